Context: an optimization exercise on an open-source flow, tuned for small area. The choices shown serve that exercise and are no tape-out recipe. Where RTL was checked, it was by simulation tests only, not by an equivalence proof against the original. The runs stand in the order in which they began. Some may have run side by side, so a run need not build on the results above it, and the first need not be the original design. Some runs may be left out. An edit can pass the tests and still lose a function that they never use. Function not checked in runs 5 to 10 and 13: the RTL went through the layout flow alone. Power is estimated from default activity; no workload was simulated.

==> design.v <==
module char_decoder(
        output reg [255:0] OUT,
        input [3:0] IN
    );
    always @(*)
    begin
        case(IN[3:0])
                4'd1:  OUT = {{16{1'b0}}, {16{1'b0}}, {16{1'b0}}, 160'b0000000000100000_0000000000100000_0000000000100000_0000000000100000_0000000000100000_0000000000100000_0000000111100000_0000000000100000_0000000000100000_0000011111100000, {16{1'b0}}, {16{1'b0}}, {16{1'b0}}};  
                4'd2:  OUT = {{16{1'b0}}, {16{1'b0}}, {16{1'b0}}, 160'b0000011111100000_0000100000100000_0000100000100000_0000100000100000_0000100000100000_0000011111100000_0000001000100000_0000001000100000_0000001000100000_0000000111100000, {16{1'b0}}, {16{1'b0}}, {16{1'b0}}};  
                4'd3:  OUT = {{16{1'b0}}, {16{1'b0}}, {16{1'b0}}, 160'b0000001111000000_0000010000100000_0000010000000000_0000010000000000_0000010000000000_0000001111000000_0000000000100000_0000000000100000_0000010000100000_0000001111000000, {16{1'b0}}, {16{1'b0}}, {16{1'b0}}};  
                4'd4:  OUT = {{16{1'b0}}, {16{1'b0}}, {16{1'b0}}, 160'b0000011111100000_0000000000100000_0000000001000000_0000000010000000_0000000100000000_0000001000000000_0000010000000000_0000010000000000_0000010000100000_0000001111000000, {16{1'b0}}, {16{1'b0}}, {16{1'b0}}};  
                4'd5:  OUT = {{16{1'b0}}, {16{1'b0}}, {16{1'b0}}, 160'b0000001111000000_0000010000100000_0000010000000000_0000010000000000_0000010000000000_0000001110000000_0000010000000000_0000010000000000_0000010000100000_0000001111000000, {16{1'b0}}, {16{1'b0}}, {16{1'b0}}};  
                4'd6:  OUT = {{16{1'b0}}, {16{1'b0}}, {16{1'b0}}, 160'b0000000111000000_0000001000000000_0000010000000000_0000010000000000_0000011111000000_0000010000100000_0000010000100000_0000010000100000_0000010000100000_0000001111000000, {16{1'b0}}, {16{1'b0}}, {16{1'b0}}};  
                4'd7:  OUT = {{16{1'b0}}, {16{1'b0}}, {16{1'b0}}, 160'b0000111100111000_0001000010010000_0001000010010000_0001000010010000_0001000010010000_0001000010010000_0001000010010000_0001000010010000_0001000010011000_0000111100010000, {16{1'b0}}, {16{1'b0}}, {16{1'b0}}};  
                4'd8:  OUT = {{16{1'b0}}, {16{1'b0}}, {16{1'b0}}, 160'b0000000000100000_0000000000100000_0000000000100000_0000000000100000_0000000000100000_0000011111100000_0000010000100000_0000010000100000_0000010000100000_0000011111100000, {16{1'b0}}, {16{1'b0}}, {16{1'b0}}};  
                4'd9:  OUT = {{16{1'b0}}, {16{1'b0}}, {16{1'b0}}, 160'b0000000111000000_0000000010000000_0000000010000000_0000000010000000_0000000010000000_0000000010000000_0000000010000000_0000000010000000_0000000000110000_0000000010000000, {16{1'b0}}, {16{1'b0}}, {16{1'b0}}};  
                4'd10: OUT = {{16{1'b0}}, {16{1'b0}}, {16{1'b0}}, 160'b0000111011100000_0001000100010000_0001000100010000_0001000100010000_0001000100010000_0001000000010000_0001000000010000_0001000000010000_0001000000010000_0001000000010000, {16{1'b0}}, {16{1'b0}}, {16{1'b0}}};  
                4'd11: OUT = {{16{1'b0}}, {16{1'b0}}, {16{1'b0}}, 160'b0000000111000000_0000000010000000_0000000010000000_0000000010000000_0000000010000000_0000000010000000_0000000010000000_0000000010000000_0000000010000000_0000000111000000, {16{1'b0}}, {16{1'b0}}, {16{1'b0}}};  
                4'd12: OUT = {{16{1'b0}}, {16{1'b0}}, {16{1'b0}}, 160'b0000010000100000_0000011000100000_0000011000100000_0000010100100000_0000010100100000_0000010010100000_0000010010100000_0000010001100000_0000010001100000_0000010000100000, {16{1'b0}}, {16{1'b0}}, {16{1'b0}}};  
                default: OUT = {256{1'b0}};  
        endcase
    end
endmodule
module draw_board_datapath(
    input clk,
	input resetn,
	input write,
	input update_x_y,
	output reg [2:0] colour,
    output reg [7:0] x,
    output reg [6:0] y, 
    output reg plot,
	output reg [14:0] long_counter,
	output reg [7:0] counter,
	input [2:0] raw_x,
	input [2:0] raw_y,
	output reg [5:0] x_y_pos,  
	input [2:0] current_phase,
	input [2:0] mouse_x,
	input [2:0] mouse_y,
	input [5:0] draw_value,
	input turn_player
    );
	wire [255:0] unit_pixels;
	char_decoder c_d1(
		.OUT(unit_pixels[255:0]),
		.IN(draw_value[4:0])
	);
    always@(posedge clk) begin
		if (update_x_y) begin
			x_y_pos <= x_y_pos + 1'b1; 
		end
		else if (write) begin
			case(draw_value[4:0])
				5'b11000: begin  
					x <= long_counter[7:0];
					y <= long_counter[14:8];
					colour <= 3'b111;
					plot <= 1'b1;
					long_counter <= long_counter + 1'b1;
				end
				5'b11100: begin  
					x <= 8'd138 + counter[3:0];
					y <= 4'd30 + counter[7:4];
					colour <= turn_player ? 3'b100 : 3'b001;
					plot <= 1'b1;
					counter <= counter + 1'b1;
				end
				5'b00000: begin  
					x <= 1'b1 + x_y_pos[2:0]*5'd17 + counter[3:0];
					y <= 1'b1 + x_y_pos[5:3]*5'd17 + counter[7:4];
					plot <= 1'b1;
					if ((raw_x[2:0] == x_y_pos[2:0]) && (raw_y[2:0] == x_y_pos[5:3]))
						colour <= 3'b101;
					else
						colour <= 3'b000;
					counter <= counter + 1'b1;
				end
				5'b11111: begin  
					x <= 1'b1 + x_y_pos[2:0]*5'd17 + counter[3:0];
					y <= 1'b1 + x_y_pos[5:3]*5'd17 + counter[7:4];
					colour <= 3'b111;
					plot <= 1'b1;
					counter <= counter + 1'b1;
				end
				default: begin
						x <= 1'b1 + x_y_pos[2:0]*5'd17 + counter[3:0];
						y <= 1'b1 + x_y_pos[5:3]*5'd17 + counter[7:4];
						plot <= 1'b1;
					if ((current_phase[2:0] == 3'd3) && (mouse_x[2:0] == x_y_pos[2:0]) && (mouse_y[2:0] == x_y_pos[5:3]))
						colour <= (unit_pixels[counter[3:0]+16*counter[7:4] +: 1] && draw_value[5:5] == turn_player) ? 3'b111 : 3'b010;
					else if ((raw_x[2:0] == x_y_pos[2:0]) && (raw_y[2:0] == x_y_pos[5:3]))
						colour <= (unit_pixels[counter[3:0]+16*counter[7:4] +: 1] && draw_value[5:5] == turn_player) ? 3'b111 : (draw_value[5:5] ? 3'b110 : 3'b011);
					else
						colour <= (unit_pixels[counter[3:0]+16*counter[7:4] +: 1] && draw_value[5:5] == turn_player) ? 3'b111 : (draw_value[5:5] ? 3'b100 : 3'b001);
					counter <= counter + 1'b1;
				end
			endcase
		end
		if (!resetn) begin
			x_y_pos <= 6'd0;
			long_counter <= 15'd0;
			counter <= 8'd0;
			x <= 8'd0;
			y <= 7'd0;
			colour <= 3'd0;
			plot <= 1'b0;
		end
	end
endmodule
module draw_board_control(clk, resetn, board, long_counter, counter, x_y_pos, write, update_x_y, draw_value);
	input clk;
	input resetn;
	input [384:0] board;
	input [14:0] long_counter;
	input [7:0] counter;              
	input [5:0] x_y_pos;  
	output reg write;
	output reg update_x_y;
	output reg [5:0] draw_value;
	reg [2:0] current_state, next_state;
	localparam S_START = 3'd0,
			   S_DRAW_BOARD = 3'd1,
			   S_DRAW_PIECE = 3'd2,
			   S_UPDATE_X_Y = 3'd3,
			   S_DRAW_PLAYER_TURN = 3'd4;
	always @(posedge clk)
	begin
		case (current_state)
			S_START: next_state <= S_DRAW_BOARD;
			S_DRAW_BOARD: begin
				if (long_counter == 15'b1111111_10001000)
					next_state <= S_DRAW_PIECE;
				else
					next_state <= S_DRAW_BOARD;
			end
			S_DRAW_PIECE: begin
				if (counter == 8'b11111111)
					next_state <= S_UPDATE_X_Y;
				else
					next_state <= S_DRAW_PIECE;
			end
			S_UPDATE_X_Y: next_state <= S_DRAW_PIECE;
		endcase
		if (!resetn)
			next_state <= S_START;
	end
	always @(posedge clk)
	begin
		write <= 1'b0;
		draw_value <= 6'd0;
		update_x_y <= 1'b0;
		case (current_state)
			S_DRAW_BOARD: begin
				write <= 1'b1;
				draw_value <= 6'b011000;  
			end
			S_DRAW_PIECE: begin
				write <= 1'b1;
				draw_value <= board[(x_y_pos[2:0] + x_y_pos[5:3]*8)*6 +: 6];
			end
			S_UPDATE_X_Y: begin
				update_x_y <= 1'b1;
			end
			S_DRAW_PLAYER_TURN: begin
				write <= 1'b1;
				draw_value <= 6'b011100;
			end
		endcase
		if (!resetn) begin
			write <= 1'b0;
			update_x_y <= 1'b0;
			draw_value <= 6'd0;
		end
	end
	always @(posedge clk)
	begin
		current_state <= next_state;  
		if (!resetn)
			current_state <= S_START;
	end
endmodule
module datapath(
    input clk,
    input resetn,
	input [2:0] raw_x,
	input [2:0] raw_y,
		input [2:0] current_phase,
		input [1:0]command,  
		input go,  
		output reg [2:0] mouse_x,
		output reg [2:0] mouse_y,
		output [11:0] ledr,
	output reg [384:0] board 
    );
	reg [2:0] c_r;
	reg [7:0] x_r;
	reg [6:0] y_r;
	reg [50:0] score;
	reg [8:0] pos;
	reg turn;
	localparam
	C_CAPTURE = 2'b00,
	C_DIE	= 2'b01,
	C_TRADE= 2'b10;
	localparam
		REMOVE_SQUARE = 2'd0,  
		DRAW_SQUARE = 2'd1,
		DRAW_LETTER = 2'd2,
		DRAW_CURSOR = 2'd3;
	localparam
		S_P1_START = 3'b000,
		S_P2_START = 3'b001,
		S_TURN =  3'b010,
		S_MOVE =  3'b011,
		S_CAP =   3'b100,
		S_CAP2 =  3'b101,
		S_STATE1 =  3'b110,
		S_DEAD =   3'b111;
	localparam
		U_F	=5'b00001,
		U_B	=5'b00010,
		U_S	=5'b00011,
		U_2 =5'b00100,
		U_3	=5'b00101,
		U_9	=5'b00110,
		U_10=5'b00111,
		U_P = 5'b01000,
		U_1 = 5'b01001,
		U_W = 5'b01010,
		U_I = 5'b01011,
		U_N = 5'b01100,
		U_BLANK = 6'b000000,
		U_NMOVE = 6'b111111;
	assign ledr[11:6] = board[ (mouse_x[2:0] + mouse_y[2:0] * 4'd8) * 4'd6+:6];
	assign ledr[2:0] = mouse_y;
	assign ledr[5:3] = mouse_x;
	always@(posedge clk) begin
		if(!resetn) begin
			pos <= 1'b0;
			mouse_x <= 3'd0;
			mouse_y <= 3'd0;
		end 
		else begin
			pos <= (raw_x[2:0] + raw_y[2:0] * 4'd8) * 4'd6;
			case (current_phase)
				S_TURN: begin	
					mouse_y[2:0] <= raw_y[2:0];				
					mouse_x[2:0] <= raw_x[2:0];
				end	
				S_CAP:
				begin
					case (command)
						C_CAPTURE:
						begin
							board[ pos+:6] <= board[ (mouse_x + mouse_y * 4'd8) * 4'd6 +: 6];
						end
						C_DIE: board[ (mouse_x + mouse_y * 4'd8) * 4'd6 +:6] <= 6'b000000;
					endcase
				end
				S_CAP2:
				begin
					case (command)
						C_CAPTURE:
						begin
							board[ (mouse_x + mouse_y * 4'd8) * 4'd6+: 6] <= 6'b000000;
						end
					endcase
				end
			endcase
		end
        if(!resetn) begin
				board <= 336'b100001_100010_000000_000000_000000_000000_000000_000000_100010_100011_000000_000000_000000_000000_000000_000000_100100_100100_000000_111111_111111_000000_000111_000110_100101_100111_000000_000000_000000_000000_000101_000101_100000_100000_000000_111111_111111_000000_000100_000100_000000_000000_000000_000000_000000_000000_000011_000010_000000_000000_000000_000000_000000_000000_000010_000001;
        end
      end
endmodule
module control(
	input clk, 
	input resetn,
	input go, 
	input back,
	output [11:0]ledr, 
		output reg [2:0]current_phase,
		output reg [1:0]command,
		output reg turn_player,
		input [384:0] board,
		input [2:0] raw_x,
		input [2:0] raw_y,
		input [2:0] mouse_x,
		input [2:0] mouse_y
	);		
	reg [2:0] next_phase;
	reg temp;  
	reg [8:0] pos;
	localparam
		C_CAPTURE = 2'b00,
		C_DIE	= 2'b01,
		C_TRADE= 2'b10;
	localparam
		U_F	=5'b00001,
		U_B	=5'b00010,
		U_S	=5'b00011,
		U_2 =5'b00100,
		U_3	=5'b00101,
		U_9	=5'b00110,
		U_10=5'b00111,
		U_P = 5'b01000,
		U_1 = 5'b01001,
		U_W = 5'b01010,
		U_I = 5'b01011,
		U_N = 5'b01100,
		U_BLANK = 6'b000000,
		U_NMOVE = 6'b111111;
	localparam
			S_P1_START = 3'd0,
			S_P2_START = 3'd1,
			S_TURN =  3'd2,
			S_MOVE =  3'd3,
			S_CAP =   3'd4,
			S_CAP2 =  3'd5,
			S_STATE1 =  3'd6,
			S_DEAD =   3'd7,
			S_LOAD_X = 			4'd7,
			S_LOAD_X_WAIT = 	4'd1,
			S_LOAD_Y = 			4'd2,
			S_LOAD_Y_WAIT = 	4'd3,
			S_LOAD_COLOUR = 	4'd4,
			S_LOAD_COLOUR_WAIT =4'd5,
			S_LOAD_COLOUR2 = 	4'd6,
			S_LOAD_COLOUR2_WAIT=4'd7,
			S_CYCLE_0 = 		4'd8,
			S_START =			4'd0;
	assign ledr[2:0] = current_phase;
	assign ledr[3:3] = turn_player;
	assign ledr[11:4] = 8'd0;
	always @(posedge clk)
	begin
		pos <= (raw_x[2:0] + raw_y[2:0] * 4'd8) * 4'd6;
		case (current_phase)
			S_TURN: 	
			begin
				next_phase <= S_TURN;
				if (go)
							begin
							next_phase <= S_MOVE;		
							end
			end
			S_MOVE: begin			
				if (back)
					next_phase <= S_TURN;
				else if (go) begin
					if ((raw_x[2:0] > mouse_x ? raw_x[2:0] - mouse_x : mouse_x - raw_x[2:0]) + (raw_y[2:0] > mouse_y ? raw_y[2:0] - mouse_y : mouse_y - raw_y[2:0]) == 1'b1)
					begin	
						if (board[ pos+:6] == 6'b000000) begin
							command <= C_CAPTURE;
							next_phase <=S_CAP;
						end
						else if (board[ pos+:6] != 6'b111111 && board[ pos+:1] != turn_player) 
						begin
							next_phase <=S_CAP;
							if (board[ (mouse_x + mouse_y * 4'd8) * 4'd6+1 +:5] == board[ pos+1 +:5])
							begin
								command <= C_TRADE;
							end
							else if (board[ pos+1 +:5] == U_B)
								command <= C_DIE;
							else if (board[ pos+1 +:5] == U_F) begin
								command <= C_CAPTURE;
							end
							else if (board[ pos+1 +:5] == U_S)begin
								command <= C_CAPTURE;
							end
							else if (board[ (mouse_x + mouse_y * 4'd8) * 4'd6+1 +:5] == U_3 && board[ pos+1 +:5] == U_B)
							begin
								command <= C_CAPTURE;
							end
							else if (board[ (mouse_x + mouse_y * 4'd8) * 4'd6+1 +:5] == U_S && board[ pos+1 +:5] == U_10)
							begin
								command <= C_CAPTURE;
							end
							if (board[ (mouse_x + mouse_y * 4'd8) * 4'd6+1 +:5] > board[ pos+ 1 +:5])
							begin
								command <= C_CAPTURE;
							end
							else
								command <= C_DIE;
						end
					end
				end
				else next_phase <= S_MOVE;
			end
			S_CAP: next_phase <= S_CAP2;
			S_CAP2: 
				begin 
				next_phase <= S_TURN;
					if (turn_player == 1'b0)
						turn_player <= 1'b1;
					else
						turn_player <= 1'b0;
				end
		endcase
		if (!resetn) begin
			current_phase <= S_TURN;
			next_phase <= S_TURN;
			turn_player <= 1'b0;
			command <= C_CAPTURE;
			end
		else begin
			current_phase <= next_phase;
			end
	end
endmodule
module stratigo
	(
		CLOCK_50,						 
        KEY,
        SW,
		LEDR,
		PIX_X,
		PIX_Y,
		PIX_COLOUR,
		PIX_PLOT
	);
	input			CLOCK_50;				 
	input   [9:0]   SW;
	input   [3:0]   KEY;
	output  [17:0] LEDR;
	output	[7:0]	PIX_X;
	output	[6:0]	PIX_Y;
	output	[2:0]	PIX_COLOUR;
	output			PIX_PLOT;
	wire [2:0] colour;
	wire [7:0] x;
	wire [6:0] y;
	wire plot;
	wire [14:0] long_counter;
	wire [7:0] counter;
	wire [5:0] x_y_pos;
	wire write;
	wire update_x_y;
	wire [5:0] draw_value;
	wire resetn;
	wire turn_player;
	assign resetn = KEY[2];
	wire [384:0] board;
	wire [2:0] current_phase;
	wire [1:0] command;
	wire [2:0] mouse_x;
	wire [2:0] mouse_y;
	wire [11:0] control_ledr;
	assign PIX_X = x;
	assign PIX_Y = y;
	assign PIX_COLOUR = colour;
	assign PIX_PLOT = plot;
		draw_board_datapath board_path(
		.clk(CLOCK_50),
		.resetn(resetn),
		.write(write),
		.update_x_y(update_x_y),
		.colour(colour),
		.x(x),
		.y(y),
		.plot(plot),
		.long_counter(long_counter),
		.counter(counter),
		.raw_x(SW[5:3]),
		.raw_y(SW[2:0]),
		.x_y_pos(x_y_pos),
		.current_phase(current_phase),
		.mouse_x(mouse_x),
		.mouse_y(mouse_y),
		.draw_value(draw_value),
		.turn_player(turn_player)
		);
	draw_board_control board_control(
		.clk(CLOCK_50),
		.resetn(resetn),
		.board(board),
		.long_counter(long_counter),
		.counter(counter),
		.x_y_pos(x_y_pos),
		.write(write),
		.update_x_y(update_x_y),
		.draw_value(draw_value)
		);
	datapath d0(
		.clk(CLOCK_50),
		.resetn(resetn),
		.raw_x(SW[5:3]),
		.raw_y(SW[2:0]),
		.current_phase(current_phase),
		.command(command),
		.go(~KEY[1]),
		.mouse_x(mouse_x),
		.mouse_y(mouse_y),
		.ledr(LEDR[17:6]),
		.board(board)
		);
    control c0(
		.clk(CLOCK_50),
		.resetn(resetn),
		.go(~KEY[1]),
		.back(~KEY[0]),
		.ledr(control_ledr),  
		.current_phase(current_phase),
		.command(command),
		.turn_player(turn_player),
		.board(board),
		.raw_x(SW[5:3]),
		.raw_y(SW[2:0]),
		.mouse_x(mouse_x),
		.mouse_y(mouse_y)
		);
	assign LEDR[3:0] = control_ledr[3:0];
	assign LEDR[5:4] = 2'b00;
endmodule
==> run.sh <==
#!/bin/bash
# synth_recipe.tcl (not shown) runs the flow's synth.tcl, then flattens the netlist and writes it again
# the make line also repeats each setting of config.mk as NAME=value (left out here)
make -C /OpenROAD-flow-scripts/flow DESIGN_CONFIG=/design/flow/config.mk WORK_HOME=/design/flow/orfs CLKGATE_MAP_FILE= SYNTH_SCRIPT=/design/flow/synth_recipe.tcl finish
==> config.mk <==
export PLATFORM = sky130hd
export DESIGN_NAME = stratigo
export DESIGN_NICKNAME = stratigo
export VERILOG_FILES = /design/flow/design.v
export SDC_FILE = /design/flow/constraint.sdc
export NUM_CORES = 4
export LEC_CHECK = 0
export CAP_MARGIN = 20
export CORE_MARGIN = 2
export CORE_UTILIZATION = 40
export SLEW_MARGIN = 20
==> constraint.sdc <==
create_clock -name core_clock -period 10.0 [get_ports {CLOCK_50}]
set_input_delay 2.0000 -clock core_clock [delete_from_list [all_inputs] [get_ports {CLOCK_50}]]
set_output_delay 2.0000 -clock core_clock [all_outputs]
set_load 0.01 [all_outputs]
==> results_dict.tcl, run 1 <==
set metrics [dict create \
    seqPwrFrac 0.308 \
    die_h_um 357 \
    syn-cell-area_mm2 0.0498 \
    p_leak_nw 17.0 \
    worstSetupPathType "reg -> reg" \
    cts_num_sinks 516 \
    cts_buffers 66 \
    hp-class "reg -> reg" \
    rows 129 \
    drc 0 \
    critPathBufInv 2 \
    min-delay-start "c0.next_phase[2]$_SDFFE_PN0P_" \
    synth-async-reset-ratio 0 \
    dieArea_mm2 0.127 \
    drive_gt1_frac 0.236 \
    avgSynthCellArea_um2 10.1 \
    max_freq_mhz 133 \
    h-tree-depth 3 \
    swShare 0.388 \
    power.density_mw_per_mm2 129 \
    worstPathMaxFanout 51 \
    cpLargestDelayFamily "compound AO/OA/AOI/OAI gates" \
    ys_seq_elements 516 \
    dpl_cell_area_mm2 0.0514 \
    initial_core_util 0.402 \
    rsz0062_at_grt "no" \
    first_global_vias 45100 \
    slew_violations 0 \
    synth_edf_count 0 \
    antenna_found_initial 12 \
    num_vias 48000 \
    tns_ps 0 \
    grt_util_all_layers 0.357 \
    worst_pin_slew_ps 1290 \
    pin_count 52 \
    fp.dieW_um 357 \
    max-cap-violations 0 \
    clkPwrFrac 0.382 \
    postSynthCellCount 4931 \
    wl_mm 232 \
    slew_headroom 0.137 \
    nets 4802 \
    cts_buffer_depth 3 \
    crit_chain "clkinv_1 > ha_4 > nand2_2 > buf_4 > o221ai_1 > o22ai_1 > nor3_1 > a21oi_1 > a21oi_1 > nand3_1 > o21ai_0 > ha_1 > nor2b_1 > o21ai_0 > nand2b_1 > a21oi_1 > nor2b_1 > o22ai_1 > nand4_1 > o21ai_0 > and3_1 > a311o_1" \
    drt-pass1-iter-count 6 \
    yosys.area.top_type_share 0.343 \
    cts-hold-fix-buffers 0 \
    status "complete, no violations" \
    post_drt_wl_per_cell_um 36.2 \
    vias_per_cell 7.51 \
    synth_top_cell_by_area "mux4_2" \
    yosysSeqAreaShare 0.208 \
    max_stage_delay_ps 970 \
    reg2reg_depth 22 \
    worstPathArrival_ps 8130 \
    grt_max_degree 129 \
    globalRouteOverflowTotal 0 \
    ys_types 95 \
    intPower_mw 4.25 \
    cp-end-kind "flip-flop" \
    stdcell_area_mm2 0.0538 \
    irDropWorstVdd_mv 0.136 \
    r2r_start "d0.mouse_x[0]$_SDFFE_PN0N_" \
    cts-resized-gates 0 \
    cts_setup_buffers 0 \
    synth.area.top_cells "mux4_2 34%, dfxtp_1 21%, mux2i_1 6.5%" \
    worstSetupStartpoint "d0.mouse_x[0]$_SDFFE_PN0N_" \
    gp_congestion 1.02 \
    comb_power_share 0.310 \
    root_buffer "clkbuf_16" \
    finalCriticalPeriod_ps 7510 \
    port_buffers 44 \
    dr.first_iter.drc_count 7467 \
    finClkSkew_ps 56.2 \
    core_area_mm2 0.124 \
    crit_slowest_cell "dfxtp_4" \
    crit_path_start_kind "flip-flop" \
    clk_pin_slew_worst_paths_ps 60 \
    cp.required_ps 10620 \
    fillers 11900 \
    grt_pass1_wl_mm 330 \
    dp_hpwl_mm 155 \
    min_period_over_period 0.751 \
    min_delay_path_depth 2 \
    area_delta_synth_final_pct 8.09 \
    yosys_warnings 7 \
    p_sw_mw 2.69 \
    cp_num_cells 22 \
    cts_tree "built" \
    setup_viol 0 \
    synth_ff_type "dfxtp_1" \
    clock_latency_ps 720 \
    ant_nets 0 \
    hold_violations 0 \
]
-- path summary, 6_finish.rpt --
check                                         to  slack [ps]
hold reg to reg   c0.current_phase[2]$_SDFF_PN0_         460
hold / removal    c0.current_phase[2]$_SDFF_PN0_         460
setup / recovery      c0.command[0]$_SDFFE_PN0P_        2490
setup reg to reg      c0.command[0]$_SDFFE_PN0P_        2490
-- cells in the mapped netlist (17+ instances only) --
cell type,n
xor2_1,32
buf_6,27
mux2i_1,325
buf_2,91
a221oi_1,47
o221ai_1,80
o22ai_1,78
nand2b_1,24
a221o_1,25
inv_1,82
ha_1,73
mux2_2,34
a211oi_1,36
mux4_2,757
o21ai_0,313
nand4_1,29
a21oi_1,326
a21o_1,20
nand2_1,505
nor2b_1,36
nor2_1,441
a22oi_1,170
buf_4,46
nand3_1,91
buf_1,24
clkbuf_1,293
and2_1,17
xnor2_1,42
mux4_1,19
dfxtp_1,516
nor3_1,56
o211ai_1,43
-- cell usage in the layout (no fill, tap or decap), types with 34 or more instances in the layout --
master,synthesis,final
o22ai_1,78,75
nor3_1,56,51
mux2_2,34,34
o21ai_0,313,311
nor2b_1,36,35
mux2i_1,325,324
a221oi_1,47,47
nor2_1,441,432
nand2_1,505,501
o211ai_1,43,43
ha_1,73,71
inv_1,82,81
dfxtp_1,516,508
buf_4,46,132
clkbuf_16,0,67
clkdlybuf4s50_1,0,43
a21oi_1,326,324
a211oi_1,36,36
o221ai_1,80,80
mux4_2,757,757
nand3_1,91,91
a22oi_1,170,170
xnor2_1,42,39
-- worst register-to-register path: stages, from the launching register on --
cell and delay (ps):
dfxtp_4 970, clkinv_1 730, ha_4 680, nand2_2 610, buf_4 600, o221ai_1 420, o22ai_1 160, nor3_1 510
a21oi_1 100, a21oi_1 380, nand3_1 130, o21ai_0 210, ha_1 330, nor2b_1 130, o21ai_0 140, nand2b_1 80
a21oi_1 150, nor2b_1 60, o22ai_1 360, nand4_1 180, o21ai_0 220, and3_1 180, a311o_1 110
-- cell type report --
| class | instances | area [um2] | share of cell area |
|---|---|---|---|
| Sequential cell | 516 | 10400 | 0.193 |
| Timing Repair Buffer | 186 | 1650 | 0.0307 |
| Clock buffer | 88 | 1850 | 0.0343 |
| Tap cell | 1637 | 2050 | 0.0381 |
| Multi-Input combinational cell | 3841 | 37100 | 0.689 |
| Antenna cell | 5 | 12.5 | 0.000233 |
| Clock inverter | 30 | 457 | 0.00849 |
| Inverter | 91 | 352 | 0.00654 |
-- metrics by stage --
stage                     hold slack [ps]  utilization  worst slack (ps)  power [mW]  std cells
after floorplan                       422            -              4220        3.29       4932
after global placement                439        0.416              2840        4.17       6269
after detailed placement              442        0.416              2730        4.17       6269
after CTS                             460        0.435              2700        6.78       6387
after global routing                  475        0.435              2170        7.00       6389
final                                 459        0.435              2490        6.93       6394
-- kinds of logic (layout without fill, tap and decap cells) --
kind of cell               count (synthesis)  count (layout)  share of synthesized area
adders and majority gates                 85              85                     0.0232
buffers and inverters                    575             395                     0.0541
xor gates and xnor gates                  76              76                     0.0138
DFF                                      516             516                      0.208
and+or+nand+nor                         1274            1274                      0.110
muxes                                   1135            1135                      0.426
AOI/OAI and AO/OA                       1269            1269                      0.165
other                                      1               7                  0.0000754
-- sequential cells by signal, summed over array words and instances (netlist names), 2 cells and up --
register / flops
d0.board: 385
board_path.counter: 8
c0.pos: 8
c0.next_phase: 3
d0.mouse_x: 3
board_control.next_state: 2
board_path.x_y_pos: 6
board_path.unit_pixels: 41
board_path.y: 7
board_path.colour: 3
board_path.long_counter: 15
d0.mouse_y: 3
board_control.draw_value: 6
c0.current_phase: 3
board_path.x: 8
board_control.current_state: 2
d0.pos: 8
-- power groups by stage --
stage,Sequential (mW),Combinational (mW),Clock (mW)
after floorplan,2.13,1.16,0
after global placement,2.18,1.99,0
after detailed placement,2.18,1.99,0
after CTS,2.13,2.00,2.65
after global routing,2.14,2.13,2.73
final,2.14,2.15,2.65
-- routing by layer --
| layer | GRT usage | part of all wire | vias up |
|---|---|---|---|
| met1 | 0.429 | 0.34 | 23800 |
| met3 | 0.171 | 0.16 | 1038 |
| met2 | 0.498 | 0.41 | 4019 |
| met5 | 0.00630 | 0.00063 | - |
| li1 | - | - | 19100 |
| met4 | 0.254 | 0.086 | 10 |
==> run 2: changes to the inputs <==
==> design.v (replaced) <==
module char_decoder(
	input [3:0] IN,
	input [3:0] ROW,
	input [3:0] COL,
	output PIX
	);
	reg [15:0] line;
	always @(*) begin
		case ({IN, ROW})
			8'h13: line = 16'b0000011111100000;
			8'h14: line = 16'b0000000000100000;
			8'h15: line = 16'b0000000000100000;
			8'h16: line = 16'b0000000111100000;
			8'h17: line = 16'b0000000000100000;
			8'h18: line = 16'b0000000000100000;
			8'h19: line = 16'b0000000000100000;
			8'h1a: line = 16'b0000000000100000;
			8'h1b: line = 16'b0000000000100000;
			8'h1c: line = 16'b0000000000100000;
			8'h23: line = 16'b0000000111100000;
			8'h24: line = 16'b0000001000100000;
			8'h25: line = 16'b0000001000100000;
			8'h26: line = 16'b0000001000100000;
			8'h27: line = 16'b0000011111100000;
			8'h28: line = 16'b0000100000100000;
			8'h29: line = 16'b0000100000100000;
			8'h2a: line = 16'b0000100000100000;
			8'h2b: line = 16'b0000100000100000;
			8'h2c: line = 16'b0000011111100000;
			8'h33: line = 16'b0000001111000000;
			8'h34: line = 16'b0000010000100000;
			8'h35: line = 16'b0000000000100000;
			8'h36: line = 16'b0000000000100000;
			8'h37: line = 16'b0000001111000000;
			8'h38: line = 16'b0000010000000000;
			8'h39: line = 16'b0000010000000000;
			8'h3a: line = 16'b0000010000000000;
			8'h3b: line = 16'b0000010000100000;
			8'h3c: line = 16'b0000001111000000;
			8'h43: line = 16'b0000001111000000;
			8'h44: line = 16'b0000010000100000;
			8'h45: line = 16'b0000010000000000;
			8'h46: line = 16'b0000010000000000;
			8'h47: line = 16'b0000001000000000;
			8'h48: line = 16'b0000000100000000;
			8'h49: line = 16'b0000000010000000;
			8'h4a: line = 16'b0000000001000000;
			8'h4b: line = 16'b0000000000100000;
			8'h4c: line = 16'b0000011111100000;
			8'h53: line = 16'b0000001111000000;
			8'h54: line = 16'b0000010000100000;
			8'h55: line = 16'b0000010000000000;
			8'h56: line = 16'b0000010000000000;
			8'h57: line = 16'b0000001110000000;
			8'h58: line = 16'b0000010000000000;
			8'h59: line = 16'b0000010000000000;
			8'h5a: line = 16'b0000010000000000;
			8'h5b: line = 16'b0000010000100000;
			8'h5c: line = 16'b0000001111000000;
			8'h63: line = 16'b0000001111000000;
			8'h64: line = 16'b0000010000100000;
			8'h65: line = 16'b0000010000100000;
			8'h66: line = 16'b0000010000100000;
			8'h67: line = 16'b0000010000100000;
			8'h68: line = 16'b0000011111000000;
			8'h69: line = 16'b0000010000000000;
			8'h6a: line = 16'b0000010000000000;
			8'h6b: line = 16'b0000001000000000;
			8'h6c: line = 16'b0000000111000000;
			8'h73: line = 16'b0000111100010000;
			8'h74: line = 16'b0001000010011000;
			8'h75: line = 16'b0001000010010000;
			8'h76: line = 16'b0001000010010000;
			8'h77: line = 16'b0001000010010000;
			8'h78: line = 16'b0001000010010000;
			8'h79: line = 16'b0001000010010000;
			8'h7a: line = 16'b0001000010010000;
			8'h7b: line = 16'b0001000010010000;
			8'h7c: line = 16'b0000111100111000;
			8'h83: line = 16'b0000011111100000;
			8'h84: line = 16'b0000010000100000;
			8'h85: line = 16'b0000010000100000;
			8'h86: line = 16'b0000010000100000;
			8'h87: line = 16'b0000011111100000;
			8'h88: line = 16'b0000000000100000;
			8'h89: line = 16'b0000000000100000;
			8'h8a: line = 16'b0000000000100000;
			8'h8b: line = 16'b0000000000100000;
			8'h8c: line = 16'b0000000000100000;
			8'h93: line = 16'b0000000010000000;
			8'h94: line = 16'b0000000000110000;
			8'h95: line = 16'b0000000010000000;
			8'h96: line = 16'b0000000010000000;
			8'h97: line = 16'b0000000010000000;
			8'h98: line = 16'b0000000010000000;
			8'h99: line = 16'b0000000010000000;
			8'h9a: line = 16'b0000000010000000;
			8'h9b: line = 16'b0000000010000000;
			8'h9c: line = 16'b0000000111000000;
			8'ha3: line = 16'b0001000000010000;
			8'ha4: line = 16'b0001000000010000;
			8'ha5: line = 16'b0001000000010000;
			8'ha6: line = 16'b0001000000010000;
			8'ha7: line = 16'b0001000000010000;
			8'ha8: line = 16'b0001000100010000;
			8'ha9: line = 16'b0001000100010000;
			8'haa: line = 16'b0001000100010000;
			8'hab: line = 16'b0001000100010000;
			8'hac: line = 16'b0000111011100000;
			8'hb3: line = 16'b0000000111000000;
			8'hb4: line = 16'b0000000010000000;
			8'hb5: line = 16'b0000000010000000;
			8'hb6: line = 16'b0000000010000000;
			8'hb7: line = 16'b0000000010000000;
			8'hb8: line = 16'b0000000010000000;
			8'hb9: line = 16'b0000000010000000;
			8'hba: line = 16'b0000000010000000;
			8'hbb: line = 16'b0000000010000000;
			8'hbc: line = 16'b0000000111000000;
			8'hc3: line = 16'b0000010000100000;
			8'hc4: line = 16'b0000010001100000;
			8'hc5: line = 16'b0000010001100000;
			8'hc6: line = 16'b0000010010100000;
			8'hc7: line = 16'b0000010010100000;
			8'hc8: line = 16'b0000010100100000;
			8'hc9: line = 16'b0000010100100000;
			8'hca: line = 16'b0000011000100000;
			8'hcb: line = 16'b0000011000100000;
			8'hcc: line = 16'b0000010000100000;
			default: line = 16'd0;
		endcase
	end
	assign PIX = line[COL];
endmodule
module draw_board_datapath(
	input clk,
	input rst,
	input write,
	input update_x_y,
	input [5:0] draw_value,
	input [2:0] raw_x,
	input [2:0] raw_y,
	input [1:0] ph,
	input [2:0] mouse_x,
	input [2:0] mouse_y,
	input turn_player,
	output reg [7:0] x,
	output reg [6:0] y,
	output reg [2:0] colour,
	output reg plot,
	output reg [14:0] long_counter,
	output reg [7:0] counter,
	output reg [5:0] x_y_pos  
	);
	wire pix;
	char_decoder c_d1(.IN(draw_value[3:0]), .ROW(counter[7:4]), .COL(counter[3:0]), .PIX(pix));
	wire on_mouse = (mouse_x == x_y_pos[2:0]) && (mouse_y == x_y_pos[5:3]);
	wire on_raw = (raw_x == x_y_pos[2:0]) && (raw_y == x_y_pos[5:3]);
	wire lit = pix && (draw_value[5] == turn_player);
	wire [7:0] sq_x = 8'd1 + x_y_pos[2:0]*5'd17 + counter[3:0];
	wire [6:0] sq_y = 7'd1 + x_y_pos[5:3]*5'd17 + counter[7:4];
	always @(posedge clk) begin
		if (update_x_y)
			x_y_pos <= x_y_pos + 1'b1;
		else if (write) begin
			plot <= 1'b1;
			if (draw_value[4:0] == 5'b11000) begin
				x <= long_counter[7:0];
				y <= long_counter[14:8];
				colour <= 3'b111;
				long_counter <= long_counter + 1'b1;
			end else begin
				counter <= counter + 1'b1;
				if (draw_value[4:0] == 5'b11100) begin
					x <= 8'd138 + counter[3:0];
					y <= 7'd14 + counter[7:4];
					colour <= turn_player ? 3'b100 : 3'b001;
				end else begin
					x <= sq_x;
					y <= sq_y;
					if (draw_value[4:0] == 5'b00000)
						colour <= on_raw ? 3'b101 : 3'b000;
					else if (draw_value[4:0] == 5'b11111)
						colour <= 3'b111;
					else if (ph == 2'd1 && on_mouse)
						colour <= lit ? 3'b111 : 3'b010;
					else if (on_raw)
						colour <= lit ? 3'b111 : (draw_value[5] ? 3'b110 : 3'b011);
					else
						colour <= lit ? 3'b111 : (draw_value[5] ? 3'b100 : 3'b001);
				end
			end
		end
		if (rst) begin
			x_y_pos <= 6'd0;
			long_counter <= 15'd0;
			counter <= 8'd0;
			x <= 8'd0;
			y <= 7'd0;
			colour <= 3'd0;
			plot <= 1'b0;
		end
	end
endmodule
module draw_board_control(
	input clk,
	input rst,
	input [14:0] long_counter,
	input [7:0] counter,
	input [5:0] draw_sq,
	output reg write,
	output reg update_x_y,
	output reg [5:0] draw_value
	);
	reg [1:0] current_state, next_state;
	always @(posedge clk) begin
		case (current_state)
			2'd0: next_state <= 2'd1;
			2'd1: next_state <= (long_counter == 15'b1111111_10001000) ? 2'd2 : 2'd1;
			2'd2: next_state <= (counter == 8'hff) ? 2'd3 : 2'd2;
			2'd3: next_state <= 2'd2;
		endcase
		write <= (current_state == 2'd1) || (current_state == 2'd2);
		update_x_y <= (current_state == 2'd3);
		draw_value <= (current_state == 2'd2) ? draw_sq :
		              (current_state == 2'd1) ? 6'b011000 : 6'd0;
		current_state <= next_state;
		if (rst) begin
			next_state <= 2'd0;
			current_state <= 2'd0;
			write <= 1'b0;
			update_x_y <= 1'b0;
			draw_value <= 6'd0;
		end
	end
endmodule
module datapath(
	input clk,
	input rst,
	input [2:0] rx,
	input [2:0] ry,
	input [1:0] ph,
	input cmd,
	input [5:0] pos,
	output reg [2:0] mouse_x,
	output reg [2:0] mouse_y,
	output [5:0] win,
	output reg [5:0] tgt,
	output [4:0] atk,
	input [5:0] xy_pos,
	output [5:0] draw_sq
	);
	localparam [383:0] PRESET = {48'd0, 336'b100001_100010_000000_000000_000000_000000_000000_000000_100010_100011_000000_000000_000000_000000_000000_000000_100100_100100_000000_111111_111111_000000_000111_000110_100101_100111_000000_000000_000000_000000_000101_000101_100000_100000_000000_111111_111111_000000_000100_000100_000000_000000_000000_000000_000000_000000_000011_000010_000000_000000_000000_000000_000000_000000_000010_000001};
	reg [383:0] board;
	wire [383:0] board_n;
	wire [2:0] k3 = mouse_x + {mouse_x[1:0], 1'b0};
	wire [4:0] m4 = {1'b0, k3, 1'b0};
	assign win = board[m4 +: 6];
	wire copy_we = (ph == 2'd2) && !cmd;
	wire clr = ((ph == 2'd2) && cmd) || ((ph == 2'd3) && !cmd);
	wire [5:0] w0 = win & {6{~rst}};
	wire [5:0] w1 = win | {6{rst}};
	wire [5:0] wc0 = win & {6{~rst & ~clr}};
	wire [5:0] wc1 = (win & {6{~clr}}) | {6{rst}};
	genvar k, i;
	generate
		for (k = 0; k < 64; k = k + 1) begin : sq
			wire we = (copy_we && pos == k) || rst;
			for (i = 0; i < 6; i = i + 1) begin : b
				if (6*k + i < 20) begin : low
					wire hit = clr && (6*k + i >= m4) && (6*k + i < m4 + 6);
					assign board_n[6*k+i] = (we || hit) ? (PRESET[6*k+i] ? wc1[i] : wc0[i]) : board[6*k+i];
				end else begin : high
					assign board_n[6*k+i] = we ? (PRESET[6*k+i] ? w1[i] : w0[i]) : board[6*k+i];
				end
			end
		end
	endgenerate
	wire [5:0] rk = {ry, rx};
	wire [5:0] rd = board_n[6*rk +: 6];
	reg [4:0] atk_r;
	wire [5:0] mk = {mouse_y, mouse_x};
	assign atk = (mouse_y == 3'd0 && !mouse_x[2]) ? board[6*mouse_x + 1 +: 5] : atk_r;
	always @(posedge clk) begin
		board <= board_n;
		tgt <= rd;
		if (ph == 2'd0)
			atk_r <= rd[5:1];
		else if (copy_we && pos == mk)
			atk_r <= win[5:1];
		if (rst) begin
			mouse_x <= 3'd0;
			mouse_y <= 3'd0;
		end else if (ph == 2'd0) begin
			mouse_x <= rx;
			mouse_y <= ry;
		end
	end
	assign draw_sq = board[6*xy_pos +: 6];
endmodule
module control(
	input clk,
	input rst,
	input go,
	input back,
	input [2:0] rx,
	input [2:0] ry,
	input [2:0] mouse_x,
	input [2:0] mouse_y,
	input [5:0] tgt,
	input [4:0] atk,
	output reg [1:0] ph,
	output reg cmd,
	output reg turn_player,
	output reg [5:0] pos
	);
	reg [1:0] nph;
	wire [2:0] dx = (rx > mouse_x) ? rx - mouse_x : mouse_x - rx;
	wire [2:0] dy = (ry > mouse_y) ? ry - mouse_y : mouse_y - ry;
	wire [2:0] dsum = dx + dy;
	wire near = (dsum == 3'd1);
	wire empty = (tgt == 6'b000000);
	wire enemy = (tgt != 6'b111111) && (tgt[0] != turn_player);
	always @(posedge clk) begin
		pos <= {ry, rx};
		case (ph)
			2'd0: nph <= go ? 2'd1 : 2'd0;
			2'd1: begin
				if (back)
					nph <= 2'd0;
				else if (go) begin
					if (near && (empty || enemy)) begin
						nph <= 2'd2;
						cmd <= empty ? 1'b0 : ~(atk > tgt[5:1]);
					end
				end
				else
					nph <= 2'd1;
			end
			2'd2: nph <= 2'd3;
			2'd3: begin
				nph <= 2'd0;
				turn_player <= ~turn_player;
			end
		endcase
		if (rst) begin
			ph <= 2'd0;
			nph <= 2'd0;
			turn_player <= 1'b0;
			cmd <= 1'b0;
		end
		else
			ph <= nph;
	end
endmodule
module stratigo
	(
		CLOCK_50,
		KEY,
		SW,
		LEDR,
		PIX_X,
		PIX_Y,
		PIX_COLOUR,
		PIX_PLOT
	);
	input			CLOCK_50;
	input   [9:0]   SW;
	input   [3:0]   KEY;
	output  [17:0] LEDR;
	output	[7:0]	PIX_X;
	output	[6:0]	PIX_Y;
	output	[2:0]	PIX_COLOUR;
	output			PIX_PLOT;
	wire rst = ~KEY[2];
	wire go = ~KEY[1];
	wire back = ~KEY[0];
	wire [2:0] rx = SW[5:3];
	wire [2:0] ry = SW[2:0];
	wire [1:0] ph;           
	wire cmd;                
	wire turn_player;
	wire [2:0] mouse_x, mouse_y;
	wire [5:0] pos;          
	wire [5:0] win;          
	wire [5:0] tgt;          
	wire [4:0] atk;          
	wire [5:0] xy_pos;
	wire [5:0] draw_sq;      
	wire write, update_x_y;
	wire [5:0] draw_value;
	wire [14:0] long_counter;
	wire [7:0] counter;
	datapath d0(
		.clk(CLOCK_50), .rst(rst), .rx(rx), .ry(ry),
		.ph(ph), .cmd(cmd), .pos(pos),
		.mouse_x(mouse_x), .mouse_y(mouse_y),
		.win(win), .tgt(tgt), .atk(atk),
		.xy_pos(xy_pos), .draw_sq(draw_sq)
	);
	control c0(
		.clk(CLOCK_50), .rst(rst), .go(go), .back(back),
		.rx(rx), .ry(ry), .mouse_x(mouse_x), .mouse_y(mouse_y),
		.tgt(tgt), .atk(atk),
		.ph(ph), .cmd(cmd), .turn_player(turn_player), .pos(pos)
	);
	draw_board_control board_control(
		.clk(CLOCK_50), .rst(rst),
		.long_counter(long_counter), .counter(counter), .draw_sq(draw_sq),
		.write(write), .update_x_y(update_x_y), .draw_value(draw_value)
	);
	draw_board_datapath board_path(
		.clk(CLOCK_50), .rst(rst),
		.write(write), .update_x_y(update_x_y), .draw_value(draw_value),
		.raw_x(rx), .raw_y(ry), .ph(ph),
		.mouse_x(mouse_x), .mouse_y(mouse_y), .turn_player(turn_player),
		.x(PIX_X), .y(PIX_Y), .colour(PIX_COLOUR), .plot(PIX_PLOT),
		.long_counter(long_counter), .counter(counter), .x_y_pos(xy_pos)
	);
	assign LEDR[17:12] = win;
	assign LEDR[11:9] = mouse_x;
	assign LEDR[8:6] = mouse_y;
	assign LEDR[5:4] = 2'b00;
	assign LEDR[3] = turn_player;
	assign LEDR[2:0] = {ph[1], ~ph[1], ph[0]};
endmodule
==> results_dict.tcl, run 2 <==
set metrics [dict create \
    synth_top_cell_by_area "dfxtp_1" \
    fp.dieW_um 276 \
    tns_ps 0 \
    synth_edf_count 5 \
    irDropWorstVdd_mv 0.108 \
    cts_buffer_depth 3 \
    cp-end-kind "primary output" \
    die_h_um 276 \
    vias_per_cell 6.88 \
    dpl_cell_area_mm2 0.0310 \
    num_vias 28900 \
    multiInputGateArea_mm2 0.0186 \
    synth_common_cells "468 x dfxtp_1, 300 x nor2_1, 248 x nand2_1" \
    cts_tree "built" \
    setup_viol 0 \
    drc 0 \
    mostFrequentLayoutCell "dfxtp_1" \
    yosys_warnings 5 \
    core_area_mm2 0.0731 \
    seq_area_mm2 0.00953 \
    cts-resized-gates 0 \
    h-tree-depth 2 \
    slew_headroom 0.187 \
    ys_types 108 \
    synth-async-reset-ratio 0 \
    cts-hold-fix-buffers 0 \
    worstPathArrival_ps 4970 \
    p_leak_nw 11.1 \
    grt_max_degree 102 \
    syn-cell-area_mm2 0.0296 \
    clock_latency_ps 640 \
    finClkSkew_ps 21.8 \
    yosysMostFrequentCell "dfxtp_1" \
    synth.area.top_cells "dfxtp_1 32%, mux4_2 12%, mux2i_1 4.0%" \
    globalRouteOverflowTotal 0 \
    slew_violations 0 \
    post-route-util 0.450 \
    grt_util_all_layers 0.327 \
    dr.first_iter.drc_count 4090 \
    pin_count 52 \
    postSynthCellCount 3303 \
    ys_seq_elements 473 \
    grt_pass1_wl_mm 187 \
    cts_buffers 54 \
    dp_hpwl_mm 83.6 \
    layout_common_cells "464 x dfxtp_1, 298 x nor2_1, 247 x nand2_1" \
    r2r_start "d0.mouse_x[1]$_SDFFE_PN0P_" \
    min-delay-start "board_control.next_state[0]$_SDFF_PN0_" \
    wl_mm 129 \
    crit_path_start_kind "flip-flop" \
    first_global_vias 26400 \
    finalCriticalPeriod_ps 6970 \
    cts_setup_buffers 0 \
    antenna_found_initial 13 \
    drt-pass1-iter-count 19 \
    nets 3269 \
    initial_core_util 0.405 \
    hold_violations 0 \
    status "complete, no violations" \
    worstPathMaxFanout 39 \
    ant_nets 0 \
    top_register "d0.board" \
    worst_pin_slew_ps 1210 \
    synth_ff_type "dfxtp_1" \
    hp-class "reg -> reg" \
    power.density_mw_per_mm2 140 \
    root_buffer "clkbuf_16" \
    largest_reg_flops 384 \
    yosysSeqAreaShare 0.322 \
    min_period_over_period 0.697 \
    max-cap-violations 0 \
    drive_gt1_frac 0.162 \
    cp.required_ps 8000 \
    port_buffers 44 \
    worstSetupStartpoint "d0.mouse_x[1]$_SDFFE_PN0P_" \
    rsz0062_at_grt "no" \
    rows 99 \
    worstSetupPathType "reg -> out" \
    stdcell_area_mm2 0.0329 \
    dieArea_mm2 0.0762 \
    clk_pin_slew_worst_paths_ps 70 \
    area_delta_synth_final_pct 11.1 \
    avgSynthCellArea_um2 8.96 \
    post_drt_wl_per_cell_um 30.7 \
    gp_congestion 1.01 \
    yosys.area.top_type_share 0.316 \
    max_freq_mhz 143 \
    cts_num_sinks 473 \
    fin_cells 4196 \
    fillers 7001 \
    dp_cells 4090 \
]
==> run 2: cell count changes in the layout (fill, tap and decap cells not counted), sizes merged, moves of 52 or more <==
| cell | previous run | this run |
|---|---|---|
| mux4 | 776 | 161 |
| a21oi | 326 | 181 |
| a31oi | 15 | 83 |
| a22oi | 171 | 7 |
| nand2 | 505 | 248 |
| a211oi | 38 | 156 |
| mux2i | 325 | 121 |
| nor2 | 443 | 300 |
| o21ai | 318 | 218 |
| o221ai | 80 | 28 |
==> run 2: cells by family after synthesis <==
family                   share of synthesized area
AO/OA/AOI/OAI                                0.229
XOR/XNOR                                    0.0188
adder cells (fa/ha/maj)                     0.0315
buffers and inverters                       0.0579
flip-flops                                   0.322
multiplexers                                 0.172
other                                     0.000127
AND/OR/NAND/NOR                              0.169
==> run 2: cell type report <==
type / instances / area share
tap: 959 / 0.0365
multi-input combinational: 2412 / 0.564
sequential: 473 / 0.290
inverter: 66 / 0.00776
clock buffer: 85 / 0.0520
antenna: 5 / 0.000380
timing repair buffer: 180 / 0.0440
clock inverter: 16 / 0.00559
==> run 2: path summary, 6_finish.rpt <==
kind,cells after the start,to,slack [ps]
worst min-delay path,1,board_control.current_state[0]$_SDFF_PN0_,430
worst max register to register,13,d0.atk_r[1]$_DFFE_PP_,3690
worst min register to register,1,board_control.current_state[0]$_SDFF_PN0_,430
worst max-delay path,7,LEDR[17],3030
==> run 2: metrics by stage <==
step / total power, mW / setup WS, ps / hold WS, ps
2_1_floorplan: 2.27 / 4560 / 412
3_3_place_gp: 2.48 / 3810 / 415
3_5_place_dp: 2.48 / 3700 / 422
4_1_cts: 4.59 / 3040 / 436
5_1_grt: 4.70 / 2900 / 452
6_report: 4.61 / 3030 / 430
==> run 2: power breakdown <==
part | internal [mW] | total [mW] | switching [mW] | leakage [nW]
Clock | 1.25 | 2.14 | 0.889 | 0.941
Combinational | 0.155 | 0.562 | 0.407 | 6.35
Sequential | 1.90 | 1.92 | 0.0148 | 3.83
==> run 2: worst max-delay path, stage by stage (launching register included) <==
cell and delay, ps:
dfxtp_1 690, inv_1 270, ha_2 500, buf_4 520
mux4_2 650, mux2i_4 550, inv_2 510, clkdlybuf4s50_1 620
==> run 2: routing by layer <==
metal | global-route usage | vias up | routed length (um)
met5 | 0 | - | 115
met4 | 0.192 | 18 | 9150
met3 | 0.132 | 550 | 19600
met2 | 0.455 | 2211 | 51300
met1 | 0.422 | 13800 | 48600
li1 | - | 12300 | -
==> run 3: changes to the inputs <==
==> flow/run.sh (new file) <==
#!/bin/bash
# Standard ORFS layout, except that the combinational logic of the standard
# synthesis netlist is re-mapped by ABC with an area-oriented script before
# floorplanning. Registers (names, cell types) are left as the standard
# synthesis made them. Each tool's output goes to a log file in this folder.
set -euo pipefail
W=$PWD
R=$W/orfs/results/$FLOW_PLATFORM/stratigo/base
LIB=$FLOW_HOME/platforms/$FLOW_PLATFORM/lib/sky130_fd_sc_hd__tt_025C_1v80.lib

# 1. the standard synthesis, unchanged
bash standard.sh $R/1_2_yosys.v > $W/synth_standard.log 2>&1
cp $R/1_2_yosys.v $W/1_2_yosys.standard.v

# 2. re-map the combinational logic for area
subst() {
  sed -e "s|@LIB@|$LIB|g" -e "s|@IN@|$W/1_2_yosys.standard.v|g" -e "s|@OUT@|$R/1_2_yosys.v|g" \
      -e "s|@SCRIPT@|$W/flow/area.abc|g" -e "s|@STAT@|$W/reabc_stat.txt|g" \
      -e "s|@CELLS@|$W/cells_comb.v|g" "$1" > "$2"
}
subst $W/flow/mkcells.ys $W/mkcells.ys
subst $W/flow/reabc.ys $W/reabc.ys
yosys -s $W/mkcells.ys > $W/mkcells.log 2>&1
subst $W/flow/eqchk.ys $W/eqchk.ys
# keep the re-mapped netlist only if it is proven equivalent to the standard one
if ! { yosys -s $W/reabc.ys > $W/reabc.log 2>&1 && yosys -s $W/eqchk.ys > $W/eqchk.log 2>&1; }; then
  echo "re-mapping failed or not proven equivalent; using the standard netlist" > $W/reabc_fallback.txt
  cp $W/1_2_yosys.standard.v $R/1_2_yosys.v
fi

# 3. the rest of the standard flow, from the re-mapped netlist
bash standard.sh > $W/layout.log 2>&1
==> flow/area.abc (new file) <==
strash
dc2
dch -f
map -a
mfs2
strash
dc2
dch -f
map -a
mfs2
strash
dch -f
map -a
topo
==> flow/eqchk.ys (new file) <==
read_liberty -ignore_miss_func @LIB@
read_verilog @IN@
rename stratigo gold
read_verilog @OUT@
rename stratigo gate
hierarchy -check
flatten gold gate
opt_clean
equiv_make gold gate eq
hierarchy -top eq
equiv_simple -seq 2
equiv_induct
equiv_status -assert
==> flow/mkcells.ys (new file) <==
read_liberty -ignore_miss_func @LIB@
delete =sky130_fd_sc_hd__*df* =sky130_fd_sc_hd__*dl* =sky130_fd_sc_hd__conb_* =sky130_fd_sc_hd__*probe* =sky130_fd_sc_hd__lpflow_*
write_verilog -noattr @CELLS@
==> flow/reabc.ys (new file) <==
read_verilog @IN@
read_liberty -lib @LIB@
hierarchy -top stratigo
# turn the combinational cells back into logic; registers and tie cells stay
# the cells the standard synthesis made
techmap -map @CELLS@
opt_clean -purge
techmap
opt -fast
abc -liberty @LIB@ -script @SCRIPT@ -dont_use sky130_fd_sc_hd__lpflow_* -dont_use sky130_fd_sc_hd__probe_p_8 -dont_use sky130_fd_sc_hd__probec_p_8
opt_clean -purge
splitnets
opt_clean -purge
hilomap -singleton -hicell sky130_fd_sc_hd__conb_1 HI -locell sky130_fd_sc_hd__conb_1 LO
insbuf -buf sky130_fd_sc_hd__buf_4 A X
opt_clean -purge
tee -o @STAT@ stat -liberty @LIB@
check -assert -mapped
write_verilog -noattr -nohex -nodec @OUT@
==> standard.sh (new file) <==
#!/bin/bash
# synth_recipe.tcl (not shown) runs the flow's synth.tcl, then flattens the netlist and writes it again
# the make line also repeats each setting of config.mk as NAME=value (left out here)
make -C /OpenROAD-flow-scripts/flow DESIGN_CONFIG=/design/flow/config.mk WORK_HOME=/design/flow/orfs CLKGATE_MAP_FILE= SYNTH_SCRIPT=/design/flow/synth_recipe.tcl "${@:-finish}"
removed: run.sh
==> results_dict.tcl, run 3 <==
set metrics [dict create \
    min_period_over_period 0.685 \
    crit_path_start_kind "flip-flop" \
    core_area_mm2 0.0576 \
    drive_gt1_frac 0.0601 \
    hp-class "reg -> reg" \
    crit_chain "clkinv_1 > nor2_1 > nor2_1 > clkinv_1 > nand2_1 > nor2_1 > clkinv_1 > o221ai_1 > nand2_2 > buf_4 > nor2_1 > clkinv_1 > o21ai_0 > a21oi_1 > o41ai_1 > o31ai_1 > o311ai_0 > buf_4 > nand2_1 > o21ai_0" \
    drc 0 \
    clock_latency_ps 650 \
    syn-cell-area_mm2 0.0232 \
    cts_setup_buffers 0 \
    tns_ps 0 \
    post_drt_wl_per_cell_um 29.4 \
    port_buffers 44 \
    cts_tree "built" \
    slew_violations 0 \
    cp.required_ps 10470 \
    area_delta_synth_final_pct 16.6 \
    fillers 5701 \
    cts-hold-fix-buffers 0 \
    dp_hpwl_mm 81.9 \
    die_h_um 245 \
    cts-resized-gates 0 \
    root_buffer "clkbuf_16" \
    irDropWorstVdd_mv 0.148 \
    worstSetupPathType "reg -> reg" \
    rows 88 \
    power.density_mw_per_mm2 167 \
    gp_congestion 1.08 \
    critPathBufInv 6 \
    pre_cts_ws_ps 3030 \
    wl_mm 122 \
    clk_pin_slew_worst_paths_ps 60 \
    cts_buffer_depth 3 \
    worstPathMaxFanout 49 \
    h-tree-depth 2 \
    dpl_cell_area_mm2 0.0252 \
    multiInputGateArea_mm2 0.0124 \
    top_register "d0.board" \
    stdcell_area_mm2 0.0271 \
    mostFrequentLayoutCell "dfxtp_1" \
    max-cap-violations 0 \
    status "complete, no violations" \
    cpLargestDelayFamily "compound AO/OA/AOI/OAI gates" \
    p_leak_nw 8.95 \
    worstPathArrival_ps 7320 \
    cts_buffers 54 \
    worst_pin_slew_ps 1260 \
    cp-end-kind "flip-flop" \
    rsz0062_at_grt "no" \
    max_stage_delay_ps 840 \
    num_vias 27500 \
    dieArea_mm2 0.0600 \
    setup_ws_ps 3150 \
    total_power_mw 4.52 \
    antenna_found_initial 3 \
    avgSynthCellArea_um2 7.31 \
    vias_per_cell 6.63 \
    globalRouteOverflowTotal 0 \
    dr.first_iter.drc_count 4227 \
    seq_area_mm2 0.00952 \
    initial_core_util 0.403 \
    first_global_vias 25700 \
    postSynthCellCount 3178 \
    grt_util_all_layers 0.397 \
    grt_max_degree 90 \
    post-route-util 0.470 \
    pin_count 52 \
    cts_num_sinks 473 \
    finalCriticalPeriod_ps 6850 \
    r2r_slack_ps 3150 \
    max_freq_mhz 146 \
    hold_violations 0 \
    largest_reg_flops 384 \
    crit_slowest_cell "nor2_1" \
    ant_nets 0 \
    grt_pass1_wl_mm 176 \
    layout_common_cells "467 x dfxtp_1, 457 x nor2_1, 444 x o21ai_0" \
    drt-pass1-iter-count 6 \
    slew_headroom 0.159 \
    nets 3351 \
    yosys_warnings 5 \
    finClkSkew_ps 32.4 \
    setup_viol 0 \
    fp.dieW_um 245 \
]
## run 3: worst register-to-register path: cells and delay by family (launching register included)
family | cells | cell delay [ps]
AOI/OAI and AO/OA | 7 | 2230
buffers and inverters | 6 | 2000
DFF | 1 | 620
and+or+nand+nor | 7 | 1850
## run 3: where the power goes
group | switching (mW) | total (mW) | internal (mW)
Combinational | 0.342 | 0.441 | 0.0990
Clock | 0.874 | 2.16 | 1.29
Sequential | 0.0152 | 1.92 | 1.90
Total | 1.23 | 4.52 | 3.29
## run 3: routing by layer
| layer | up-vias | track usage | routed length [um] |
|---|---|---|---|
| met2 | 2188 | 0.566 | 49500 |
| met5 | - | 0 | 13 |
| met4 | 2 | 0.259 | 9240 |
| met1 | 12800 | 0.508 | 46000 |
| met3 | 506 | 0.134 | 17300 |
| li1 | 12000 | - | - |
## run 3: worst paths after layout
path | start | to | cells past startpoint
worst max-delay path | d0.mouse_x[1]$_SDFFE_PN0P_ | d0.atk_r[3]$_DFFE_PP_ | 20
worst min-delay path | board_control.next_state[0]$_SDFF_PN0_ | board_control.current_state[0]$_SDFF_PN0_ | 2
worst max register to register | d0.mouse_x[1]$_SDFFE_PN0P_ | d0.atk_r[3]$_DFFE_PP_ | 20
worst min register to register | board_control.next_state[0]$_SDFF_PN0_ | board_control.current_state[0]$_SDFF_PN0_ | 2
## run 3: per-stage QoR
step           cells  hold slack, ps
2_1_floorplan   3179             383
3_3_place_gp    4044             394
3_5_place_dp    4044             395
4_1_cts         4144             403
5_1_grt         4145             409
6_report        4150             400
## run 3: final cells by class
cell class | count | share of cell area
timing repair buffer | 119 | 0.0375
clock buffer | 79 | 0.0593
tap | 765 | 0.0354
inverter | 324 | 0.0451
multi-input combinational | 2364 | 0.460
clock inverter | 21 | 0.0109
antenna | 5 | 0.000462
sequential | 473 | 0.352
==> run 4: changes to the inputs <==
--- a/design.v
+++ b/design.v
@@ -245,49 +245,84 @@
 	output reg [2:0] mouse_x,
 	output reg [2:0] mouse_y,
 	output [5:0] win,
-	output reg [5:0] tgt,
+	output [5:0] tgt,
 	output [4:0] atk,
 	input [5:0] xy_pos,
+	input update_x_y,
 	output [5:0] draw_sq
 	);
 	localparam [383:0] PRESET = {48'd0, 336'b100001_100010_000000_000000_000000_000000_000000_000000_100010_100011_000000_000000_000000_000000_000000_000000_100100_100100_000000_111111_111111_000000_000111_000110_100101_100111_000000_000000_000000_000000_000101_000101_100000_100000_000000_111111_111111_000000_000100_000100_000000_000000_000000_000000_000000_000000_000011_000010_000000_000000_000000_000000_000000_000000_000010_000001};
-	reg [383:0] board;
-	wire [383:0] board_n;
+	reg [23:0] fixed;        
+	wire [23:0] fixed_n;
+	reg [359:0] ring;        
+	wire [359:0] ring_n;
+	reg [5:0] s;             
 	wire [2:0] k3 = mouse_x + {mouse_x[1:0], 1'b0};
 	wire [4:0] m4 = {1'b0, k3, 1'b0};
-	assign win = board[m4 +: 6];
+	assign win = fixed[m4 +: 6];
 	wire copy_we = (ph == 2'd2) && !cmd;
 	wire clr = ((ph == 2'd2) && cmd) || ((ph == 2'd3) && !cmd);
 	wire [5:0] w0 = win & {6{~rst}};
 	wire [5:0] w1 = win | {6{rst}};
 	wire [5:0] wc0 = win & {6{~rst & ~clr}};
 	wire [5:0] wc1 = (win & {6{~clr}}) | {6{rst}};
+	function [5:0] slot_of;
+		input [5:0] k;
+		input [5:0] s0;
+		begin
+			slot_of = (k >= s0) ? k - s0 : k - s0 + 6'd60;
+		end
+	endfunction
+	wire pos_ring = (pos[5:2] != 4'd0);
+	wire [5:0] pos_slot = slot_of(pos, s);
+	wire [7:0] wr_hi, wr_lo;
+	genvar h;
+	generate
+		for (h = 0; h < 8; h = h + 1) begin : pdec
+			assign wr_hi[h] = (copy_we && pos_ring && pos_slot[5:3] == h) || rst;
+			assign wr_lo[h] = (pos_slot[2:0] == h) || rst;
+		end
+	endgenerate
 	genvar k, i;
 	generate
-		for (k = 0; k < 64; k = k + 1) begin : sq
+		for (k = 0; k < 4; k = k + 1) begin : fsq
 			wire we = (copy_we && pos == k) || rst;
 			for (i = 0; i < 6; i = i + 1) begin : b
 				if (6*k + i < 20) begin : low
 					wire hit = clr && (6*k + i >= m4) && (6*k + i < m4 + 6);
-					assign board_n[6*k+i] = (we || hit) ? (PRESET[6*k+i] ? wc1[i] : wc0[i]) : board[6*k+i];
+					assign fixed_n[6*k+i] = (we || hit) ? (PRESET[6*k+i] ? wc1[i] : wc0[i]) : fixed[6*k+i];
 				end else begin : high
-					assign board_n[6*k+i] = we ? (PRESET[6*k+i] ? w1[i] : w0[i]) : board[6*k+i];
+					assign fixed_n[6*k+i] = we ? (PRESET[6*k+i] ? w1[i] : w0[i]) : fixed[6*k+i];
 				end
 			end
 		end
+		for (k = 0; k < 60; k = k + 1) begin : rsq
+			wire we = wr_hi[((k + 1) % 60) / 8] & wr_lo[((k + 1) % 60) % 8];
+			for (i = 0; i < 6; i = i + 1) begin : b
+				assign ring_n[6*k+i] = we ? (PRESET[6*(k+4)+i] ? w1[i] : w0[i]) : ring[6*(((k + 1) % 60))+i];
+			end
+		end
 	endgenerate
-	wire [5:0] rk = {ry, rx};
-	wire [5:0] rd = board_n[6*rk +: 6];
+	wire [5:0] rd = pos_ring ? ring[6*pos_slot +: 6] : fixed[6*pos[1:0] +: 6];
+	assign tgt = rd;
+	reg was_turn;
 	reg [4:0] atk_r;
 	wire [5:0] mk = {mouse_y, mouse_x};
-	assign atk = (mouse_y == 3'd0 && !mouse_x[2]) ? board[6*mouse_x + 1 +: 5] : atk_r;
+	assign atk = (mouse_y == 3'd0 && !mouse_x[2]) ? fixed[6*mouse_x + 1 +: 5] :
+	             was_turn ? rd[5:1] : atk_r;
+	reg [5:0] cur, nxt;
+	wire [5:0] xy1 = xy_pos + 1'b1;
+	wire [5:0] nxt_n = (copy_we && pos == xy1) ? win : (s == xy1) ? ring[5:0] : nxt;
+	assign draw_sq = (xy_pos[5:2] == 4'd0) ? fixed[6*xy_pos[1:0] +: 6] : cur;
 	always @(posedge clk) begin
-		board <= board_n;
-		tgt <= rd;
-		if (ph == 2'd0)
-			atk_r <= rd[5:1];
-		else if (copy_we && pos == mk)
+		fixed <= fixed_n;
+		ring <= ring_n;
+		s <= (rst || s == 6'd63) ? 6'd4 : s + 1'b1;
+		was_turn <= (ph == 2'd0);
+		if (copy_we && pos == mk)
 			atk_r <= win[5:1];
+		else if (was_turn)
+			atk_r <= rd[5:1];
 		if (rst) begin
 			mouse_x <= 3'd0;
 			mouse_y <= 3'd0;
@@ -295,8 +330,12 @@
 			mouse_x <= rx;
 			mouse_y <= ry;
 		end
+		nxt <= nxt_n;
+		if (update_x_y)
+			cur <= nxt_n;
+		else if (copy_we && pos == xy_pos)
+			cur <= win;
 	end
-	assign draw_sq = board[6*xy_pos +: 6];
 endmodule
 module control(
 	input clk,
@@ -396,7 +435,7 @@
 		.ph(ph), .cmd(cmd), .pos(pos),
 		.mouse_x(mouse_x), .mouse_y(mouse_y),
 		.win(win), .tgt(tgt), .atk(atk),
-		.xy_pos(xy_pos), .draw_sq(draw_sq)
+		.xy_pos(xy_pos), .update_x_y(update_x_y), .draw_sq(draw_sq)
 	);
 	control c0(
 		.clk(CLOCK_50), .rst(rst), .go(go), .back(back),
==> results_dict.tcl, run 4 <==
set metrics [dict create \
    p_sw_mw 1.70 \
    cts_buffers 51 \
    vias_per_cell 5.81 \
    grt_pass1_wl_mm 113 \
    intPower_mw 3.74 \
    postSynthCellCount 2701 \
    cp_common_cell "nor2_1" \
    antennaDiodeCount 0 \
    max_stage_delay_ps 650 \
    dieArea_mm2 0.0539 \
    area_delta_synth_final_pct 14.6 \
    rsz0062_at_grt "no" \
    min_period_over_period 0.645 \
    syn-cell-area_mm2 0.0208 \
    cts_tree "built" \
    irDropWorstVdd_mv 0.150 \
    crit_slowest_cell "nor2_1" \
    multiInputGateArea_mm2 0.00979 \
    fillers 5194 \
    finalCriticalPeriod_ps 6450 \
    dp_hpwl_mm 50.3 \
    num_vias 20500 \
    slew_headroom 0.283 \
    post_drt_wl_per_cell_um 20.5 \
    first_global_vias 19200 \
    ant_nets 0 \
    rows 83 \
    p_leak_nw 8.76 \
    tns_ps 0 \
    root_buffer "clkbuf_16" \
    wl_mm 72.4 \
    finClkSkew_ps 18.5 \
    cts_num_sinks 486 \
    worst_pin_slew_ps 1060 \
    hold_violations 0 \
    largest_reg_flops 360 \
    drc 0 \
    max-cap-violations 0 \
    worstSetupPathType "reg -> reg" \
    antenna_found_initial 0 \
    die_h_um 232 \
    yosys_warnings 5 \
    grt_max_degree 57 \
    h-tree-depth 2 \
    grt_util_all_layers 0.267 \
    cp-end-kind "flip-flop" \
    max_freq_mhz 155 \
    initial_core_util 0.405 \
    layout_common_cells "547 x nand2_1, 459 x o21ai_0, 456 x dfxtp_1" \
    post-route-util 0.464 \
    drt-pass1-iter-count 6 \
    worstPathArrival_ps 6980 \
    pin_count 52 \
    comb_power_share 0.194 \
    mostFrequentLayoutCell "nand2_1" \
    status "complete, no violations" \
    power.density_mw_per_mm2 228 \
    cts_setup_buffers 0 \
    cts-resized-gates 0 \
    clkPwrFrac 0.344 \
    globalRouteOverflowTotal 0 \
    cp.required_ps 10530 \
    swShare 0.312 \
    seq_area_mm2 0.0100 \
    top_register "d0.ring" \
    nets 2821 \
    clk_pin_slew_worst_paths_ps 60 \
    worstPathMaxFanout 14 \
    stdcell_area_mm2 0.0239 \
    fp.dieW_um 232 \
    cts_buffer_depth 3 \
    crit_path_start_kind "flip-flop" \
    clock_latency_ps 590 \
    cts-hold-fix-buffers 0 \
    dr.first_iter.drc_count 1918 \
    gp_congestion 0.996 \
    avgSynthCellArea_um2 7.71 \
    core_area_mm2 0.0514 \
    port_buffers 44 \
    dpl_cell_area_mm2 0.0222 \
    seqPwrFrac 0.462 \
    drive_gt1_frac 0.0426 \
    slew_violations 0 \
    setup_viol 0 \
    hp-class "reg -> reg" \
]
## run 4: cell count changes in the layout (fill, tap and decap cells not counted), moves of 12 or more
| cell | before | now |
|---|---|---|
| o221ai_1 | 29 | 8 |
| nand3_1 | 118 | 71 |
| o21ai_0 | 444 | 459 |
| nand2_1 | 328 | 547 |
| o22ai_1 | 111 | 28 |
| a221oi_1 | 39 | 15 |
| clkinv_1 | 322 | 234 |
| edfxtp_1 | 5 | 30 |
| a21oi_1 | 351 | 165 |
| nor3_1 | 59 | 34 |
| nor2_1 | 457 | 290 |
| buf_4 | 73 | 29 |
| a22oi_1 | 201 | 189 |
## run 4: worst max-delay path: cells and delay by family (launching register included)
kind	cells	cell delay (ps)
buf+inv	5	1250
compound gates	8	1370
flops	1	400
simple gates	16	3350
## run 4: worst paths after layout
kind | to | from | cells past startpoint | slack (ps)
worst min-delay path | board_control.current_state[0]$_SDFF_PN0_ | board_control.next_state[0]$_SDFF_PN0_ | 2 | 400
worst max register to register | c0.cmd$_SDFFE_PN0P_ | d0.s[0]$_SDFF_PP0_ | 29 | 3550
worst max-delay path | c0.cmd$_SDFFE_PN0P_ | d0.s[0]$_SDFF_PP0_ | 29 | 3550
worst min register to register | board_control.current_state[0]$_SDFF_PN0_ | board_control.next_state[0]$_SDFF_PN0_ | 2 | 400
## run 4: power by group through the flow
| stage | Combinational, mW | Clock (mW) | Sequential (mW) |
|---|---|---|---|
| 2_1_floorplan | 0.677 | 0 | 2.48 |
| 3_3_place_gp | 1.02 | 0 | 2.54 |
| 3_5_place_dp | 1.04 | 0 | 2.54 |
| 4_1_cts | 1.04 | 1.90 | 2.51 |
| 5_1_grt | 1.18 | 1.99 | 2.55 |
| 6_report | 1.05 | 1.87 | 2.51 |
## run 4: layout make-up
cell class	count	area share
Clock buffer	80	0.0655
Clock inverter	10	0.00341
Inverter	236	0.0371
Multi-Input combinational cell	1958	0.410
Sequential cell	486	0.420
Tap cell	680	0.0357
Timing Repair Buffer	73	0.0274
## run 4: through the flow
stage,power [mW],instances,hold slack (ps),setup WS [ps]
final,5.44,3523,403,3550
after global routing,5.71,3523,427,2850
after CTS,5.45,3523,404,3670
after detailed placement,3.58,3433,394,3710
after global placement,3.56,3432,387,3860
after floorplan,3.16,2702,383,3340
## run 4: per-layer routing
| metal | GRT usage | up-vias | wire length, um |
|---|---|---|---|
| li1 | - | 9736 | - |
| met1 | 0.359 | 9789 | 31400 |
| met2 | 0.433 | 795 | 33400 |
| met3 | 0.0400 | 157 | 5000 |
| met4 | 0.104 | 0 | 2620 |
| met5 | 0 | - | 0 |
==> run 5: changes to the inputs <==
--- a/design.v
+++ b/design.v
@@ -257,6 +257,9 @@
 	reg [359:0] ring;        
 	wire [359:0] ring_n;
 	reg [5:0] s;             
+	reg fix;                 
+	reg pend;                
+	reg [5:0] pend_slot;     
 	wire [2:0] k3 = mouse_x + {mouse_x[1:0], 1'b0};
 	wire [4:0] m4 = {1'b0, k3, 1'b0};
 	assign win = fixed[m4 +: 6];
@@ -266,6 +269,10 @@
 	wire [5:0] w1 = win | {6{rst}};
 	wire [5:0] wc0 = win & {6{~rst & ~clr}};
 	wire [5:0] wc1 = (win & {6{~clr}}) | {6{rst}};
+	wire [5:0] wr00 = win & {6{~rst & ~fix}};
+	wire [5:0] wr11 = win | {6{rst | fix}};
+	wire [5:0] wr10 = rst ? 6'b111111 : fix ? 6'b000000 : win;
+	wire [5:0] wr01 = rst ? 6'b000000 : fix ? 6'b111111 : win;
 	function [5:0] slot_of;
 		input [5:0] k;
 		input [5:0] s0;
@@ -275,15 +282,14 @@
 	endfunction
 	wire pos_ring = (pos[5:2] != 4'd0);
 	wire [5:0] pos_slot = slot_of(pos, s);
-	wire [7:0] wr_hi, wr_lo;
-	genvar h;
+	wire copy_ring = copy_we && pos_ring;
+	wire [29:0] ev_we;
+	genvar k, i;
 	generate
-		for (h = 0; h < 8; h = h + 1) begin : pdec
-			assign wr_hi[h] = (copy_we && pos_ring && pos_slot[5:3] == h) || rst;
-			assign wr_lo[h] = (pos_slot[2:0] == h) || rst;
+		for (k = 0; k < 30; k = k + 1) begin : ewe
+			assign ev_we[k] = (copy_ring && pos_slot == 2*k + 1) || (pend && pend_slot == 2*k + 1) || rst || fix;
 		end
 	endgenerate
-	genvar k, i;
 	generate
 		for (k = 0; k < 4; k = k + 1) begin : fsq
 			wire we = (copy_we && pos == k) || rst;
@@ -297,13 +303,20 @@
 			end
 		end
 		for (k = 0; k < 60; k = k + 1) begin : rsq
-			wire we = wr_hi[((k + 1) % 60) / 8] & wr_lo[((k + 1) % 60) % 8];
 			for (i = 0; i < 6; i = i + 1) begin : b
-				assign ring_n[6*k+i] = we ? (PRESET[6*(k+4)+i] ? w1[i] : w0[i]) : ring[6*(((k + 1) % 60))+i];
+				if (k % 2 == 0) begin : ev
+					localparam P0 = PRESET[6*(k+4)+i];
+					localparam P1 = PRESET[6*(((k + 1) % 60) + 4)+i];
+					wire wd = P0 ? (P1 ? wr11[i] : wr10[i]) : (P1 ? wr01[i] : wr00[i]);
+					assign ring_n[6*k+i] = ev_we[k/2] ? wd : ring[6*(k+1)+i];
+				end else begin : od
+					assign ring_n[6*k+i] = ring[6*((k + 1) % 60)+i];
+				end
 			end
 		end
 	endgenerate
-	wire [5:0] rd = pos_ring ? ring[6*pos_slot +: 6] : fixed[6*pos[1:0] +: 6];
+	wire [5:0] rd = !pos_ring ? fixed[6*pos[1:0] +: 6] :
+	                (pend && pend_slot == pos_slot) ? win : ring[6*pos_slot +: 6];
 	assign tgt = rd;
 	reg was_turn;
 	reg [4:0] atk_r;
@@ -318,6 +331,9 @@
 		fixed <= fixed_n;
 		ring <= ring_n;
 		s <= (rst || s == 6'd63) ? 6'd4 : s + 1'b1;
+		fix <= rst;
+		pend <= copy_ring && !pos_slot[0] && !rst;
+		pend_slot <= (pos_slot == 6'd0) ? 6'd59 : pos_slot - 1'b1;
 		was_turn <= (ph == 2'd0);
 		if (copy_we && pos == mk)
 			atk_r <= win[5:1];
--- a/config.mk
+++ b/config.mk
@@ -8,4 +8,7 @@
 export CAP_MARGIN = 20
 export CORE_MARGIN = 2
 export CORE_UTILIZATION = 40
+export CTS_BUF_LIST = sky130_fd_sc_hd__clkbuf_16
+export CTS_CLUSTER_DIAMETER = 60
+export CTS_CLUSTER_SIZE = 25
 export SLEW_MARGIN = 20
==> results_dict.tcl, run 5 <==
set metrics [dict create \
    status "complete, no violations" \
    syn-cell-area_mm2 0.0202 \
    cts_tree "built" \
    rsz0062_at_grt "no" \
    fp.dieW_um 229 \
    avgSynthCellArea_um2 8.12 \
    grt_pass1_wl_mm 108 \
    total_power_mw 4.92 \
    dr.first_iter.drc_count 1924 \
    finalCriticalPeriod_ps 7350 \
    stdcell_area_mm2 0.0231 \
    drive_gt1_frac 0.0470 \
    layout_common_cells "501 x nand2_1, 464 x dfxtp_1, 327 x o21ai_0" \
    cp-end-kind "primary output" \
    h-tree-depth 2 \
    pin_count 52 \
    clk_pin_slew_worst_paths_ps 90 \
    setup_ws_ps 2650 \
    dp_cells 3218 \
    slew_violations 0 \
    min_period_over_period 0.735 \
    postSynthCellCount 2487 \
    cts_buffers 38 \
    cts_buffer_depth 3 \
    hold_ws_ps 345 \
    cts-resized-gates 0 \
    gp_congestion 0.952 \
    post-route-util 0.462 \
    max_stage_delay_ps 770 \
    worstPathArrival_ps 5350 \
    grt_util_all_layers 0.261 \
    nets 2603 \
    post_drt_wl_per_cell_um 21.2 \
    yosys_warnings 5 \
    cpLargestDelayFamily "buffers and inverters" \
    crit_chain "clkinv_1 > nor2_1 > nor2_1 > clkinv_1 > nor2_1 > a21oi_1 > nand2_1 > clkinv_1 > nand2_1 > o221ai_1 > nand2_1 > nand2_1 > clkinv_1 > clkdlybuf4s50_1" \
    irDropWorstVdd_mv 0.138 \
    dpl_cell_area_mm2 0.0216 \
    largest_reg_flops 360 \
    area_delta_synth_final_pct 14.1 \
    multiInputGateArea_mm2 0.00919 \
    drc 0 \
    max_freq_mhz 136 \
    grt_max_degree 69 \
    cts_num_sinks 494 \
    worstSetupPathType "reg -> out" \
    critPathBufInv 5 \
    cts_setup_buffers 0 \
    seq_area_mm2 0.0102 \
    crit_slowest_cell "dfxtp_1" \
    tns_ps 0 \
    drt-pass1-iter-count 6 \
    top_register "d0.ring" \
    wl_mm 69.8 \
    core_area_mm2 0.0500 \
    clock_latency_ps 600 \
    hold_violations 0 \
    slew_headroom 0.242 \
    root_buffer "clkbuf_16" \
    finClkSkew_ps 36.0 \
    power.density_mw_per_mm2 213 \
    die_h_um 229 \
    antenna_found_initial 1 \
    worstPathMaxFanout 15 \
    first_global_vias 18000 \
    rows 82 \
    setup_viol 0 \
    ant_nets 0 \
    dp_hpwl_mm 48.8 \
    crit_path_start_kind "flip-flop" \
    hp-class "reg -> reg" \
    fillers 4899 \
    antennaDiodeCount 0 \
    initial_core_util 0.404 \
    pre_cts_ws_ps 3450 \
    port_buffers 44 \
    p_leak_nw 8.42 \
    worst_pin_slew_ps 1140 \
    max-cap-violations 0 \
    vias_per_cell 5.81 \
    num_vias 19100 \
    fin_cells 3289 \
    globalRouteOverflowTotal 0 \
    cp.required_ps 8000 \
    cts-hold-fix-buffers 0 \
    mostFrequentLayoutCell "nand2_1" \
    dieArea_mm2 0.0523 \
]
## run 5: final timing paths
path / from / to / slack [ps] / cells past startpoint
hold reg to reg: d0.ring[341]$_DFF_P_ / d0.ring[335]$_DFF_P_ / 340 / 0
setup reg to reg: c0.pos[1]$_DFF_P_ / c0.nph[0]$_SDFFE_PN0P_ / 3310 / 29
setup / recovery: d0.mouse_x[0]$_SDFFE_PN0P_ / LEDR[13] / 2650 / 14
hold / removal: d0.ring[341]$_DFF_P_ / d0.ring[335]$_DFF_P_ / 340 / 0
## run 5: per-layer routing
layer	track usage	wire length, um
met1	0.345	29700
met3	0.0390	5040
met5	0	0
met2	0.432	32700
met4	0.0974	2470
## run 5: cell type report
| cell class | count | share of cell area |
|---|---|---|
| Clock buffer | 38 | 0.0412 |
| Clock inverter | 31 | 0.0186 |
| Inverter | 199 | 0.0324 |
| Multi-Input combinational cell | 1774 | 0.398 |
| Sequential cell | 494 | 0.442 |
| Tap cell | 672 | 0.0365 |
| Timing Repair Buffer | 81 | 0.0310 |
## run 5: report_power, final
part,total [mW],switching [mW],internal [mW],leakage [nW]
registers,2.39,0.152,2.24,4.13
clock network,1.68,0.859,0.821,0.672
logic,0.851,0.589,0.261,3.62
==> run 6: changes to the inputs <==
--- a/config.mk
+++ b/config.mk
@@ -8,7 +8,7 @@
 export CAP_MARGIN = 20
 export CORE_MARGIN = 2
 export CORE_UTILIZATION = 40
-export CTS_BUF_LIST = sky130_fd_sc_hd__clkbuf_16
+export CTS_BUF_LIST = sky130_fd_sc_hd__clkbuf_8
 export CTS_CLUSTER_DIAMETER = 60
-export CTS_CLUSTER_SIZE = 25
+export CTS_CLUSTER_SIZE = 16
 export SLEW_MARGIN = 20
==> results_dict.tcl, run 6 <==
set metrics [dict create \
    status "complete, no violations" \
    dr.first_iter.drc_count 2034 \
    irDropWorstVdd_mv 0.124 \
    syn-cell-area_mm2 0.0202 \
    grt_max_degree 69 \
    max_freq_mhz 135 \
    cpLargestDelayFamily "buffers and inverters" \
    dpl_cell_area_mm2 0.0216 \
    cts_buffers 42 \
    area_delta_synth_final_pct 11.3 \
    slew_headroom 0.264 \
    clock_latency_ps 660 \
    finClkSkew_ps 48.2 \
    slew_violations 0 \
    root_buffer "clkbuf_8" \
    vias_per_cell 5.84 \
    hp-class "reg -> reg" \
    layout_common_cells "501 x nand2_1, 464 x dfxtp_1, 327 x o21ai_0" \
    postSynthCellCount 2487 \
    drive_gt1_frac 0.0448 \
    power.density_mw_per_mm2 196 \
    cp.required_ps 8000 \
    core_area_mm2 0.0500 \
    grt_pass1_wl_mm 107 \
    critPathBufInv 5 \
    first_global_vias 18100 \
    rows 82 \
    num_vias 19200 \
    ant_nets 0 \
    initial_core_util 0.404 \
    max-cap-violations 0 \
    pin_count 52 \
    fp.dieW_um 229 \
    port_buffers 44 \
    die_h_um 229 \
    worst_pin_slew_ps 1100 \
    grt_util_all_layers 0.261 \
    wl_mm 70.2 \
    post_drt_wl_per_cell_um 21.4 \
    cts_num_sinks 494 \
    top_register "d0.ring" \
    cts_buffer_depth 3 \
    globalRouteOverflowTotal 0 \
    drt-pass1-iter-count 6 \
    hold_violations 0 \
    antenna_found_initial 1 \
    crit_path_start_kind "flip-flop" \
    tns_ps 0 \
    drc 0 \
    setup_viol 0 \
    total_power_mw 4.40 \
    rsz0062_at_grt "no" \
    yosys_warnings 5 \
    stdcell_area_mm2 0.0225 \
    nets 2609 \
    cts-hold-fix-buffers 0 \
    p_leak_nw 8.18 \
    cts_setup_buffers 0 \
    worstSetupPathType "reg -> out" \
    dieArea_mm2 0.0523 \
    gp_congestion 0.952 \
    cp-end-kind "primary output" \
    max_stage_delay_ps 770 \
    dp_hpwl_mm 48.8 \
    clk_pin_slew_worst_paths_ps 100 \
    avgSynthCellArea_um2 8.12 \
    worstPathMaxFanout 15 \
    cts-resized-gates 0 \
    crit_chain "clkinv_1 > nor2_1 > nor2_1 > clkinv_1 > nor2_1 > a21oi_1 > nand2_1 > clkinv_1 > nand2_1 > o22ai_1 > nand2_1 > nand2_1 > clkinv_1 > clkdlybuf4s50_1" \
    cts_tree "built" \
    worstPathArrival_ps 5380 \
    finalCriticalPeriod_ps 7380 \
    h-tree-depth 2 \
    min_period_over_period 0.738 \
    mostFrequentLayoutCell "nand2_1" \
    largest_reg_flops 360 \
    crit_slowest_cell "dfxtp_1" \
]
## run 6: worst reg2reg max path: cells and delay by family, from the launching register on
| family | cells | cell delay (ps) |
|---|---|---|
| buffers and inverters | 8 | 1730 |
| AND/OR/NAND/NOR | 14 | 2690 |
| AO/OA/AOI/OAI | 8 | 1820 |
| flip-flops | 1 | 470 |
## run 6: area by class of cell
class / instances / area, um2
well taps: 672 / 841
fillers: 4984 / 27500
multi-input cells: 1774 / 9190
diodes: 2 / 5.00
inverters: 199 / 747
repair buffers: 83 / 731
flip-flops and latches: 494 / 10200
clock buffers: 45 / 619
clock inverters: 18 / 166
## run 6: metrics by stage
| stage | utilization | hold WS, ps | std cells | setup slack, ps |
|---|---|---|---|---|
| 2_1_floorplan | - | 331 | 2488 | 3740 |
| 3_3_place_gp | 0.433 | 334 | 3215 | 3260 |
| 3_5_place_dp | 0.433 | 337 | 3218 | 3450 |
| 4_1_cts | 0.449 | 339 | 3281 | 2770 |
| 5_1_grt | 0.450 | 356 | 3285 | 2390 |
| 6_report | 0.450 | 338 | 3287 | 2620 |
## run 6: report_power, final
| group | leakage [nW] | switching [mW] | internal (mW) |
|---|---|---|---|
| sequential | 4.13 | 0.152 | 2.24 |
| combinational | 3.63 | 0.592 | 0.262 |
| clock | 0.421 | 0.700 | 0.457 |
| total | 8.18 | 1.44 | 2.96 |
## run 6: path summary, 6_finish.rpt
path	start	to	slack, ps	cells past startpoint
hold reg to reg	d0.ring[134]$_DFF_P_	d0.ring[128]$_DFF_P_	340	0
setup reg to reg	c0.pos[1]$_DFF_P_	c0.cmd$_SDFFE_PN0P_	3250	30
setup / recovery	d0.mouse_x[0]$_SDFFE_PN0P_	LEDR[15]	2620	14
hold / removal	d0.ring[134]$_DFF_P_	d0.ring[128]$_DFF_P_	340	0
## run 6: metal layers
| metal | global-route usage | share of wire | routed length, um | vias to the layer above |
|---|---|---|---|---|
| met2 | 0.433 | 0.47 | 32800 | 837 |
| met5 | 0 | 0 | 0 | - |
| met3 | 0.0390 | 0.068 | 4760 | 160 |
| li1 | - | - | - | 9071 |
| met4 | 0.0929 | 0.035 | 2490 | 0 |
| met1 | 0.345 | 0.43 | 30200 | 9141 |
==> run 7: changes to the inputs <==
--- a/flow/run.sh
+++ b/flow/run.sh
@@ -29,4 +29,5 @@
 fi
 
 # 3. the rest of the standard flow, from the re-mapped netlist
-bash standard.sh > $W/layout.log 2>&1
+# port buffers: the smallest buffer cell
+bash standard.sh "BUFFER_PORTS_ARGS=-buffer_cell sky130_fd_sc_hd__buf_1" finish > $W/layout.log 2>&1
==> results_dict.tcl, run 7 <==
set metrics [dict create \
    status "complete, no violations" \
    clk_pin_slew_worst_paths_ps 110 \
    dieArea_mm2 0.0523 \
    cts_buffers 41 \
    wl_met3_mm 4.72 \
    area_delta_synth_final_pct 9.66 \
    power.density_mw_per_mm2 197 \
    hp-class "reg -> reg" \
    irDropWorstVdd_mv 0.110 \
    root_buffer "clkbuf_8" \
    port_buffers 44 \
    grt_max_degree 70 \
    wl_met1_mm 30.2 \
    cts-resized-gates 0 \
    cts_setup_buffers 0 \
    max_freq_mhz 142 \
    globalRouteOverflowTotal 0 \
    clock_latency_ps 650 \
    tns_ps 0 \
    routed.top_layer "met5" \
    drt-pass1-iter-count 6 \
    drc 0 \
    min-delay-start "d0.ring[49]$_DFF_P_" \
    vias_per_cell 5.86 \
    max_stage_delay_ps 780 \
    postSynthCellCount 2487 \
    antennaDiodeCount 0 \
    wl_mm 69.8 \
    ant_nets 0 \
    finClkSkew_ps 59.4 \
    dpl_cell_area_mm2 0.0213 \
    worstSetupPathType "reg -> out" \
    grt_pass1_wl_mm 107 \
    grt_util_all_layers 0.261 \
    wl_met2_mm 32.6 \
    timing.rr.end "c0.nph[0]$_SDFFE_PN0P_" \
    core_area_mm2 0.0500 \
    layout_common_cells "501 x nand2_1, 464 x dfxtp_1, 327 x o21ai_0" \
    gp_congestion 0.966 \
    r2r_start "c0.pos[1]$_DFF_P_" \
    hold_ws_ps 319 \
    fillers 5080 \
    cp-end-kind "primary output" \
    num_vias 19200 \
    drive_gt1_frac 0.0434 \
    rsz0062_at_grt "no" \
    top_register "d0.ring" \
    syn-cell-area_mm2 0.0202 \
    r2r_slack_ps 3420 \
    post_drt_wl_per_cell_um 21.3 \
    cts_buffer_depth 3 \
    cts-hold-fix-buffers 0 \
    first_global_vias 18100 \
    slew_headroom 0.224 \
    fin_cells 3278 \
    crit_slowest_cell "dfxtp_1" \
    initial_core_util 0.404 \
    hold_violations 0 \
    finalCriticalPeriod_ps 7050 \
    crit_chain "clkinv_1 > nor2_1 > nor2_1 > clkinv_1 > nor2_1 > a21oi_1 > nand2_1 > clkinv_1 > nand2_1 > o22ai_1 > nand2_1 > nand2_1 > clkinv_1 > buf_1" \
    dr.first_iter.drc_count 1921 \
    min_delay_path_depth 0 \
    avgSynthCellArea_um2 8.12 \
    mostFrequentLayoutCell "nand2_1" \
    reg2reg_depth 26 \
    critPathBufInv 5 \
    max-cap-violations 0 \
    dp_hpwl_mm 49.0 \
    stdcell_area_mm2 0.0222 \
    dp_cells 3210 \
    crit_path_start_kind "flip-flop" \
    min_period_over_period 0.705 \
    yosys_warnings 5 \
    worst_pin_slew_ps 1160 \
    worstPathMaxFanout 15 \
    die_h_um 229 \
    worstPathArrival_ps 5050 \
    fp.dieW_um 229 \
    largest_reg_flops 360 \
    antenna_found_initial 2 \
    pin_count 52 \
    cp.required_ps 8000 \
    setup_viol 0 \
    min_to "d0.ring[43]$_DFF_P_" \
    rows 82 \
    p_leak_nw 8.03 \
    post-route-util 0.443 \
    nets 2603 \
    slew_violations 0 \
    cts_tree "built" \
    cts_num_sinks 494 \
    cpLargestDelayFamily "simple AND/OR/NAND/NOR gates" \
    h-tree-depth 2 \
]
run 7: final cells by class:
cell class / instances / area, um2 / share of cell area
flip-flops and latches: 494 / 10200 / 0.460
multi-input cells: 1774 / 9170 / 0.414
well taps: 672 / 841 / 0.0380
inverters: 199 / 747 / 0.0337
clock buffers: 46 / 633 / 0.0286
repair buffers: 78 / 424 / 0.0191
clock inverters: 15 / 145 / 0.00655
run 7: worst max-delay path by stage:
stage / from / end / depth (start not counted)
3_5_place_dp: c0.pos[1]$_DFF_P_ / c0.nph[0]$_SDFFE_PN0P_ / 26
2_1_floorplan: c0.pos[0]$_DFF_P_ / c0.nph[0]$_SDFFE_PN0P_ / 20
3_3_place_gp: d0.mouse_x[0]$_SDFFE_PN0P_ / LEDR[14] / 14
6_report: d0.mouse_x[0]$_SDFFE_PN0P_ / LEDR[15] / 14
4_1_cts: d0.mouse_x[0]$_SDFFE_PN0P_ / LEDR[14] / 14
5_1_grt: d0.mouse_x[0]$_SDFFE_PN0P_ / LEDR[14] / 14
run 7: through the flow:
step                      worst slack, ps  power [mW]
final                                2950        4.37
after global routing                 2750        4.57
after CTS                            3070        4.37
after detailed placement             3680        3.24
after global placement               3760        3.22
after floorplan                      3740        2.91
run 7: layer usage:
metal	track usage	vias to the layer above
met5	0	-
met3	0.0367	154
li1	-	9070
met4	0.0888	2
met1	0.346	9171
met2	0.434	827
run 7: report_power, final:
part           total [mW]  internal, mW  switching [mW]
combinational       0.830         0.245           0.586
sequential           2.39          2.24           0.155
clock                1.14         0.459           0.684
total                4.37          2.94            1.42
==> run 8: changes to the inputs <==
--- a/config.mk
+++ b/config.mk
@@ -8,7 +8,7 @@
 export CAP_MARGIN = 20
 export CORE_MARGIN = 2
 export CORE_UTILIZATION = 40
-export CTS_BUF_LIST = sky130_fd_sc_hd__clkbuf_8
-export CTS_CLUSTER_DIAMETER = 60
-export CTS_CLUSTER_SIZE = 16
+export CTS_BUF_LIST = sky130_fd_sc_hd__clkbuf_4
+export CTS_CLUSTER_DIAMETER = 40
+export CTS_CLUSTER_SIZE = 8
 export SLEW_MARGIN = 20
==> results_dict.tcl, run 8 <==
set metrics [dict create \
    die_h_um 229 \
    hp-class "reg -> reg" \
    wl_met1_mm 30.2 \
    max_freq_mhz 138 \
    p_sw_mw 1.48 \
    p_leak_nw 8.23 \
    cp-end-kind "primary output" \
    worstPathMaxFanout 15 \
    clkPwrFrac 0.298 \
    wl_met3_mm 5.21 \
    slew_headroom 0.233 \
    finClkSkew_ps 68.8 \
    max-cap-violations 0 \
    wl_met2_mm 32.5 \
    rsz0062_at_grt "no" \
    seqPwrFrac 0.521 \
    crit_path_start_kind "flip-flop" \
    tns_ps 0 \
    fp.dieW_um 229 \
    h-tree-depth 3 \
    timing.rr.end "c0.nph[0]$_SDFFE_PN0P_" \
    yosys_warnings 5 \
    r2r_slack_ps 3380 \
    first_global_vias 18600 \
    drc 0 \
    drive_gt1_frac 0.0655 \
    clock_latency_ps 860 \
    vias_per_cell 5.84 \
    num_vias 19600 \
    gp_congestion 0.966 \
    dp_hpwl_mm 49.0 \
    globalRouteOverflowTotal 0 \
    setup_viol 0 \
    dr.first_iter.drc_count 1784 \
    routed.top_layer "met4" \
    top_register "d0.ring" \
    pin_count 52 \
    power.density_mw_per_mm2 205 \
    reg2reg_depth 26 \
    crit_slowest_cell "dfxtp_1" \
    core_area_mm2 0.0500 \
    grt_pass1_wl_mm 108 \
    dieArea_mm2 0.0523 \
    cts_buffers 83 \
    wl_mm 70.6 \
    drt-pass1-iter-count 6 \
    postSynthCellCount 2487 \
    cts_buffer_depth 3 \
    dpl_cell_area_mm2 0.0213 \
    comb_power_share 0.181 \
    largest_reg_flops 360 \
    cp_num_cells 14 \
    cts-hold-fix-buffers 0 \
    worstSetupPathType "reg -> out" \
    crit_chain "clkinv_1 > nor2_1 > nor2_1 > clkinv_1 > nor2_1 > a21oi_1 > nand2_1 > clkinv_1 > nand2_1 > o221ai_1 > nand2_1 > nand2_1 > clkinv_1 > buf_1" \
    syn-cell-area_mm2 0.0202 \
    hold_violations 0 \
    nets 2645 \
    worstSetupStartpoint "d0.mouse_x[0]$_SDFFE_PN0P_" \
    cpLargestDelayFamily "simple AND/OR/NAND/NOR gates" \
    root_buffer "clkbuf_4" \
    swShare 0.323 \
    cts_tree "built" \
    cts_num_sinks 494 \
    irDropWorstVdd_mv 0.112 \
    hold_ws_ps 319 \
    mostFrequentLayoutCell "nand2_1" \
    crit_end "LEDR[13]" \
    worst_pin_slew_ps 1150 \
    intPower_mw 3.11 \
    layout_common_cells "501 x nand2_1, 464 x dfxtp_1, 327 x o21ai_0" \
    initial_core_util 0.404 \
    port_buffers 44 \
    cts_setup_buffers 0 \
    finalCriticalPeriod_ps 7240 \
    slew_violations 0 \
    clk_pin_slew_worst_paths_ps 90 \
    status "complete, no violations" \
    min_period_over_period 0.724 \
    worstPathArrival_ps 5240 \
    antenna_found_initial 2 \
    max_stage_delay_ps 770 \
    area_delta_synth_final_pct 11.0 \
    grt_util_all_layers 0.265 \
    grt_max_degree 70 \
    avgSynthCellArea_um2 8.12 \
    cp.required_ps 8000 \
    cts-resized-gates 0 \
    post_drt_wl_per_cell_um 21.1 \
    r2r_start "c0.pos[1]$_DFF_P_" \
    critPathBufInv 5 \
    ant_nets 0 \
    stdcell_area_mm2 0.0224 \
    rows 82 \
]
## run 8: how the worst min path moves through the flow
| stage | to | slack [ps] | cells past startpoint | startpoint |
|---|---|---|---|---|
| 2_1_floorplan | d0.ring[176]$_DFF_P_ | 330 | 0 | d0.ring[182]$_DFF_P_ |
| 3_3_place_gp | d0.ring[154]$_DFF_P_ | 330 | 0 | d0.ring[160]$_DFF_P_ |
| 3_5_place_dp | d0.ring[294]$_DFF_P_ | 340 | 0 | d0.ring[300]$_DFF_P_ |
| 4_1_cts | d0.ring[70]$_DFF_P_ | 320 | 0 | d0.ring[76]$_DFF_P_ |
| 5_1_grt | d0.ring[344]$_DFF_P_ | 330 | 0 | d0.ring[350]$_DFF_P_ |
| 6_report | d0.ring[8]$_DFF_P_ | 320 | 0 | d0.ring[14]$_DFF_P_ |
## run 8: stage by stage
stage | setup slack (ps) | instances | util | power (mW)
after CTS | 2830 | 3337 | 0.448 | 4.60
after detailed placement | 3680 | 3210 | 0.427 | 3.24
after floorplan | 3740 | 2488 | - | 2.91
after global placement | 3760 | 3207 | 0.426 | 3.22
after global routing | 2530 | 3346 | 0.449 | 4.82
final | 2760 | 3347 | 0.449 | 4.59
## run 8: power groups by stage
stage,clock network [mW],logic [mW],registers [mW]
3_5_place_dp,0,0.805,2.43
4_1_cts,1.40,0.809,2.39
2_1_floorplan,0,0.531,2.38
5_1_grt,1.50,0.904,2.42
6_report,1.37,0.830,2.39
3_3_place_gp,0,0.794,2.43
## run 8: metal layers
metal / global-route usage / vias to the layer above
met5: 0 / -
met4: 0.116 / 0
met3: 0.0433 / 174
met2: 0.435 / 907
met1: 0.345 / 9264
li1: - / 9211
## run 8: cell type report
type / instances / area, um2
clock inverters: 29 / 310
inverters: 199 / 747
diodes: 3 / 7.51
fillers: 5077 / 27500
multi-input cells: 1774 / 9170
well taps: 672 / 841
repair buffers: 78 / 424
clock buffers: 98 / 736
flip-flops and latches: 494 / 10200
## run 8: worst register-to-register path, delay by kind of cell, from the launching register on
| family | cells | cell delay (ps) |
|---|---|---|
| AOI/OAI and AO/OA | 8 | 1960 |
| and+or+nand+nor | 11 | 2620 |
| buffers and inverters | 7 | 1370 |
| DFF | 1 | 530 |
==> run 9: changes to the inputs <==
--- a/flow/run.sh
+++ b/flow/run.sh
@@ -30,4 +30,6 @@
 
 # 3. the rest of the standard flow, from the re-mapped netlist
 # port buffers: the smallest buffer cell
-bash standard.sh "BUFFER_PORTS_ARGS=-buffer_cell sky130_fd_sc_hd__buf_1" finish > $W/layout.log 2>&1
+bash standard.sh "BUFFER_PORTS_ARGS=-buffer_cell sky130_fd_sc_hd__buf_1" \
+  "CTS_ARGS=-sink_clustering_enable -repair_clock_nets -sink_clustering_size 16 -sink_clustering_max_diameter 60 -buf_list sky130_fd_sc_hd__clkbuf_8 -dont_use_dummy_load" \
+  finish > $W/layout.log 2>&1
--- a/config.mk
+++ b/config.mk
@@ -8,7 +8,4 @@
 export CAP_MARGIN = 20
 export CORE_MARGIN = 2
 export CORE_UTILIZATION = 40
-export CTS_BUF_LIST = sky130_fd_sc_hd__clkbuf_4
-export CTS_CLUSTER_DIAMETER = 40
-export CTS_CLUSTER_SIZE = 8
 export SLEW_MARGIN = 20
==> results_dict.tcl, run 9 <==
set metrics [dict create \
    finClkSkew_ps 91.6 \
    finalCriticalPeriod_ps 7040 \
    drive_gt1_frac 0.0371 \
    postSynthCellCount 2487 \
    cp-end-kind "primary output" \
    worstPathArrival_ps 5040 \
    max_stage_delay_ps 780 \
    grtUsageMet2 0.434 \
    worst_pin_slew_ps 1150 \
    crit_path_start_kind "flip-flop" \
    fp.dieW_um 229 \
    cts_num_sinks 494 \
    cts_buffer_depth 3 \
    setup_ws_ps 2960 \
    hold_ws_ps 302 \
    cts_setup_buffers 0 \
    grt_use_met3 0.0366 \
    irDropWorstVdd_mv 0.112 \
    avgSynthCellArea_um2 8.12 \
    nets 2603 \
    cts_tree "built" \
    min_period_over_period 0.704 \
    cp.required_ps 8000 \
    cts-resized-gates 0 \
    cts_buffers 41 \
    initial_core_util 0.404 \
    antenna_found_initial 2 \
    dieArea_mm2 0.0523 \
    clk_pin_slew_worst_paths_ps 110 \
    tns_ps 0 \
    fillers 5094 \
    port_buffers 44 \
    core_area_mm2 0.0500 \
    ant_nets 0 \
    pre_cts_ws_ps 3680 \
    dp_hpwl_mm 49.0 \
    critPathBufInv 5 \
    drc 0 \
    mostFrequentLayoutCell "nand2_1" \
    layout_common_cells "501 x nand2_1, 464 x dfxtp_1, 327 x o21ai_0" \
    syn-cell-area_mm2 0.0202 \
    rsz0062_at_grt "no" \
    area_delta_synth_final_pct 8.60 \
    max-cap-violations 0 \
    wl_mm 69.9 \
    top_register "d0.ring" \
    grt_util_all_layers 0.260 \
    yosys_warnings 5 \
    largest_reg_flops 360 \
    drt-pass1-iter-count 8 \
    crit_chain "clkinv_1 > nor2_1 > nor2_1 > clkinv_1 > nor2_1 > a21oi_1 > nand2_1 > clkinv_1 > nand2_1 > o221ai_1 > nand2_1 > nand2_1 > clkinv_1 > buf_1" \
    hp-class "reg -> reg" \
    root_buffer "clkbuf_8" \
    num_vias 19200 \
    power.density_mw_per_mm2 192 \
    p_leak_nw 7.92 \
    dr.first_iter.drc_count 1747 \
    pin_count 52 \
    die_h_um 229 \
    globalRouteOverflowTotal 0 \
    gp_congestion 0.966 \
    worstPathMaxFanout 15 \
    hold_violations 0 \
    rows 82 \
    h-tree-depth 2 \
    crit_slowest_cell "dfxtp_1" \
    cts-hold-fix-buffers 0 \
    setup_viol 0 \
    slew_violations 0 \
    vias_per_cell 5.88 \
    top_usage_layer "met2" \
    antennaDiodeCount 0 \
    grtUsageMet1 0.347 \
    post_drt_wl_per_cell_um 21.5 \
    max_freq_mhz 142 \
    cpLargestDelayFamily "simple AND/OR/NAND/NOR gates" \
    status "complete, no violations" \
    clock_latency_ps 650 \
    first_global_vias 18100 \
    slew_headroom 0.231 \
    grt_pass1_wl_mm 107 \
    worstSetupPathType "reg -> out" \
    grt_max_degree 70 \
    total_power_mw 4.22 \
]
## run 9: worst paths after layout
path	from	to	slack [ps]	cells after the start
setup reg to reg	c0.pos[1]$_DFF_P_	c0.nph[0]$_SDFFE_PN0P_	3380	26
setup / recovery	d0.mouse_x[0]$_SDFFE_PN0P_	LEDR[13]	2960	14
hold reg to reg	d0.ring[49]$_DFF_P_	d0.ring[43]$_DFF_P_	300	0
hold / removal	d0.ring[49]$_DFF_P_	d0.ring[43]$_DFF_P_	300	0
## run 9: layer usage
| layer | part of all wire | routed length [um] |
|---|---|---|
| met5 | 0.00024 | 17 |
| met4 | 0.033 | 2300 |
| met3 | 0.066 | 4580 |
| met1 | 0.44 | 30500 |
| met2 | 0.46 | 32500 |
## run 9: per-stage QoR
step	cells	utilization	instance area (um2)
2_1_floorplan	2488	-	20200
3_3_place_gp	3207	0.426	21300
3_5_place_dp	3210	0.427	21300
4_1_cts	3251	0.438	21900
5_1_grt	3258	0.439	21900
6_report	3258	0.439	21900
## run 9: worst reg2reg max path: cells and delay by family, from the launching register on
kind	cells	cell delay [ps]
compound gates	8	1940
buf+inv	7	1370
flops	1	520
simple gates	11	2650
## run 9: cell type report
cell class                      instances  area (um2)  area share
Clock buffer                           41         564      0.0257
Multi-Input combinational cell       1774        9170       0.418
Tap cell                              672         841      0.0383
Sequential cell                       494       10200       0.464
Timing Repair Buffer                   78         424      0.0193
Inverter                              199         747      0.0340
## run 9: where the power goes
part / total [mW] / switching [mW] / internal (mW)
registers: 2.39 / 0.155 / 2.24
logic: 0.831 / 0.587 / 0.245
clock network: 0.995 / 0.627 / 0.368
total: 4.22 / 1.37 / 2.85
==> run 10: changes to the inputs <==
--- a/flow/run.sh
+++ b/flow/run.sh
@@ -30,6 +30,4 @@
 
 # 3. the rest of the standard flow, from the re-mapped netlist
 # port buffers: the smallest buffer cell
-bash standard.sh "BUFFER_PORTS_ARGS=-buffer_cell sky130_fd_sc_hd__buf_1" \
-  "CTS_ARGS=-sink_clustering_enable -repair_clock_nets -sink_clustering_size 16 -sink_clustering_max_diameter 60 -buf_list sky130_fd_sc_hd__clkbuf_8 -dont_use_dummy_load" \
-  finish > $W/layout.log 2>&1
+bash standard.sh "BUFFER_PORTS_ARGS=-buffer_cell sky130_fd_sc_hd__buf_1" finish > $W/layout.log 2>&1
--- a/config.mk
+++ b/config.mk
@@ -7,5 +7,8 @@
 export LEC_CHECK = 0
 export CAP_MARGIN = 20
 export CORE_MARGIN = 2
-export CORE_UTILIZATION = 40
+export CORE_UTILIZATION = 65
+export CTS_BUF_LIST = sky130_fd_sc_hd__clkbuf_8
+export CTS_CLUSTER_DIAMETER = 60
+export CTS_CLUSTER_SIZE = 16
 export SLEW_MARGIN = 20
==> results_dict.tcl, run 10 <==
set metrics [dict create \
    wl_mm 67.0 \
    irDropWorstVdd_mv 0.187 \
    rsz0062_at_grt "no" \
    drc 0 \
    cp-end-kind "primary output" \
    root_buffer "clkbuf_8" \
    worstPathMaxFanout 15 \
    fp.dieW_um 180 \
    worstSetupPathType "reg -> out" \
    globalRouteOverflowTotal 0 \
    syn-cell-area_mm2 0.0202 \
    status "complete, no violations" \
    num_vias 19900 \
    clk_pin_slew_worst_paths_ps 100 \
    pin_count 52 \
    postSynthCellCount 2487 \
    gp_congestion 0.997 \
    yosys_warnings 5 \
    crit_path_start_kind "flip-flop" \
    cts-resized-gates 0 \
    dpl_cell_area_mm2 0.0210 \
    port_buffers 44 \
    setup_viol 0 \
    area_delta_synth_final_pct 7.58 \
    fin_cells 2995 \
    crit_slowest_cell "dfxtp_1" \
    nets 2600 \
    p_leak_nw 7.99 \
    grt_util_all_layers 0.403 \
    core_area_mm2 0.0306 \
    hp-class "reg -> reg" \
    avgSynthCellArea_um2 8.12 \
    max-cap-violations 0 \
    dr.first_iter.drc_count 2364 \
    top_register "d0.ring" \
    first_global_vias 18900 \
    grt_pass1_wl_mm 105 \
    reg2reg_depth 27 \
    finClkSkew_ps 40.8 \
    max_freq_mhz 147 \
    layout_common_cells "500 x nand2_1, 464 x dfxtp_1, 327 x o21ai_0" \
    antenna_found_initial 0 \
    cts-hold-fix-buffers 0 \
    slew_violations 0 \
    dp_cells 2935 \
    cts_buffer_depth 3 \
    cts_buffers 40 \
    worstPathArrival_ps 4810 \
    power.density_mw_per_mm2 199 \
    min_period_over_period 0.681 \
    fillers 2408 \
    worst_pin_slew_ps 1230 \
    min_delay_path_depth 0 \
    dp_hpwl_mm 46.5 \
    largest_reg_flops 360 \
    cts_num_sinks 494 \
    cts_tree "built" \
    mostFrequentLayoutCell "nand2_1" \
    cts_setup_buffers 0 \
    dieArea_mm2 0.0325 \
    drt-pass1-iter-count 8 \
    rows 64 \
    post_drt_wl_per_cell_um 22.4 \
    drive_gt1_frac 0.0416 \
    vias_per_cell 6.65 \
    max_stage_delay_ps 700 \
    ant_nets 0 \
    hold_violations 0 \
    grt_max_degree 62 \
    post-route-util 0.710 \
    clock_latency_ps 620 \
    finalCriticalPeriod_ps 6810 \
    die_h_um 180 \
    tns_ps 0 \
    cp.required_ps 8000 \
    h-tree-depth 2 \
    stdcell_area_mm2 0.0217 \
    antennaDiodeCount 0 \
    crit_chain "clkinv_1 > nor2_1 > nor2_1 > clkinv_1 > nor2_1 > a21oi_1 > nand2_1 > clkinv_1 > nand2_1 > o221ai_1 > nand2_1 > nand2_1 > clkinv_1 > buf_1" \
    initial_core_util 0.660 \
    slew_headroom 0.171 \
]
[run 10: cell types whose count changed in the layout (fill, tap and decap cells not counted), sizes merged]
cell	before	now
buf	72	74
inv	0	10
clkinv	199	202
clkbuf	47	43
clkinvlp	0	1
bufinv	0	1
[run 10: final cells by class]
type	instances	area, um2	share of cell area
clock buffers	41	564	0.0260
clock inverters	15	144	0.00662
well taps	396	495	0.0228
inverters	199	747	0.0344
flip-flops and latches	494	10200	0.469
multi-input cells	1774	9190	0.423
repair buffers	76	402	0.0185
[run 10: report_power, final]
group | switching, mW | total (mW) | internal, mW
clock | 0.674 | 1.09 | 0.420
combinational | 0.585 | 0.830 | 0.244
sequential | 0.162 | 2.40 | 2.24
[run 10: layer usage]
| layer | GRT usage | part of all wire |
|---|---|---|
| met1 | 0.502 | 0.37 |
| met2 | 0.652 | 0.46 |
| met3 | 0.0673 | 0.098 |
| met4 | 0.260 | 0.072 |
| met5 | 0 | 0 |
[run 10: critical path, delay by kind of cell (launching register included)]
family	cells	cell delay, ps
DFF	1	700
buffers and inverters	5	1460
and+or+nand+nor	7	1650
AOI/OAI and AO/OA	2	400
[run 10: final timing paths]
path | startpoint | end | slack (ps)
worst max register to register | c0.pos[1]$_DFF_P_ | c0.cmd$_SDFFE_PN0P_ | 3440
worst min-delay path | d0.ring[63]$_DFF_P_ | d0.ring[57]$_DFF_P_ | 340
worst min register to register | d0.ring[63]$_DFF_P_ | d0.ring[57]$_DFF_P_ | 340
worst max-delay path | d0.mouse_x[0]$_SDFFE_PN0P_ | LEDR[13] | 3190
[run 10: metrics by stage]
step	hold WS (ps)	total power, mW	setup WS (ps)
4_1_cts	347	4.28	3380
5_1_grt	355	4.48	2870
6_report	345	4.32	3190
2_1_floorplan	331	2.91	3740
3_5_place_dp	337	3.22	3860
3_3_place_gp	333	3.19	3890
==> run 11: changes to the inputs <==
--- a/design.v
+++ b/design.v
@@ -315,8 +315,23 @@
 			end
 		end
 	endgenerate
+	wire [7:0] sel_hi, sel_lo;
+	genvar q;
+	generate
+		for (q = 0; q < 8; q = q + 1) begin : rdec
+			assign sel_hi[q] = pos_slot[5:3] == q;
+			assign sel_lo[q] = pos_slot[2:0] == q;
+		end
+	endgenerate
+	reg [5:0] ring_rd;
+	integer j;
+	always @(*) begin
+		ring_rd = 6'd0;
+		for (j = 0; j < 60; j = j + 1)
+			ring_rd = ring_rd | (ring[6*j +: 6] & {6{sel_hi[j/8] & sel_lo[j%8]}});
+	end
 	wire [5:0] rd = !pos_ring ? fixed[6*pos[1:0] +: 6] :
-	                (pend && pend_slot == pos_slot) ? win : ring[6*pos_slot +: 6];
+	                (pend && pend_slot == pos_slot) ? win : ring_rd;
 	assign tgt = rd;
 	reg was_turn;
 	reg [4:0] atk_r;
--- a/flow/run.sh
+++ b/flow/run.sh
@@ -30,4 +30,6 @@
 
 # 3. the rest of the standard flow, from the re-mapped netlist
 # port buffers: the smallest buffer cell
-bash standard.sh "BUFFER_PORTS_ARGS=-buffer_cell sky130_fd_sc_hd__buf_1" finish > $W/layout.log 2>&1
+bash standard.sh "BUFFER_PORTS_ARGS=-buffer_cell sky130_fd_sc_hd__buf_1" \
+  "CTS_ARGS=-sink_clustering_enable -repair_clock_nets -sink_clustering_size 16 -sink_clustering_max_diameter 60 -buf_list sky130_fd_sc_hd__clkbuf_8 -dont_use_dummy_load" \
+  finish > $W/layout.log 2>&1
--- a/config.mk
+++ b/config.mk
@@ -7,8 +7,5 @@
 export LEC_CHECK = 0
 export CAP_MARGIN = 20
 export CORE_MARGIN = 2
-export CORE_UTILIZATION = 65
-export CTS_BUF_LIST = sky130_fd_sc_hd__clkbuf_8
-export CTS_CLUSTER_DIAMETER = 60
-export CTS_CLUSTER_SIZE = 16
+export CORE_UTILIZATION = 40
 export SLEW_MARGIN = 20
==> results_dict.tcl, run 11 <==
set metrics [dict create \
    tns_ps 0 \
    port_buffers 44 \
    first_global_vias 19000 \
    rsz0062_at_grt "no" \
    core_area_mm2 0.0499 \
    top_register "d0.ring" \
    gp_congestion 1.02 \
    dr.first_iter.drc_count 2209 \
    cp.required_ps 10560 \
    intPower_mw 2.86 \
    reg2reg_depth 30 \
    swShare 0.343 \
    wl_mm 88.1 \
    fin_cells 3358 \
    slew_headroom 0.199 \
    mostFrequentLayoutCell "dfxtp_1" \
    cts-hold-fix-buffers 0 \
    rows 82 \
    min_to "d0.ring[263]$_DFF_P_" \
    pin_count 52 \
    dp_hpwl_mm 65.0 \
    p_leak_nw 8.02 \
    initial_core_util 0.403 \
    seqPwrFrac 0.553 \
    slew_violations 0 \
    h-tree-depth 2 \
    drive_gt1_frac 0.0611 \
    grt_max_degree 56 \
    ant_nets 0 \
    cts_setup_buffers 0 \
    cpLargestDelayFamily "compound AO/OA/AOI/OAI gates" \
    r2r_slack_ps 2360 \
    dieArea_mm2 0.0520 \
    cts_num_sinks 494 \
    max_stage_delay_ps 550 \
    yosys_warnings 5 \
    hp-class "reg -> reg" \
    worstPathArrival_ps 8200 \
    drt-pass1-iter-count 7 \
    finClkSkew_ps 85.5 \
    clk_pin_slew_worst_paths_ps 90 \
    largest_reg_flops 360 \
    power.density_mw_per_mm2 195 \
    num_vias 20200 \
    cp-end-kind "flip-flop" \
    comb_power_share 0.205 \
    root_buffer "clkbuf_8" \
    hold_violations 0 \
    total_power_mw 4.35 \
    timing.rr.end "c0.cmd$_SDFFE_PN0P_" \
    worst_pin_slew_ps 1190 \
    seq_area_mm2 0.0102 \
    irDropWorstVdd_mv 0.123 \
    vias_per_cell 6.00 \
    layout_common_cells "464 x dfxtp_1, 429 x nand2_1, 378 x nor2_1" \
    antenna_found_initial 2 \
    globalRouteOverflowTotal 0 \
    cts_tree "built" \
    drc 0 \
    dp_cells 3314 \
    area_delta_synth_final_pct 11.0 \
    cts_buffers 43 \
    fp.dieW_um 228 \
    grt_util_all_layers 0.331 \
    clkPwrFrac 0.242 \
    max_freq_mhz 131 \
    avgSynthCellArea_um2 7.94 \
    finalCriticalPeriod_ps 7640 \
    critPathBufInv 5 \
    multiInputGateArea_mm2 0.00891 \
    fillers 5100 \
    cp_common_cell "nor2_1" \
    crit_slowest_cell "clkinv_1" \
    p_sw_mw 1.49 \
    syn-cell-area_mm2 0.0201 \
    worstPathMaxFanout 24 \
    nets 2702 \
    min_delay_path_depth 0 \
    r2r_start "c0.pos[1]$_DFF_P_" \
    grt_pass1_wl_mm 128 \
    postSynthCellCount 2530 \
    min_period_over_period 0.764 \
    crit_path_start_kind "flip-flop" \
    clock_latency_ps 690 \
    post_drt_wl_per_cell_um 26.3 \
    cts-resized-gates 0 \
    cp_num_cells 30 \
    max-cap-violations 0 \
    die_h_um 228 \
    cts_buffer_depth 3 \
    post-route-util 0.447 \
    setup_viol 0 \
    status "complete, no violations" \
    worstSetupPathType "reg -> reg" \
    min-delay-start "d0.ring[269]$_DFF_P_" \
]
==> run 11: cell count changes in the layout (fill, tap and decap cells not counted), moves of 22 or more <==
cell | before | now
a22oi_1 | 249 | 119
nor2_1 | 273 | 378
nand2_1 | 500 | 429
buf_4 | 29 | 88
clkinv_1 | 199 | 246
a21oi_1 | 110 | 149
o22ai_1 | 50 | 28
==> run 11: worst max path at each step <==
stage,startpoint,to,slack (ps)
finish,c0.pos[1]$_DFF_P_,c0.cmd$_SDFFE_PN0P_,2360
global route,c0.pos[1]$_DFF_P_,c0.cmd$_SDFFE_PN0P_,2080
CTS,c0.pos[1]$_DFF_P_,c0.cmd$_SDFFE_PN0P_,2760
detailed placement,c0.pos[1]$_DFF_P_,c0.cmd$_SDFFE_PN0P_,2810
global placement,d0.s[0]$_SDFF_PP0_,c0.cmd$_SDFFE_PN0P_,2800
floorplan,c0.pos[1]$_DFF_P_,c0.cmd$_SDFFE_PN0P_,4720
==> run 11: power groups by stage <==
| stage | logic [mW] | clock network [mW] | registers [mW] |
|---|---|---|---|
| after floorplan | 0.451 | 0 | 2.37 |
| after global placement | 0.855 | 0 | 2.44 |
| after detailed placement | 0.855 | 0 | 2.44 |
| after CTS | 0.858 | 1.06 | 2.40 |
| after global routing | 0.933 | 1.13 | 2.42 |
| final | 0.892 | 1.05 | 2.40 |
==> run 11: layout make-up <==
type | count | area share
diodes | 1 | 0.000112
multi-input cells | 1770 | 0.400
flip-flops and latches | 494 | 0.457
clock buffers | 43 | 0.0266
well taps | 672 | 0.0377
inverters | 246 | 0.0414
repair buffers | 132 | 0.0371
==> run 11: per-layer routing <==
| layer | track usage | share of wire | up-vias | wire (um) |
|---|---|---|---|---|
| met5 | 0 | 0 | - | 0 |
| met1 | 0.416 | 0.40 | 9581 | 34900 |
| met3 | 0.0561 | 0.088 | 303 | 7740 |
| li1 | - | - | 9136 | - |
| met2 | 0.529 | 0.44 | 1132 | 39000 |
| met4 | 0.211 | 0.074 | 0 | 6500 |
==> run 11: per-stage QoR <==
stage	setup WS (ps)	hold WS (ps)	area, um2
2_1_floorplan	4720	323	20100
5_1_grt	2080	308	22300
3_3_place_gp	2800	332	21700
4_1_cts	2760	303	22300
3_5_place_dp	2810	337	21700
6_report	2360	301	22300
==> run 11: worst register-to-register path, delay by kind of cell (launching register included) <==
kind / cells / cell delay (ps)
buf+inv: 5 / 1800
compound gates: 13 / 2860
xor+xnor: 1 / 490
simple gates: 11 / 1910
flops: 1 / 490
==> run 12: changes to the inputs <==
==> flow/area.abc (replaced) <==
strash
dc2
&get -n
&deepsyn -T 120
&dch -f
&nf -R 1000
&put
topo
--- a/flow/reabc.ys
+++ b/flow/reabc.ys
@@ -12,7 +12,7 @@
 splitnets
 opt_clean -purge
 hilomap -singleton -hicell sky130_fd_sc_hd__conb_1 HI -locell sky130_fd_sc_hd__conb_1 LO
-insbuf -buf sky130_fd_sc_hd__buf_4 A X
+insbuf -buf sky130_fd_sc_hd__buf_1 A X
 opt_clean -purge
 tee -o @STAT@ stat -liberty @LIB@
 check -assert -mapped
--- a/config.mk
+++ b/config.mk
@@ -8,4 +8,5 @@
 export CAP_MARGIN = 20
 export CORE_MARGIN = 2
 export CORE_UTILIZATION = 40
+export GPL_TIMING_DRIVEN = 0
 export SLEW_MARGIN = 20
==> results_dict.tcl, run 12 <==
set metrics [dict create \
    dp_cells 2735 \
    crit_slowest_cell "a2111oi_1" \
    hold_violations 0 \
    nets 2189 \
    syn-cell-area_mm2 0.0189 \
    status "complete, no violations" \
    cts_buffers 42 \
    dp_hpwl_mm 53.0 \
    stdcell_area_mm2 0.0210 \
    power.density_mw_per_mm2 207 \
    avgSynthCellArea_um2 9.27 \
    hp-class "reg -> reg" \
    crit_path_start_kind "flip-flop" \
    mostFrequentLayoutCell "dfxtp_1" \
    post_drt_wl_per_cell_um 26.5 \
    first_global_vias 16900 \
    grt_max_degree 37 \
    die_h_um 221 \
    finClkSkew_ps 98.0 \
    yosys_warnings 5 \
    max_freq_mhz 105 \
    dr.first_iter.drc_count 2113 \
    cts-hold-fix-buffers 0 \
    rsz0062_at_grt "no" \
    drive_gt1_frac 0.0631 \
    fp.dieW_um 221 \
    worstSetupPathType "reg -> reg" \
    vias_per_cell 6.35 \
    rows 79 \
    ant_nets 0 \
    num_vias 17600 \
    antenna_found_initial 3 \
    cts-resized-gates 0 \
    core_area_mm2 0.0466 \
    finalCriticalPeriod_ps 9500 \
    irDropWorstVdd_mv 0.150 \
    fin_cells 2779 \
    cts_num_sinks 494 \
    grt_util_all_layers 0.292 \
    h-tree-depth 2 \
    layout_common_cells "464 x dfxtp_1, 266 x nand2_1, 237 x o21ai_0" \
    postSynthCellCount 2034 \
    clk_pin_slew_worst_paths_ps 100 \
    pin_count 52 \
    post-route-util 0.451 \
    total_power_mw 4.34 \
    cts_tree "built" \
    fillers 4514 \
    setup_viol 0 \
    worstPathArrival_ps 9980 \
    cp-end-kind "flip-flop" \
    grt_pass1_wl_mm 108 \
    antennaDiodeCount 0 \
    min_period_over_period 0.950 \
    gp_congestion 0.963 \
    max-cap-violations 0 \
    largest_reg_flops 360 \
    tns_ps 0 \
    drt-pass1-iter-count 9 \
    dpl_cell_area_mm2 0.0204 \
    worst_pin_slew_ps 1280 \
    wl_mm 73.8 \
    slew_headroom 0.145 \
    cp.required_ps 10480 \
    top_register "d0.ring" \
    drc 0 \
    cts_setup_buffers 0 \
    slew_violations 0 \
    dieArea_mm2 0.0489 \
    clock_latency_ps 680 \
    area_delta_synth_final_pct 11.4 \
    p_leak_nw 7.64 \
    port_buffers 44 \
    root_buffer "clkbuf_8" \
    max_stage_delay_ps 990 \
    worstPathMaxFanout 10 \
    cts_buffer_depth 3 \
    initial_core_util 0.405 \
    globalRouteOverflowTotal 0 \
]
-- run 12: cell type report --
class	count	area [um2]	area share
buffer	17	63.8	0.00304
clock buffer	42	578	0.0275
inverter	28	106	0.00506
multi-input combinational	1496	8660	0.412
sequential	494	10200	0.485
tap	607	759	0.0362
timing repair buffer	95	639	0.0304
-- run 12: final timing paths --
kind / startpoint / end / slack, ps / depth (start not counted)
worst max-delay path: c0.pos[1]$_DFF_P_ / c0.cmd$_SDFFE_PN0P_ / 500 / 29
worst min-delay path: d0.ring[170]$_DFF_P_ / d0.ring[164]$_DFF_P_ / 300 / 0
worst max register to register: c0.pos[1]$_DFF_P_ / c0.cmd$_SDFFE_PN0P_ / 500 / 29
worst min register to register: d0.ring[170]$_DFF_P_ / d0.ring[164]$_DFF_P_ / 300 / 0
-- run 12: metrics by stage --
stage / hold WS (ps) / setup WS [ps]
finish: 301 / 496
global route: 313 / 64.1
CTS: 302 / 875
detailed placement: 335 / 977
global placement: 331 / 135
floorplan: 326 / 3410
-- run 12: per-layer routing --
layer	global-route usage	routed length (um)	vias to the layer above
li1	-	-	7890
met1	0.368	29100	8422
met2	0.451	32700	1044
met3	0.0790	7470	273
met4	0.163	4440	4
met5	0	23	-
-- run 12: report_power, final --
part           internal [mW]  total (mW)  switching [mW]
combinational          0.273       0.889           0.617
sequential              2.25        2.44           0.190
clock                  0.376        1.01           0.639
-- run 12: critical path: cells and delay by family, from the launching register on --
kind,cells,cell delay (ps)
fa+ha+maj,3,1310
compound gates,12,2910
xor+xnor,3,1330
mux,1,410
buf+inv,1,230
simple gates,9,2700
flops,1,500
==> run 13: changes to the inputs <==
--- a/design.v
+++ b/design.v
@@ -259,7 +259,7 @@
 	reg [5:0] s;             
 	reg fix;                 
 	reg pend;                
-	reg [5:0] pend_slot;     
+	reg [5:1] pend_slot;     
 	wire [2:0] k3 = mouse_x + {mouse_x[1:0], 1'b0};
 	wire [4:0] m4 = {1'b0, k3, 1'b0};
 	assign win = fixed[m4 +: 6];
@@ -287,7 +287,7 @@
 	genvar k, i;
 	generate
 		for (k = 0; k < 30; k = k + 1) begin : ewe
-			assign ev_we[k] = (copy_ring && pos_slot == 2*k + 1) || (pend && pend_slot == 2*k + 1) || rst || fix;
+			assign ev_we[k] = (copy_ring && pos_slot == 2*k + 1) || (pend && pend_slot == k) || rst || fix;
 		end
 	endgenerate
 	generate
@@ -331,7 +331,7 @@
 			ring_rd = ring_rd | (ring[6*j +: 6] & {6{sel_hi[j/8] & sel_lo[j%8]}});
 	end
 	wire [5:0] rd = !pos_ring ? fixed[6*pos[1:0] +: 6] :
-	                (pend && pend_slot == pos_slot) ? win : ring_rd;
+	                (pend && pos_slot[0] && pend_slot == pos_slot[5:1]) ? win : ring_rd;
 	assign tgt = rd;
 	reg was_turn;
 	reg [4:0] atk_r;
@@ -348,7 +348,7 @@
 		s <= (rst || s == 6'd63) ? 6'd4 : s + 1'b1;
 		fix <= rst;
 		pend <= copy_ring && !pos_slot[0] && !rst;
-		pend_slot <= (pos_slot == 6'd0) ? 6'd59 : pos_slot - 1'b1;
+		pend_slot <= (pos_slot == 6'd0) ? 5'd29 : pos_slot[5:1] - 1'b1;
 		was_turn <= (ph == 2'd0);
 		if (copy_we && pos == mk)
 			atk_r <= win[5:1];
--- a/config.mk
+++ b/config.mk
@@ -7,6 +7,6 @@
 export LEC_CHECK = 0
 export CAP_MARGIN = 20
 export CORE_MARGIN = 2
-export CORE_UTILIZATION = 40
+export CORE_UTILIZATION = 55
 export GPL_TIMING_DRIVEN = 0
 export SLEW_MARGIN = 20
==> results_dict.tcl, run 13 <==
set metrics [dict create \
    worst_pin_slew_ps 1190 \
    port_buffers 44 \
    cts_tree "built" \
    grt_pass1_wl_mm 103 \
    r2r_start "c0.pos[1]$_DFF_P_" \
    drive_gt1_frac 0.0526 \
    setup_viol 0 \
    h-tree-depth 2 \
    avgSynthCellArea_um2 9.21 \
    max_freq_mhz 115 \
    reg2reg_depth 23 \
    tns_ps 0 \
    irDropWorstVdd_mv 0.186 \
    cts_setup_buffers 0 \
    worstPathMaxFanout 13 \
    drt-pass1-iter-count 9 \
    cts_buffers 39 \
    p_sw_mw 1.61 \
    dieArea_mm2 0.0360 \
    core_area_mm2 0.0343 \
    cts-hold-fix-buffers 0 \
    clkPwrFrac 0.209 \
    vias_per_cell 6.72 \
    crit_chain "xnor2_1 > a21oi_1 > maj3_1 > maj3_1 > nor2_1 > a21oi_1 > maj3_1 > nor2_1 > nand2_1 > xnor2_2 > nand2_1 > nor3_2 > a221oi_1 > a21oi_1 > nor3_1 > a221oi_1 > nand3_1 > o311ai_0 > o211ai_1 > o211a_1 > and3_1 > o21ai_0 > a21oi_1" \
    layout_common_cells "463 x dfxtp_1, 228 x nor2_1, 227 x nand2_1" \
    min_period_over_period 0.871 \
    root_buffer "clkbuf_8" \
    post_drt_wl_per_cell_um 26.1 \
    yosys_warnings 5 \
    worstPathArrival_ps 9180 \
    swShare 0.344 \
    clock_latency_ps 650 \
    slew_violations 0 \
    die_h_um 190 \
    fp.dieW_um 190 \
    ant_nets 0 \
    cp-end-kind "flip-flop" \
    syn-cell-area_mm2 0.0190 \
    rsz0062_at_grt "no" \
    drc 0 \
    finClkSkew_ps 93.4 \
    max_stage_delay_ps 900 \
    comb_power_share 0.224 \
    clk_pin_slew_worst_paths_ps 100 \
    cts_buffer_depth 3 \
    slew_headroom 0.206 \
    num_vias 17700 \
    grt_max_degree 33 \
    wl_mm 69.0 \
    rows 68 \
    p_leak_nw 7.67 \
    first_global_vias 16500 \
    dr.first_iter.drc_count 2583 \
    hp-class "reg -> reg" \
    power.density_mw_per_mm2 224 \
    cp.required_ps 10470 \
    pin_count 52 \
    cp_common_cell "a21oi_1" \
    cts-resized-gates 0 \
    timing.rr.end "c0.cmd$_SDFFE_PN0P_" \
    seqPwrFrac 0.568 \
    crit_end "c0.cmd$_SDFFE_PN0P_" \
    mostFrequentLayoutCell "dfxtp_1" \
    grt_util_all_layers 0.380 \
    r2r_slack_ps 1290 \
    finalCriticalPeriod_ps 8710 \
    dp_hpwl_mm 48.9 \
    initial_core_util 0.553 \
    antenna_found_initial 4 \
    nets 2202 \
    worstSetupStartpoint "c0.pos[1]$_DFF_P_" \
    antennaDiodeCount 0 \
    postSynthCellCount 2060 \
    area_delta_synth_final_pct 10.6 \
    hold_violations 0 \
    top_register "d0.ring" \
    total_power_mw 4.69 \
    dp_cells 2598 \
    worstSetupPathType "reg -> reg" \
    crit_slowest_cell "nor3_2" \
    globalRouteOverflowTotal 0 \
    gp_congestion 1.03 \
    crit_path_start_kind "flip-flop" \
    max-cap-violations 0 \
    largest_reg_flops 360 \
    fin_cells 2640 \
    status "complete, no violations" \
    min-delay-start "d0.ring[111]$_DFF_P_" \
    intPower_mw 3.08 \
    cts_num_sinks 493 \
]
-- run 13: metrics by stage --
step           hold WS, ps  utilization  worst slack, ps  cell area, um2
5_1_grt                325        0.612             1050           21000
3_5_place_dp           333        0.594             1710           20400
6_report               321        0.612             1290           21000
2_1_floorplan          326            -             2680           19000
3_3_place_gp           330        0.575            -2270           19700
4_1_cts                318        0.610             1660           20900
-- run 13: how the worst min path moves through the flow --
stage / cells past startpoint / slack, ps / to
after global placement: 0 / 330 / d0.ring[202]$_DFF_P_
after global routing: 0 / 320 / d0.ring[105]$_DFF_P_
after floorplan: 0 / 330 / d0.ring[202]$_DFF_P_
after CTS: 0 / 320 / d0.ring[105]$_DFF_P_
after detailed placement: 0 / 330 / d0.ring[202]$_DFF_P_
final: 0 / 320 / d0.ring[105]$_DFF_P_
-- run 13: power by group through the flow --
stage | Sequential (mW) | Clock [mW] | Combinational [mW]
after floorplan | 2.58 | 0 | 0.596
after global placement | 2.68 | 0 | 0.928
after detailed placement | 2.69 | 0 | 1.00
after CTS | 2.65 | 0.987 | 1.01
after global routing | 2.69 | 1.05 | 1.12
final | 2.66 | 0.980 | 1.05
-- run 13: worst max-delay path, delay by kind of cell (launching register included) --
kind / cells / cell delay, ps
AO/OA/AOI/OAI: 10 / 2510
XOR/XNOR: 2 / 1050
adder cells (fa/ha/maj): 3 / 1360
flip-flops: 1 / 660
AND/OR/NAND/NOR: 8 / 2970
-- run 13: final cells by class --
| class | count | area (um2) |
|---|---|---|
| Multi-Input combinational cell | 1515 | 8830 |
| Buffer | 17 | 63.8 |
| Timing Repair Buffer | 85 | 681 |
| Tap cell | 455 | 569 |
| Clock buffer | 39 | 537 |
| Fill cell | 3023 | 13300 |
| Sequential cell | 493 | 10200 |
| Inverter | 36 | 135 |
-- run 13: routing by layer --
layer,wire (um),track usage,up-vias
li1,-,-,8019
met1,27000,0.500,8396
met2,31100,0.604,1068
met3,6820,0.0640,247
met4,4060,0.194,4
met5,27,0,-
==> run 14: changes to the inputs <==
--- a/design.v
+++ b/design.v
@@ -259,7 +259,7 @@
 	reg [5:0] s;             
 	reg fix;                 
 	reg pend;                
-	reg [5:1] pend_slot;     
+	reg [5:0] pend_slot;     
 	wire [2:0] k3 = mouse_x + {mouse_x[1:0], 1'b0};
 	wire [4:0] m4 = {1'b0, k3, 1'b0};
 	assign win = fixed[m4 +: 6];
@@ -287,7 +287,7 @@
 	genvar k, i;
 	generate
 		for (k = 0; k < 30; k = k + 1) begin : ewe
-			assign ev_we[k] = (copy_ring && pos_slot == 2*k + 1) || (pend && pend_slot == k) || rst || fix;
+			assign ev_we[k] = (copy_ring && pos_slot == 2*k + 1) || (pend && pend_slot == 2*k + 1) || rst || fix;
 		end
 	endgenerate
 	generate
@@ -331,7 +331,7 @@
 			ring_rd = ring_rd | (ring[6*j +: 6] & {6{sel_hi[j/8] & sel_lo[j%8]}});
 	end
 	wire [5:0] rd = !pos_ring ? fixed[6*pos[1:0] +: 6] :
-	                (pend && pos_slot[0] && pend_slot == pos_slot[5:1]) ? win : ring_rd;
+	                (pend && pend_slot == pos_slot) ? win : ring_rd;
 	assign tgt = rd;
 	reg was_turn;
 	reg [4:0] atk_r;
@@ -348,7 +348,7 @@
 		s <= (rst || s == 6'd63) ? 6'd4 : s + 1'b1;
 		fix <= rst;
 		pend <= copy_ring && !pos_slot[0] && !rst;
-		pend_slot <= (pos_slot == 6'd0) ? 5'd29 : pos_slot[5:1] - 1'b1;
+		pend_slot <= (pos_slot == 6'd0) ? 6'd59 : pos_slot - 1'b1;
 		was_turn <= (ph == 2'd0);
 		if (copy_we && pos == mk)
 			atk_r <= win[5:1];
==> flow/run.sh (replaced) <==
#!/bin/bash
# Standard ORFS layout, except that the combinational logic of the standard
# synthesis netlist is re-mapped by ABC with an area-oriented script before
# floorplanning (three seeds of ABC's deep synthesis, the smallest result is
# kept). Registers (names, cell types) are left as the standard synthesis
# made them. Each tool's output goes to a log file in this folder.
set -euo pipefail
W=$PWD
R=$W/orfs/results/$FLOW_PLATFORM/stratigo/base
LIB=$FLOW_HOME/platforms/$FLOW_PLATFORM/lib/sky130_fd_sc_hd__tt_025C_1v80.lib

# 1. the standard synthesis, unchanged
bash standard.sh $R/1_2_yosys.v > $W/synth_standard.log 2>&1
cp $R/1_2_yosys.v $W/1_2_yosys.standard.v

# 2. re-map the combinational logic for area
subst() {  # template output seed
  sed -e "s|@LIB@|$LIB|g" -e "s|@IN@|$W/1_2_yosys.standard.v|g" -e "s|@OUT@|$W/reabc_$3.v|g" \
      -e "s|@SCRIPT@|$W/area_$3.abc|g" -e "s|@STAT@|$W/reabc_stat_$3.txt|g" \
      -e "s|@CELLS@|$W/cells_comb.v|g" -e "s|@SEED@|$3|g" "$1" > "$2"
}
subst $W/flow/mkcells.ys $W/mkcells.ys 0
yosys -s $W/mkcells.ys > $W/mkcells.log 2>&1
for S in 0 1 2; do
  subst $W/flow/area.abc $W/area_$S.abc $S
  subst $W/flow/reabc.ys $W/reabc_$S.ys $S
  yosys -s $W/reabc_$S.ys > $W/reabc_$S.log 2>&1 &
done
wait || true
best=""; best_area=""
for S in 0 1 2; do
  if [[ -s $W/reabc_$S.v && -s $W/reabc_stat_$S.txt ]]; then
    a=$(awk '/Chip area/ {print $NF}' $W/reabc_stat_$S.txt)
    if [[ -z "$best" ]] || awk -v a="$a" -v b="$best_area" 'BEGIN {exit !(a < b)}'; then best=$S; best_area=$a; fi
  fi
done
echo "seed $best area $best_area" > $W/reabc_choice.txt
# keep the re-mapped netlist only if it is proven equivalent to the standard one
sed -e "s|@LIB@|$LIB|g" -e "s|@IN@|$W/1_2_yosys.standard.v|g" -e "s|@OUT@|$W/reabc_$best.v|g" \
    $W/flow/eqchk.ys > $W/eqchk.ys
if [[ -n "$best" ]] && yosys -s $W/eqchk.ys > $W/eqchk.log 2>&1; then
  cp $W/reabc_$best.v $R/1_2_yosys.v
else
  echo "re-mapping failed or not proven equivalent; using the standard netlist" > $W/reabc_fallback.txt
  cp $W/1_2_yosys.standard.v $R/1_2_yosys.v
fi

# 3. the rest of the standard flow, from the re-mapped netlist
# port buffers: the smallest buffer cell; clock tree: clusters of at most 16
# flip-flops on clkbuf_8, no dummy loads
bash standard.sh "BUFFER_PORTS_ARGS=-buffer_cell sky130_fd_sc_hd__buf_1" \
  "CTS_ARGS=-sink_clustering_enable -repair_clock_nets -sink_clustering_size 16 -sink_clustering_max_diameter 60 -buf_list sky130_fd_sc_hd__clkbuf_8 -dont_use_dummy_load" \
  finish > $W/layout.log 2>&1
==> flow/area.abc (replaced) <==
strash
dc2
&get -n
&deepsyn -T 120 -S @SEED@
&dch -f
&nf -p -F 8 -A 4 -R 1000
&put
topo
--- a/config.mk
+++ b/config.mk
@@ -7,6 +7,6 @@
 export LEC_CHECK = 0
 export CAP_MARGIN = 20
 export CORE_MARGIN = 2
-export CORE_UTILIZATION = 55
+export CORE_UTILIZATION = 40
 export GPL_TIMING_DRIVEN = 0
 export SLEW_MARGIN = 20
==> results_dict.tcl, run 14 <==
set metrics [dict create \
    status "complete, no violations" \
    finalCriticalPeriod_ps 9530 \
    root_buffer "clkbuf_8" \
    drive_gt1_frac 0.0690 \
    yosys_warnings 5 \
    die_h_um 221 \
    max-cap-violations 0 \
    cts_num_sinks 494 \
    cts_setup_buffers 0 \
    setup_viol 0 \
    power.density_mw_per_mm2 203 \
    num_vias 17700 \
    worstSetupPathType "reg -> reg" \
    post_drt_wl_per_cell_um 26.2 \
    intPower_mw 2.88 \
    grt_pass1_wl_mm 108 \
    timing.rr.end "c0.cmd$_SDFFE_PN0P_" \
    cp.required_ps 10490 \
    irDropWorstVdd_mv 0.107 \
    p_sw_mw 1.41 \
    gp_congestion 0.958 \
    avgSynthCellArea_um2 9.29 \
    top_usage_layer "met2" \
    crit_slowest_cell "dfxtp_1" \
    antennaDiodeCount 0 \
    largest_reg_flops 360 \
    cpLargestDelayFamily "simple AND/OR/NAND/NOR gates" \
    reg2reg_depth 24 \
    tns_ps 0 \
    cp-end-kind "flip-flop" \
    nets 2192 \
    worstSetupStartpoint "c0.pos[1]$_DFF_P_" \
    cts_buffers 40 \
    seq_area_mm2 0.0102 \
    min-delay-start "d0.ring[121]$_DFF_P_" \
    globalRouteOverflowTotal 0 \
    first_global_vias 16400 \
    hold_violations 0 \
    h-tree-depth 2 \
    dr.first_iter.drc_count 2663 \
    total_power_mw 4.30 \
    p_leak_nw 7.70 \
    worstPathMaxFanout 14 \
    crit_chain "clkinv_1 > maj3_1 > a21oi_1 > mux2i_1 > xnor2_2 > xnor2_1 > clkinv_1 > maj3_1 > maj3_1 > and2_0 > xnor2_4 > nand2b_2 > nand2_1 > and2_1 > a222oi_1 > nand4_1 > nor4_1 > nor2_1 > a221oi_1 > o41ai_1 > o21ai_0 > nand4_1 > nor2b_1 > nor3_1" \
    r2r_slack_ps 470 \
    crit_path_start_kind "flip-flop" \
    top_register "d0.ring" \
    comb_power_share 0.201 \
    max_stage_delay_ps 740 \
    worstPathArrival_ps 10030 \
    grt_util_all_layers 0.290 \
    layout_common_cells "464 x dfxtp_1, 263 x nand2_1, 248 x o21ai_0" \
    rows 79 \
    cts_buffer_depth 3 \
    slew_headroom 0.202 \
    dieArea_mm2 0.0490 \
    fillers 4530 \
    area_delta_synth_final_pct 11.9 \
    swShare 0.329 \
    clkPwrFrac 0.233 \
    critPathBufInv 2 \
    max_freq_mhz 105 \
    core_area_mm2 0.0466 \
    r2r_start "c0.pos[1]$_DFF_P_" \
    wl_mm 72.8 \
    postSynthCellCount 2033 \
    drt-pass1-iter-count 9 \
    vias_per_cell 6.36 \
    slew_violations 0 \
    cp_common_cell "maj3_1" \
    port_buffers 44 \
    crit_end "c0.cmd$_SDFFE_PN0P_" \
    grtUsageMet2 0.417 \
    dp_hpwl_mm 51.9 \
    finClkSkew_ps 78.6 \
    pin_count 52 \
    syn-cell-area_mm2 0.0189 \
    clk_pin_slew_worst_paths_ps 110 \
    drc 0 \
    worst_pin_slew_ps 1190 \
    antenna_found_initial 1 \
    clock_latency_ps 650 \
    hp-class "reg -> reg" \
    post-route-util 0.454 \
    multiInputGateArea_mm2 0.00867 \
    cts_tree "built" \
    grt_max_degree 40 \
    fp.dieW_um 221 \
    rsz0062_at_grt "no" \
    ant_nets 0 \
    grt_use_met3 0.0625 \
    min_period_over_period 0.953 \
    seqPwrFrac 0.566 \
    mostFrequentLayoutCell "dfxtp_1" \
    cp_num_cells 24 \
    initial_core_util 0.406 \
    grtUsageMet1 0.415 \
]
[run 14: worst min-delay path by stage]
stage | to | slack [ps] | cells after the start
floorplan | d0.ring[151]$_DFF_P_ | 330 | 0
global placement | d0.ring[151]$_DFF_P_ | 330 | 0
detailed placement | d0.ring[177]$_DFF_P_ | 340 | 0
CTS | d0.ring[115]$_DFF_P_ | 320 | 0
global route | d0.ring[284]$_DFF_P_ | 330 | 0
finish | d0.ring[115]$_DFF_P_ | 310 | 0
[run 14: stage by stage]
| step | setup slack, ps | cell area, um2 | cells | hold slack (ps) |
|---|---|---|---|---|
| after floorplan | 3070 | 18900 | 2034 | 326 |
| after global placement | -919 | 19800 | 2685 | 332 |
| after detailed placement | -321 | 20500 | 2741 | 337 |
| after CTS | 224 | 21100 | 2781 | 324 |
| after global routing | 12.1 | 21100 | 2782 | 330 |
| final | 465 | 21100 | 2782 | 313 |
[run 14: timing repair]
action / in CTS / in global routing
pin swaps: 0 / 0
setup endpoints to repair: 3 / 3
gates cloned: 0 / 0
gates resized for setup: 3 / 8
hold buffers: 0 / 0
[run 14: layout make-up]
class | instances | area share
Clock buffer | 40 | 0.0261
Inverter | 45 | 0.00805
Timing Repair Buffer | 101 | 0.0346
Multi-Input combinational cell | 1478 | 0.410
Buffer | 17 | 0.00302
Tap cell | 607 | 0.0359
Sequential cell | 494 | 0.482
[run 14: per-layer routing]
layer	part of all wire	routed length [um]
met4	0.052	3800
met3	0.12	8540
met1	0.42	30500
met2	0.41	29900
met5	0	0
[run 14: power groups by stage]
stage          Clock (mW)  Sequential, mW  Combinational, mW
6_report             1.00            2.43              0.863
5_1_grt              1.09            2.45              0.909
4_1_cts              1.01            2.42              0.821
3_5_place_dp            0            2.46              0.816
3_3_place_gp            0            2.46              0.755
2_1_floorplan           0            2.39              0.466

==> port drivers added, routing unchanged <==
The flow's constraints put no driver on any port. The routed layouts listed below were extracted and timed again, unchanged, in two steps. Step 1, drivers: a clkbuf_16 drives CLOCK_50 and a buf_2 each remaining input, both assumed. Step 2 times the ports against the registers' clock, not the clock port: input delays grow and output delays shrink by t, the midpoint of the rising clock arrivals with the driver on. Three values: no drivers, after step 1, after step 2; two values: the first two.
run	shift t [ns]	setup WS [ns]	cell pins on the clock port's net
run 1	0.764	2.490 / 2.490 / 2.490	1
run 2	0.704	3.026 / 2.959 / 3.456	1
run 3	0.690	3.154 / 3.154 / 2.642	1
run 4	0.647	3.548 / 3.548 / 3.548	1
run 5	0.641	2.650 / 2.593 / 3.234	1
run 6	0.687	2.618 / 2.564 / 3.249	1
run 7	0.668	2.955 / 2.903 / 3.416	1
run 8	0.872	2.759 / 2.706 / 3.381	1
run 9	0.645	2.960 / 2.908 / 3.384	1
run 10	0.646	3.186 / 3.137 / 3.435	1
run 11	0.704	2.361 / 2.361 / 2.361	1
run 12	0.683	0.496 / 0.496 / 0.496	1
run 13	0.656	1.288 / 1.288 / 1.288	1
run 14	0.661	0.465 / 0.465 / 0.465	1
After both steps every run listed still meets setup and hold. The setup slack of run 3, which loses most, moves by 0.000 ns with the drivers and by -0.512 ns with both steps.
